Source: an optimization exercise on an open RTL-to-GDS flow (aim: small area). Production flows keep margins and buffers that such runs may drop. RTL that was checked went through simulation tests only; none was proved equivalent to the original. The runs stand in the order in which they began. Some may have run side by side, so a run need not build on the results above it, and the first need not be the original design. Not every run is shown, and edits may drop behaviour that the tests do not exercise. No functional check of the RTL was part of runs 2 to 5, 9, 10, 23 and 24. Power figures rest on the tool's default switching activity, not on a simulated workload.

**flow/run.sh**
```bash
#!/bin/bash
# synth_recipe.tcl (not shown) runs the flow's synth.tcl, then flattens the netlist and writes it again
# the make line also repeats each setting of config.mk as NAME=value (left out here)
make -C /OpenROAD-flow-scripts/flow DESIGN_CONFIG=/design/flow/config.mk WORK_HOME=/design/flow/orfs CLKGATE_MAP_FILE= SYNTH_SCRIPT=/design/flow/synth_recipe.tcl finish
```
**flow/config.mk**
```make
export PLATFORM = sky130hd
export DESIGN_NAME = crypto_dimension
export DESIGN_NICKNAME = crypto_dimension
export VERILOG_FILES = /design/flow/design.v
export SDC_FILE = /design/flow/constraint.sdc
export NUM_CORES = 8
export LEC_CHECK = 0
export ABC_AREA = 1
export CAP_MARGIN = 20
export CORE_MARGIN = 2
export CORE_UTILIZATION = 40
export SLEW_MARGIN = 20
```
**flow/constraint.sdc**
```tcl
create_clock -name core_clock -period 250.0 [get_ports {clk}]
set_input_delay 50.0000 -clock core_clock [delete_from_list [all_inputs] [get_ports {clk}]]
set_output_delay 50.0000 -clock core_clock [all_outputs]
set_load 0.01 [all_outputs]
```
**flow/design.v**
```verilog
module debouncer(
    input clk,
    input rst,
    input btnIn,
    output wire btnOut
);
    reg [2:0] cnt;
    reg btnO;
    assign btnOut = btnO;
    always @(posedge clk) begin
        if (~rst) begin
            cnt <= 0;
            btnO <= 1'b0;
        end else begin
            btnO <= ~btnIn & (cnt == 3'd7);
            if (btnIn)
                cnt <= (cnt == 3'd7) ? cnt : cnt + 3'd1;
            else
                cnt <= 0;
        end
    end
endmodule
module debouncer_long(
    input clk,
    input rst,
    input btnIn,
    output wire btnOut,
    output wire btnOutLong
);
    reg [4:0] cnt;
    reg btnO;
    reg btnL;
    assign btnOut = btnO;
    assign btnOutLong = btnL;
    always @(posedge clk) begin
        if (~rst) begin
            cnt <= 0;
            btnO <= 1'b0;
            btnL <= 1'b0;
        end else begin
            btnO <= ~btnIn & (cnt >= 5'd7);
            btnL <= ~btnIn & (cnt == 5'd21);
            if (btnIn)
                cnt <= (cnt == 5'd21) ? cnt : cnt + 5'd1;
            else
                cnt <= 0;
        end
    end
endmodule
module sonic(
    input clk,
    input rst,
    input ech,
    output trg,
    output [10:0] distance
);
    reg [10:0] period_cnt;
    reg counting;
    reg [5:0] rem;
    reg [10:0] quo;
    reg [10:0] dist_r;
    assign trg = (period_cnt != 0) && (period_cnt <= 11'd10);
    assign distance = dist_r;
    always @(posedge clk) begin
        if (~rst) begin
            period_cnt <= 0;
            counting <= 1'b0;
            rem <= 0;
            quo <= 0;
            dist_r <= 0;
        end else begin
            period_cnt <= (period_cnt >= 11'd1999) ? 11'd0 : period_cnt + 11'd1;
            if (~counting)
                dist_r <= quo;
            if (ech) begin
                counting <= 1'b1;
                if (~counting) begin
                    quo <= 0;
                    rem <= 6'd1;
                end else if (rem == 6'd57) begin
                    quo <= quo + 11'd1;
                    rem <= 0;
                end else begin
                    rem <= rem + 6'd1;
                end
            end else begin
                counting <= 1'b0;
            end
        end
    end
endmodule
module seg_dis(
    input [2:0] offset,
    input [1:0] data_left,
    input [1:0] data_type,
    input [18:0] value_to_display,
    output [7:0] segment,
    output [7:0] anode
);
    reg [23:0] bcd;
    reg [3:0] what_number;
    reg [2:0] equal_position;
    reg [3:0] digit;
    reg [7:0] seg_val;
    integer i, j;
    assign anode = ~(8'd1 << offset);
    assign segment = seg_val;
    always @(*) begin
        bcd = 0;
        for (i = 18; i >= 0; i = i - 1) begin
            for (j = 0; j < 6; j = j + 1)
                if (bcd[4*j +: 4] >= 4'd5)
                    bcd[4*j +: 4] = bcd[4*j +: 4] + 4'd3;
            bcd = {bcd[22:0], value_to_display[i]};
        end
        if (bcd[23:20] != 0)      equal_position = 6;
        else if (bcd[19:16] != 0) equal_position = 5;
        else if (bcd[15:12] != 0) equal_position = 4;
        else if (bcd[11:8] != 0)  equal_position = 3;
        else if (bcd[7:4] != 0)   equal_position = 2;
        else                      equal_position = 1;
        case (offset)
            3'd0: digit = bcd[3:0];
            3'd1: digit = bcd[7:4];
            3'd2: digit = bcd[11:8];
            3'd3: digit = bcd[15:12];
            3'd4: digit = bcd[19:16];
            default: digit = bcd[23:20];
        endcase
        if (data_left == 0) begin
            if (offset > equal_position) begin
                if (offset - 3'd1 == equal_position) begin
                    if (data_type == 0)
                        what_number = 11;
                    else if (data_type == 1)
                        what_number = 12;
                    else
                        what_number = 13;
                end else begin
                    what_number = 15;
                end
            end else if (offset == equal_position) begin
                what_number = 10;
            end else begin
                what_number = digit;
            end
        end else begin
            what_number = 14;
        end
    end
    always @(*) begin
        case (what_number)
            4'b0000: seg_val = 8'b11000000;  
            4'b0001: seg_val = 8'b11111001;  
            4'b0010: seg_val = 8'b10100100;  
            4'b0011: seg_val = 8'b10110000;  
            4'b0100: seg_val = 8'b10011001;  
            4'b0101: seg_val = 8'b10010010;  
            4'b0110: seg_val = 8'b10000010;  
            4'b0111: seg_val = 8'b11111000;  
            4'b1000: seg_val = 8'b10000000;  
            4'b1001: seg_val = 8'b10010000;  
            4'b1010: seg_val = 8'b10110111;  
            4'b1011: seg_val = 8'b11000111;  
            4'b1100: seg_val = 8'b10001000;  
            4'b1101: seg_val = 8'b11000001;  
            4'b1110: seg_val = 8'b10111111;  
            default: seg_val = 8'b11111111;  
        endcase
    end
endmodule
module crypto_dimension(
    input clk,
    input btns,
    input btnr,
    input btnd,
    input btnl,
    input btnu,
    input rst,
    input echo,
    input [15:0] sw,
    output led16_b,
    output led16_g,
    output led16_r,
    output led17_b,
    output led17_g,
    output led17_r,
    output trig,
    output [15:0] Led,
    output wire [7:0] seg,
    output wire [7:0] an
);
    wire [10:0] good_data;
    wire s, r, d, l, u, d_long;
    reg rst_seen;
    reg [2:0] offset;
    reg [1:0] dat;
    reg [15:0] pw;
    reg auth;
    reg [15:0] enc_mask;
    reg [1:0] units;
    reg [1:0] dimension;
    reg [1:0] measurements_left;
    reg [1:0] dimension_id;
    reg [10:0] dim0, dim1, dim2;
    reg [1:0] l16;       
    reg l17_blue;        
    reg [6:0] storage_id;
    reg storage_full;
    reg [6:0] current;
    reg orig_valid;
    reg [18:0] orig_data;
    reg [18:0] sec_data;
    reg [18:0] first_data;
    reg [18:0] prev_data;
    reg prev_fetch;
    reg [18:0] hist_val;
    reg [1899:0] ring;
    reg [6:0] rot;
    reg pend;
    reg [6:0] pend_slot;
    assign Led = sw & {16{auth}};
    assign led16_b = l16[1];
    assign led16_g = l16[0];
    assign led16_r = 1'b0;
    assign led17_b = (|l16) & l17_blue;
    assign led17_g = (|l16) & ~l17_blue;
    assign led17_r = 1'b0;
    function [6:0] up_target;
        input [6:0] c;
        input [6:0] size;
        begin
            if (c == 7'd0 || (c - 7'd1) > size)
                up_target = size - 7'd1;
            else
                up_target = c - 7'd1;
        end
    endfunction
    reg rl, unlock, set_pw, auth_n, uu, ss, commit;
    reg [15:0] orig_lo;
    reg [6:0] sid_m1, size, c1, c2, cur_n, sid_inc, sid_n, size_n, x_n, newest_n;
    reg full_n;
    reg [1:0] id_a, id_b;
    reg [10:0] fac, d0n, d1n, d2n, mb, mc;
    reg [18:0] prod, hist_n, prev_n, sel_val;
    reg prev_fetch_n;
    reg [7:0] add_s;
    reg [6:0] add_a, slot;
    reg [18:0] tap;
    reg [6:0] wslot;
    reg wr;
    integer k;
    always @(*) begin
        rl = (r | l) & auth & rst;
        orig_lo = orig_valid ? orig_data[15:0] : 16'd0;
        set_pw = d_long & auth;
        unlock = d & ~auth & (pw == sw);
        auth_n = d ? unlock : auth;
        uu = u & auth_n & rst;
        ss = s & auth_n & rst;
        sid_m1 = storage_id - 7'd1;
        size = storage_full ? 7'd100 : storage_id;
        c1 = rl ? sid_m1 : current;
        c2 = uu ? up_target(c1, size) : c1;
        case (units)
            2'd0: fac = good_data / 7'd100;
            2'd1: fac = good_data;
            2'd2: fac = good_data / 5'd30;
            default: fac = {good_data, 1'b0} / 12'd5;
        endcase
        id_a = rl ? 2'd0 : dimension_id;
        d0n = (ss && id_a == 2'd0) ? fac : dim0;
        d1n = (ss && id_a == 2'd1) ? fac : dim1;
        d2n = (ss && id_a == 2'd2) ? fac : dim2;
        id_b = id_a + 2'd1;
        commit = ss && (id_b >= measurements_left);
        mb = (measurements_left == 2'd1) ? 11'd1 : d1n;
        mc = (measurements_left == 2'd1 || measurements_left == 2'd2) ? 11'd1 : d2n;
        prod = d0n * mb;
        prod = prod * mc;
        sid_inc = (storage_id == 7'd99) ? 7'd0 : storage_id + 7'd1;
        sid_n = commit ? sid_inc : storage_id;
        full_n = storage_full | (commit && storage_id == 7'd99);
        size_n = full_n ? 7'd100 : sid_n;
        cur_n = ss ? ((sid_n != 7'd0) ? sid_n - 7'd1 : 7'd0) : c2;
        if (storage_id >= 7'd2 || (storage_id == 7'd1 && storage_full))
            sel_val = sec_data;
        else if (storage_id == 7'd1 || storage_full)
            sel_val = orig_data;
        else
            sel_val = 19'd0;
        if (ss)
            hist_n = (sid_n == 7'd0) ? first_data : (commit ? prod : orig_data);
        else if (uu && rl)
            hist_n = sel_val;
        else if (uu)
            hist_n = prev_data;
        else if (rl)
            hist_n = (storage_id == 7'd0) ? 19'd0 : orig_data;
        else
            hist_n = hist_val;
        x_n = up_target(cur_n, size_n);
        newest_n = (sid_n == 7'd0) ? 7'd99 : sid_n - 7'd1;
        add_a = commit ? sid_inc : x_n;
        add_s = {1'b0, add_a} + {1'b0, rot};
        slot = (add_s >= 8'd100) ? add_s - 8'd100 : add_s[6:0];
        tap = 19'd0;
        for (k = 0; k < 13; k = k + 1)
            if (slot[6:3] == k)
                tap = ring[152*k +: 19];
        prev_fetch_n = 1'b0;
        if (ss) begin
            if (commit)
                prev_n = (sid_n >= 7'd2 || (sid_n == 7'd1 && full_n)) ? orig_data : prod;
            else
                prev_n = sel_val;
        end else if (rl && !uu) begin
            prev_n = sel_val;
        end else if (uu || prev_fetch) begin
            if (x_n >= 7'd100)
                prev_n = 19'd0;
            else if (x_n == newest_n)
                prev_n = orig_data;
            else if (slot[2:0] == 3'd0)
                prev_n = tap;
            else begin
                prev_n = prev_data;
                prev_fetch_n = 1'b1;
            end
        end else begin
            prev_n = prev_data;
        end
        wslot = (pend_slot >= 7'd99) ? 7'd0 : pend_slot + 7'd1;
        wr = pend && (wslot[2:0] == 3'd0);
    end
    genvar p;
    generate
        for (p = 0; p < 100; p = p + 1) begin : ring_slot
            if (p % 8 == 0) begin : ins
                always @(posedge clk)
                    ring[19*p +: 19] <= (wr && wslot[6:3] == p / 8) ? orig_data
                                                                    : ring[19*((p + 99) % 100) +: 19];
            end else begin : sh
                always @(posedge clk)
                    ring[19*p +: 19] <= ring[19*(p - 1) +: 19];
            end
        end
    endgenerate
    always @(posedge clk) begin
        rot <= (rot >= 7'd99) ? 7'd0 : rot + 7'd1;
        pend <= commit | (pend & ~wr);
        pend_slot <= commit ? slot : wslot;
    end
    always @(posedge clk) begin
        if (rst) begin
            measurements_left <= dimension + 2'd1;
            if (commit) begin
                orig_data <= prod;
                sec_data <= orig_data;
                if (storage_id == 7'd0)
                    first_data <= prod;
            end
        end
    end
    always @(posedge clk) begin
        if (~rst) begin
            rst_seen <= 1'b1;
            offset <= 3'd7;
            dat <= 0;
            pw <= 0;
            auth <= 1'b0;
            enc_mask <= 0;
            units <= 0;
            dimension <= 0;
            dimension_id <= 0;
            dim0 <= 0;
            dim1 <= 0;
            dim2 <= 0;
            l16 <= 0;
            storage_id <= 0;
            storage_full <= 1'b0;
            current <= 7'd127;
            orig_valid <= 1'b0;
            prev_data <= 0;
            prev_fetch <= 1'b0;
            hist_val <= 0;
        end else begin
            rst_seen <= 1'b0;
            offset <= rst_seen ? 3'd7 : offset + 3'd1;
            if (units[1] ? (l16 == 2'b10) : (l16 == 2'b01)) begin
                l16 <= 2'b00;
            end else begin
                l16 <= units[1] ? 2'b10 : 2'b01;
                l17_blue <= units[1] ^ units[0];
            end
            if (r && auth)
                units <= sw[1:0];
            if (l && auth)
                dimension <= dimension + 2'd1;
            if (set_pw)
                pw <= sw;
            auth <= auth_n;
            if (rst_seen)
                enc_mask <= 16'd5000;
            else if (d)
                enc_mask <= unlock ? 16'd0 : {5'd0, good_data} ^ orig_lo;
            if (ss) begin
                dim0 <= d0n;
                dim1 <= d1n;
                dim2 <= d2n;
                dat <= measurements_left - id_b;
                dimension_id <= commit ? 2'd0 : id_b;
            end else begin
                dimension_id <= id_a;
            end
            if (commit) begin
                orig_valid <= 1'b1;
                storage_id <= sid_n;
                storage_full <= full_n;
            end
            current <= cur_n;
            hist_val <= hist_n;
            prev_data <= prev_n;
            prev_fetch <= prev_fetch_n;
        end
    end
    debouncer dbs(clk, rst, btns, s);
    debouncer dbr(clk, rst, btnr, r);
    debouncer dbl(clk, rst, btnl, l);
    debouncer dbu(clk, rst, btnu, u);
    debouncer_long dbd(clk, rst, btnd, d, d_long);
    sonic MEASUREMENT(clk, rst, echo, trig, good_data);
    seg_dis DISP_SEG(offset, dat, dimension, hist_val ^ {3'd0, enc_mask}, seg, an);
endmodule
```
==> reports/results.ini, run 1 <==
[clocking]
clk_latency_ns=0.83
max-clock-path-buffers=3
path_clk_slew_ns=0.06
cts_sinks=2173
ctsResizeCount=0
clockRootBuffer=clkbuf_16
cts_post_setup_buffers_inserted=0
cts_hold_buf=0
htreeDepth=4
numCtsBuffers=198
cts_tree=yes

[die]
core_area_um2=187400
die_h_um=438.0
pin_count=63
rows=159
die-area_um2=191800
fp.dieW_um=438.0
initial_utilization=0.4020

[final_layout]
nNetsFinal=8397
drive_gt1_frac=0.08451
fill_cells=17737
syn2layout_area_growth_pct=13.40

[route]
ant_nets=0
wire_per_inst_um=15.73
first_pass_iters=5
drc=0
dr.first_iter.drc_count=3061
avgViaCountPerCell=4.723
num_vias=49798
wirelength_um=165800

[global_route]
met1_usage=0.2352
antenna_found_initial=3
grt_pass1_vias=49340
grtUsageMet2=0.2794
gr-usage-met3=0.02776
grt_max_degree=81
overflow=0
grt_use_total=0.1718
busiest_layer=met2
grt_pass1_wl_um=264800

[setup_path]
crit_path_start=sw[0]
reg2reg_to=hist_val[18]$_SDFFE_PN0P_
crit_type=in2out
startpoint_type=input port
cp_max_fo=5
r2r_slack_ns=227.83
reg2reg_depth=119
r2r_start=units[0]$_SDFFE_PN0P_
cp-endpoint=Led[0]
crit_required_ns=200.00
crit_path_end_kind=primary output
worstPathArrival_ns=51.24

[synth]
synth.top_cell.area_share=0.5615
synth_edf_count=60
yosysWarnings=5
yosysMostFrequentCell=dfxtp_1
ys_ff_latch=2173
synth_commonest_cells=2,113 x dfxtp_1, 1,552 x nand2_1, 873 x inv_1
synth_top_area_cell=dfxtp_1
synthFlopType=dfxtp_1
synth.distinct_cells=70
synth_area_um2=75340
syn_area_per_cell_um2=9.688
synth_area_leaders=dfxtp_1 56%, nand2_1 7.7%, ha_1 5.1%
syn_inst=7777
synthArstFlopShare=0
seq_area_frac_synth=0.5854

[status]
outcome=no timing/DRC/antenna violations

[sta]
report.final.slew_viol_count=0
max_slew_margin=0.2675
fmax_mhz=9.878
finalCritPeriodShare=0.4049
hold_viol=0
fin_crit_ns=101.24
worst_pin_slew_ns=1.095
fin_ws_ns=148.76
setup_viol=0
rsz0062_at_grt=false
skew_ns=0.08506
fin_tns_setup_ns=0

[placement]
portBuffers=59
dpl.hpwl_um=112800
pre_cts_ws_ns=148.77
place_congestion=0.8777

[hold_path]
holdCritPathClass=reg2reg

[power]
p_per_area_nw_per_um2=10.05
p_leak_nw=37.31
vdd_drop_max_mv=0.02569

[run]
max_cap_viol_count=0

-- worst max-delay path: stages --
cell,delay (ns)
clkdlybuf4s50_1,0.56
nand2_1,0.07
inv_1,0.08
clkdlybuf4s50_1,0.53
-- state kept, by name, summed over array words and instances (netlist names), 11 cells and up --
| register | flops |
|---|---|
| dim0 | 11 |
| MEASUREMENT.period_cnt | 11 |
| orig_data | 19 |
| dim2 | 11 |
| first_data | 19 |
| sec_data | 19 |
| dim1 | 11 |
| hist_val | 19 |
| enc_mask | 16 |
| prev_data | 19 |
| pw | 16 |
| MEASUREMENT.quo | 11 |
| ring | 1900 |
| MEASUREMENT.dist_r | 11 |
-- area by class of cell --
class / instances / area (um2) / share of cell area
inverter: 954 / 3586 / 0.04197
clock inverter: 81 / 992.2 / 0.01161
clock buffer: 280 / 5831 / 0.06825
multi-input combinational: 4450 / 26840 / 0.3142
tap: 2495 / 3122 / 0.03654
antenna: 2 / 5.005 / 0.00005858
sequential: 2173 / 44100 / 0.5162
timing repair buffer: 108 / 955.9 / 0.01119
-- worst min-delay path by stage --
stage / start / to / slack, ns / cells after the start
6_report: ring[1708]$_DFF_P_ / ring[1727]$_DFF_P_ / 0.26 / 0
3_3_place_gp: ring[229]$_DFF_P_ / ring[248]$_DFF_P_ / 0.31 / 0
3_5_place_dp: ring[1709]$_DFF_P_ / ring[1728]$_DFF_P_ / 0.31 / 0
4_1_cts: ring[1708]$_DFF_P_ / ring[1727]$_DFF_P_ / 0.27 / 0
5_1_grt: ring[1708]$_DFF_P_ / ring[1727]$_DFF_P_ / 0.28 / 0
2_1_floorplan: ring[981]$_DFF_P_ / ring[1000]$_DFF_P_ / 0.31 / 0
-- logic make-up (layout without fill, tap and decap cells) --
logic type                 count (synthesis)  after routing  share of synthesized area
other                                      2              5                 0.00009968
adders and majority gates                488            488                    0.09918
buffers and inverters                   1155           1423                    0.05927
xor gates and xnor gates                 143            143                    0.01662
and+or+nand+nor                         2780           2780                     0.1599
AOI/OAI and AO/OA                       1036           1036                    0.07950
DFF                                     2173           2173                     0.5854
-- per-layer routing --
metal  share of wire  vias to the layer above  wire, um
met3           0.046                      248      7615
met4           0.023                        2      3832
met5        0.000078                        -        13
li1                -                    24982         -
met1            0.48                    23582     79060
met2            0.45                      984     75320
-- cell usage in the layout (no fill, tap or decap), drive strengths merged, types with 182 or more instances in the layout --
cell / netlist / final
fa: 182 / 182
nand2: 1649 / 1649
dfxtp: 2113 / 2113
ha: 306 / 306
nor2: 454 / 454
inv: 935 / 948
a21oi: 250 / 250
clkbuf: 180 / 280
o21ai: 579 / 579
nand3: 484 / 484
-- through the flow --
step	util	hold WS [ns]	instances	total power [mW]	instance area [um2]
2_1_floorplan	-	0.3096	7778	0.5039	75340
3_3_place_gp	0.4194	0.3096	10180	0.5516	78600
3_5_place_dp	0.4195	0.3121	10180	0.5583	78610
4_1_cts	0.4559	0.2669	10541	0.8652	85430
5_1_grt	0.4559	0.2759	10542	0.9097	85430
6_report	0.4559	0.2592	10543	0.8586	85430
-- where the power goes --
group          internal (mW)  switching (mW)
Combinational         0.0737           0.117
Clock                  0.177           0.130
Sequential             0.357         0.00340
==> inputs of run 2 (changes only) <==
--- a/flow/design.v
+++ b/flow/design.v
@@ -4,3 +4,4 @@
     input btnIn,
-    output wire btnOut
+    output wire btnOut,
+    output wire btnNext      
 );
@@ -9,2 +10,3 @@
     assign btnOut = btnO;
+    assign btnNext = ~btnIn & (cnt == 3'd7);
     always @(posedge clk) begin
@@ -14,3 +16,3 @@
         end else begin
-            btnO <= ~btnIn & (cnt == 3'd7);
+            btnO <= btnNext;
             if (btnIn)
@@ -54,3 +56,10 @@
     output trg,
-    output [10:0] distance
+    output [10:0] dist_cm,
+    output [3:0] dist_m,
+    output [5:0] dist_ft,
+    output [8:0] dist_in,
+    output [10:0] next_cm,   
+    output [3:0] next_m,     
+    output [5:0] next_ft,
+    output [8:0] next_in
 );
@@ -58,7 +67,23 @@
     reg counting;
-    reg [5:0] rem;
-    reg [10:0] quo;
-    reg [10:0] dist_r;
-    assign trg = (period_cnt != 0) && (period_cnt <= 11'd10);
-    assign distance = dist_r;
+    reg [5:0] rem;       
+    reg [10:0] quo;      
+    reg [2:0] r5;        
+    reg [4:0] t20;       
+    reg [2:0] t6;        
+    reg [3:0] qm;        
+    reg [5:0] qf;        
+    reg [8:0] qi;        
+    reg [10:0] g_cm;
+    reg [3:0] g_m;
+    reg [5:0] g_ft;
+    reg [8:0] g_in;
+    assign trg = (period_cnt != 0) && (period_cnt[10:4] == 0) && (period_cnt[3:0] <= 4'd10);
+    assign dist_cm = g_cm;
+    assign dist_m = g_m;
+    assign dist_ft = g_ft;
+    assign dist_in = g_in;
+    assign next_cm = counting ? g_cm : quo;
+    assign next_m = counting ? g_m : qm;
+    assign next_ft = counting ? g_ft : qf;
+    assign next_in = counting ? g_in : qi;
     always @(posedge clk) begin
@@ -69,7 +94,18 @@
             quo <= 0;
-            dist_r <= 0;
+            r5 <= 0;
+            t20 <= 0;
+            t6 <= 0;
+            qm <= 0;
+            qf <= 0;
+            qi <= 0;
+            g_cm <= 0;
+            g_m <= 0;
+            g_ft <= 0;
+            g_in <= 0;
         end else begin
-            period_cnt <= (period_cnt >= 11'd1999) ? 11'd0 : period_cnt + 11'd1;
-            if (~counting)
-                dist_r <= quo;
+            period_cnt <= (period_cnt == 11'd1999) ? 11'd0 : period_cnt + 11'd1;
+            g_cm <= next_cm;
+            g_m <= next_m;
+            g_ft <= next_ft;
+            g_in <= next_in;
             if (ech) begin
@@ -77,7 +113,24 @@
                 if (~counting) begin
-                    quo <= 0;
                     rem <= 6'd1;
+                    quo <= 0;
+                    r5 <= 0;
+                    t20 <= 0;
+                    t6 <= 0;
+                    qm <= 0;
+                    qf <= 0;
+                    qi <= 0;
                 end else if (rem == 6'd57) begin
-                    quo <= quo + 11'd1;
                     rem <= 0;
+                    quo <= quo + 11'd1;
+                    r5 <= (r5 == 3'd4) ? 3'd0 : r5 + 3'd1;
+                    if (r5 == 3'd2 || r5 == 3'd4)
+                        qi <= qi + 9'd1;
+                    if (r5 == 3'd4) begin
+                        t20 <= (t20 == 5'd19) ? 5'd0 : t20 + 5'd1;
+                        if (t20 == 5'd19)
+                            qm <= qm + 4'd1;
+                        t6 <= (t6 == 3'd5) ? 3'd0 : t6 + 3'd1;
+                        if (t6 == 3'd5)
+                            qf <= qf + 6'd1;
+                    end
                 end else begin
@@ -99,2 +152,15 @@
 );
+    function [3:0] add3;
+        input [3:0] x;
+        begin
+            case (x)
+                4'd5: add3 = 4'd8;
+                4'd6: add3 = 4'd9;
+                4'd7: add3 = 4'd10;
+                4'd8: add3 = 4'd11;
+                4'd9: add3 = 4'd12;
+                default: add3 = x;
+            endcase
+        end
+    endfunction
     reg [23:0] bcd;
@@ -111,4 +177,3 @@
             for (j = 0; j < 6; j = j + 1)
-                if (bcd[4*j +: 4] >= 4'd5)
-                    bcd[4*j +: 4] = bcd[4*j +: 4] + 4'd3;
+                bcd[4*j +: 4] = add3(bcd[4*j +: 4]);
             bcd = {bcd[22:0], value_to_display[i]};
@@ -193,3 +258,11 @@
     wire [10:0] good_data;
+    wire [3:0] dist_m;
+    wire [5:0] dist_ft;
+    wire [8:0] dist_in;
     wire s, r, d, l, u, d_long;
+    wire r_next, l_next;
+    wire [10:0] cm_next;
+    wire [3:0] m_next;
+    wire [5:0] ft_next;
+    wire [8:0] in_next;
     reg rst_seen;
@@ -219,4 +292,6 @@
     reg [6:0] rot;
-    reg pend;
-    reg [6:0] pend_slot;
+    reg pend_a;          
+    reg pend_b;          
+    reg [6:0] pend_slot;     
+    reg [18:0] mul_lo;
     assign Led = sw & {16{auth}};
@@ -228,2 +303,40 @@
     assign led17_r = 1'b0;
+    function [18:0] mul19x11;
+        input [18:0] x;
+        input [10:0] y;
+        reg [18:0] s, cy, pp, t;
+        reg cc;
+        integer i, j;
+        begin
+            s = x & {19{y[0]}};
+            cy = 0;
+            for (i = 1; i < 11; i = i + 1) begin
+                pp = (x << i) & {19{y[i]}};
+                t = s ^ cy ^ pp;
+                cy = ((s & cy) | (s & pp) | (cy & pp)) << 1;
+                s = t;
+            end
+            cc = 1'b0;
+            for (j = 0; j < 19; j = j + 1) begin
+                mul19x11[j] = s[j] ^ cy[j] ^ cc;
+                cc = (s[j] & cy[j]) | (s[j] & cc) | (cy[j] & cc);
+            end
+        end
+    endfunction
+    function [6:0] add_mod100;
+        input [6:0] a;
+        input [6:0] b;
+        reg [7:0] sum;
+        reg cc;
+        integer j;
+        begin
+            cc = 1'b0;
+            for (j = 0; j < 7; j = j + 1) begin
+                sum[j] = a[j] ^ b[j] ^ cc;
+                cc = (a[j] & b[j]) | (a[j] & cc) | (b[j] & cc);
+            end
+            sum[7] = cc;
+            add_mod100 = (sum >= 8'd100) ? sum - 8'd100 : sum[6:0];
+        end
+    endfunction
     function [6:0] up_target;
@@ -240,13 +353,16 @@
     reg [15:0] orig_lo;
-    reg [6:0] sid_m1, size, c1, c2, cur_n, sid_inc, sid_n, size_n, x_n, newest_n;
+    reg [6:0] sid_m1, size, c1, c2, cur_n, sid_inc, sid_n, size_n, x_n, newest_n, second_n;
     reg full_n;
     reg [1:0] id_a, id_b;
-    reg [10:0] fac, d0n, d1n, d2n, mb, mc;
+    reg [10:0] fac, d0n, d1n, d2n, mc;
+    reg [1:0] units_la, ml_la, id_la;
+    reg [10:0] fac_la, ma_la, mb_la, mul_y;
+    reg [18:0] mul_x, mul_out;
     reg [18:0] prod, hist_n, prev_n, sel_val;
     reg prev_fetch_n;
-    reg [7:0] add_s;
     reg [6:0] add_a, slot;
     reg [18:0] tap;
-    reg [6:0] wslot;
-    reg wr;
+    reg [6:0] slot_a, wslot;
+    reg wr_a, wr_b, wr;
+    reg [18:0] wdata;
     integer k;
@@ -265,6 +381,6 @@
         case (units)
-            2'd0: fac = good_data / 7'd100;
+            2'd0: fac = {7'd0, dist_m};
             2'd1: fac = good_data;
-            2'd2: fac = good_data / 5'd30;
-            default: fac = {good_data, 1'b0} / 12'd5;
+            2'd2: fac = {5'd0, dist_ft};
+            default: fac = {2'd0, dist_in};
         endcase
@@ -276,6 +392,19 @@
         commit = ss && (id_b >= measurements_left);
-        mb = (measurements_left == 2'd1) ? 11'd1 : d1n;
-        mc = (measurements_left == 2'd1 || measurements_left == 2'd2) ? 11'd1 : d2n;
-        prod = d0n * mb;
-        prod = prod * mc;
+        mc = (measurements_left == 2'd1 || measurements_left == 2'd2) ? 11'd1
+             : (id_a == 2'd2) ? fac : dim2;
+        units_la = (r && auth && rst) ? sw[1:0] : units;
+        case (units_la)
+            2'd0: fac_la = {7'd0, m_next};
+            2'd1: fac_la = cm_next;
+            2'd2: fac_la = {5'd0, ft_next};
+            default: fac_la = {2'd0, in_next};
+        endcase
+        ml_la = dimension + 2'd1;
+        id_la = (rl || ((r_next | l_next) && auth_n)) ? 2'd0 : dimension_id;
+        ma_la = (id_la == 2'd0) ? fac_la : dim0;
+        mb_la = (ml_la == 2'd1) ? 11'd1 : (id_la == 2'd1) ? fac_la : dim1;
+        mul_x = s ? mul_lo : {8'd0, ma_la};
+        mul_y = s ? mc : mb_la;
+        mul_out = mul19x11(mul_x, mul_y);
+        prod = mul_out;
         sid_inc = (storage_id == 7'd99) ? 7'd0 : storage_id + 7'd1;
@@ -303,5 +432,5 @@
         newest_n = (sid_n == 7'd0) ? 7'd99 : sid_n - 7'd1;
+        second_n = (newest_n == 7'd0) ? 7'd99 : newest_n - 7'd1;
         add_a = commit ? sid_inc : x_n;
-        add_s = {1'b0, add_a} + {1'b0, rot};
-        slot = (add_s >= 8'd100) ? add_s - 8'd100 : add_s[6:0];
+        slot = add_mod100(add_a, rot);
         tap = 19'd0;
@@ -323,2 +452,4 @@
                 prev_n = orig_data;
+            else if (x_n == second_n)
+                prev_n = sec_data;
             else if (slot[2:0] == 3'd0)
@@ -332,4 +463,8 @@
         end
-        wslot = (pend_slot >= 7'd99) ? 7'd0 : pend_slot + 7'd1;
-        wr = pend && (wslot[2:0] == 3'd0);
+        slot_a = (pend_slot >= 7'd99) ? 7'd0 : pend_slot + 7'd1;
+        wr_a = pend_a && (slot_a[3:0] == 4'd0);
+        wr_b = pend_b && (pend_slot[3:0] == 4'd0);
+        wr = wr_a | wr_b;
+        wslot = wr_a ? slot_a : pend_slot;
+        wdata = wr_a ? orig_data : sec_data;
     end
@@ -338,6 +473,6 @@
         for (p = 0; p < 100; p = p + 1) begin : ring_slot
-            if (p % 8 == 0) begin : ins
+            if (p % 16 == 0) begin : ins
                 always @(posedge clk)
-                    ring[19*p +: 19] <= (wr && wslot[6:3] == p / 8) ? orig_data
-                                                                    : ring[19*((p + 99) % 100) +: 19];
+                    ring[19*p +: 19] <= (wr && wslot[6:4] == p / 16) ? wdata
+                                                                     : ring[19*((p + 99) % 100) +: 19];
             end else begin : sh
@@ -350,4 +485,14 @@
         rot <= (rot >= 7'd99) ? 7'd0 : rot + 7'd1;
-        pend <= commit | (pend & ~wr);
-        pend_slot <= commit ? slot : wslot;
+        mul_lo <= mul_out;
+        pend_slot <= commit ? slot : slot_a;
+        if (~rst) begin
+            pend_a <= 1'b0;
+            pend_b <= 1'b0;
+        end else if (commit) begin
+            pend_a <= 1'b1;
+            pend_b <= pend_a & ~wr_a;
+        end else begin
+            pend_a <= pend_a & ~wr_a;
+            pend_b <= pend_b & ~wr_b;
+        end
     end
@@ -426,8 +571,9 @@
     end
-    debouncer dbs(clk, rst, btns, s);
-    debouncer dbr(clk, rst, btnr, r);
-    debouncer dbl(clk, rst, btnl, l);
-    debouncer dbu(clk, rst, btnu, u);
+    debouncer dbs(clk, rst, btns, s, );
+    debouncer dbr(clk, rst, btnr, r, r_next);
+    debouncer dbl(clk, rst, btnl, l, l_next);
+    debouncer dbu(clk, rst, btnu, u, );
     debouncer_long dbd(clk, rst, btnd, d, d_long);
-    sonic MEASUREMENT(clk, rst, echo, trig, good_data);
+    sonic MEASUREMENT(clk, rst, echo, trig, good_data, dist_m, dist_ft, dist_in,
+                      cm_next, m_next, ft_next, in_next);
     seg_dis DISP_SEG(offset, dat, dimension, hist_val ^ {3'd0, enc_mask}, seg, an);
--- a/flow/config.mk
+++ b/flow/config.mk
@@ -11,2 +11,4 @@
 export CORE_UTILIZATION = 40
+export CTS_CLUSTER_DIAMETER = 60
+export CTS_CLUSTER_SIZE = 24
 export SLEW_MARGIN = 20
==> run 2 against run 1 <==
  * Largest power group unchanged
  * Global-route usage down 0.98 points
  * Largest cell class unchanged
  * Non-clock buffer count up 20
  * Clock power down 28%
  * Routed wire length down 14%
  * Synthesized area down 9.6%
==> reports/results.ini, run 2 <==
[status]
outcome=no timing/DRC/antenna violations

[clocking]
path_clk_slew_ns=0.08  ; +0.02 ns
cts_hold_buf=0  ; unchanged
clk_latency_ns=0.78  ; -0.05 ns
htreeDepth=4  ; unchanged
cts_post_setup_buffers_inserted=0  ; unchanged
numCtsBuffers=130  ; -34%
max-clock-path-buffers=3  ; unchanged
cts_tree=yes
ctsResizeCount=0  ; unchanged
cts_sinks=2242  ; +3.2%
clockRootBuffer=clkbuf_16

[die]
die_h_um=416.7  ; -4.9%
die-area_um2=173600  ; -9.5%
initial_utilization=0.4024  ; about the same
core_area_um2=169300  ; -9.7%
rows=151  ; -5.0%
pin_count=63  ; unchanged
fp.dieW_um=416.7  ; -4.9%

[final_layout]
multiInputGateArea_um2=19750  ; -26%
syn2layout_area_growth_pct=10.79
final_cell_mix=2,181 x dfxtp_1, 1,068 x nand2_1, 573 x inv_1, 369 x nor2_1, 286 x o21ai_0
regArea_um2=45480  ; +3.1%
largest_reg_flops=1900  ; unchanged
final_common_cell=dfxtp_1
fin_cells=8701  ; -17%
nNetsFinal=6678  ; -20%
diodes=0  ; -2
drive_gt1_frac=0.08839  ; +0.003871
fill_cells=15747  ; -11%
largest_register=ring

[synth]
synth.distinct_cells=72  ; +2.9%
synthFlopType=dfxtp_1
synthArstFlopShare=0  ; unchanged
synth.top_cell.area_share=0.6413  ; +0.07981
seq_area_frac_synth=0.6677  ; +0.08234
yosysWarnings=5  ; unchanged
yosysMostFrequentCell=dfxtp_1
synth_area_leaders=dfxtp_1 64%, nand2_1 5.9%, fa_1 3.6%
synth_edf_count=60  ; unchanged
syn_area_per_cell_um2=10.77  ; +11%
synth_top_area_cell=dfxtp_1
syn_inst=6326  ; -19%
synth_area_um2=68120  ; -9.6%
synth_commonest_cells=2,182 x dfxtp_1, 1,068 x nand2_1, 573 x inv_1
ys_ff_latch=2242  ; +3.2%

[route]
avgViaCountPerCell=4.783  ; +1.3%
wirelength_um=142200  ; -14%
drc=0  ; unchanged
wire_per_inst_um=16.34  ; +3.9%
first_pass_iters=6  ; +1
dr.first_iter.drc_count=3159  ; +3.2%
ant_nets=0  ; unchanged
num_vias=41617  ; -16%

[power]
p_per_area_nw_per_um2=8.661  ; -14%
vdd_drop_max_mv=0.005985  ; -77%
p_leak_nw=30.69  ; -18%

[setup_path]
r2r_start=auth$_SDFF_PN0_
crit_path_end_kind=primary output
startpoint_type=input port
cp_cell_sequence=clkdlybuf4s50_1 -> nand2_1 -> inv_1 -> clkdlybuf4s50_1
crit_path_start=sw[0]
crit_top_cell=clkdlybuf4s50_1
cp_max_fo=5  ; unchanged
crit_type=in2out
cp_top_family=buffers and inverters
path_buf_inv=3  ; unchanged
max_stage_delay_ns=0.58  ; +0.02 ns
crit_required_ns=200.00  ; about the same
crit_slowest_cell=clkdlybuf4s50_1
worstPathArrival_ns=51.25  ; about the same

[global_route]
overflow=0  ; unchanged
antenna_found_initial=2  ; -1
grt_pass1_wl_um=222800  ; -16%
grt_max_degree=82  ; +1.2%
grt_use_total=0.1620  ; -0.009796
grt_pass1_vias=40265  ; -18%

[sta]
report.final.slew_viol_count=0  ; unchanged
finalCritPeriodShare=0.4050  ; about the same
hold_viol=0  ; unchanged
rsz0062_at_grt=false
worst_pin_slew_ns=1.156  ; +0.06087 ns
max_slew_margin=0.2245  ; -0.04305
fmax_mhz=9.877  ; about the same
fin_crit_ns=101.25  ; +0.01200 ns
fin_tns_setup_ns=0  ; unchanged
setup_viol=0  ; unchanged
skew_ns=0.03617  ; -0.04888 ns

[hold_path]
min_from=ring[1059]$_DFF_P_
holdCritPathClass=reg2reg

[placement]
dpl.hpwl_um=95720  ; -15%
place_congestion=0.8402  ; -4.3%
portBuffers=59  ; unchanged
place_inst=8515  ; -16%

[run]
max_cap_viol_count=0  ; unchanged

==> run 2: changes by cell type after synthesis, sizes merged, moves of 61 or more <==
cell   before   now
nand3     484   275
fa        182   121
o21ai     579   348
ha        306   103
inv       935   625
nand2    1649  1107
dfxtp    2113  2182
mux2        0   133
==> run 2: metal layers <==
metal,wire length [um],vias up,share of wire,track usage
li1,-,20574,-,-
met1,70460,19970,0.50,0.2342
met2,62420,877,0.44,0.2529
met3,6407,196,0.045,0.02450
met4,2884,0,0.020,0.04237
met5,0,-,0,0
==> run 2: final timing paths <==
path         cells after the start  slack, ns                         end
max                              4     148.75                      Led[0]
min                              0       0.31          ring[1078]$_DFF_P_
max reg2reg                     70     232.96  prev_data[11]$_SDFFE_PN0P_
min reg2reg                      0       0.31          ring[1078]$_DFF_P_
==> run 2: power by group <==
part | total [mW] | leakage, nW | switching (mW) | internal, mW
clock | 0.220 | 1.92 | 0.118 | 0.103
combinational | 0.0717 | 10.6 | 0.0440 | 0.0276
sequential | 0.362 | 18.1 | 0.00159 | 0.360
total | 0.654 | 30.7 | 0.163 | 0.490
==> run 2: logic make-up after synthesis <==
kind of cell	Yosys count	share of synthesized area
flops	2242	0.6677
compound gates	857	0.07494
other cells	2	0.0001103
xor+xnor	97	0.01247
simple gates	1971	0.1236
buf+inv	796	0.04408
fa+ha+maj	224	0.05448
mux	137	0.02257
==> run 2: area by class of cell <==
class	instances	share of cell area
Sequential cell	2242	0.6027
Timing Repair Buffer	128	0.01462
Tap cell	2218	0.03677
Clock inverter	46	0.008704
Inverter	639	0.03180
Multi-Input combinational cell	3289	0.2617
Clock buffer	139	0.04369
==> run 2: per-stage QoR <==
stage	worst slack, ns	hold slack [ns]	total power [mW]	area (um2)	utilization
2_1_floorplan	149.88	0.3096	0.4181	68120	-
3_3_place_gp	148.75	0.3096	0.4399	71500	0.4224
3_5_place_dp	148.75	0.3121	0.4410	71500	0.4224
4_1_cts	148.75	0.2954	0.6591	75450	0.4457
5_1_grt	148.68	0.3106	0.6834	75470	0.4458
6_report	148.75	0.3051	0.6536	75470	0.4458
==> inputs of run 3 (changes only) <==
--- a/flow/config.mk
+++ b/flow/config.mk
@@ -11,4 +11,4 @@
 export CORE_UTILIZATION = 40
-export CTS_CLUSTER_DIAMETER = 60
-export CTS_CLUSTER_SIZE = 24
+export CTS_CLUSTER_DIAMETER = 80
+export CTS_CLUSTER_SIZE = 30
 export SLEW_MARGIN = 20
==> run 3 against run 2 <==
  * Still clean on timing, DRC and antenna
  * Maximum frequency is essentially flat
  * Power decreased by 5.0%
  * Non-clock buffer count unchanged
  * Sequential cell count stayed put
  * Count of clock-buffer cells in the layout is 39 lower
==> reports/results.ini, run 3 <==
[synth]
yosysWarnings=5  ; unchanged
synth_compound_area_frac=0.07494  ; unchanged
synth_area_um2=68120  ; unchanged
syn_area_per_cell_um2=10.77  ; unchanged
synth.distinct_cells=72  ; unchanged
yosysMostFrequentCell=dfxtp_1
ys_ff_latch=2242  ; unchanged
synthArstFlopShare=0  ; unchanged
synth_xor_area_frac=0.01247  ; unchanged
synth_top_area_cell=dfxtp_1
synth_commonest_cells=2,182 x dfxtp_1, 1,068 x nand2_1, 573 x inv_1
synth_edf_count=60  ; unchanged
synth-simple-area-share=0.1236  ; unchanged
synthAdderAreaFrac=0.05448  ; unchanged
synthFlopType=dfxtp_1
synth.top_cell.area_share=0.6413  ; unchanged
synth_area_leaders=dfxtp_1 64%, nand2_1 5.9%, fa_1 3.6%
syn_inst=6326  ; unchanged
muxShareOfSynthArea=0.02257  ; unchanged
seq_area_frac_synth=0.6677  ; unchanged
synth_top_family_by_area=simple AND/OR/NAND/NOR gates

[power]
finalPower_mw=0.6209  ; -5.0%
seq_power_share=0.583  ; +0.030
vdd_drop_max_mv=0.006047  ; +1.0%
p_clk_frac=0.302  ; -0.035
p_leak_nw=30.21  ; -1.6%
pwr-share-comb=0.115  ; +0.005
p_per_area_nw_per_um2=8.335  ; -3.8%
switching_power_mw=0.1575  ; -3.5%
p_int_mw=0.4634  ; -5.5%
swShare=0.2537  ; +0.003969

[setup_path]
crit_required_ns=200.00  ; about the same
crit_path_end_kind=primary output
r2r_slack_ns=232.93  ; -0.03 ns
startpoint_type=input port
worstPathArrival_ns=51.25  ; about the same
r2r_start=auth$_SDFF_PN0_
reg2reg_depth=71  ; +1.4%
cp_max_fo=5  ; unchanged
reg2reg_to=prev_data[11]$_SDFFE_PN0P_
crit_type=in2out

[final_layout]
largest_register=ring
drive_gt1_frac=0.08122  ; -0.007165
fin_util=0.4401  ; -0.005721
diodes=0  ; unchanged
nNetsFinal=6643  ; -0.52%
fill_cells=15843  ; +0.61%
largest_reg_flops=1900  ; unchanged
syn2layout_area_growth_pct=9.370
final_cell_mix=2,181 x dfxtp_1, 1,068 x nand2_1, 573 x inv_1, 369 x nor2_1, 286 x o21ai_0
final_common_cell=dfxtp_1

[hold_path]
min_from=ring[253]$_DFF_P_
hold_depth=0  ; unchanged
hold_path_end=ring[272]$_DFF_P_
holdCritPathClass=reg2reg

[sta]
max_slew_margin=0.2110  ; -0.01343
report.final.slew_viol_count=0  ; unchanged
fin_crit_ns=101.25  ; -0.001000 ns
worst_pin_slew_ns=1.176  ; +0.02001 ns
setup_viol=0  ; unchanged
finalCritPeriodShare=0.4050  ; about the same
fin_tns_setup_ns=0  ; unchanged
hold_viol=0  ; unchanged
fin_hold_ws_ns=0.3070  ; +0.001945 ns
fmax_mhz=9.877  ; about the same
rsz0062_at_grt=false
skew_ns=0.06180  ; +0.02562 ns

[clocking]
path_clk_slew_ns=0.10  ; +0.02 ns
max-clock-path-buffers=3  ; unchanged
cts_sinks=2242  ; unchanged
clk_latency_ns=0.77  ; about the same
clockRootBuffer=clkbuf_16
cts_post_setup_buffers_inserted=0  ; unchanged
numCtsBuffers=95  ; -27%
ctsResizeCount=0  ; unchanged
cts_hold_buf=0  ; unchanged
htreeDepth=3  ; -1
cts_tree=yes

[route]
drc=0  ; unchanged
avgViaCountPerCell=4.771  ; -0.25%
num_vias=41247  ; -0.89%
ant_nets=0  ; unchanged
wire_per_inst_um=16.33  ; about the same
wirelength_um=141200  ; -0.70%
first_pass_iters=7  ; +1
dr.first_iter.drc_count=3095  ; -2.0%

[die]
die-area_um2=173600  ; unchanged
initial_utilization=0.4024  ; unchanged
pin_count=63  ; unchanged
rows=151  ; unchanged
fp.dieW_um=416.7  ; unchanged
core_area_um2=169300  ; unchanged
die_h_um=416.7  ; unchanged

[placement]
dpl.hpwl_um=95720  ; unchanged
place_congestion=0.8402  ; unchanged
portBuffers=59  ; unchanged

[run]
max_cap_viol_count=0  ; unchanged

[global_route]
grt_pass1_wl_um=221200  ; -0.74%
overflow=0  ; unchanged
grt_max_degree=82  ; unchanged
antenna_found_initial=1  ; -1
grt_use_total=0.1605  ; -0.001525
grt_pass1_vias=39849  ; -1.0%

[status]
outcome=no timing/DRC/antenna violations

run 3: cell counts after synthesis:
No cell type changed its count.
run 3: kinds of logic (layout without fill, tap and decap cells):
logic type | Yosys count | in the layout
AO/OA/AOI/OAI | 857 | 857
XOR/XNOR | 97 | 97
adder cells (fa/ha/maj) | 224 | 224
buffers and inverters | 796 | 896
flip-flops | 2242 | 2242
multiplexers | 137 | 137
other | 2 | 3
AND/OR/NAND/NOR | 1971 | 1971
run 3: power groups by stage:
stage,logic (mW),registers (mW),clock network [mW]
4_1_cts,0.0716,0.362,0.193
3_3_place_gp,0.0699,0.370,0
3_5_place_dp,0.0710,0.370,0
6_report,0.0716,0.362,0.188
5_1_grt,0.0816,0.362,0.205
2_1_floorplan,0.0487,0.369,0
run 3: area by class of cell:
type | count | area, um2 | share of cell area
flip-flops and latches | 2242 | 45480 | 0.6105
clock buffers | 100 | 2427 | 0.03258
repair buffers | 128 | 1104 | 0.01481
inverters | 639 | 2400 | 0.03221
multi-input cells | 3289 | 19750 | 0.2651
clock inverters | 29 | 558.0 | 0.007490
well taps | 2218 | 2775 | 0.03725
run 3: critical path, cell delays in order:
cell,delay [ns]
clkdlybuf4s50_1,0.58
nand2_1,0.07
inv_1,0.07
clkdlybuf4s50_1,0.52
run 3: worst max path at each step:
stage | cells after the start | startpoint | endpoint
finish | 4 | sw[0] | Led[0]
global route | 4 | sw[0] | Led[0]
CTS | 4 | sw[0] | Led[0]
detailed placement | 4 | sw[0] | Led[0]
global placement | 4 | sw[0] | Led[0]
floorplan | 2 | sw[0] | Led[0]
run 3: routing by layer:
| metal | part of all wire | global-route usage | wire (um) | vias up |
|---|---|---|---|---|
| met3 | 0.038 | 0.02165 | 5400 | 186 |
| met2 | 0.44 | 0.2524 | 62170 | 717 |
| met5 | 0 | 0 | 0 | - |
| li1 | - | - | - | 20473 |
| met1 | 0.50 | 0.2326 | 70560 | 19871 |
| met4 | 0.022 | 0.04071 | 3048 | 0 |
run 3: metrics by stage:
stage	cell area (um2)	setup slack, ns	cells
floorplan	68120	149.88	6327
global placement	71500	148.75	8515
detailed placement	71500	148.75	8515
CTS	74490	148.75	8644
global route	74500	148.68	8645
finish	74500	148.75	8645
==> inputs of run 4 (changes only) <==
--- a/flow/design.v
+++ b/flow/design.v
@@ -89,2 +89,8 @@
     always @(posedge clk) begin
+        g_cm <= next_cm;
+        g_m <= next_m;
+        g_ft <= next_ft;
+        g_in <= next_in;
+    end
+    always @(posedge clk) begin
         if (~rst) begin
@@ -92,7 +98,3 @@
             counting <= 1'b0;
-            rem <= 0;
             quo <= 0;
-            r5 <= 0;
-            t20 <= 0;
-            t6 <= 0;
             qm <= 0;
@@ -100,12 +102,4 @@
             qi <= 0;
-            g_cm <= 0;
-            g_m <= 0;
-            g_ft <= 0;
-            g_in <= 0;
         end else begin
             period_cnt <= (period_cnt == 11'd1999) ? 11'd0 : period_cnt + 11'd1;
-            g_cm <= next_cm;
-            g_m <= next_m;
-            g_ft <= next_ft;
-            g_in <= next_in;
             if (ech) begin
@@ -345,3 +339,3 @@
         begin
-            if (c == 7'd0 || (c - 7'd1) > size)
+            if (c == 7'd0 || c == 7'd127)
                 up_target = size - 7'd1;
@@ -448,3 +442,3 @@
         end else if (uu || prev_fetch) begin
-            if (x_n >= 7'd100)
+            if (x_n == 7'd127)
                 prev_n = 19'd0;
@@ -486,2 +480,3 @@
         mul_lo <= mul_out;
+        prev_data <= prev_n;
         pend_slot <= commit ? slot : slot_a;
@@ -528,4 +523,3 @@
             orig_valid <= 1'b0;
-            prev_data <= 0;
-            prev_fetch <= 1'b0;
+            prev_fetch <= 1'b1;
             hist_val <= 0;
@@ -567,3 +561,2 @@
             hist_val <= hist_n;
-            prev_data <= prev_n;
             prev_fetch <= prev_fetch_n;
--- a/flow/config.mk
+++ b/flow/config.mk
@@ -11,4 +11,4 @@
 export CORE_UTILIZATION = 40
-export CTS_CLUSTER_DIAMETER = 80
-export CTS_CLUSTER_SIZE = 30
+export CTS_CLUSTER_DIAMETER = 70
+export CTS_CLUSTER_SIZE = 36
 export SLEW_MARGIN = 20
==> run 4 against run 3 <==
  * Die area is 0.69% lower
  * Clock power up 7%
  * Routed wire length decreased by 3.6%
  * Utilization increased by 0.42 points
  * Global-route usage fell by 0.53 points
  * Sequential share of layout area increased by 0.52 points
  * Power is 2.6% higher
  * Largest power group unchanged
==> reports/results.ini, run 4 <==
[status]
outcome=no timing/DRC/antenna violations

[sta]
hold_viol=0  ; unchanged
max_slew_margin=0.2513  ; +0.04022
rsz0062_at_grt=false
fmax_mhz=9.879  ; about the same
setup_viol=0  ; unchanged
fin_ws_ns=148.78  ; +0.02300 ns
report.final.slew_viol_count=0  ; unchanged
finalCritPeriodShare=0.4049  ; about the same
worst_pin_slew_ns=1.116  ; -0.05992 ns
skew_ns=0.07026  ; +0.008462 ns
fin_tns_setup_ns=0  ; unchanged
fin_hold_ws_ns=0.2733  ; -0.03371 ns
fin_crit_ns=101.22  ; -0.02300 ns

[route]
avgViaCountPerCell=4.713  ; -1.2%
num_vias=40138  ; -2.7%
drc=0  ; unchanged
wirelength_um=136100  ; -3.6%
dr.first_iter.drc_count=2788  ; -9.9%
wire_per_inst_um=15.99  ; -2.1%
ant_nets=0  ; unchanged
first_pass_iters=8  ; +1

[synth]
synthArstFlopShare=0  ; unchanged
synth.distinct_cells=68  ; -5.6%
synthFlopType=dfxtp_1
yosysWarnings=5  ; unchanged
synth_area_um2=67650  ; -0.69%
syn_area_per_cell_um2=10.95  ; +1.7%
syn_inst=6175  ; -2.4%
synth_top_area_cell=dfxtp_1
synth.top_cell.area_share=0.6351  ; -0.006182
seq_area_frac_synth=0.6777  ; +0.009983
ys_ff_latch=2242  ; unchanged
yosysMostFrequentCell=dfxtp_1
synth_edf_count=96  ; +60%
synth_area_leaders=dfxtp_1 64%, nand2_1 5.9%, edfxtp_1 4.3%
synth_commonest_cells=2,146 x dfxtp_1, 1,068 x nand2_1, 582 x inv_1

[setup_path]
crit_slowest_cell=clkdlybuf4s50_1
r2r_slack_ns=236.18  ; +3.25 ns
crit_required_ns=200.00  ; about the same
worstPathArrival_ns=51.22  ; -0.03 ns
crit_path_end_kind=primary output
startpoint_type=input port
cp_top_family=buffers and inverters
reg2reg_to=prev_data[8]$_DFFE_PP_
cp_max_fo=5  ; unchanged
max_stage_delay_ns=0.55  ; -0.03 ns
reg2reg_depth=66  ; -7.0%
crit_path_start=sw[0]
crit_top_cell=clkdlybuf4s50_1
r2r_start=auth$_SDFF_PN0_
cp_cell_sequence=clkdlybuf4s50_1 -> nand2_1 -> inv_1 -> clkdlybuf4s50_1
crit_type=in2out
path_buf_inv=3  ; unchanged

[hold_path]
min_from=ring[1727]$_DFF_P_
holdCritPathClass=reg2reg
hold_path_end=ring[1746]$_DFF_P_
hold_depth=0  ; unchanged

[power]
p_leak_nw=30.46  ; +0.82%
p_per_area_nw_per_um2=8.557  ; +2.7%
vdd_drop_max_mv=0.01310  ; +120%
finalPower_mw=0.6371  ; +2.6%

[placement]
place_congestion=0.8853  ; +5.4%
pre_cts_ws_ns=148.79  ; +0.04000 ns
dpl.hpwl_um=91920  ; -4.0%
portBuffers=59  ; unchanged

[clocking]
cts_hold_buf=0  ; unchanged
cts_sinks=2242  ; unchanged
htreeDepth=3  ; unchanged
clockRootBuffer=clkbuf_16
numCtsBuffers=93  ; -2.1%
max-clock-path-buffers=3  ; unchanged
cts_tree=yes
ctsResizeCount=0  ; unchanged
cts_post_setup_buffers_inserted=0  ; unchanged
clk_latency_ns=0.77  ; about the same
path_clk_slew_ns=0.11  ; about the same

[final_layout]
final_cell_mix=2,145 x dfxtp_1, 1,067 x nand2_1, 581 x inv_1, 313 x nor2_1, 285 x o21ai_0
largest_reg_flops=1900  ; unchanged
syn2layout_area_growth_pct=10.07
largest_register=ring
nNetsFinal=6479  ; -2.5%
drive_gt1_frac=0.08605  ; +0.004834
final_common_cell=dfxtp_1

[global_route]
grt_use_total=0.1552  ; -0.005283
grt_max_degree=66  ; -20%
antenna_found_initial=2  ; +1
overflow=0  ; unchanged
grt_pass1_vias=38549  ; -3.3%
grt_pass1_wl_um=213700  ; -3.4%

[die]
pin_count=63  ; unchanged
core_area_um2=167600  ; -0.99%
initial_utilization=0.4036  ; +0.001229
fp.dieW_um=415.2  ; -0.34%
die_h_um=415.2  ; -0.34%
rows=150  ; -0.66%
die-area_um2=172400  ; -0.69%

[run]
max_cap_viol_count=0  ; unchanged

## run 4: cell count changes after synthesis, sizes merged, moves of 13 or more
cell,change
nor2,-61
nand3,-38
dfxtp,-36
edfxtp,+36
a31oi,+27
ha,-15
nor3b,-15
a21oi,-13
o22ai,+13
## run 4: stage by stage
step	util	instances	instance area [um2]
4_1_cts	0.4441	8513	74430
2_1_floorplan	-	6176	67650
3_5_place_dp	0.4236	8354	71000
5_1_grt	0.4442	8514	74450
6_report	0.4443	8516	74460
3_3_place_gp	0.4236	8354	71000
## run 4: final cells by class
cell class	count	area [um2]
Antenna cell	2	5.005
Clock buffer	103	2416
Clock inverter	56	1011
Fill cell	15480	93140
Inverter	647	2429
Multi-Input combinational cell	3136	18890
Sequential cell	2242	45850
Tap cell	2204	2758
Timing Repair Buffer	126	1109
## run 4: logic make-up (layout without fill, tap and decap cells)
| group | count (synthesis) | count (layout) | synth area share |
|---|---|---|---|
| flip-flops | 2242 | 2242 | 0.6777 |
| AND/OR/NAND/NOR | 1828 | 1828 | 0.1139 |
| AO/OA/AOI/OAI | 876 | 876 | 0.07817 |
| buffers and inverters | 798 | 932 | 0.04463 |
| adder cells (fa/ha/maj) | 209 | 209 | 0.05209 |
| multiplexers | 134 | 134 | 0.02229 |
| XOR/XNOR | 86 | 86 | 0.01113 |
| other | 2 | 5 | 0.0001110 |
## run 4: power by group
part / switching (mW) / internal (mW)
Combinational: 0.0453 / 0.0276
Sequential: 0.00165 / 0.362
Clock: 0.117 / 0.0838
## run 4: worst max path at each step
stage                         end  slack, ns  cells after the start
after global placement     Led[0]     148.79                      4
after detailed placement   Led[0]     148.79                      4
after global routing       Led[0]     148.73                      4
final                      Led[0]     148.78                      4
after CTS                  Led[0]     148.78                      4
after floorplan           Led[10]     149.88                      2
## run 4: per-layer routing
| metal | vias to the layer above | share of wire | GRT usage |
|---|---|---|---|
| li1 | 20020 | - | - |
| met1 | 19277 | 0.51 | 0.2280 |
| met4 | 0 | 0.020 | 0.03823 |
| met5 | - | 0 | 0 |
| met2 | 670 | 0.44 | 0.2402 |
| met3 | 171 | 0.039 | 0.02151 |
==> inputs of run 5 (changes only) <==
--- a/flow/config.mk
+++ b/flow/config.mk
@@ -11,4 +11,5 @@
 export CORE_UTILIZATION = 40
-export CTS_CLUSTER_DIAMETER = 70
-export CTS_CLUSTER_SIZE = 36
+export CTS_BUF_LIST = sky130_fd_sc_hd__clkbuf_8
+export CTS_CLUSTER_DIAMETER = 50
+export CTS_CLUSTER_SIZE = 20
 export SLEW_MARGIN = 20
==> run 5 against run 4 <==
  * Routed wire length increased by 0.74%
  * Clock skew decreased by 0.0026 ns
  * Clock power decreased by 8%
  * Register-to-register slack got worse by 0.03 ns
  * Still clean on timing, DRC and antenna
  * Critical endpoint unchanged
  * Final cell count increased by 0.90%
==> reports/results.ini, run 5 <==
[die]
rows=150  ; unchanged
fp.dieW_um=415.2  ; unchanged
core_area_um2=167600  ; unchanged
pin_count=63  ; unchanged
die-area_um2=172400  ; unchanged
die_h_um=415.2  ; unchanged
initial_utilization=0.4036  ; unchanged

[sta]
fin_ws_ns=148.78  ; +0.003000 ns
fin_tns_setup_ns=0  ; unchanged
setup_viol=0  ; unchanged
max_slew_margin=0.2374  ; -0.01383
skew_ns=0.06770  ; -0.002558 ns
report.final.slew_viol_count=0  ; unchanged
fin_crit_ns=101.22  ; -0.003000 ns
fmax_mhz=9.879  ; about the same
rsz0062_at_grt=false
finalCritPeriodShare=0.4049  ; about the same
fin_hold_ws_ns=0.2767  ; +0.003436 ns
worst_pin_slew_ns=1.143  ; +0.02700 ns
hold_viol=0  ; unchanged

[route]
avgViaCountPerCell=4.711  ; about the same
ant_nets=0  ; unchanged
wire_per_inst_um=15.96  ; -0.16%
first_pass_iters=6  ; -2
dr_wl_met2_um=59470  ; +0.30%
m1WireLength_um=68340  ; -0.61%
top_layer_used=met4
wirelength_um=137100  ; +0.74%
num_vias=40482  ; +0.86%
wl_met3_um=6460  ; +22%
drc=0  ; unchanged
dr.first_iter.drc_count=2725  ; -2.3%

[setup_path]
max_stage_delay_ns=0.54  ; about the same
crit_type=in2out
path_buf_inv=3  ; unchanged
crit_slowest_cell=clkdlybuf4s50_1
cp-endpoint=Led[0]
crit_required_ns=200.00  ; about the same
worstPathArrival_ns=51.22  ; about the same
r2r_start=auth$_SDFF_PN0_
startpoint_type=input port
reg2reg_to=prev_data[8]$_DFFE_PP_
crit_path_start=sw[0]
crit_top_cell=clkdlybuf4s50_1
cp_top_family=buffers and inverters
reg2reg_depth=65  ; -1.5%
r2r_slack_ns=236.15  ; -0.03 ns
cp_max_fo=5  ; unchanged
crit_path_end_kind=primary output
cp_num_cells=4  ; unchanged
cp_cell_sequence=clkdlybuf4s50_1 -> nand2_1 -> inv_1 -> clkdlybuf4s50_1

[clocking]
cts_post_setup_buffers_inserted=0  ; unchanged
clockRootBuffer=clkbuf_8
path_clk_slew_ns=0.11  ; about the same
cts_sinks=2242  ; unchanged
clk_latency_ns=0.91  ; +0.14 ns
ctsResizeCount=0  ; unchanged
cts_tree=yes
htreeDepth=4  ; +1
cts_hold_buf=0  ; unchanged
numCtsBuffers=157  ; +69%
max-clock-path-buffers=3  ; unchanged

[global_route]
grt_pass1_wl_um=215800  ; +0.97%
grt_pass1_vias=39158  ; +1.6%
antenna_found_initial=4  ; +2
overflow=0  ; unchanged
grt_max_degree=66  ; unchanged
grt_use_total=0.1572  ; +0.001984

[synth]
synth_area_leaders=dfxtp_1 64%, nand2_1 5.9%, edfxtp_1 4.3%
synth_edf_count=96  ; unchanged
ys_ff_latch=2242  ; unchanged
syn_inst=6175  ; unchanged
synthFlopType=dfxtp_1
synth_commonest_cells=2,146 x dfxtp_1, 1,068 x nand2_1, 582 x inv_1
synth_top_area_cell=dfxtp_1
seq_area_frac_synth=0.6777  ; unchanged
yosysMostFrequentCell=dfxtp_1
synthArstFlopShare=0  ; unchanged
syn_area_per_cell_um2=10.95  ; unchanged
synth.distinct_cells=68  ; unchanged
yosysWarnings=5  ; unchanged
synth.top_cell.area_share=0.6351  ; unchanged
synth_area_um2=67650  ; unchanged

[power]
p_int_mw=0.4609  ; -2.6%
swShare=0.2569  ; about the same
seq_power_share=0.586  ; +0.015
switching_power_mw=0.1594  ; -2.7%
p_per_area_nw_per_um2=8.376  ; -2.1%
vdd_drop_max_mv=0.01320  ; +0.74%
p_leak_nw=30.41  ; -0.17%
pwr-share-comb=0.118  ; +0.004
finalPower_mw=0.6203  ; -2.6%
p_clk_frac=0.296  ; -0.019

[final_layout]
drive_gt1_frac=0.09569  ; +0.009639
largest_register=ring
nNetsFinal=6543  ; +0.99%
final_cell_mix=2,145 x dfxtp_1, 1,067 x nand2_1, 594 x inv_1, 313 x nor2_1, 285 x o21ai_0
syn2layout_area_growth_pct=9.470
final_common_cell=dfxtp_1
largest_reg_flops=1900  ; unchanged
stdcell_area_um2=74050  ; -0.55%

[placement]
dpl.hpwl_um=91920  ; unchanged
pre_cts_ws_ns=148.79  ; unchanged
portBuffers=59  ; unchanged
place_congestion=0.8853  ; unchanged
dpl_cell_area_um2=71000  ; unchanged

[hold_path]
holdCritPathClass=reg2reg

[run]
max_cap_viol_count=0  ; unchanged

[status]
outcome=no timing/DRC/antenna violations

==> run 5: cell counts after synthesis <==
No cell type changed its count.
==> run 5: how the worst min path moves through the flow <==
stage	from	to	depth (start not counted)
3_3_place_gp	ring[1451]$_DFF_P_	ring[1470]$_DFF_P_	0
6_report	ring[1428]$_DFF_P_	ring[1447]$_DFF_P_	0
4_1_cts	ring[1428]$_DFF_P_	ring[1447]$_DFF_P_	0
2_1_floorplan	ring[981]$_DFF_P_	ring[1000]$_DFF_P_	0
3_5_place_dp	ring[1281]$_DFF_P_	ring[1300]$_DFF_P_	0
5_1_grt	ring[1428]$_DFF_P_	ring[1447]$_DFF_P_	0
==> run 5: cells by family (layout without fill, tap and decap cells) <==
| group | after synthesis | in the layout | synth area share |
|---|---|---|---|
| mux | 134 | 134 | 0.02229 |
| buf+inv | 798 | 1007 | 0.04463 |
| fa+ha+maj | 209 | 209 | 0.05209 |
| compound gates | 876 | 876 | 0.07817 |
| simple gates | 1828 | 1828 | 0.1139 |
| other cells | 2 | 7 | 0.0001110 |
| xor+xnor | 86 | 86 | 0.01113 |
| flops | 2242 | 2242 | 0.6777 |
==> run 5: worst reg2reg max path: cells and delay by family (launching register included) <==
family / cells / cell delay [ns]
buffers and inverters: 21 / 3.87
and+or+nand+nor: 22 / 3.47
adders and majority gates: 10 / 2.86
AOI/OAI and AO/OA: 12 / 2.68
DFF: 1 / 0.77
==> run 5: final cells by class <==
cell class,instances,area (um2)
Inverter,647,2429
Clock buffer,164,2257
Sequential cell,2242,45850
Multi-Input combinational cell,3136,18890
Timing Repair Buffer,126,1109
Fill cell,15549,93550
Tap cell,2204,2758
Clock inverter,70,758.2
Antenna cell,4,10.01
==> run 5: per-layer routing <==
| metal | track usage | up-vias |
|---|---|---|
| met1 | 0.2284 | 19320 |
| met5 | 0 | - |
| met2 | 0.2410 | 794 |
| met4 | 0.04330 | 0 |
| li1 | - | 20148 |
| met3 | 0.02598 | 220 |
==> run 5: power groups by stage <==
stage,Sequential [mW],Combinational (mW),Clock (mW)
floorplan,0.371,0.0490,0
global placement,0.372,0.0706,0
detailed placement,0.372,0.0725,0
CTS,0.363,0.0727,0.190
global route,0.364,0.0825,0.203
finish,0.363,0.0730,0.184
==> run 5: metrics by stage <==
step	util	instances
2_1_floorplan	-	6176
3_3_place_gp	0.4236	8354
3_5_place_dp	0.4236	8354
4_1_cts	0.4416	8588
5_1_grt	0.4418	8590
6_report	0.4418	8593
==> inputs of run 6 (changes only) <==
--- a/flow/design.v
+++ b/flow/design.v
@@ -59,8 +59,8 @@
     output [5:0] dist_ft,
-    output [8:0] dist_in,
-    output [10:0] next_cm,   
-    output [3:0] next_m,     
-    output [5:0] next_ft,
-    output [8:0] next_in
+    output [8:0] dist_in
 );
+    wire [10:0] next_cm;
+    wire [3:0] next_m;
+    wire [5:0] next_ft;
+    wire [8:0] next_in;
     reg [10:0] period_cnt;
@@ -257,6 +257,2 @@
     wire r_next, l_next;
-    wire [10:0] cm_next;
-    wire [3:0] m_next;
-    wire [5:0] ft_next;
-    wire [8:0] in_next;
     reg rst_seen;
@@ -351,4 +347,4 @@
     reg [10:0] fac, d0n, d1n, d2n, mc;
-    reg [1:0] units_la, ml_la, id_la;
-    reg [10:0] fac_la, ma_la, mb_la, mul_y;
+    reg [1:0] ml_la, id_la;
+    reg [10:0] ma_la, mb_la, mul_y;
     reg [18:0] mul_x, mul_out;
@@ -386,15 +382,15 @@
         commit = ss && (id_b >= measurements_left);
-        mc = (measurements_left == 2'd1 || measurements_left == 2'd2) ? 11'd1
-             : (id_a == 2'd2) ? fac : dim2;
-        units_la = (r && auth && rst) ? sw[1:0] : units;
-        case (units_la)
-            2'd0: fac_la = {7'd0, m_next};
-            2'd1: fac_la = cm_next;
-            2'd2: fac_la = {5'd0, ft_next};
-            default: fac_la = {2'd0, in_next};
-        endcase
         ml_la = dimension + 2'd1;
         id_la = (rl || ((r_next | l_next) && auth_n)) ? 2'd0 : dimension_id;
-        ma_la = (id_la == 2'd0) ? fac_la : dim0;
-        mb_la = (ml_la == 2'd1) ? 11'd1 : (id_la == 2'd1) ? fac_la : dim1;
+        if (ml_la == 2'd1)
+            ma_la = (id_la == 2'd0) ? 11'd1 : dim0;
+        else
+            ma_la = (id_la == 2'd0) ? dim1 : dim0;
+        if (ml_la == 2'd1)
+            mb_la = 11'd1;
+        else if (ml_la == 2'd2)
+            mb_la = (id_la == 2'd2) ? dim1 : 11'd1;
+        else
+            mb_la = (id_la == 2'd2) ? dim1 : dim2;
+        mc = (id_a < measurements_left || measurements_left == 2'd0) ? fac : 11'd1;
         mul_x = s ? mul_lo : {8'd0, ma_la};
@@ -569,4 +565,3 @@
     debouncer_long dbd(clk, rst, btnd, d, d_long);
-    sonic MEASUREMENT(clk, rst, echo, trig, good_data, dist_m, dist_ft, dist_in,
-                      cm_next, m_next, ft_next, in_next);
+    sonic MEASUREMENT(clk, rst, echo, trig, good_data, dist_m, dist_ft, dist_in);
     seg_dis DISP_SEG(offset, dat, dimension, hist_val ^ {3'd0, enc_mask}, seg, an);
==> run 6 against run 5 <==
  * Still clean on timing, DRC and antenna
  * Worst hold slack gained 0.030 ns
  * Combinational power shrank 8.9%
  * Power decreased by 1.1%
  * Final area is 1.2% lower
  * Count of clock-buffer cells in the layout fell by 1
  * Final cell count decreased by 0.21%
  * Routed wire length barely moved
  * Via count decreased by 0.64%
  * Critical path depth unchanged
  * Synthesized cell count is essentially flat
  * Sequential power barely moved
  * Critical path type unchanged
  * Largest cell class unchanged
==> reports/results.ini, run 6 <==
[synth]
synth_edf_count=126  ; +31%
seq_area_frac_synth=0.6896  ; +0.01191
synthFlopType=dfxtp_1
syn_area_per_cell_um2=10.84  ; -1.1%
synth_area_leaders=dfxtp_1 63%, nand2_1 6.2%, edfxtp_1 5.7%
synth.top_cell.area_share=0.6331  ; -0.002016
yosysMostFrequentCell=dfxtp_1
syn_inst=6174  ; -0.016%
yosysWarnings=5  ; unchanged
synth_area_um2=66910  ; -1.1%
synth.distinct_cells=73  ; +7.4%
synthArstFlopShare=0  ; unchanged
synth_commonest_cells=2,116 x dfxtp_1, 1,102 x nand2_1, 572 x inv_1
ys_ff_latch=2242  ; unchanged
synth_top_area_cell=dfxtp_1

[setup_path]
r2r_start=auth$_SDFF_PN0_
r2r_slack_ns=235.06  ; -1.09 ns
startpoint_type=input port
crit_required_ns=200.00  ; about the same
cp-endpoint=Led[5]
worstPathArrival_ns=51.21  ; about the same
crit_path_start=sw[5]
reg2reg_to=prev_data[4]$_DFFE_PP_
reg2reg_depth=64  ; -1.5%
cp_max_fo=4  ; -1
crit_type=in2out
crit_path_end_kind=primary output

[clocking]
path_clk_slew_ns=0.11  ; about the same
cts_tree=yes
clockRootBuffer=clkbuf_8
max-clock-path-buffers=3  ; unchanged
cts_post_setup_buffers_inserted=0  ; unchanged
htreeDepth=4  ; unchanged
clk_latency_ns=0.94  ; +0.03 ns
ctsResizeCount=0  ; unchanged
numCtsBuffers=157  ; unchanged
cts_sinks=2242  ; unchanged
cts_hold_buf=0  ; unchanged

[sta]
fin_hold_ws_ns=0.3065  ; +0.02976 ns
fin_crit_ns=101.21  ; -0.01600 ns
setup_viol=0  ; unchanged
worst_pin_slew_ns=1.184  ; +0.04112 ns
max_slew_margin=0.2055  ; -0.03189
skew_ns=0.05038  ; -0.01732 ns
finalCritPeriodShare=0.4048  ; about the same
rsz0062_at_grt=false
hold_viol=0  ; unchanged
fmax_mhz=9.881  ; about the same
report.final.slew_viol_count=0  ; unchanged
fin_tns_setup_ns=0  ; unchanged

[global_route]
overflow=0  ; unchanged
grt_pass1_wl_um=217600  ; +0.85%
grt_pass1_vias=39838  ; +1.7%
grt_max_degree=73  ; +11%
grt_use_total=0.1620  ; +0.004812
antenna_found_initial=9  ; +5

[route]
num_vias=40223  ; -0.64%
dr_wl_met2_um=59650  ; +0.32%
dr.first_iter.drc_count=2981  ; +9.4%
wl_met3_um=7447  ; +15%
ant_nets=0  ; unchanged
m1WireLength_um=66800  ; -2.3%
drc=0  ; unchanged
top_layer_used=met4
wirelength_um=137200  ; about the same
avgViaCountPerCell=4.691  ; -0.43%
first_pass_iters=5  ; -1
wire_per_inst_um=16.00  ; +0.28%

[die]
rows=150  ; unchanged
pin_count=63  ; unchanged
die_h_um=413  ; -0.54%
initial_utilization=0.4015  ; -0.002127
die-area_um2=170600  ; -1.1%
fp.dieW_um=413  ; -0.54%
core_area_um2=166700  ; -0.56%

[placement]
portBuffers=59  ; unchanged
dpl.hpwl_um=89990  ; -2.1%
place_congestion=0.8481  ; -4.2%

[status]
outcome=no timing/DRC/antenna violations

[hold_path]
holdCritPathClass=reg2reg

[power]
p_per_area_nw_per_um2=8.379  ; about the same
vdd_drop_max_mv=0.007676  ; -42%
p_leak_nw=29.55  ; -2.8%

[final_layout]
final_common_cell=dfxtp_1
drive_gt1_frac=0.06582  ; -0.02987
syn2layout_area_growth_pct=9.385  ; about the same
largest_reg_flops=1900  ; unchanged
largest_register=ring
nNetsFinal=6525  ; -0.28%
final_cell_mix=2,116 x dfxtp_1, 1,098 x nand2_1, 587 x inv_1, 412 x o21ai_0, 342 x nor2_1

[run]
max_cap_viol_count=0  ; unchanged

==> run 6: cells by family (layout without fill, tap and decap cells) <==
kind of cell             after synthesis  in the layout  share of synthesized area
buffers and inverters                762            953                    0.04295
adder cells (fa/ha/maj)              212            212                    0.05322
AND/OR/NAND/NOR                     1925           1925                     0.1208
other                                  2              8                  0.0001122
flip-flops                          2242           2242                     0.6896
AO/OA/AOI/OAI                        941            941                    0.08140
XOR/XNOR                              90             90                    0.01189
==> run 6: how the worst min path moves through the flow <==
stage	depth (start not counted)	end	startpoint
6_report	0	ring[1168]$_DFF_P_	ring[1149]$_DFF_P_
4_1_cts	0	ring[549]$_DFF_P_	ring[530]$_DFF_P_
3_5_place_dp	0	ring[345]$_DFF_P_	ring[326]$_DFF_P_
3_3_place_gp	0	ring[353]$_DFF_P_	ring[334]$_DFF_P_
2_1_floorplan	0	ring[1000]$_DFF_P_	ring[981]$_DFF_P_
5_1_grt	0	ring[1730]$_DFF_P_	ring[1711]$_DFF_P_
==> run 6: power by group <==
part           switching [mW]  internal (mW)  total (mW)
registers             0.00170          0.362       0.364
clock network           0.115         0.0684       0.183
logic                  0.0405         0.0260      0.0665
==> run 6: critical path, cell delays in order <==
cell	delay [ns]
clkdlybuf4s50_1	0.53
nand2_1	0.07
inv_1	0.08
clkdlybuf4s50_1	0.53
==> run 6: final cells by class <==
cell class	instances	area, um2
fill	15556	93470
sequential	2242	46140
multi-input combinational	3171	17970
tap	2204	2758
inverter	604	2267
clock buffer	163	2243
timing repair buffer	113	1033
clock inverter	73	763.2
antenna	5	12.51
==> run 6: stage by stage <==
step           utilization  std cells  instance area [um2]  total power, mW  worst slack [ns]
6_report            0.4392       8575                73190           0.6133            148.80
2_1_floorplan            -       6175                66920           0.4182            149.88
3_3_place_gp        0.4207       8332                70110           0.4361            148.79
4_1_cts             0.4388       8568                73130           0.6191            148.79
5_1_grt             0.4391       8573                73190           0.6421            148.69
3_5_place_dp        0.4207       8332                70120           0.4380            148.79
==> run 6: routing by layer <==
metal	up-vias	global-route usage
met3	222	0.03414
met2	836	0.2490
met5	-	0
li1	20094	-
met1	19071	0.2282
met4	0	0.05009
==> inputs of run 7 (changes only) <==
==> flow/flow/run.sh (new file) <==
#!/bin/bash
# Own layout flow:
#  1. the standard synthesis (standard.sh synth), unchanged;
#  2. its combinational logic mapped again for area with Yosys and ABC
#     (remap.tcl, remap.abc); every register and tie cell stays as it is;
#  3. the standard layout from floorplan to finish on that netlist, with
#     the clock tree built without dummy loads (CTS_ARGS).
# Each tool's output goes to a log file of its own in the work folder.
set -euo pipefail
WORK=$(pwd)
RES=$WORK/orfs/results/$FLOW_PLATFORM/crypto_dimension/base
PLAT=$FLOW_HOME/platforms/$FLOW_PLATFORM

bash standard.sh synth > 1_synth_standard.log 2>&1
cp "$RES/1_2_yosys.v" "$WORK/1_2_yosys_standard.v"

export REMAP_LIB=$PLAT/lib/sky130_fd_sc_hd__tt_025C_1v80.lib
export REMAP_IN=$WORK/1_2_yosys_standard.v
export REMAP_TOP=$FLOW_TOP
export REMAP_ABC=$WORK/flow/remap.abc
export REMAP_OUT=$RES/1_2_yosys.v
export REMAP_DONT_USE="$(sed -n '/DONT_USE_CELLS += /,/^$/p' "$PLAT/config.mk" | tr -d '\\' | sed 's/export DONT_USE_CELLS += //' | tr '\n' ' ')"
yosys -c flow/remap.tcl > 1_remap.log 2>&1
rm -f "$RES/1_synth.odb" "$RES/1_synth.sdc"

export CTS_ARGS="-sink_clustering_enable -repair_clock_nets -sink_clustering_size 20 -sink_clustering_max_diameter 50 -buf_list sky130_fd_sc_hd__clkbuf_8 -dont_use_dummy_load"
bash standard.sh > 2_layout.log 2>&1
==> flow/flow/remap.abc (new file) <==
strash
&get -n
&fraig -x
&put
dch -f
amap
mfs2
strash
dch -f
amap
topo
==> flow/flow/remap.tcl (new file) <==
# Re-map the combinational logic of the standard synthesis netlist for area.
# Every register and tie cell is kept as it is (same instance, name and cell).
yosys -import
set lib $::env(REMAP_LIB)
read_liberty -ignore_miss_func $lib
read_verilog -noblackbox $::env(REMAP_IN)
hierarchy -top $::env(REMAP_TOP)
# the sequential and tie cells stay as they are
blackbox =sky130_fd_sc_hd__*df* =sky130_fd_sc_hd__*dl* =sky130_fd_sc_hd__conb_*
setattr -set keep 1 t:sky130_fd_sc_hd__*df* t:sky130_fd_sc_hd__*dl* t:sky130_fd_sc_hd__conb_*
flatten
opt_clean -purge
opt_expr
opt_clean -purge
set du {}
foreach c $::env(REMAP_DONT_USE) { lappend du -dont_use $c }
abc -liberty $lib {*}$du -script $::env(REMAP_ABC)
opt_clean -purge
splitnets
opt_clean -purge
hilomap -singleton -hicell sky130_fd_sc_hd__conb_1 HI -locell sky130_fd_sc_hd__conb_1 LO
insbuf -buf sky130_fd_sc_hd__buf_4 A X
opt_clean -purge
select -module $::env(REMAP_TOP)
stat -liberty $lib
write_verilog -noattr -nohex -nodec -selected $::env(REMAP_OUT)
==> flow/standard.sh (new file) <==
#!/bin/bash
# synth_recipe.tcl (not shown) runs the flow's synth.tcl, then flattens the netlist and writes it again
# the make line also repeats each setting of config.mk as NAME=value (left out here)
make -C /OpenROAD-flow-scripts/flow DESIGN_CONFIG=/design/flow/config.mk WORK_HOME=/design/flow/orfs CLKGATE_MAP_FILE= SYNTH_SCRIPT=/design/flow/synth_recipe.tcl "${@:-finish}"
--- a/flow/config.mk
+++ b/flow/config.mk
@@ -11,5 +11,2 @@
 export CORE_UTILIZATION = 40
-export CTS_BUF_LIST = sky130_fd_sc_hd__clkbuf_8
-export CTS_CLUSTER_DIAMETER = 50
-export CTS_CLUSTER_SIZE = 20
 export SLEW_MARGIN = 20
removed: flow/run.sh
==> run 7 against run 6 <==
  * Final area down 5.4%
  * Setup slack worse by 0.094 ns
  * Count of clock-buffer cells in the layout down 11
  * Synthesized cell count down 9.7%
  * Critical path type unchanged
  * Largest cell class unchanged
  * Largest power group unchanged
==> reports/results.ini, run 7 <==
[status]
outcome=no timing/DRC/antenna violations

[sta]
fmax_mhz=9.872  ; about the same
fin_ws_ns=148.70  ; -0.09400 ns
finalCritPeriodShare=0.4052  ; about the same
rsz0062_at_grt=false
worst_pin_slew_ns=1.141  ; -0.04293 ns
report.final.slew_viol_count=0  ; unchanged
fin_crit_ns=101.30  ; +0.09400 ns
skew_ns=0.1100  ; +0.05966 ns
fin_tns_setup_ns=0  ; unchanged
max_slew_margin=0.2314  ; +0.02588
hold_viol=0  ; unchanged
setup_viol=0  ; unchanged

[route]
drc=0  ; unchanged
dr.first_iter.drc_count=3200  ; +7.3%
wirelength_um=143300  ; +4.4%
ant_nets=0  ; unchanged
avgViaCountPerCell=5.072  ; +8.1%
first_pass_iters=8  ; +3
num_vias=40250  ; +0.067%
wire_per_inst_um=18.06  ; +13%

[setup_path]
path_buf_inv=3  ; unchanged
startpoint_type=input port
crit_slowest_cell=clkdlybuf4s50_1
cp_max_fo=4  ; unchanged
crit_top_cell=clkdlybuf4s50_1
worstPathArrival_ns=51.30  ; +0.09 ns
crit_type=in2out
cp_cell_sequence=clkdlybuf4s50_1 -> clkinv_1 -> nor2_1 -> clkdlybuf4s50_1
crit_required_ns=200.00  ; about the same
crit_path_end_kind=primary output
cp_top_family=buffers and inverters
max_stage_delay_ns=0.57  ; +0.04 ns

[die]
fp.dieW_um=401.5  ; -2.8%
die_h_um=401.5  ; -2.8%
core_area_um2=156600  ; -6.1%
die-area_um2=161200  ; -5.5%
initial_utilization=0.4036  ; +0.002126
rows=145  ; -3.3%
pin_count=63  ; unchanged

[global_route]
antenna_found_initial=4  ; -5
grt_max_degree=56  ; -23%
grt_use_total=0.1746  ; +0.01258
grt_pass1_wl_um=218700  ; +0.49%
grt_pass1_vias=37317  ; -6.3%
overflow=0  ; unchanged

[placement]
place_congestion=0.8526  ; +0.53%
portBuffers=59  ; unchanged
place_inst=7778  ; -6.6%
dpl.hpwl_um=96460  ; +7.2%
pre_cts_ws_ns=148.68  ; -0.1060 ns

[final_layout]
multiInputGateArea_um2=15780  ; -12%
largest_reg_flops=1900  ; unchanged
fill_cells=14368  ; -7.6%
drive_gt1_frac=0.04614  ; -0.01968
final_common_cell=dfxtp_1
nNetsFinal=5900  ; -9.6%
final_cell_mix=2,116 x dfxtp_1, 935 x nor2_1, 389 x o21ai_0, 355 x clkinv_1, 332 x nand2_1
syn2layout_area_growth_pct=9.543
fin_cells=7936  ; -7.5%
regArea_um2=46140  ; unchanged
largest_register=ring
fin_util=0.4421  ; +0.002964

[clocking]
cts_post_setup_buffers_inserted=0  ; unchanged
clockRootBuffer=clkbuf_8
htreeDepth=4  ; unchanged
cts_sinks=2242  ; unchanged
ctsResizeCount=0  ; unchanged
max-clock-path-buffers=3  ; unchanged
path_clk_slew_ns=0.10  ; about the same
clk_latency_ns=0.90  ; -0.04 ns
numCtsBuffers=152  ; -3.2%
cts_hold_buf=0  ; unchanged
cts_tree=yes

[run]
max_cap_viol_count=0  ; unchanged

[power]
finalPower_mw=0.5556  ; -9.4%
p_per_area_nw_per_um2=8.027  ; -4.2%
p_leak_nw=25.38  ; -14%
vdd_drop_max_mv=0.005665  ; -26%

[synth]
synth_area_um2=63190  ; -5.6%
syn_area_per_cell_um2=11.34  ; +4.6%
syn_inst=5573  ; -9.7%
yosysWarnings=5  ; unchanged

[hold_path]
holdCritPathClass=reg2reg

-- run 7: cell count changes in the layout (fill, tap and decap cells not counted), sizes merged, moves of 55 or more --
cell and change:
inv -633, clkinv +324, o21ai -61, fa -121, ha -91, xor2 -55
nand2 -801, o22a +142, a222oi +56, nand4 -55, o22ai +108, nand3 -223
nor2 +578
-- run 7: power breakdown --
| part | internal, mW | total, mW | switching [mW] |
|---|---|---|---|
| Combinational | 0.0149 | 0.0363 | 0.0215 |
| Clock | 0.0546 | 0.156 | 0.101 |
| Sequential | 0.362 | 0.364 | 0.00136 |
| Total | 0.432 | 0.556 | 0.124 |
-- run 7: final timing paths --
path	start	cells past startpoint	slack [ns]	to
worst max-delay path	sw[10]	4	148.70	Led[10]
worst min-delay path	ring[91]$_DFF_P_	0	0.27	ring[110]$_DFF_P_
worst max register to register	pw[0]$_SDFFE_PN0P_	63	233.63	prev_data[5]$_DFFE_PP_
worst min register to register	ring[91]$_DFF_P_	0	0.27	ring[110]$_DFF_P_
-- run 7: metal layers --
metal  up-vias  track usage  wire length, um
met1     19032       0.2517            69330
met4         0      0.05051             3415
met3       226      0.03111             8532
met2      1087       0.2673            62040
met5         -            0                0
li1      19905            -                -
-- run 7: area by class of cell --
type                            instances  share of cell area
Antenna cell                            4           0.0001446
Clock buffer                          152             0.03022
Inverter                              358             0.01941
Multi-Input combinational cell       2971              0.2280
Sequential cell                      2242              0.6666
Tap cell                             2058             0.03720
Timing Repair Buffer                  151             0.01844
-- run 7: worst register-to-register path: cells and delay by family (launching register included) --
| family | cells | cell delay [ns] |
|---|---|---|
| AOI/OAI and AO/OA | 23 | 5.69 |
| and+or+nand+nor | 27 | 5.49 |
| buffers and inverters | 13 | 4.50 |
| DFF | 1 | 0.38 |
-- run 7: metrics by stage --
stage	hold WS (ns)	instance area [um2]
floorplan	0.3096	63200
global placement	0.3097	67100
detailed placement	0.3121	67110
CTS	0.2634	69200
global route	0.2603	69220
finish	0.2656	69230
==> inputs of run 8 (changes only) <==
--- a/flow/flow/run.sh
+++ b/flow/flow/run.sh
@@ -25,2 +25,4 @@
 
+# delay cells are no use here: setup slack is large and hold is met with buffers
+export DONT_USE_CELLS="sky130_fd_sc_hd__clkdlybuf4s15_1 sky130_fd_sc_hd__clkdlybuf4s15_2 sky130_fd_sc_hd__clkdlybuf4s18_1 sky130_fd_sc_hd__clkdlybuf4s18_2 sky130_fd_sc_hd__clkdlybuf4s25_1 sky130_fd_sc_hd__clkdlybuf4s25_2 sky130_fd_sc_hd__clkdlybuf4s50_1 sky130_fd_sc_hd__clkdlybuf4s50_2"
 export CTS_ARGS="-sink_clustering_enable -repair_clock_nets -sink_clustering_size 20 -sink_clustering_max_diameter 50 -buf_list sky130_fd_sc_hd__clkbuf_8 -dont_use_dummy_load"
==> flow/flow/remap.abc (replaced) <==
strash
&get -n
&deepsyn -T 300
&put
dch -f
amap
mfs2
strash
dch -f
amap
topo
--- a/flow/config.mk
+++ b/flow/config.mk
@@ -8,5 +8,5 @@
 export ABC_AREA = 1
-export CAP_MARGIN = 20
+export CAP_MARGIN = 0
 export CORE_MARGIN = 2
 export CORE_UTILIZATION = 40
-export SLEW_MARGIN = 20
+export SLEW_MARGIN = 0
==> run 8 against run 7 <==
  * Still clean on timing, DRC and antenna
  * Synthesized cell count decreased by 5.6%
  * Sequential cell count unchanged
  * Setup slack got worse by 0.031 ns
  * Clock skew increased by 0.0061 ns
  * Die area decreased by 2.1%
  * Final area decreased by 2.2%
  * Critical path depth unchanged
  * Utilization decreased by 0.19 points
  * Non-clock buffer count decreased by 15
  * Critical endpoint is now Led[1]
  * Largest power group unchanged
==> reports/results.ini, run 8 <==
[global_route]
grt_pass1_vias=35413  ; -5.1%
grt_pass1_wl_um=212600  ; -2.8%
overflow=0  ; unchanged
grt_max_degree=52  ; -7.1%
antenna_found_initial=3  ; -1
grt_use_total=0.1761  ; +0.001527

[setup_path]
cp_cell_sequence=clkdlybuf4s50_1 -> clkinv_1 -> nor2_1 -> clkdlybuf4s50_1
crit_type=in2out
startpoint_type=input port
cp_max_fo=3  ; -1
crit_top_cell=clkdlybuf4s50_1
worstPathArrival_ns=51.33  ; +0.03 ns
crit_required_ns=200.00  ; about the same
max_stage_delay_ns=0.58  ; about the same
crit_path_end_kind=primary output
reg2reg_depth=55  ; -13%
crit_slowest_cell=clkdlybuf4s50_1

[placement]
dpl.hpwl_um=93330  ; -3.2%
place_congestion=0.9077  ; +6.5%
pre_cts_ws_ns=148.70  ; +0.01700 ns
dpl_cell_area_um2=65660  ; -2.2%
portBuffers=59  ; unchanged

[final_layout]
fill_cells=14322  ; -0.32%
nNetsFinal=5571  ; -5.6%
syn2layout_area_growth_pct=9.554  ; about the same
largest_register=ring
stdcell_area_um2=67740  ; -2.2%
largest_reg_flops=1900  ; unchanged
final_common_cell=dfxtp_1
final_cell_mix=2,116 x dfxtp_1, 694 x nor2_1, 419 x clkinv_1, 295 x nand2_1, 293 x o21ai_0
drive_gt1_frac=0.04653  ; +0.0003929

[power]
p_clk_frac=0.261  ; -0.019
seq_power_share=0.614  ; -0.040
vdd_drop_max_mv=0.01441  ; +150%
switching_power_mw=0.1464  ; +18%
p_per_area_nw_per_um2=8.730  ; +8.8%
pwr-share-comb=0.125  ; +0.060
p_int_mw=0.4450  ; +3.1%
p_leak_nw=24.72  ; -2.6%
finalPower_mw=0.5913  ; +6.4%
swShare=0.2475  ; +0.02438

[route]
ant_nets=0  ; unchanged
dr.first_iter.drc_count=3027  ; -5.4%
num_vias=38449  ; -4.5%
avgViaCountPerCell=5.064  ; -0.16%
wirelength_um=141500  ; -1.3%
wire_per_inst_um=18.63  ; +3.2%
drc=0  ; unchanged
first_pass_iters=6  ; -2

[synth]
syn_inst=5261  ; -5.6%
yosysWarnings=5  ; unchanged
synth_area_um2=61830  ; -2.2%
syn_area_per_cell_um2=11.75  ; +3.6%

[clocking]
cts_hold_buf=0  ; unchanged
clk_latency_ns=0.91  ; about the same
cts_tree=yes
max-clock-path-buffers=3  ; unchanged
ctsResizeCount=0  ; unchanged
htreeDepth=4  ; unchanged
numCtsBuffers=150  ; -1.3%
path_clk_slew_ns=0.11  ; about the same
clockRootBuffer=clkbuf_8
cts_post_setup_buffers_inserted=0  ; unchanged
cts_sinks=2242  ; unchanged

[die]
fp.dieW_um=397.2  ; -1.1%
rows=144  ; -0.69%
die-area_um2=157700  ; -2.1%
pin_count=63  ; unchanged
core_area_um2=153900  ; -1.7%
initial_utilization=0.4018  ; -0.001786
die_h_um=397.2  ; -1.1%

[sta]
setup_viol=0  ; unchanged
rsz0062_at_grt=false
worst_pin_slew_ns=1.301  ; +0.1600 ns
report.final.slew_viol_count=0  ; unchanged
hold_viol=0  ; unchanged
fmax_mhz=9.869  ; about the same
max_slew_margin=0.1328  ; -0.09865
skew_ns=0.1161  ; +0.006101 ns
fin_ws_ns=148.67  ; -0.03100 ns
fin_tns_setup_ns=0  ; unchanged
finalCritPeriodShare=0.4053  ; about the same
fin_crit_ns=101.33  ; +0.03100 ns

[hold_path]
hold_depth=0  ; unchanged
holdCritPathClass=reg2reg

[status]
outcome=no timing/DRC/antenna violations

[run]
max_cap_viol_count=0  ; unchanged

## run 8: metrics by stage
step / instances / hold slack [ns] / utilization
floorplan: 5262 / 0.3096 / -
global placement: 7439 / 0.3096 / 0.4267
detailed placement: 7439 / 0.3121 / 0.4267
CTS: 7589 / 0.2687 / 0.4402
global route: 7591 / 0.2758 / 0.4402
finish: 7593 / 0.2689 / 0.4402
## run 8: path summary, 6_finish.rpt
path                                               end  slack (ns)           startpoint
worst max-delay path                            Led[1]      148.67                sw[1]
worst max register to register  prev_data[3]$_DFFE_PP_      235.97  pw[11]$_SDFFE_PN0P_
worst min-delay path                 ring[673]$_DFF_P_        0.27    ring[654]$_DFF_P_
worst min register to register       ring[673]$_DFF_P_        0.27    ring[654]$_DFF_P_
## run 8: per-layer routing
layer  global-route usage  up-vias  wire length, um
li1                     -    18848                -
met1               0.2566    18307            69280
met2               0.2658     1034            60750
met3              0.02826      260             7617
met4              0.05844        0             3820
met5                    0        -                0
## run 8: power by group through the flow
stage | combinational, mW | clock, mW | sequential [mW]
6_report | 0.0740 | 0.154 | 0.363
5_1_grt | 0.0831 | 0.172 | 0.363
4_1_cts | 0.0732 | 0.160 | 0.363
3_5_place_dp | 0.0728 | 0 | 0.371
3_3_place_gp | 0.0707 | 0 | 0.371
2_1_floorplan | 0.0490 | 0 | 0.371
## run 8: area by class of cell
cell class / instances / area (um2) / area share
Clock buffer: 150 / 2064 / 0.03048
Inverter: 421 / 1580 / 0.02333
Tap cell: 2044 / 2557 / 0.03776
Antenna cell: 4 / 10.01 / 0.0001478
Sequential cell: 2242 / 46140 / 0.6812
Timing Repair Buffer: 136 / 1164 / 0.01718
Multi-Input combinational cell: 2596 / 14220 / 0.2099
## run 8: critical path, delay by kind of cell
| family | cells | cell delay, ns |
|---|---|---|
| buf+inv | 3 | 1.22 |
| simple gates | 1 | 0.11 |
==> inputs of run 9 (changes only) <==
--- a/flow/design.v
+++ b/flow/design.v
@@ -270,2 +270,4 @@
     reg l17_blue;        
+    localparam [2:0] SEL_ZERO = 3'd0, SEL_A = 3'd1, SEL_B = 3'd2,
+                     SEL_ORIG = 3'd3, SEL_SEC = 3'd4, SEL_FIRST = 3'd5;
     reg [6:0] storage_id;
@@ -277,6 +279,8 @@
     reg [18:0] first_data;
-    reg [18:0] prev_data;
-    reg prev_fetch;
-    reg [18:0] hist_val;
-    reg [1899:0] ring;
+    reg [18:0] buf_a;
+    reg [18:0] buf_b;
+    reg [2:0] disp_sel;
+    reg [2:0] next_sel;
+    reg next_fetch;      
+    reg [1880:0] ring;   
     reg [6:0] rot;
@@ -315,3 +319,3 @@
     endfunction
-    function [6:0] add_mod100;
+    function [6:0] add_mod99;
         input [6:0] a;
@@ -328,3 +332,3 @@
             sum[7] = cc;
-            add_mod100 = (sum >= 8'd100) ? sum - 8'd100 : sum[6:0];
+            add_mod99 = (sum >= 8'd99) ? sum - 8'd99 : sum[6:0];
         end
@@ -349,5 +353,5 @@
     reg [10:0] ma_la, mb_la, mul_y;
-    reg [18:0] mul_x, mul_out;
-    reg [18:0] prod, hist_n, prev_n, sel_val;
-    reg prev_fetch_n;
+    reg [18:0] mul_x, mul_out, hist_val;
+    reg [2:0] sel_jump, disp_n, next_n, fetch_to;
+    reg next_fetch_n, load_a, load_b;
     reg [6:0] add_a, slot;
@@ -398,3 +402,2 @@
         mul_out = mul19x11(mul_x, mul_y);
-        prod = mul_out;
         sid_inc = (storage_id == 7'd99) ? 7'd0 : storage_id + 7'd1;
@@ -405,17 +408,17 @@
         if (storage_id >= 7'd2 || (storage_id == 7'd1 && storage_full))
-            sel_val = sec_data;
+            sel_jump = SEL_SEC;
         else if (storage_id == 7'd1 || storage_full)
-            sel_val = orig_data;
+            sel_jump = SEL_ORIG;
         else
-            sel_val = 19'd0;
+            sel_jump = SEL_ZERO;
         if (ss)
-            hist_n = (sid_n == 7'd0) ? first_data : (commit ? prod : orig_data);
+            disp_n = (sid_n == 7'd0) ? SEL_FIRST : SEL_ORIG;
         else if (uu && rl)
-            hist_n = sel_val;
+            disp_n = sel_jump;
         else if (uu)
-            hist_n = prev_data;
+            disp_n = next_sel;
         else if (rl)
-            hist_n = (storage_id == 7'd0) ? 19'd0 : orig_data;
+            disp_n = (storage_id == 7'd0) ? SEL_ZERO : SEL_ORIG;
         else
-            hist_n = hist_val;
+            disp_n = disp_sel;
         x_n = up_target(cur_n, size_n);
@@ -423,4 +426,7 @@
         second_n = (newest_n == 7'd0) ? 7'd99 : newest_n - 7'd1;
-        add_a = commit ? sid_inc : x_n;
-        slot = add_mod100(add_a, rot);
+        if (commit)
+            add_a = (storage_id == 7'd0) ? 7'd2 : (storage_id == 7'd99) ? 7'd1 : storage_id + 7'd1;
+        else
+            add_a = x_n;
+        slot = add_mod99(add_a, rot);
         tap = 19'd0;
@@ -429,27 +435,43 @@
                 tap = ring[152*k +: 19];
-        prev_fetch_n = 1'b0;
+        fetch_to = (disp_n == SEL_A) ? SEL_B : SEL_A;
+        next_fetch_n = 1'b0;
+        load_a = 1'b0;
+        load_b = 1'b0;
         if (ss) begin
             if (commit)
-                prev_n = (sid_n >= 7'd2 || (sid_n == 7'd1 && full_n)) ? orig_data : prod;
+                next_n = (sid_n >= 7'd2 || (sid_n == 7'd1 && full_n)) ? SEL_SEC : SEL_ORIG;
             else
-                prev_n = sel_val;
+                next_n = sel_jump;
         end else if (rl && !uu) begin
-            prev_n = sel_val;
-        end else if (uu || prev_fetch) begin
+            next_n = sel_jump;
+        end else if (uu || next_fetch) begin
             if (x_n == 7'd127)
-                prev_n = 19'd0;
+                next_n = SEL_ZERO;
             else if (x_n == newest_n)
-                prev_n = orig_data;
+                next_n = SEL_ORIG;
             else if (x_n == second_n)
-                prev_n = sec_data;
-            else if (slot[2:0] == 3'd0)
-                prev_n = tap;
+                next_n = SEL_SEC;
+            else if (x_n == 7'd0)
+                next_n = SEL_FIRST;
             else begin
-                prev_n = prev_data;
-                prev_fetch_n = 1'b1;
+                next_n = fetch_to;
+                if (slot[2:0] == 3'd0) begin
+                    load_a = (fetch_to == SEL_A);
+                    load_b = (fetch_to == SEL_B);
+                end else begin
+                    next_fetch_n = 1'b1;
+                end
             end
         end else begin
-            prev_n = prev_data;
+            next_n = next_sel;
         end
-        slot_a = (pend_slot >= 7'd99) ? 7'd0 : pend_slot + 7'd1;
+        case (disp_sel)
+            SEL_A: hist_val = buf_a;
+            SEL_B: hist_val = buf_b;
+            SEL_ORIG: hist_val = orig_data;
+            SEL_SEC: hist_val = sec_data;
+            SEL_FIRST: hist_val = first_data;
+            default: hist_val = 19'd0;
+        endcase
+        slot_a = (pend_slot >= 7'd98) ? 7'd0 : pend_slot + 7'd1;
         wr_a = pend_a && (slot_a[3:0] == 4'd0);
@@ -462,3 +484,3 @@
     generate
-        for (p = 0; p < 100; p = p + 1) begin : ring_slot
+        for (p = 0; p < 99; p = p + 1) begin : ring_slot
             if (p % 16 == 0) begin : ins
@@ -466,3 +488,3 @@
                     ring[19*p +: 19] <= (wr && wslot[6:4] == p / 16) ? wdata
-                                                                     : ring[19*((p + 99) % 100) +: 19];
+                                                                     : ring[19*((p + 98) % 99) +: 19];
             end else begin : sh
@@ -474,5 +496,4 @@
     always @(posedge clk) begin
-        rot <= (rot >= 7'd99) ? 7'd0 : rot + 7'd1;
+        rot <= (rot >= 7'd98) ? 7'd0 : rot + 7'd1;
         mul_lo <= mul_out;
-        prev_data <= prev_n;
         pend_slot <= commit ? slot : slot_a;
@@ -482,3 +503,3 @@
         end else if (commit) begin
-            pend_a <= 1'b1;
+            pend_a <= (storage_id != 7'd0);
             pend_b <= pend_a & ~wr_a;
@@ -488,2 +509,6 @@
         end
+        if (load_a)
+            buf_a <= tap;
+        if (load_b)
+            buf_b <= tap;
     end
@@ -493,6 +518,6 @@
             if (commit) begin
-                orig_data <= prod;
+                orig_data <= mul_out;
                 sec_data <= orig_data;
                 if (storage_id == 7'd0)
-                    first_data <= prod;
+                    first_data <= mul_out;
             end
@@ -519,4 +544,5 @@
             orig_valid <= 1'b0;
-            prev_fetch <= 1'b1;
-            hist_val <= 0;
+            disp_sel <= SEL_ZERO;
+            next_sel <= SEL_ZERO;
+            next_fetch <= 1'b0;
         end else begin
@@ -556,4 +582,5 @@
             current <= cur_n;
-            hist_val <= hist_n;
-            prev_fetch <= prev_fetch_n;
+            disp_sel <= disp_n;
+            next_sel <= next_n;
+            next_fetch <= next_fetch_n;
         end
--- a/flow/flow/run.sh
+++ b/flow/flow/run.sh
@@ -25,4 +25,4 @@
 
-# delay cells are no use here: setup slack is large and hold is met with buffers
-export DONT_USE_CELLS="sky130_fd_sc_hd__clkdlybuf4s15_1 sky130_fd_sc_hd__clkdlybuf4s15_2 sky130_fd_sc_hd__clkdlybuf4s18_1 sky130_fd_sc_hd__clkdlybuf4s18_2 sky130_fd_sc_hd__clkdlybuf4s25_1 sky130_fd_sc_hd__clkdlybuf4s25_2 sky130_fd_sc_hd__clkdlybuf4s50_1 sky130_fd_sc_hd__clkdlybuf4s50_2"
+# plain buffers on the ports (the delay cells the default picks are larger)
+export BUFFER_PORTS_ARGS="-buffer_cell sky130_fd_sc_hd__buf_1"
 export CTS_ARGS="-sink_clustering_enable -repair_clock_nets -sink_clustering_size 20 -sink_clustering_max_diameter 50 -buf_list sky130_fd_sc_hd__clkbuf_8 -dont_use_dummy_load"
--- a/flow/config.mk
+++ b/flow/config.mk
@@ -10,3 +10,4 @@
 export CORE_MARGIN = 2
-export CORE_UTILIZATION = 40
+export CORE_UTILIZATION = 60
+export PLACE_DENSITY = 0.72
 export SLEW_MARGIN = 0
==> run 9 against run 8 <==
  * Via count is 4.6% lower
  * Power is 6.3% lower
  * Sequential power hardly changed
  * Routed wire length is 11% lower
  * Final cell count is 12% lower
  * Count of clock-buffer cells in the layout is 3 higher
  * Setup slack better by 0.69 ns
  * Critical endpoint unchanged
==> reports/results.ini, run 9 <==
[status]
outcome=no timing/DRC/antenna violations

[final_layout]
largest_register=ring
final_common_cell=dfxtp_1
fill_cells=7504  ; -48%
final_cell_mix=2,084 x dfxtp_1, 703 x nor2_1, 342 x o21ai_0, 317 x nand2_1, 290 x a21oi_1
drive_gt1_frac=0.04625  ; -0.0002824
syn2layout_area_growth_pct=7.543
fin_util=0.6530  ; +0.2127
nNetsFinal=5367  ; -3.7%
largest_reg_flops=1881  ; -1.0%

[route]
num_vias=36698  ; -4.6%
drc=0  ; unchanged
wire_per_inst_um=18.83  ; +1.1%
ant_nets=0  ; unchanged
avgViaCountPerCell=5.477  ; +8.2%
first_pass_iters=7  ; +1
wirelength_um=126100  ; -11%
dr.first_iter.drc_count=3310  ; +9.3%

[hold_path]
holdCritPathClass=reg2reg
min_from=ring[852]$_DFF_P_

[setup_path]
crit_required_ns=200.00  ; about the same
cp_max_fo=4  ; +1
crit_path_start=sw[1]
crit_type=in2out
worstPathArrival_ns=50.64  ; -0.69 ns
r2r_start=auth$_SDFF_PN0_
startpoint_type=input port
crit_path_end_kind=primary output

[die]
die_h_um=322.6  ; -19%
fp.dieW_um=322.6  ; -19%
die-area_um2=104100  ; -34%
pin_count=63  ; unchanged
rows=116  ; -19%
core_area_um2=100300  ; -35%
initial_utilization=0.6072  ; +0.2053

[sta]
fin_crit_ns=100.64  ; -0.6910 ns
worst_pin_slew_ns=1.234  ; -0.06675 ns
max_slew_margin=0.1722  ; +0.03942
setup_viol=0  ; unchanged
rsz0062_at_grt=false
fin_tns_setup_ns=0  ; unchanged
fmax_mhz=9.936  ; +0.69%
report.final.slew_viol_count=0  ; unchanged
finalCritPeriodShare=0.4026  ; -0.002764
skew_ns=0.1121  ; -0.004020 ns
hold_viol=0  ; unchanged
fin_ws_ns=149.36  ; +0.6910 ns

[power]
vdd_drop_max_mv=0.006974  ; -52%
p_leak_nw=24.42  ; -1.2%
p_per_area_nw_per_um2=8.459  ; -3.1%

[clocking]
path_clk_slew_ns=0.10  ; about the same
ctsResizeCount=0  ; unchanged
cts_hold_buf=0  ; unchanged
cts_sinks=2229  ; -0.58%
clockRootBuffer=clkbuf_8
numCtsBuffers=153  ; +2.0%
htreeDepth=4  ; unchanged
cts_tree=yes
clk_latency_ns=0.86  ; -0.05 ns
max-clock-path-buffers=3  ; unchanged
cts_post_setup_buffers_inserted=0  ; unchanged

[global_route]
overflow=0  ; unchanged
grt_max_degree=55  ; +5.8%
grt_pass1_vias=33793  ; -4.6%
grt_use_total=0.2413  ; +0.06524
grt_pass1_wl_um=191100  ; -10%
antenna_found_initial=3  ; unchanged

[synth]
yosysWarnings=5  ; unchanged
syn_area_per_cell_um2=12.01  ; +2.2%
syn_inst=5070  ; -3.6%
synth_area_um2=60890  ; -1.5%

[placement]
pre_cts_ws_ns=149.36  ; +0.6670 ns
place_congestion=0.9297  ; +2.4%
dpl.hpwl_um=81370  ; -13%
portBuffers=59  ; unchanged

[run]
max_cap_viol_count=0  ; unchanged

==> run 9: critical path, stage by stage <==
cell and delay [ns]:
buf_1 0.16, clkinv_1 0.18, nor2_1 0.12, buf_1 0.18
==> run 9: layout make-up <==
class                      instances  area, um2  area share
tap                             1357       1698     0.02593
clock buffer                     153       2106     0.03216
multi-input combinational       2574      13930      0.2127
timing repair buffer             120      680.7     0.01039
inverter                         265      994.7     0.01519
antenna                            2      5.005  0.00007642
sequential                      2229      46070      0.7036
==> run 9: path summary, 6_finish.rpt <==
kind | cells after the start | end | slack (ns)
worst max-delay path | 4 | Led[1] | 149.36
worst min-delay path | 0 | ring[871]$_DFF_P_ | 0.27
worst max register to register | 69 | buf_a[7]$_DFFE_PP_ | 235.58
worst min register to register | 0 | ring[871]$_DFF_P_ | 0.27
==> run 9: power breakdown <==
group	switching (mW)	leakage, nW	internal (mW)	total (mW)
Clock	0.0984	1.10	0.0549	0.153
Combinational	0.0251	5.07	0.0118	0.0370
Sequential	0.00206	18.3	0.362	0.364
==> run 9: metrics by stage <==
| stage | instances | hold WS (ns) | cell area, um2 | power [mW] |
|---|---|---|---|---|
| after floorplan | 5071 | 0.3096 | 60900 | 0.3980 |
| after global placement | 6545 | 0.3095 | 63380 | 0.4066 |
| after detailed placement | 6545 | 0.3121 | 63380 | 0.4078 |
| after global routing | 6699 | 0.2658 | 65480 | 0.5755 |
| final | 6700 | 0.2678 | 65490 | 0.5540 |
| after CTS | 6698 | 0.2668 | 65480 | 0.5574 |
==> run 9: per-layer routing <==
metal / share of wire / vias up / track usage
met1: 0.47 / 17261 / 0.3514
met4: 0.029 / 0 / 0.07934
met3: 0.070 / 257 / 0.04182
li1: - / 18058 / -
met5: 0 / - / 0
met2: 0.43 / 1122 / 0.3674
==> inputs of run 10 (changes only) <==
--- a/flow/config.mk
+++ b/flow/config.mk
@@ -10,4 +10,3 @@
 export CORE_MARGIN = 2
-export CORE_UTILIZATION = 60
-export PLACE_DENSITY = 0.72
+export CORE_UTILIZATION = 40
 export SLEW_MARGIN = 0
==> run 10 against run 9 <==
  * Routed wire length grew 5.2%
  * Global-route usage shrank 7.4 points
  * Critical endpoint is now Led[13]
  * Sequential power is essentially flat
  * Clock power is essentially flat
  * Still clean
  * Clock skew shrank 0.016 ns
  * Count of clock-buffer cells in the layout grew 3
  * Critical path depth is the same
  * Highest routed layer unchanged
  * Utilization shrank 21 points
==> reports/results.ini, run 10 <==
[setup_path]
cp_max_fo=4  ; unchanged
reg2reg_depth=71  ; +2.9%
crit_path_end_kind=primary output
crit_slowest_cell=clkinv_1
cp_top_family=buffers and inverters
path_buf_inv=3  ; unchanged
cp_cell_sequence=buf_1 -> clkinv_1 -> nor2_1 -> buf_1
crit_top_cell=buf_1
crit_required_ns=200.00  ; about the same
worstPathArrival_ns=50.59  ; -0.05 ns
cp_num_cells=4  ; unchanged
max_stage_delay_ns=0.21  ; +0.03 ns
crit_type=in2out
startpoint_type=input port

[power]
swShare=0.2287  ; +0.001915
p_clk_frac=0.281  ; +0.004
p_leak_nw=24.48  ; +0.23%
pwr-share-comb=0.066  ; about the same
finalPower_mw=0.5567  ; +0.49%
p_per_area_nw_per_um2=8.383  ; -0.90%
seq_power_share=0.653  ; -0.003
vdd_drop_max_mv=0.005277  ; -24%
switching_power_mw=0.1273  ; +1.3%
p_int_mw=0.4293  ; +0.25%

[status]
outcome=no timing/DRC/antenna violations

[synth]
syn_area_per_cell_um2=12.01  ; unchanged
synth_area_um2=60890  ; unchanged
yosysWarnings=5  ; unchanged
syn_inst=5070  ; unchanged

[clocking]
cts_post_setup_buffers_inserted=0  ; unchanged
path_clk_slew_ns=0.10  ; about the same
cts_hold_buf=0  ; unchanged
clk_latency_ns=0.87  ; about the same
max-clock-path-buffers=3  ; unchanged
cts_tree=yes
numCtsBuffers=156  ; +2.0%
cts_sinks=2229  ; unchanged
htreeDepth=4  ; unchanged
ctsResizeCount=0  ; unchanged
clockRootBuffer=clkbuf_8

[die]
die_h_um=394.2  ; +22%
die-area_um2=155400  ; +49%
rows=143  ; +23%
initial_utilization=0.4018  ; -0.2054
fp.dieW_um=394.2  ; +22%
pin_count=63  ; unchanged
core_area_um2=151500  ; +51%

[sta]
skew_ns=0.09578  ; -0.01634 ns
hold_viol=0  ; unchanged
fin_ws_ns=149.41  ; +0.05000 ns
setup_viol=0  ; unchanged
finalCritPeriodShare=0.4024  ; about the same
max_slew_margin=0.1591  ; -0.01311
report.final.slew_viol_count=0  ; unchanged
fmax_mhz=9.941  ; about the same
rsz0062_at_grt=false
fin_tns_setup_ns=0  ; unchanged
fin_crit_ns=100.59  ; -0.05000 ns
worst_pin_slew_ns=1.261  ; +0.02729 ns

[final_layout]
drive_gt1_frac=0.04786  ; +0.001613
largest_register=ring
largest_reg_flops=1881  ; unchanged
nNetsFinal=5375  ; +0.15%
final_common_cell=dfxtp_1
syn2layout_area_growth_pct=9.055
fin_cells=7381  ; +10%
final_cell_mix=2,084 x dfxtp_1, 704 x nor2_1, 342 x o21ai_0, 317 x nand2_1, 290 x a21oi_1

[run]
max_cap_viol_count=0  ; unchanged

[route]
dr.first_iter.drc_count=2915  ; -12%
first_pass_iters=7  ; unchanged
ant_nets=0  ; unchanged
wire_per_inst_um=17.98  ; -4.5%
drc=0  ; unchanged
wirelength_um=132700  ; +5.2%
num_vias=36493  ; -0.56%
avgViaCountPerCell=4.944  ; -9.7%

[hold_path]
hold_depth=0  ; unchanged
holdCritPathClass=reg2reg

[placement]
pre_cts_ws_ns=149.41  ; +0.04300 ns
dpl.hpwl_um=83780  ; +3.0%
place_inst=7223  ; +10%
portBuffers=59  ; unchanged
place_congestion=0.8816  ; -5.2%

[global_route]
antenna_found_initial=4  ; +1
grt_pass1_vias=33958  ; +0.49%
grt_use_total=0.1675  ; -0.07381
grt_pass1_wl_um=200400  ; +4.8%
overflow=0  ; unchanged
grt_max_degree=60  ; +9.1%

-- run 10: metal layers --
| layer | routed length (um) | global-route usage |
|---|---|---|
| met4 | 3337 | 0.05268 |
| met1 | 65680 | 0.2468 |
| met5 | 0 | 0 |
| met2 | 55960 | 0.2506 |
| met3 | 7719 | 0.02774 |
-- run 10: stage by stage --
step           utilization  hold WS, ns  cell area, um2
2_1_floorplan            -       0.3096           60900
3_3_place_gp        0.4240       0.3095           64260
3_5_place_dp        0.4240       0.3121           64260
4_1_cts             0.4382       0.2552           66400
5_1_grt             0.4382       0.2542           66400
6_report            0.4382       0.2576           66410
-- run 10: final cells by class --
cell class                 instances  area [um2]
antenna                            2       5.005
multi-input combinational       2574       13930
clock buffer                     156        2147
fill                           13973       85140
timing repair buffer             125       718.2
tap                             2030        2540
inverter                         265       994.7
sequential                      2229       46070
-- run 10: final timing paths --
path | end | startpoint | slack, ns
worst max-delay path | Led[13] | sw[13] | 149.41
worst max register to register | buf_a[2]$_DFFE_PP_ | auth$_SDFF_PN0_ | 233.43
worst min register to register | ring[1306]$_DFF_P_ | ring[1287]$_DFF_P_ | 0.26
worst min-delay path | ring[1306]$_DFF_P_ | ring[1287]$_DFF_P_ | 0.26
-- run 10: power groups by stage --
stage | clock network, mW | registers [mW] | logic, mW
global placement | 0 | 0.372 | 0.0357
detailed placement | 0 | 0.372 | 0.0365
floorplan | 0 | 0.371 | 0.0273
finish | 0.156 | 0.364 | 0.0367
CTS | 0.162 | 0.364 | 0.0366
global route | 0.175 | 0.364 | 0.0418
==> inputs of run 11 (changes only) <==
--- a/flow/design.v
+++ b/flow/design.v
@@ -61,34 +61,37 @@
 );
-    wire [10:0] next_cm;
-    wire [3:0] next_m;
-    wire [5:0] next_ft;
-    wire [8:0] next_in;
     reg [10:0] period_cnt;
     reg counting;
-    reg [5:0] rem;       
-    reg [10:0] quo;      
-    reg [2:0] r5;        
-    reg [4:0] t20;       
-    reg [2:0] t6;        
-    reg [3:0] qm;        
-    reg [5:0] qf;        
-    reg [8:0] qi;        
-    reg [10:0] g_cm;
-    reg [3:0] g_m;
-    reg [5:0] g_ft;
-    reg [8:0] g_in;
+    reg [5:0] rem;
+    reg [2:0] r5;
+    reg [7:0] t;
+    reg [2:0] hold_r5;
+    reg [7:0] hold_t;
+    function [10:0] times5_plus;
+        input [7:0] a;
+        input [2:0] b;
+        reg [10:0] x, y, z;
+        reg cc;
+        integer j;
+        begin
+            x = {1'b0, a, 2'b00};
+            y = {3'b000, a};
+            z = 0;
+            cc = 1'b0;
+            for (j = 0; j < 11; j = j + 1) begin
+                z[j] = x[j] ^ y[j] ^ cc;
+                cc = (x[j] & y[j]) | (x[j] & cc) | (y[j] & cc);
+            end
+            times5_plus = z + {8'd0, b};
+        end
+    endfunction
     assign trg = (period_cnt != 0) && (period_cnt[10:4] == 0) && (period_cnt[3:0] <= 4'd10);
-    assign dist_cm = g_cm;
-    assign dist_m = g_m;
-    assign dist_ft = g_ft;
-    assign dist_in = g_in;
-    assign next_cm = counting ? g_cm : quo;
-    assign next_m = counting ? g_m : qm;
-    assign next_ft = counting ? g_ft : qf;
-    assign next_in = counting ? g_in : qi;
+    assign dist_cm = times5_plus(hold_t, hold_r5);
+    assign dist_m = hold_t / 5'd20;
+    assign dist_ft = hold_t / 3'd6;
+    assign dist_in = {hold_t, hold_r5 >= 3'd3};
     always @(posedge clk) begin
-        g_cm <= next_cm;
-        g_m <= next_m;
-        g_ft <= next_ft;
-        g_in <= next_in;
+        if (~counting) begin
+            hold_t <= t;
+            hold_r5 <= r5;
+        end
     end
@@ -98,6 +101,4 @@
             counting <= 1'b0;
-            quo <= 0;
-            qm <= 0;
-            qf <= 0;
-            qi <= 0;
+            r5 <= 0;
+            t <= 0;
         end else begin
@@ -108,22 +109,11 @@
                     rem <= 6'd1;
-                    quo <= 0;
                     r5 <= 0;
-                    t20 <= 0;
-                    t6 <= 0;
-                    qm <= 0;
-                    qf <= 0;
-                    qi <= 0;
+                    t <= 0;
                 end else if (rem == 6'd57) begin
                     rem <= 0;
-                    quo <= quo + 11'd1;
-                    r5 <= (r5 == 3'd4) ? 3'd0 : r5 + 3'd1;
-                    if (r5 == 3'd2 || r5 == 3'd4)
-                        qi <= qi + 9'd1;
                     if (r5 == 3'd4) begin
-                        t20 <= (t20 == 5'd19) ? 5'd0 : t20 + 5'd1;
-                        if (t20 == 5'd19)
-                            qm <= qm + 4'd1;
-                        t6 <= (t6 == 3'd5) ? 3'd0 : t6 + 3'd1;
-                        if (t6 == 3'd5)
-                            qf <= qf + 6'd1;
+                        r5 <= 0;
+                        t <= t + 8'd1;
+                    end else begin
+                        r5 <= r5 + 3'd1;
                     end
--- a/flow/flow/run.sh
+++ b/flow/flow/run.sh
@@ -27,3 +27,3 @@
 export BUFFER_PORTS_ARGS="-buffer_cell sky130_fd_sc_hd__buf_1"
-export CTS_ARGS="-sink_clustering_enable -repair_clock_nets -sink_clustering_size 20 -sink_clustering_max_diameter 50 -buf_list sky130_fd_sc_hd__clkbuf_8 -dont_use_dummy_load"
+export CTS_ARGS="-sink_clustering_enable -repair_clock_nets -sink_clustering_size 40 -sink_clustering_max_diameter 55 -buf_list sky130_fd_sc_hd__clkbuf_16 -dont_use_dummy_load"
 bash standard.sh > 2_layout.log 2>&1
--- a/flow/config.mk
+++ b/flow/config.mk
@@ -10,3 +10,4 @@
 export CORE_MARGIN = 2
-export CORE_UTILIZATION = 40
+export CORE_UTILIZATION = 60
+export PLACE_DENSITY = 0.72
 export SLEW_MARGIN = 0
==> run 11 against run 10 <==
  * Count of clock-buffer cells in the layout fell by 45
  * Maximum frequency hardly changed
  * Sequential share of layout area decreased by 0.52 points
  * Register-to-register slack gained 0.02 ns
  * Critical path depth stayed put
  * Via count decreased by 1.2%
  * Synthesized area shrank 1.7%
  * Utilization increased by 22 points
  * Power grew 1.6%
  * Worst hold slack improved by 0.0010 ns
  * Critical path type unchanged
  * Largest cell class unchanged
  * Highest routed layer is now met5
==> reports/results.ini, run 11 <==
[status]
outcome=no timing/DRC/antenna violations

[global_route]
grt_pass1_wl_um=192700  ; -3.8%
grt_max_degree=55  ; -8.3%
grt_use_total=0.2446  ; +0.07704
antenna_found_initial=3  ; -1
overflow=0  ; unchanged
grt_pass1_vias=33809  ; -0.44%

[power]
p_leak_nw=24.54  ; +0.26%
vdd_drop_max_mv=0.01088  ; +110%
p_per_area_nw_per_um2=8.691  ; +3.7%

[die]
rows=115  ; -20%
die-area_um2=102300  ; -34%
fp.dieW_um=319.8  ; -19%
pin_count=63  ; unchanged
die_h_um=319.8  ; -19%
core_area_um2=98560  ; -35%
initial_utilization=0.6071  ; +0.2053

[placement]
dpl.hpwl_um=82790  ; -1.2%
place_inst=6493  ; -10%
pre_cts_ws_ns=149.44  ; +0.03000 ns
portBuffers=59  ; unchanged
place_congestion=0.8969  ; +1.7%

[setup_path]
cp_cell_sequence=buf_1 -> clkinv_1 -> nor2_1 -> buf_1
max_stage_delay_ns=0.17  ; -0.04 ns
crit_required_ns=200.00  ; about the same
crit_slowest_cell=clkinv_1
crit_top_cell=buf_1
worstPathArrival_ns=50.55  ; -0.04 ns
startpoint_type=input port
cp_max_fo=5  ; +1
crit_type=in2out
crit_path_end_kind=primary output

[route]
dr.first_iter.drc_count=2843  ; -2.5%
first_pass_iters=6  ; -1
drc=0  ; unchanged
ant_nets=0  ; unchanged
wire_per_inst_um=19.13  ; +6.4%
num_vias=36057  ; -1.2%
wirelength_um=126300  ; -4.8%
avgViaCountPerCell=5.459  ; +10%

[final_layout]
largest_register=ring
fin_util=0.6599  ; +0.2217
final_cell_mix=2,065 x dfxtp_1, 713 x nor2_1, 354 x nand2_1, 326 x o21ai_0, 292 x clkinv_1
nNetsFinal=5343  ; -0.60%
largest_reg_flops=1881  ; unchanged
fill_cells=7313  ; -48%
final_common_cell=dfxtp_1
syn2layout_area_growth_pct=8.700
drive_gt1_frac=0.03931  ; -0.008552
fin_cells=6605  ; -11%

[synth]
syn_inst=5081  ; +0.22%
synth_area_um2=59840  ; -1.7%
yosysWarnings=5  ; unchanged
syn_area_per_cell_um2=11.78  ; -1.9%

[sta]
worst_pin_slew_ns=1.205  ; -0.05655 ns
fin_ws_ns=149.45  ; +0.03900 ns
fin_crit_ns=100.55  ; -0.03900 ns
rsz0062_at_grt=false
hold_viol=0  ; unchanged
max_slew_margin=0.1968  ; +0.03770
finalCritPeriodShare=0.4022  ; about the same
report.final.slew_viol_count=0  ; unchanged
skew_ns=0.1424  ; +0.04662 ns
fin_tns_setup_ns=0  ; unchanged
fmax_mhz=9.945  ; about the same
setup_viol=0  ; unchanged

[clocking]
cts_hold_buf=0  ; unchanged
htreeDepth=3  ; -1
ctsResizeCount=0  ; unchanged
clk_latency_ns=0.76  ; -0.11 ns
cts_post_setup_buffers_inserted=0  ; unchanged
numCtsBuffers=111  ; -29%
path_clk_slew_ns=0.12  ; +0.02 ns
cts_sinks=2180  ; -2.2%
max-clock-path-buffers=3  ; unchanged
clockRootBuffer=clkbuf_16
cts_tree=yes

[hold_path]
holdCritPathClass=reg2reg

[run]
max_cap_viol_count=0  ; unchanged

## run 11: worst paths after layout
kind                                          start            endpoint  slack (ns)  depth (start not counted)
worst max register to register  dbd.btnO$_SDFF_PN0_  buf_a[3]$_DFFE_PP_      233.45                         66
worst max-delay path                          sw[0]              Led[0]      149.45                          4
worst min-delay path              ring[858]$_DFF_P_   ring[877]$_DFF_P_        0.26                          0
worst min register to register    ring[858]$_DFF_P_   ring[877]$_DFF_P_        0.26                          0
## run 11: metrics by stage
step	hold slack (ns)	area, um2	total power [mW]
2_1_floorplan	0.3096	59840	0.3865
3_3_place_gp	0.3096	62270	0.3940
3_5_place_dp	0.3121	62270	0.3953
4_1_cts	0.2618	65040	0.5677
5_1_grt	0.2601	65040	0.5856
6_report	0.2587	65050	0.5653
## run 11: cell type report
type / count / area (um2) / share of cell area
Multi-Input combinational cell: 2605 / 14030 / 0.2156
Tap cell: 1287 / 1610 / 0.02476
Sequential cell: 2180 / 44790 / 0.6886
Timing Repair Buffer: 127 / 733.2 / 0.01127
Inverter: 294 / 1104 / 0.01697
Clock buffer: 111 / 2778 / 0.04270
Antenna cell: 1 / 2.502 / 0.00003847
## run 11: critical path, delay by kind of cell
family	cells	cell delay, ns
buffers and inverters	3	0.40
AND/OR/NAND/NOR	1	0.14
## run 11: power by group
group          internal, mW  total, mW  switching [mW]
logic                0.0116     0.0356          0.0240
registers             0.351      0.352         0.00123
clock network        0.0786      0.177          0.0988
total                 0.441      0.565           0.124
## run 11: per-layer routing
layer / up-vias / GRT usage / wire (um)
li1: 18024 / - / -
met1: 16875 / 0.3429 / 58720
met4: 2 / 0.07631 / 4108
met2: 918 / 0.3976 / 57110
met3: 238 / 0.03172 / 6401
met5: - / 0 / 10
==> inputs of run 12 (changes only) <==
--- a/flow/flow/run.sh
+++ b/flow/flow/run.sh
@@ -27,3 +27,3 @@
 export BUFFER_PORTS_ARGS="-buffer_cell sky130_fd_sc_hd__buf_1"
-export CTS_ARGS="-sink_clustering_enable -repair_clock_nets -sink_clustering_size 40 -sink_clustering_max_diameter 55 -buf_list sky130_fd_sc_hd__clkbuf_16 -dont_use_dummy_load"
+export CTS_ARGS="-sink_clustering_enable -repair_clock_nets -sink_clustering_size 20 -sink_clustering_max_diameter 50 -buf_list sky130_fd_sc_hd__clkbuf_8 -dont_use_dummy_load"
 bash standard.sh > 2_layout.log 2>&1
==> run 12 against run 11 <==
  * Clock skew decreased by 0.0099 ns
  * Final cell count increased by 0.56%
  * Non-clock buffer count did not move
  * Die area unchanged
  * Largest power group unchanged
  * Still clean on timing, DRC and antenna
==> reports/results.ini, run 12 <==
[status]
outcome=no timing/DRC/antenna violations

[synth]
yosysWarnings=5  ; unchanged
synth_area_um2=59840  ; unchanged
syn_area_per_cell_um2=11.78  ; unchanged
syn_inst=5081  ; unchanged

[clocking]
max-clock-path-buffers=3  ; unchanged
cts_hold_buf=0  ; unchanged
clk_latency_ns=0.87  ; +0.11 ns
ctsResizeCount=0  ; unchanged
numCtsBuffers=144  ; +30%
clockRootBuffer=clkbuf_8
cts_tree=yes
path_clk_slew_ns=0.11  ; about the same
cts_sinks=2180  ; unchanged
cts_post_setup_buffers_inserted=0  ; unchanged
htreeDepth=4  ; +1

[final_layout]
multiInputGateArea_um2=14030  ; unchanged
stdcell_area_um2=64260  ; -1.2%
final_common_cell=dfxtp_1
fin_cells=6642  ; +0.56%
nNetsFinal=5376  ; +0.62%
syn2layout_area_growth_pct=7.387
regArea_um2=44790  ; unchanged
largest_reg_flops=1881  ; unchanged
largest_register=ring
fill_cells=7435  ; +1.7%
drive_gt1_frac=0.04523  ; +0.005926
final_cell_mix=2,065 x dfxtp_1, 713 x nor2_1, 354 x nand2_1, 326 x o21ai_0, 292 x clkinv_1

[power]
vdd_drop_max_mv=0.01055  ; -3.0%
p_leak_nw=24.21  ; -1.4%
p_per_area_nw_per_um2=8.335  ; -4.1%

[sta]
report.final.slew_viol_count=0  ; unchanged
fin_ws_ns=149.44  ; -0.01200 ns
worst_pin_slew_ns=1.198  ; -0.006912 ns
fmax_mhz=9.944  ; about the same
fin_crit_ns=100.56  ; +0.01200 ns
hold_viol=0  ; unchanged
rsz0062_at_grt=false
finalCritPeriodShare=0.4022  ; about the same
skew_ns=0.1325  ; -0.009851 ns
fin_tns_setup_ns=0  ; unchanged
max_slew_margin=0.1984  ; +0.001657
setup_viol=0  ; unchanged
fin_hold_ws_ns=0.2809  ; +0.02224 ns

[global_route]
grt_max_degree=55  ; unchanged
grt_use_total=0.2438  ; -0.0007821
overflow=0  ; unchanged
grt_pass1_wl_um=191500  ; -0.63%
grt_pass1_vias=33884  ; +0.22%
antenna_found_initial=6  ; +3

[die]
die-area_um2=102300  ; unchanged
rows=115  ; unchanged
fp.dieW_um=319.8  ; unchanged
pin_count=63  ; unchanged
core_area_um2=98560  ; unchanged
die_h_um=319.8  ; unchanged
initial_utilization=0.6071  ; unchanged

[setup_path]
startpoint_type=input port
cp_max_fo=5  ; unchanged
crit_required_ns=200.00  ; about the same
crit_path_end_kind=primary output
worstPathArrival_ns=50.56  ; about the same
crit_type=in2out

[run]
max_cap_viol_count=0  ; unchanged

[route]
dr.first_iter.drc_count=2703  ; -4.9%
num_vias=36139  ; +0.23%
wire_per_inst_um=18.86  ; -1.4%
avgViaCountPerCell=5.441  ; -0.33%
wirelength_um=125300  ; -0.86%
first_pass_iters=6  ; unchanged
drc=0  ; unchanged
ant_nets=0  ; unchanged

[placement]
place_congestion=0.8969  ; unchanged
dpl_cell_area_um2=62270  ; unchanged
portBuffers=59  ; unchanged
pre_cts_ws_ns=149.44  ; unchanged
dpl.hpwl_um=82790  ; unchanged
place_inst=6493  ; unchanged

[hold_path]
holdCritPathClass=reg2reg

## run 12: power breakdown
part	internal (mW)	switching, mW
logic	0.0116	0.0240
registers	0.351	0.00121
clock network	0.0519	0.0958
## run 12: metrics by stage
step,power (mW),util
after global routing,0.5574,0.6519
after floorplan,0.3865,-
after detailed placement,0.3953,0.6317
final,0.5356,0.6520
after global placement,0.3940,0.6317
after CTS,0.5390,0.6518
## run 12: area by class of cell
type	instances	share of cell area
antenna	5	0.0001947
multi-input combinational	2605	0.2183
clock buffer	144	0.03084
tap	1287	0.02506
inverter	294	0.01717
timing repair buffer	127	0.01141
sequential	2180	0.6971
## run 12: final timing paths
| check | start | to | slack (ns) | cells after the start |
|---|---|---|---|---|
| hold / removal | ring[889]$_DFF_P_ | ring[908]$_DFF_P_ | 0.28 | 0 |
| hold reg to reg | ring[889]$_DFF_P_ | ring[908]$_DFF_P_ | 0.28 | 0 |
| setup / recovery | sw[0] | Led[0] | 149.44 | 4 |
| setup reg to reg | dbd.btnO$_SDFF_PN0_ | buf_a[3]$_DFFE_PP_ | 233.39 | 66 |
## run 12: worst max-delay path: stages
cell and delay [ns]:
buf_1 0.07, clkinv_1 0.18, nor2_1 0.15, buf_1 0.16
## run 12: metal layers
layer	track usage	vias to the layer above	wire [um]
met3	0.04084	263	7279
met4	0.08973	4	4241
li1	-	18057	-
met2	0.3865	1017	55930
met5	0	-	23
met1	0.3388	16798	57790
==> inputs of run 13 (changes only) <==
--- a/flow/flow/run.sh
+++ b/flow/flow/run.sh
@@ -4,3 +4,4 @@
 #  2. its combinational logic mapped again for area with Yosys and ABC
-#     (remap.tcl, remap.abc); every register and tie cell stays as it is;
+#     (remap.tcl, remap.abc); every register and tie cell stays as it is, and
+#     so do the full and half adders of the multiplier (keep_cells.v);
 #  3. the standard layout from floorplan to finish on that netlist, with
@@ -20,2 +21,3 @@
 export REMAP_ABC=$WORK/flow/remap.abc
+export REMAP_KEEP=$WORK/flow/keep_cells.v
 export REMAP_OUT=$RES/1_2_yosys.v
@@ -27,3 +29,3 @@
 export BUFFER_PORTS_ARGS="-buffer_cell sky130_fd_sc_hd__buf_1"
-export CTS_ARGS="-sink_clustering_enable -repair_clock_nets -sink_clustering_size 20 -sink_clustering_max_diameter 50 -buf_list sky130_fd_sc_hd__clkbuf_8 -dont_use_dummy_load"
+export CTS_ARGS="-sink_clustering_enable -repair_clock_nets -sink_clustering_size 22 -sink_clustering_max_diameter 45 -buf_list sky130_fd_sc_hd__clkbuf_8 -dont_use_dummy_load"
 bash standard.sh > 2_layout.log 2>&1
==> flow/flow/keep_cells.v (new file) <==
module sky130_fd_sc_hd__fa_1_keep(A, B, CIN, COUT, SUM);
  input A, B, CIN;
  output COUT, SUM;
endmodule
module sky130_fd_sc_hd__ha_1_keep(A, B, COUT, SUM);
  input A, B;
  output COUT, SUM;
endmodule
==> flow/flow/remap.abc (replaced) <==
strash
&get -n
&deepsyn -T 120
&put
dch -f
amap -m -F 4 -A 8
mfs2
strash
dch -f
amap -m -F 4 -A 8
topo
--- a/flow/flow/remap.tcl
+++ b/flow/flow/remap.tcl
@@ -10,2 +10,12 @@
 setattr -set keep 1 t:sky130_fd_sc_hd__*df* t:sky130_fd_sc_hd__*dl* t:sky130_fd_sc_hd__conb_*
+# the full and half adders that feed mul_lo (the multiplier) stay as they are
+read_verilog -lib $::env(REMAP_KEEP)
+select -set mulff c:*mul_lo* {%ci1:+sky130_fd_sc_hd__dfxtp_1[D]}
+select -set cone @mulff %ci*:-sky130_fd_sc_hd__dfxtp_1:-sky130_fd_sc_hd__edfxtp_1
+select -set mulfa @cone t:sky130_fd_sc_hd__fa_1 %i
+select -set mulha @cone t:sky130_fd_sc_hd__ha_1 %i
+select -list @mulfa
+chtype -set sky130_fd_sc_hd__fa_1_keep @mulfa
+chtype -set sky130_fd_sc_hd__ha_1_keep @mulha
+select -clear
 flatten
@@ -17,2 +27,4 @@
 abc -liberty $lib {*}$du -script $::env(REMAP_ABC)
+chtype -set sky130_fd_sc_hd__fa_1 t:sky130_fd_sc_hd__fa_1_keep
+chtype -set sky130_fd_sc_hd__ha_1 t:sky130_fd_sc_hd__ha_1_keep
 opt_clean -purge
==> run 13 against run 12 <==
  * First-iteration DRC count grew 21%
  * Die area shrank 0.48%
  * Global-route usage is 0.46 points lower
  * Sequential cell count stayed put
  * Sequential power about the same
  * Critical path depth unchanged
  * Final area down 0.32%
  * Synthesized cell count fell by 9.9%
  * Count of clock-buffer cells in the layout increased by 6
  * Power hardly changed
  * Still clean on timing, DRC and antenna
  * Worst hold slack worse by 0.035 ns
==> reports/results.ini, run 13 <==
[clocking]
path_clk_slew_ns=0.11  ; about the same
cts_hold_buf=0  ; unchanged
cts_sinks=2180  ; unchanged
cts_post_setup_buffers_inserted=0  ; unchanged
clk_latency_ns=0.87  ; about the same
ctsResizeCount=0  ; unchanged
clockRootBuffer=clkbuf_8
numCtsBuffers=150  ; +4.2%
cts_tree=yes
htreeDepth=4  ; unchanged
max-clock-path-buffers=3  ; unchanged

[setup_path]
cp_max_fo=3  ; -2
crit_top_cell=buf_1
crit_path_end_kind=primary output
max_stage_delay_ns=0.18  ; about the same
crit_required_ns=200.00  ; about the same
crit_path_start=sw[0]
r2r_start=pw[9]$_SDFFE_PN0P_
cp_cell_sequence=buf_1 -> clkinv_1 -> nor2_1 -> buf_1
worstPathArrival_ns=50.58  ; +0.02 ns
startpoint_type=input port
crit_type=in2out
crit_slowest_cell=buf_1

[route]
drc=0  ; unchanged
avgViaCountPerCell=5.443  ; about the same
dr.first_iter.drc_count=3278  ; +21%
wirelength_um=121800  ; -2.8%
ant_nets=0  ; unchanged
wire_per_inst_um=19.81  ; +5.1%
first_pass_iters=9  ; +3
num_vias=33453  ; -7.4%

[power]
switching_power_mw=0.1205  ; -0.36%
p_int_mw=0.4153  ; +0.16%
p_clk_frac=0.280  ; +0.004
p_per_area_nw_per_um2=8.365  ; +0.36%
finalPower_mw=0.5359  ; about the same
pwr-share-comb=0.062  ; -0.004
p_leak_nw=24.11  ; -0.41%
seq_power_share=0.657  ; about the same
swShare=0.2250  ; -0.0009052
vdd_drop_max_mv=0.005556  ; -47%

[sta]
report.final.slew_viol_count=0  ; unchanged
setup_viol=0  ; unchanged
fin_tns_setup_ns=0  ; unchanged
max_slew_margin=0.1578  ; -0.04063
fmax_mhz=9.942  ; about the same
finalCritPeriodShare=0.4023  ; about the same
fin_crit_ns=100.58  ; +0.01800 ns
worst_pin_slew_ns=1.250  ; +0.05216 ns
skew_ns=0.1061  ; -0.02649 ns
hold_viol=0  ; unchanged
rsz0062_at_grt=false

[global_route]
grt_max_degree=45  ; -18%
antenna_found_initial=5  ; -1
grt_use_total=0.2392  ; -0.004627
grt_pass1_wl_um=184300  ; -3.7%
overflow=0  ; unchanged
grt_pass1_vias=31985  ; -5.6%

[placement]
place_congestion=0.8788  ; -2.0%
portBuffers=59  ; unchanged
dpl.hpwl_um=81050  ; -2.1%

[hold_path]
min_from=ring[816]$_DFF_P_
holdCritPathClass=reg2reg

[final_layout]
nNetsFinal=5037  ; -6.3%
largest_reg_flops=1881  ; unchanged
final_cell_mix=2,065 x dfxtp_1, 449 x nor2_1, 431 x clkinv_1, 200 x nand2_1, 168 x o21ai_0
final_common_cell=dfxtp_1
drive_gt1_frac=0.05088  ; +0.005642
fill_cells=7336  ; -1.3%
syn2layout_area_growth_pct=7.568
largest_register=ring

[die]
fp.dieW_um=319.0  ; -0.24%
core_area_um2=98420  ; -0.15%
pin_count=63  ; unchanged
rows=115  ; unchanged
die_h_um=319.0  ; -0.24%
die-area_um2=101800  ; -0.48%
initial_utilization=0.6051  ; -0.002049

[synth]
syn_inst=4579  ; -9.9%
yosysWarnings=5  ; unchanged
syn_area_per_cell_um2=13.01  ; +10%
synth_area_um2=59550  ; -0.48%

[run]
max_cap_viol_count=0  ; unchanged

[status]
outcome=no timing/DRC/antenna violations

-- run 13: area by class of cell --
class	instances	area [um2]	share of cell area
antenna	4	10.01	0.0001563
clock buffer	150	2064	0.03223
inverter	431	1618	0.02526
multi-input combinational	1966	13220	0.2064
sequential	2180	44790	0.6993
tap	1287	1610	0.02514
timing repair buffer	128	740.7	0.01156
-- run 13: metrics by stage --
step                      instance area (um2)  utilization  worst slack, ns  instances  hold slack [ns]
final                                   64060       0.6509           149.42       6146           0.2456
after detailed placement                61980       0.6298           149.41       5992           0.3121
after floorplan                         59550            -           149.75       4580           0.3096
after global placement                  61980       0.6298           149.42       5992           0.3097
after CTS                               64050       0.6508           149.41       6142           0.2496
after global routing                    64050       0.6508           149.39       6143           0.2436
-- run 13: routing by layer --
| layer | part of all wire | GRT usage | vias to the layer above | wire [um] |
|---|---|---|---|---|
| met3 | 0.074 | 0.04750 | 235 | 8979 |
| met2 | 0.42 | 0.3551 | 1016 | 51610 |
| met1 | 0.47 | 0.3510 | 16065 | 57430 |
| met5 | 0.00011 | 0 | - | 13 |
| li1 | - | - | 16135 | - |
| met4 | 0.031 | 0.08470 | 2 | 3740 |
-- run 13: worst max-delay path: cells and delay by family --
family	cells	cell delay (ns)
buffers and inverters	3	0.47
and+or+nand+nor	1	0.11
-- run 13: power by group through the flow --
stage          registers [mW]  clock network [mW]  logic [mW]
3_3_place_gp            0.360                   0      0.0323
3_5_place_dp            0.360                   0      0.0330
6_report                0.352               0.150      0.0335
5_1_grt                 0.352               0.167      0.0377
4_1_cts                 0.352               0.154      0.0331
2_1_floorplan           0.360                   0      0.0248
-- run 13: worst paths after layout --
| check | to | slack [ns] | cells after the start |
|---|---|---|---|
| setup / recovery | Led[0] | 149.42 | 4 |
| hold / removal | ring[835]$_DFF_P_ | 0.25 | 0 |
| setup reg to reg | buf_a[17]$_DFFE_PP_ | 235.91 | 51 |
| hold reg to reg | ring[835]$_DFF_P_ | 0.25 | 0 |
==> inputs of run 14 (changes only) <==
--- a/flow/flow/run.sh
+++ b/flow/flow/run.sh
@@ -29,3 +29,3 @@
 export BUFFER_PORTS_ARGS="-buffer_cell sky130_fd_sc_hd__buf_1"
-export CTS_ARGS="-sink_clustering_enable -repair_clock_nets -sink_clustering_size 22 -sink_clustering_max_diameter 45 -buf_list sky130_fd_sc_hd__clkbuf_8 -dont_use_dummy_load"
+export CTS_ARGS="-sink_clustering_enable -repair_clock_nets -sink_clustering_size 20 -sink_clustering_max_diameter 50 -buf_list sky130_fd_sc_hd__clkbuf_8 -dont_use_dummy_load"
 bash standard.sh > 2_layout.log 2>&1
==> run 14 against run 13 <==
  * Sequential power hardly changed
  * Power down 0.40%
  * Clock skew fell by 0.024 ns
  * Sequential cell count unchanged
  * Via count grew 0.25%
  * Combinational power about the same
  * Worst hold slack better by 0.037 ns
  * Die area stayed put
  * Highest routed layer is now met4
  * Final cell count barely moved
  * Synthesized cell count stayed put
  * Routed wire length is 0.42% lower
==> reports/results.ini, run 14 <==
[status]
outcome=no timing/DRC/antenna violations

[sta]
skew_ns=0.08238  ; -0.02367 ns
fin_crit_ns=100.57  ; -0.005000 ns
worst_pin_slew_ns=1.299  ; +0.04896 ns
fin_tns_setup_ns=0  ; unchanged
rsz0062_at_grt=false
setup_viol=0  ; unchanged
fmax_mhz=9.943  ; about the same
report.final.slew_viol_count=0  ; unchanged
finalCritPeriodShare=0.4023  ; about the same
hold_viol=0  ; unchanged
max_slew_margin=0.1286  ; -0.02919

[clocking]
ctsResizeCount=0  ; unchanged
path_clk_slew_ns=0.11  ; about the same
numCtsBuffers=145  ; -3.3%
max-clock-path-buffers=3  ; unchanged
cts_sinks=2180  ; unchanged
cts_post_setup_buffers_inserted=0  ; unchanged
clk_latency_ns=0.87  ; about the same
clockRootBuffer=clkbuf_8
htreeDepth=4  ; unchanged
cts_hold_buf=0  ; unchanged
cts_tree=yes

[final_layout]
fin_util=0.6502  ; -0.0006990
nNetsFinal=5032  ; -0.099%
syn2layout_area_growth_pct=7.453
drive_gt1_frac=0.04990  ; -0.0009785
final_common_cell=dfxtp_1
fin_cells=6141  ; -0.081%
final_cell_mix=2,065 x dfxtp_1, 449 x nor2_1, 431 x clkinv_1, 200 x nand2_1, 168 x o21ai_0
largest_reg_flops=1881  ; unchanged
largest_register=ring

[synth]
yosysWarnings=5  ; unchanged
syn_area_per_cell_um2=13.01  ; unchanged
syn_inst=4579  ; unchanged
synth_area_um2=59550  ; unchanged

[hold_path]
holdCritPathClass=reg2reg
hold_depth=0  ; unchanged

[placement]
place_congestion=0.8788  ; unchanged
place_inst=5992  ; unchanged
portBuffers=59  ; unchanged
dpl.hpwl_um=81050  ; unchanged

[global_route]
antenna_found_initial=3  ; -2
grt_pass1_wl_um=184800  ; +0.26%
grt_pass1_vias=31916  ; -0.22%
overflow=0  ; unchanged
grt_use_total=0.2390  ; about the same
grt_max_degree=45  ; unchanged

[power]
p_leak_nw=24.07  ; -0.15%
vdd_drop_max_mv=0.006400  ; +15%
p_per_area_nw_per_um2=8.341  ; -0.29%

[setup_path]
crit_required_ns=200.00  ; about the same
reg2reg_depth=52  ; +2.0%
crit_type=in2out
worstPathArrival_ns=50.58  ; about the same
cp_max_fo=3  ; unchanged
startpoint_type=input port
crit_path_end_kind=primary output

[run]
max_cap_viol_count=0  ; unchanged

[route]
first_pass_iters=7  ; -2
num_vias=33537  ; +0.25%
wirelength_um=121300  ; -0.42%
avgViaCountPerCell=5.461  ; +0.33%
wire_per_inst_um=19.75  ; -0.34%
drc=0  ; unchanged
dr.first_iter.drc_count=3284  ; +0.18%
ant_nets=0  ; unchanged

[die]
pin_count=63  ; unchanged
initial_utilization=0.6051  ; unchanged
core_area_um2=98420  ; unchanged
die_h_um=319.0  ; unchanged
rows=115  ; unchanged
die-area_um2=101800  ; unchanged
fp.dieW_um=319.0  ; unchanged

run 14: stage by stage:
stage | setup slack (ns) | area (um2) | total power [mW] | hold slack, ns
floorplan | 149.75 | 59550 | 0.3845 | 0.3096
global placement | 149.42 | 61980 | 0.3922 | 0.3097
detailed placement | 149.41 | 61980 | 0.3930 | 0.3121
CTS | 149.41 | 63980 | 0.5375 | 0.2809
global route | 149.39 | 63980 | 0.5546 | 0.2743
finish | 149.43 | 63990 | 0.5337 | 0.2830
run 14: where the power goes:
part	switching (mW)	total [mW]	leakage, nW	internal (mW)
clock network	0.0959	0.148	1.04	0.0522
registers	0.00101	0.352	17.8	0.351
logic	0.0232	0.0336	5.27	0.0103
total	0.120	0.534	24.1	0.414
run 14: worst paths after layout:
path	from	endpoint	slack, ns
hold / removal	ring[1014]$_DFF_P_	ring[1033]$_DFF_P_	0.28
setup reg to reg	pw[10]$_SDFFE_PN0P_	buf_b[17]$_DFFE_PP_	235.95
setup / recovery	sw[0]	Led[0]	149.43
hold reg to reg	ring[1014]$_DFF_P_	ring[1033]$_DFF_P_	0.28
run 14: layout make-up:
cell class              instances  area [um2]
clock buffers                 145        1996
inverters                     431        1618
diodes                          4       10.01
repair buffers                128       740.7
multi-input cells            1966       13220
flip-flops and latches       2180       44790
fillers                      7321       34430
well taps                    1287        1610
run 14: critical path, cell delays in order:
cell and delay, ns:
buf_1 0.13, clkinv_1 0.16, nor2_1 0.11, buf_1 0.18
run 14: layer usage:
layer / GRT usage / routed length, um / up-vias
li1: - / - / 16118
met1: 0.3587 / 58450 / 16239
met2: 0.3593 / 52310 / 974
met3: 0.03702 / 7574 / 206
met4: 0.07317 / 2932 / 0
met5: 0 / 0 / -
==> inputs of run 15 (changes only) <==
--- a/flow/design.v
+++ b/flow/design.v
@@ -290,10 +290,22 @@
         input [10:0] y;
-        reg [18:0] s, cy, pp, t;
-        reg cc;
+        reg [18:0] s, cy, pp, t, negs;
+        reg [11:0] ye;
+        reg one, two, neg, cc;
         integer i, j;
         begin
-            s = x & {19{y[0]}};
+            ye = {y, 1'b0};
+            s = 0;
             cy = 0;
-            for (i = 1; i < 11; i = i + 1) begin
-                pp = (x << i) & {19{y[i]}};
+            negs = 0;
+            for (i = 0; i < 6; i = i + 1) begin
+                one = ye[2*i] ^ ye[2*i+1];
+                if (i < 5) begin
+                    two = (ye[2*i+2] & ~ye[2*i+1] & ~ye[2*i]) | (~ye[2*i+2] & ye[2*i+1] & ye[2*i]);
+                    neg = ye[2*i+2];
+                end else begin
+                    two = ye[11] & ye[10];
+                    neg = 1'b0;
+                end
+                pp = ((({19{one}} & x) | ({19{two}} & (x << 1))) ^ {19{neg}}) << (2*i);
+                negs[2*i] = neg;
                 t = s ^ cy ^ pp;
@@ -302,2 +314,5 @@
             end
+            t = s ^ cy ^ negs;
+            cy = ((s & cy) | (s & negs) | (cy & negs)) << 1;
+            s = t;
             cc = 1'b0;
--- a/flow/flow/run.sh
+++ b/flow/flow/run.sh
@@ -4,4 +4,3 @@
 #  2. its combinational logic mapped again for area with Yosys and ABC
-#     (remap.tcl, remap.abc); every register and tie cell stays as it is, and
-#     so do the full and half adders of the multiplier (keep_cells.v);
+#     (remap.tcl, remap.abc); every register and tie cell stays as it is;
 #  3. the standard layout from floorplan to finish on that netlist, with
@@ -21,3 +20,2 @@
 export REMAP_ABC=$WORK/flow/remap.abc
-export REMAP_KEEP=$WORK/flow/keep_cells.v
 export REMAP_OUT=$RES/1_2_yosys.v
--- a/flow/flow/remap.tcl
+++ b/flow/flow/remap.tcl
@@ -10,12 +10,2 @@
 setattr -set keep 1 t:sky130_fd_sc_hd__*df* t:sky130_fd_sc_hd__*dl* t:sky130_fd_sc_hd__conb_*
-# the full and half adders that feed mul_lo (the multiplier) stay as they are
-read_verilog -lib $::env(REMAP_KEEP)
-select -set mulff c:*mul_lo* {%ci1:+sky130_fd_sc_hd__dfxtp_1[D]}
-select -set cone @mulff %ci*:-sky130_fd_sc_hd__dfxtp_1:-sky130_fd_sc_hd__edfxtp_1
-select -set mulfa @cone t:sky130_fd_sc_hd__fa_1 %i
-select -set mulha @cone t:sky130_fd_sc_hd__ha_1 %i
-select -list @mulfa
-chtype -set sky130_fd_sc_hd__fa_1_keep @mulfa
-chtype -set sky130_fd_sc_hd__ha_1_keep @mulha
-select -clear
 flatten
@@ -27,4 +17,2 @@
 abc -liberty $lib {*}$du -script $::env(REMAP_ABC)
-chtype -set sky130_fd_sc_hd__fa_1 t:sky130_fd_sc_hd__fa_1_keep
-chtype -set sky130_fd_sc_hd__ha_1 t:sky130_fd_sc_hd__ha_1_keep
 opt_clean -purge
removed: flow/flow/keep_cells.v
==> run 15 against run 14 <==
  * Still clean
  * Final area decreased by 0.76%
  * Utilization decreased by 0.21 points
  * Routed wire length increased by 2.7%
  * Sequential cell count unchanged
  * Combinational power increased by 4%
  * Count of clock-buffer cells in the layout increased by 5
  * Synthesized cell count increased by 6.8%
  * Final cell count increased by 4.9%
  * Die area decreased by 0.79%
  * Setup slack got worse by 0.028 ns
  * Clock power about the same
  * Global-route usage increased by 0.49 points
  * Largest power group unchanged
==> reports/results.ini, run 15 <==
[status]
outcome=no timing/DRC/antenna violations

[global_route]
grt_max_degree=57  ; +27%
overflow=0  ; unchanged
grt_pass1_vias=33438  ; +4.8%
antenna_found_initial=1  ; -2
grt_pass1_wl_um=190400  ; +3.0%
grt_use_total=0.2439  ; +0.004920

[clocking]
clockRootBuffer=clkbuf_8
path_clk_slew_ns=0.11  ; about the same
cts_hold_buf=0  ; unchanged
cts_post_setup_buffers_inserted=0  ; unchanged
numCtsBuffers=150  ; +3.4%
ctsResizeCount=0  ; unchanged
cts_tree=yes
htreeDepth=4  ; unchanged
clk_latency_ns=0.85  ; -0.02 ns
cts_sinks=2180  ; unchanged
max-clock-path-buffers=3  ; unchanged

[die]
pin_count=63  ; unchanged
core_area_um2=97990  ; -0.44%
initial_utilization=0.6028  ; -0.002238
rows=115  ; unchanged
fp.dieW_um=317.8  ; -0.40%
die-area_um2=101000  ; -0.79%
die_h_um=317.8  ; -0.40%

[sta]
fin_crit_ns=100.60  ; +0.02800 ns
hold_viol=0  ; unchanged
report.final.slew_viol_count=0  ; unchanged
skew_ns=0.1195  ; +0.03710 ns
fin_tns_setup_ns=0  ; unchanged
fmax_mhz=9.940  ; about the same
setup_viol=0  ; unchanged
worst_pin_slew_ns=1.219  ; -0.07984 ns
rsz0062_at_grt=false
finalCritPeriodShare=0.4024  ; about the same
fin_hold_ws_ns=0.2528  ; -0.03020 ns
max_slew_margin=0.1872  ; +0.05858

[synth]
syn_area_per_cell_um2=12.08  ; -7.1%
yosysWarnings=5  ; unchanged
synth_area_um2=59070  ; -0.81%
syn_inst=4889  ; +6.8%

[setup_path]
crit_type=in2out
cp_max_fo=4  ; +1
startpoint_type=input port
crit_required_ns=200.00  ; about the same
worstPathArrival_ns=50.60  ; +0.02 ns
crit_path_end_kind=primary output

[final_layout]
final_cell_mix=2,065 x dfxtp_1, 520 x nor2_1, 371 x o21ai_0, 323 x clkinv_1, 320 x nand2_1
multiInputGateArea_um2=13150  ; -0.55%
regArea_um2=44790  ; unchanged
nNetsFinal=5180  ; +2.9%
largest_reg_flops=1881  ; unchanged
final_common_cell=dfxtp_1
largest_register=ring
fill_cells=7329  ; +0.11%
syn2layout_area_growth_pct=7.503  ; about the same
drive_gt1_frac=0.04695  ; -0.002943
fin_util=0.6481  ; -0.002103

[route]
wire_per_inst_um=19.32  ; -2.2%
avgViaCountPerCell=5.491  ; +0.55%
drc=0  ; unchanged
wirelength_um=124500  ; +2.7%
dr.first_iter.drc_count=2742  ; -17%
first_pass_iters=6  ; -1
num_vias=35386  ; +5.5%
ant_nets=0  ; unchanged

[power]
p_leak_nw=23.42  ; -2.7%
finalPower_mw=0.5374  ; +0.68%
vdd_drop_max_mv=0.008884  ; +39%
p_per_area_nw_per_um2=8.462  ; +1.5%

[run]
max_cap_viol_count=0  ; unchanged

[placement]
place_congestion=0.9466  ; +7.7%
portBuffers=59  ; unchanged
dpl.hpwl_um=80670  ; -0.46%

[hold_path]
holdCritPathClass=reg2reg

run 15: metrics by stage:
step	area [um2]	setup WS [ns]	std cells
after floorplan	59070	149.75	4890
after global placement	61430	149.41	6291
after detailed placement	61430	149.41	6291
after CTS	63490	149.41	6441
after global routing	63500	149.30	6443
final	63500	149.40	6444
run 15: final timing paths:
| path | depth (start not counted) | from | slack (ns) | to |
|---|---|---|---|---|
| max | 4 | sw[0] | 149.40 | Led[0] |
| min | 0 | ring[439]$_DFF_P_ | 0.25 | ring[458]$_DFF_P_ |
| max reg2reg | 63 | pw[1]$_SDFFE_PN0P_ | 234.26 | buf_b[4]$_DFFE_PP_ |
| min reg2reg | 0 | ring[439]$_DFF_P_ | 0.25 | ring[458]$_DFF_P_ |
run 15: worst max-delay path, stage by stage:
cell and delay, ns:
buf_1 0.10, clkinv_1 0.17, nor2_1 0.14, buf_1 0.19
run 15: cell type report:
cell class | count | share of cell area
Sequential cell | 2180 | 0.7054
Multi-Input combinational cell | 2382 | 0.2071
Clock buffer | 150 | 0.03251
Tap cell | 1287 | 0.02536
Inverter | 325 | 0.01921
Timing Repair Buffer | 117 | 0.01036
Antenna cell | 3 | 0.0001182
run 15: metal layers:
metal | vias to the layer above | wire (um) | global-route usage
met5 | - | 0 | 0
met3 | 222 | 6693 | 0.03694
li1 | 17583 | - | -
met4 | 0 | 3547 | 0.08201
met2 | 938 | 54880 | 0.3847
met1 | 16643 | 59380 | 0.3468
run 15: power breakdown:
part / internal (mW) / total, mW / switching (mW)
Clock: 0.0539 / 0.151 / 0.0974
Combinational: 0.0117 / 0.0348 / 0.0231
Sequential: 0.351 / 0.351 / 0.000669
Total: 0.416 / 0.537 / 0.121
==> inputs of run 16 (changes only) <==
--- a/flow/flow/run.sh
+++ b/flow/flow/run.sh
@@ -27,3 +27,3 @@
 export BUFFER_PORTS_ARGS="-buffer_cell sky130_fd_sc_hd__buf_1"
-export CTS_ARGS="-sink_clustering_enable -repair_clock_nets -sink_clustering_size 20 -sink_clustering_max_diameter 50 -buf_list sky130_fd_sc_hd__clkbuf_8 -dont_use_dummy_load"
+export CTS_ARGS="-sink_clustering_enable -repair_clock_nets -sink_clustering_size 21 -sink_clustering_max_diameter 55 -buf_list sky130_fd_sc_hd__clkbuf_8 -dont_use_dummy_load"
 bash standard.sh > 2_layout.log 2>&1
==> flow/flow/remap.abc (replaced) <==
strash
&get -n
&fraig -x
&put
dch -f
amap
mfs2
strash
dch -f
amap
topo
==> run 16 against run 15 <==
  * Via count is 2.5% higher
  * Final cell count increased by 3.3%
  * Still clean
  * Synthesized area rose by 1.3%
==> reports/results.ini, run 16 <==
[hold_path]
holdCritPathClass=reg2reg

[clocking]
cts_post_setup_buffers_inserted=0  ; unchanged
htreeDepth=4  ; unchanged
cts_sinks=2180  ; unchanged
path_clk_slew_ns=0.11  ; about the same
ctsResizeCount=0  ; unchanged
cts_tree=yes
cts_hold_buf=0  ; unchanged
clk_latency_ns=0.82  ; -0.03 ns
numCtsBuffers=137  ; -8.7%
max-clock-path-buffers=3  ; unchanged
clockRootBuffer=clkbuf_8

[power]
p_per_area_nw_per_um2=8.253  ; -2.5%
finalPower_mw=0.5296  ; -1.4%
vdd_drop_max_mv=0.007613  ; -14%
p_leak_nw=23.66  ; +1.0%

[final_layout]
nNetsFinal=5388  ; +4.0%
fin_util=0.6511  ; +0.002995
stdcell_area_um2=64170  ; +1.1%
syn2layout_area_growth_pct=7.241
largest_register=ring
final_common_cell=dfxtp_1
largest_reg_flops=1881  ; unchanged
drive_gt1_frac=0.04308  ; -0.003873
final_cell_mix=2,065 x dfxtp_1, 737 x nor2_1, 336 x clkinv_1, 317 x o21ai_0, 300 x nand2_1

[route]
drc=0  ; unchanged
wire_per_inst_um=18.62  ; -3.6%
avgViaCountPerCell=5.448  ; -0.78%
first_pass_iters=9  ; +3
wirelength_um=123900  ; -0.44%
dr.first_iter.drc_count=2887  ; +5.3%
ant_nets=0  ; unchanged
num_vias=36259  ; +2.5%

[die]
initial_utilization=0.6071  ; +0.004261
die_h_um=319.8  ; +0.64%
die-area_um2=102300  ; +1.3%
pin_count=63  ; unchanged
core_area_um2=98560  ; +0.59%
fp.dieW_um=319.8  ; +0.64%
rows=115  ; unchanged

[global_route]
grt_max_degree=58  ; +1.8%
antenna_found_initial=3  ; +2
overflow=0  ; unchanged
grt_use_total=0.2396  ; -0.004324
grt_pass1_vias=33412  ; -0.078%
grt_pass1_wl_um=188800  ; -0.81%

[placement]
place_congestion=0.9103  ; -3.8%
dpl_cell_area_um2=62270  ; +1.4%
pre_cts_ws_ns=149.51  ; +0.09600 ns
portBuffers=59  ; unchanged
dpl.hpwl_um=81790  ; +1.4%

[status]
outcome=no timing/DRC/antenna violations

[setup_path]
crit_slowest_cell=buf_1
worstPathArrival_ns=50.49  ; -0.11 ns
r2r_slack_ns=235.79  ; +1.53 ns
crit_path_end_kind=primary output
cp_cell_sequence=buf_1 -> clkinv_1 -> nor2_1 -> buf_1
crit_top_cell=buf_1
crit_type=in2out
startpoint_type=input port
cp_max_fo=3  ; -1
max_stage_delay_ns=0.16  ; -0.03 ns
crit_required_ns=200.00  ; about the same

[sta]
report.final.slew_viol_count=0  ; unchanged
max_slew_margin=0.1300  ; -0.05718
fin_tns_setup_ns=0  ; unchanged
fin_ws_ns=149.51  ; +0.1150 ns
fin_crit_ns=100.49  ; -0.1150 ns
hold_viol=0  ; unchanged
setup_viol=0  ; unchanged
rsz0062_at_grt=false
worst_pin_slew_ns=1.291  ; +0.07213 ns
skew_ns=0.09607  ; -0.02341 ns
fmax_mhz=9.951  ; +0.11%
finalCritPeriodShare=0.4020  ; -0.0004600

[synth]
yosysWarnings=5  ; unchanged
syn_area_per_cell_um2=11.73  ; -2.9%
synth_area_um2=59840  ; +1.3%
syn_inst=5100  ; +4.3%

[run]
max_cap_viol_count=0  ; unchanged

## run 16: where the power goes
part           internal, mW  switching (mW)
Combinational        0.0107          0.0213
Sequential            0.351         0.00118
Clock                0.0496          0.0955
Total                 0.412           0.118
## run 16: final timing paths
kind	startpoint	to	cells after the start
worst min register to register	ring[1670]$_DFF_P_	ring[1689]$_DFF_P_	0
worst min-delay path	ring[1670]$_DFF_P_	ring[1689]$_DFF_P_	0
worst max register to register	auth$_SDFF_PN0_	buf_b[16]$_DFFE_PP_	58
worst max-delay path	sw[15]	Led[15]	4
## run 16: through the flow
stage	hold slack, ns	std cells
2_1_floorplan	0.3096	5101
3_3_place_gp	0.3096	6512
3_5_place_dp	0.3121	6512
4_1_cts	0.2802	6649
5_1_grt	0.2797	6652
6_report	0.2775	6655
## run 16: worst max-delay path, delay by kind of cell
| family | cells | cell delay, ns |
|---|---|---|
| buf+inv | 3 | 0.38 |
| simple gates | 1 | 0.10 |
## run 16: metal layers
| layer | track usage | vias up | share of wire |
|---|---|---|---|
| li1 | - | 18134 | - |
| met1 | 0.3354 | 16990 | 0.47 |
| met2 | 0.3899 | 953 | 0.46 |
| met3 | 0.03337 | 182 | 0.051 |
| met4 | 0.07170 | 0 | 0.023 |
| met5 | 0 | - | 0 |
## run 16: cell type report
cell class              instances  area, um2
repair buffers                127      733.2
fillers                      7529      34390
multi-input cells            2581      13870
diodes                          6      15.01
inverters                     337       1265
well taps                    1287       1610
clock buffers                 137       1886
flip-flops and latches       2180      44790
==> inputs of run 17 (changes only) <==
--- a/flow/flow/run.sh
+++ b/flow/flow/run.sh
@@ -27,3 +27,3 @@
 export BUFFER_PORTS_ARGS="-buffer_cell sky130_fd_sc_hd__buf_1"
-export CTS_ARGS="-sink_clustering_enable -repair_clock_nets -sink_clustering_size 21 -sink_clustering_max_diameter 55 -buf_list sky130_fd_sc_hd__clkbuf_8 -dont_use_dummy_load"
+export CTS_ARGS="-sink_clustering_enable -repair_clock_nets -sink_clustering_size 20 -sink_clustering_max_diameter 50 -buf_list sky130_fd_sc_hd__clkbuf_8 -dont_use_dummy_load"
 bash standard.sh > 2_layout.log 2>&1
==> run 17 against run 16 <==
  * Synthesized cell count did not move
  * Synthesized area is the same
  * Combinational power barely moved
  * Maximum frequency about the same
  * Sequential share of layout area decreased by 0.14 points
  * Power rose by 0.74%
  * Worst hold slack got worse by 0.0040 ns
  * Sequential power hardly changed
==> reports/results.ini, run 17 <==
[status]
outcome=no timing/DRC/antenna violations

[die]
die_h_um=319.8  ; unchanged
rows=115  ; unchanged
pin_count=63  ; unchanged
initial_utilization=0.6071  ; unchanged
fp.dieW_um=319.8  ; unchanged
core_area_um2=98560  ; unchanged
die-area_um2=102300  ; unchanged

[synth]
yosysWarnings=5  ; unchanged
syn_area_per_cell_um2=11.73  ; unchanged
synth_area_um2=59840  ; unchanged
syn_inst=5100  ; unchanged

[global_route]
antenna_found_initial=3  ; unchanged
grt_pass1_wl_um=189400  ; +0.31%
grt_pass1_vias=33449  ; +0.11%
grt_max_degree=58  ; unchanged
overflow=0  ; unchanged
grt_use_total=0.2404  ; +0.0008151

[clocking]
ctsResizeCount=0  ; unchanged
htreeDepth=4  ; unchanged
max-clock-path-buffers=3  ; unchanged
cts_post_setup_buffers_inserted=0  ; unchanged
cts_tree=yes
clockRootBuffer=clkbuf_8
path_clk_slew_ns=0.11  ; about the same
cts_sinks=2180  ; unchanged
clk_latency_ns=0.85  ; +0.03 ns
numCtsBuffers=147  ; +7.3%
cts_hold_buf=0  ; unchanged

[setup_path]
r2r_slack_ns=235.82  ; +0.03 ns
cp_max_fo=4  ; +1
crit_path_end_kind=primary output
r2r_start=auth$_SDFF_PN0_
startpoint_type=input port
crit_path_start=sw[9]
crit_type=in2out
crit_required_ns=200.00  ; about the same
worstPathArrival_ns=50.49  ; about the same

[sta]
fin_tns_setup_ns=0  ; unchanged
report.final.slew_viol_count=0  ; unchanged
setup_viol=0  ; unchanged
skew_ns=0.1175  ; +0.02146 ns
worst_pin_slew_ns=1.274  ; -0.01724 ns
rsz0062_at_grt=false
max_slew_margin=0.1416  ; +0.01162
finalCritPeriodShare=0.4020  ; about the same
fmax_mhz=9.951  ; about the same
fin_crit_ns=100.49  ; +0.003000 ns
hold_viol=0  ; unchanged
fin_ws_ns=149.51  ; -0.003000 ns

[route]
num_vias=36233  ; -0.072%
first_pass_iters=7  ; -2
dr.first_iter.drc_count=2913  ; +0.90%
ant_nets=0  ; unchanged
drc=0  ; unchanged
avgViaCountPerCell=5.439  ; -0.18%
wire_per_inst_um=18.60  ; -0.12%
wirelength_um=123900  ; about the same

[final_layout]
drive_gt1_frac=0.04486  ; +0.001781
fin_cells=6662  ; +0.11%
syn2layout_area_growth_pct=7.459
largest_register=ring
final_cell_mix=2,065 x dfxtp_1, 737 x nor2_1, 336 x clkinv_1, 317 x o21ai_0, 300 x nand2_1
fin_util=0.6524  ; +0.001320
final_common_cell=dfxtp_1
nNetsFinal=5398  ; +0.19%
largest_reg_flops=1881  ; unchanged

[power]
p_per_area_nw_per_um2=8.297  ; +0.53%
vdd_drop_max_mv=0.007580  ; -0.43%
p_leak_nw=23.74  ; +0.30%

[hold_path]
min_from=ring[1727]$_DFF_P_
holdCritPathClass=reg2reg

[placement]
place_congestion=0.9103  ; unchanged
dpl.hpwl_um=81790  ; unchanged
portBuffers=59  ; unchanged
place_inst=6512  ; unchanged
pre_cts_ws_ns=149.51  ; unchanged

[run]
max_cap_viol_count=0  ; unchanged

==> run 17: final timing paths <==
kind	cells past startpoint	endpoint
min reg2reg	0	ring[1746]$_DFF_P_
max reg2reg	58	buf_a[16]$_DFFE_PP_
max	3	Led[9]
min	0	ring[1746]$_DFF_P_
==> run 17: metrics by stage <==
stage / power (mW) / area [um2] / hold WS, ns
after global routing: 0.5548 / 64300 / 0.2747
after detailed placement: 0.3923 / 62270 / 0.3121
after floorplan: 0.3842 / 59840 / 0.3096
after CTS: 0.5374 / 64290 / 0.2706
after global placement: 0.3911 / 62270 / 0.3096
final: 0.5335 / 64300 / 0.2735
==> run 17: area by class of cell <==
cell class / instances / area [um2]
fillers: 7496 / 34260
multi-input cells: 2581 / 13870
flip-flops and latches: 2180 / 44790
repair buffers: 127 / 733.2
diodes: 3 / 7.507
inverters: 337 / 1265
well taps: 1287 / 1610
clock buffers: 147 / 2023
==> run 17: power by group <==
group          internal [mW]  switching (mW)  leakage [nW]
sequential             0.351         0.00117          17.7
combinational         0.0107          0.0213          4.99
clock                 0.0529          0.0961          1.06
total                  0.415           0.119          23.7
==> run 17: critical path, stage by stage <==
cell,delay [ns]
buf_1,0.15
nor2b_1,0.17
buf_1,0.17
==> run 17: metal layers <==
| metal | track usage | part of all wire | vias up |
|---|---|---|---|
| met2 | 0.3917 | 0.46 | 972 |
| met1 | 0.3350 | 0.47 | 16907 |
| met5 | 0 | 0 | - |
| li1 | - | - | 18158 |
| met4 | 0.06897 | 0.023 | 0 |
| met3 | 0.03692 | 0.049 | 196 |
==> inputs of run 18 (changes only) <==
--- a/flow/flow/run.sh
+++ b/flow/flow/run.sh
@@ -27,3 +27,3 @@
 export BUFFER_PORTS_ARGS="-buffer_cell sky130_fd_sc_hd__buf_1"
-export CTS_ARGS="-sink_clustering_enable -repair_clock_nets -sink_clustering_size 20 -sink_clustering_max_diameter 50 -buf_list sky130_fd_sc_hd__clkbuf_8 -dont_use_dummy_load"
+export CTS_ARGS="-sink_clustering_enable -repair_clock_nets -sink_clustering_size 22 -sink_clustering_max_diameter 55 -buf_list sky130_fd_sc_hd__clkbuf_8 -dont_use_dummy_load"
 bash standard.sh > 2_layout.log 2>&1
==> run 18 against run 17 <==
  * Worst hold slack got worse by 0.017 ns
  * Die area unchanged
  * Combinational power hardly changed
  * Routed wire length is 0.14% lower
  * Clock skew shrank 0.023 ns
  * Largest power group unchanged
  * Sequential share of layout area up 0.21 points
  * Still clean on timing, DRC and antenna
  * Non-clock buffer count did not move
  * Critical path type unchanged
==> reports/results.ini, run 18 <==
[global_route]
grt_pass1_vias=33394  ; -0.16%
antenna_found_initial=2  ; -1
grt_pass1_wl_um=188800  ; -0.32%
overflow=0  ; unchanged
grt_use_total=0.2399  ; -0.0005546
grt_max_degree=58  ; unchanged

[die]
fp.dieW_um=319.8  ; unchanged
pin_count=63  ; unchanged
core_area_um2=98560  ; unchanged
die-area_um2=102300  ; unchanged
rows=115  ; unchanged
initial_utilization=0.6071  ; unchanged
die_h_um=319.8  ; unchanged

[hold_path]
min_from=ring[1651]$_DFF_P_
hold_path_end=ring[1670]$_DFF_P_
holdCritPathClass=reg2reg
hold_depth=0  ; unchanged

[final_layout]
final_cell_mix=2,065 x dfxtp_1, 737 x nor2_1, 336 x clkinv_1, 317 x o21ai_0, 300 x nand2_1
final_common_cell=dfxtp_1
drive_gt1_frac=0.04237  ; -0.002496
fill_cells=7509  ; +0.17%
syn2layout_area_growth_pct=7.137
nNetsFinal=5384  ; -0.26%
largest_register=ring
largest_reg_flops=1881  ; unchanged

[clocking]
cts_hold_buf=0  ; unchanged
numCtsBuffers=133  ; -9.5%
clockRootBuffer=clkbuf_8
clk_latency_ns=0.84  ; about the same
path_clk_slew_ns=0.11  ; about the same
cts_post_setup_buffers_inserted=0  ; unchanged
cts_tree=yes
max-clock-path-buffers=3  ; unchanged
htreeDepth=4  ; unchanged
ctsResizeCount=0  ; unchanged
cts_sinks=2180  ; unchanged

[setup_path]
reg2reg_to=buf_b[16]$_DFFE_PP_
startpoint_type=input port
r2r_start=auth$_SDFF_PN0_
crit_type=in2out
crit_path_end_kind=primary output
worstPathArrival_ns=50.49  ; about the same
cp_max_fo=3  ; -1
crit_required_ns=200.00  ; about the same
r2r_slack_ns=235.76  ; -0.06 ns
reg2reg_depth=58  ; unchanged
crit_path_start=sw[15]

[sta]
fin_ws_ns=149.51  ; +0.003000 ns
report.final.slew_viol_count=0  ; unchanged
fin_tns_setup_ns=0  ; unchanged
setup_viol=0  ; unchanged
rsz0062_at_grt=false
skew_ns=0.09454  ; -0.02299 ns
finalCritPeriodShare=0.4020  ; about the same
fin_crit_ns=100.49  ; -0.003000 ns
fmax_mhz=9.951  ; about the same
hold_viol=0  ; unchanged
worst_pin_slew_ns=1.271  ; -0.002763 ns
max_slew_margin=0.1435  ; +0.001861

[placement]
portBuffers=59  ; unchanged
place_congestion=0.9103  ; unchanged
dpl.hpwl_um=81790  ; unchanged
pre_cts_ws_ns=149.51  ; unchanged

[status]
outcome=no timing/DRC/antenna violations

[power]
vdd_drop_max_mv=0.007611  ; +0.40%
finalPower_mw=0.5277  ; -1.1%
p_leak_nw=23.63  ; -0.42%
p_per_area_nw_per_um2=8.231  ; -0.80%

[synth]
syn_inst=5100  ; unchanged
yosysWarnings=5  ; unchanged
syn_area_per_cell_um2=11.73  ; unchanged
synth_area_um2=59840  ; unchanged

[route]
dr.first_iter.drc_count=2962  ; +1.7%
wirelength_um=123700  ; -0.14%
wire_per_inst_um=18.61  ; about the same
drc=0  ; unchanged
num_vias=36212  ; -0.058%
first_pass_iters=7  ; unchanged
avgViaCountPerCell=5.447  ; +0.15%
ant_nets=0  ; unchanged

[run]
max_cap_viol_count=0  ; unchanged

run 18: how the worst max path moves through the flow:
stage                   end  slack [ns]  cells past startpoint
global placement     Led[5]      149.52                      4
CTS                  Led[0]      149.51                      4
finish              Led[15]      149.51                      4
global route         Led[0]      149.42                      4
floorplan            Led[0]      149.73                      2
detailed placement   Led[0]      149.51                      4
run 18: layout make-up:
cell class                      instances  area [um2]  share of cell area
Tap cell                             1287        1610             0.02512
Clock buffer                          133        1831             0.02855
Sequential cell                      2180       44790              0.6987
Multi-Input combinational cell       2581       13870              0.2163
Timing Repair Buffer                  127       733.2             0.01144
Inverter                              337        1265             0.01973
Antenna cell                            3       7.507           0.0001171
run 18: routing by layer:
metal  GRT usage  part of all wire  up-vias
met2      0.3894              0.46      961
li1            -                 -    18128
met4     0.07600             0.026        0
met3     0.03261             0.050      202
met5           0                 0        -
met1      0.3353              0.47    16921
run 18: stage by stage:
| stage | utilization | area [um2] | hold slack [ns] | std cells |
|---|---|---|---|---|
| finish | 0.6504 | 64110 | 0.2562 | 6648 |
| global route | 0.6504 | 64100 | 0.2579 | 6646 |
| CTS | 0.6503 | 64100 | 0.2584 | 6645 |
| detailed placement | 0.6318 | 62270 | 0.3121 | 6512 |
| global placement | 0.6318 | 62270 | 0.3096 | 6512 |
| floorplan | - | 59840 | 0.3096 | 5101 |
run 18: report_power, final:
group          total (mW)  internal [mW]  switching (mW)
Sequential          0.353          0.351         0.00117
Combinational      0.0320         0.0107          0.0213
Clock               0.143         0.0482          0.0949
Total               0.528          0.410           0.117
run 18: worst max-delay path, stage by stage:
cell,delay (ns)
buf_1,0.11
clkinv_1,0.11
nor2_1,0.10
buf_1,0.16
==> inputs of run 19 (changes only) <==
--- a/flow/flow/run.sh
+++ b/flow/flow/run.sh
@@ -27,3 +27,3 @@
 export BUFFER_PORTS_ARGS="-buffer_cell sky130_fd_sc_hd__buf_1"
-export CTS_ARGS="-sink_clustering_enable -repair_clock_nets -sink_clustering_size 22 -sink_clustering_max_diameter 55 -buf_list sky130_fd_sc_hd__clkbuf_8 -dont_use_dummy_load"
+export CTS_ARGS="-sink_clustering_enable -repair_clock_nets -sink_clustering_size 21 -sink_clustering_max_diameter 55 -buf_list sky130_fd_sc_hd__clkbuf_8 -dont_use_dummy_load"
 bash standard.sh > 2_layout.log 2>&1
==> flow/flow/remap.abc (replaced) <==
strash
&get -n
&deepsyn -T 120
&put
dch -f
amap -m -F 4 -A 8
mfs2
strash
dch -f
amap -m -F 4 -A 8
topo
==> run 19 against run 18 <==
  * Sequential share of layout area up 0.87 points
  * Setup slack got worse by 0.11 ns
  * Die area shrank 1.3%
  * Synthesized area fell by 1.3%
  * Sequential power about the same
  * Final cell count shrank 3.3%
  * Critical path depth did not move
  * Clock skew increased by 0.0042 ns
  * Final area shrank 1.2%
  * Worst hold slack worse by 0.0075 ns
  * Combinational power is 8.8% higher
  * Largest cell class unchanged
  * Largest power group unchanged
==> reports/results.ini, run 19 <==
[status]
outcome=no timing/DRC/antenna violations

[setup_path]
crit_type=in2out
reg2reg_depth=61  ; +5.2%
crit_slowest_cell=buf_1
cp_top_family=buffers and inverters
crit_required_ns=200.00  ; about the same
crit_path_end_kind=primary output
r2r_start=pw[1]$_SDFFE_PN0P_
max_stage_delay_ns=0.19  ; +0.03 ns
path_buf_inv=3  ; unchanged
r2r_slack_ns=234.22  ; -1.54 ns
startpoint_type=input port
cp_cell_sequence=buf_1 -> clkinv_1 -> nor2_1 -> buf_1
reg2reg_to=buf_b[1]$_DFFE_PP_
cp_max_fo=4  ; +1
crit_top_cell=buf_1
worstPathArrival_ns=50.60  ; +0.11 ns

[sta]
setup_viol=0  ; unchanged
skew_ns=0.09875  ; +0.004210 ns
worst_pin_slew_ns=1.231  ; -0.04070 ns
hold_viol=0  ; unchanged
fmax_mhz=9.940  ; -0.11%
fin_crit_ns=100.60  ; +0.1140 ns
finalCritPeriodShare=0.4024  ; +0.0004560
report.final.slew_viol_count=0  ; unchanged
fin_hold_ws_ns=0.2487  ; -0.007454 ns
fin_ws_ns=149.40  ; -0.1140 ns
rsz0062_at_grt=false
fin_tns_setup_ns=0  ; unchanged
max_slew_margin=0.1796  ; +0.03609

[synth]
syn_inst=4889  ; -4.1%
synth_area_um2=59070  ; -1.3%
syn_area_per_cell_um2=12.08  ; +3.0%
yosysWarnings=5  ; unchanged

[final_layout]
largest_reg_flops=1881  ; unchanged
syn2layout_area_growth_pct=7.195  ; about the same
largest_register=ring
nNetsFinal=5167  ; -4.0%
drive_gt1_frac=0.04454  ; +0.002177
fin_util=0.6462  ; -0.004211
final_cell_mix=2,065 x dfxtp_1, 520 x nor2_1, 371 x o21ai_0, 323 x clkinv_1, 320 x nand2_1
final_common_cell=dfxtp_1

[die]
core_area_um2=97990  ; -0.58%
rows=115  ; unchanged
die_h_um=317.8  ; -0.63%
fp.dieW_um=317.8  ; -0.63%
pin_count=63  ; unchanged
die-area_um2=101000  ; -1.3%
initial_utilization=0.6028  ; -0.004261

[global_route]
grt_pass1_vias=33334  ; -0.18%
antenna_found_initial=1  ; -1
grt_pass1_wl_um=189800  ; +0.52%
grt_use_total=0.2436  ; +0.003695
overflow=0  ; unchanged
grt_max_degree=57  ; -1.7%

[power]
vdd_drop_max_mv=0.008885  ; +17%
finalPower_mw=0.5316  ; +0.74%
p_leak_nw=23.33  ; -1.3%
p_per_area_nw_per_um2=8.395  ; +2.0%

[clocking]
ctsResizeCount=0  ; unchanged
numCtsBuffers=137  ; +3.0%
htreeDepth=4  ; unchanged
clk_latency_ns=0.86  ; +0.02 ns
cts_sinks=2180  ; unchanged
cts_tree=yes
cts_post_setup_buffers_inserted=0  ; unchanged
clockRootBuffer=clkbuf_8
max-clock-path-buffers=3  ; unchanged
cts_hold_buf=0  ; unchanged
path_clk_slew_ns=0.11  ; about the same

[route]
dr.first_iter.drc_count=3012  ; +1.7%
first_pass_iters=6  ; -1
avgViaCountPerCell=5.509  ; +1.1%
num_vias=35421  ; -2.2%
drc=0  ; unchanged
wire_per_inst_um=19.32  ; +3.8%
ant_nets=0  ; unchanged
wirelength_um=124200  ; +0.37%

[hold_path]
holdCritPathClass=reg2reg
min_from=ring[515]$_DFF_P_
hold_path_end=ring[534]$_DFF_P_
hold_depth=0  ; unchanged

[placement]
portBuffers=59  ; unchanged
dpl.hpwl_um=80670  ; -1.4%
pre_cts_ws_ns=149.41  ; -0.09600 ns
place_congestion=0.9466  ; +4.0%

[run]
max_cap_viol_count=0  ; unchanged

-- run 19: metal layers --
| layer | share of wire | up-vias | GRT usage |
|---|---|---|---|
| met2 | 0.44 | 951 | 0.3836 |
| met5 | 0 | - | 0 |
| met4 | 0.029 | 0 | 0.08444 |
| li1 | - | 17551 | - |
| met1 | 0.47 | 16706 | 0.3452 |
| met3 | 0.055 | 213 | 0.03764 |
-- run 19: area by class of cell --
type	instances	area, um2
well taps	1287	1610
inverters	325	1220
repair buffers	117	658.1
multi-input cells	2382	13150
fillers	7344	34670
diodes	2	5.005
flip-flops and latches	2180	44790
clock buffers	137	1886
-- run 19: worst reg2reg max path: cells and delay by family (launching register included) --
| kind | cells | cell delay (ns) |
|---|---|---|
| flops | 1 | 0.36 |
| buf+inv | 11 | 3.35 |
| compound gates | 28 | 7.20 |
| simple gates | 22 | 4.62 |
-- run 19: worst max path at each step --
stage | start | endpoint | slack [ns] | depth (start not counted)
final | sw[0] | Led[0] | 149.40 | 4
after global routing | sw[0] | Led[0] | 149.30 | 4
after CTS | sw[0] | Led[0] | 149.41 | 4
after detailed placement | sw[0] | Led[0] | 149.41 | 4
after global placement | sw[0] | Led[0] | 149.41 | 4
after floorplan | sw[12] | Led[12] | 149.75 | 2
-- run 19: report_power, final --
| group | switching [mW] | leakage, nW | internal [mW] | total, mW |
|---|---|---|---|---|
| clock | 0.0960 | 0.985 | 0.0495 | 0.146 |
| combinational | 0.0231 | 4.62 | 0.0117 | 0.0348 |
| sequential | 0.000666 | 17.7 | 0.351 | 0.351 |
| total | 0.120 | 23.3 | 0.412 | 0.532 |
-- run 19: metrics by stage --
step | instance area, um2 | std cells
after CTS | 63320 | 6428
final | 63320 | 6430
after global placement | 61430 | 6291
after floorplan | 59070 | 4890
after detailed placement | 61430 | 6291
after global routing | 63320 | 6430
==> inputs of run 20 (changes only) <==
--- a/flow/config.mk
+++ b/flow/config.mk
@@ -10,4 +10,4 @@
 export CORE_MARGIN = 2
-export CORE_UTILIZATION = 60
-export PLACE_DENSITY = 0.72
+export CORE_UTILIZATION = 70
+export PLACE_DENSITY = 0.82
 export SLEW_MARGIN = 0
==> run 20 against run 19 <==
  * Sequential cell count stayed put
  * Synthesized area unchanged
  * Count of clock-buffer cells in the layout fell by 5
  * Critical endpoint unchanged
  * Largest cell class unchanged
  * Highest routed layer is now met5
==> reports/results.ini, run 20 <==
[route]
wire_per_inst_um=20.65  ; +6.9%
dr.first_iter.drc_count=3497  ; +16%
wirelength_um=128500  ; +3.4%
first_pass_iters=9  ; +3
num_vias=36080  ; +1.9%
ant_nets=0  ; unchanged
avgViaCountPerCell=5.800  ; +5.3%
drc=0  ; unchanged

[setup_path]
crit_path_end_kind=primary output
cp_max_fo=4  ; unchanged
crit_required_ns=200.00  ; about the same
r2r_slack_ns=234.06  ; -0.16 ns
crit_type=in2out
startpoint_type=input port
worstPathArrival_ns=50.59  ; about the same

[sta]
finalCritPeriodShare=0.4024  ; about the same
skew_ns=0.1245  ; +0.02578 ns
fin_crit_ns=100.59  ; -0.01100 ns
rsz0062_at_grt=false
fmax_mhz=9.941  ; about the same
max_slew_margin=0.1911  ; +0.01149
report.final.slew_viol_count=0  ; unchanged
fin_tns_setup_ns=0  ; unchanged
setup_viol=0  ; unchanged
worst_pin_slew_ns=1.213  ; -0.01723 ns
hold_viol=0  ; unchanged

[clocking]
htreeDepth=4  ; unchanged
cts_tree=yes
cts_hold_buf=0  ; unchanged
ctsResizeCount=0  ; unchanged
numCtsBuffers=132  ; -3.6%
clk_latency_ns=0.86  ; about the same
clockRootBuffer=clkbuf_8
max-clock-path-buffers=3  ; unchanged
cts_sinks=2180  ; unchanged
path_clk_slew_ns=0.12  ; about the same
cts_post_setup_buffers_inserted=0  ; unchanged

[hold_path]
holdCritPathClass=reg2reg

[synth]
synth_area_um2=59070  ; unchanged
syn_area_per_cell_um2=12.08  ; unchanged
yosysWarnings=5  ; unchanged
syn_inst=4889  ; unchanged

[final_layout]
nNetsFinal=5166  ; -0.019%
largest_register=ring
final_cell_mix=2,065 x dfxtp_1, 520 x nor2_1, 371 x o21ai_0, 323 x clkinv_1, 320 x nand2_1
drive_gt1_frac=0.04455  ; about the same
final_common_cell=dfxtp_1
syn2layout_area_growth_pct=6.719
largest_reg_flops=1881  ; unchanged
stdcell_area_um2=63040  ; -0.44%

[global_route]
grt_max_degree=54  ; -5.3%
grt_pass1_vias=33915  ; +1.7%
grt_pass1_wl_um=193300  ; +1.9%
antenna_found_initial=6  ; +5
grt_use_total=0.2959  ; +0.05234
overflow=0  ; unchanged

[die]
initial_utilization=0.7070  ; +0.1041
rows=106  ; -7.8%
die-area_um2=86730  ; -14%
die_h_um=294.5  ; -7.3%
core_area_um2=83560  ; -15%
fp.dieW_um=294.5  ; -7.3%
pin_count=63  ; unchanged

[placement]
dpl.hpwl_um=84880  ; +5.2%
place_congestion=0.9110  ; -3.8%
dpl_cell_area_um2=61220  ; -0.34%
portBuffers=59  ; unchanged

[power]
finalPower_mw=0.5293  ; -0.42%
p_per_area_nw_per_um2=8.397  ; about the same
vdd_drop_max_mv=0.01226  ; +38%
p_leak_nw=23.31  ; about the same

[run]
max_cap_viol_count=0  ; unchanged

[status]
outcome=no timing/DRC/antenna violations

## run 20: routing by layer
metal  wire (um)  track usage  up-vias
li1            -            -    17555
met1       55050       0.3958    16911
met2       59240       0.4814     1304
met3        9173      0.05414      308
met4        4989       0.1171        2
met5          13            0        -
## run 20: worst max-delay path, stage by stage
cell and delay (ns):
buf_1 0.11, clkinv_1 0.18, nor2_1 0.13, buf_1 0.17
## run 20: report_power, final
part | internal, mW | switching [mW] | leakage, nW | total (mW)
Combinational | 0.0117 | 0.0229 | 4.65 | 0.0346
Clock | 0.0479 | 0.0956 | 0.949 | 0.144
Sequential | 0.351 | 0.000700 | 17.7 | 0.351
## run 20: final timing paths
check | startpoint | to | cells after the start
max | sw[0] | Led[0] | 4
min | ring[1579]$_DFF_P_ | ring[1598]$_DFF_P_ | 0
max reg2reg | pw[1]$_SDFFE_PN0P_ | buf_a[6]$_DFFE_PP_ | 59
min reg2reg | ring[1579]$_DFF_P_ | ring[1598]$_DFF_P_ | 0
## run 20: final cells by class
type,instances,area (um2)
clock buffer,132,1817
multi-input combinational,2382,13170
fill,5151,20520
tap,1080,1351
inverter,325,1220
sequential,2180,44790
antenna,1,2.502
timing repair buffer,121,688.2
## run 20: through the flow
stage	hold slack (ns)	worst slack (ns)	utilization	cells
finish	0.2403	149.41	0.7545	6221
global placement	0.3095	149.41	0.7327	6088
global route	0.2353	149.35	0.7545	6221
detailed placement	0.3121	149.42	0.7327	6088
floorplan	0.3096	149.75	-	4890
CTS	0.2353	149.42	0.7544	6220
==> inputs of run 21 (changes only) <==
--- a/flow/design.v
+++ b/flow/design.v
@@ -61,3 +61,4 @@
 );
-    reg [10:0] period_cnt;
+    reg [10:0] period_lfsr;      
+    reg trig_r;
     reg counting;
@@ -86,3 +87,3 @@
     endfunction
-    assign trg = (period_cnt != 0) && (period_cnt[10:4] == 0) && (period_cnt[3:0] <= 4'd10);
+    assign trg = trig_r;
     assign dist_cm = times5_plus(hold_t, hold_r5);
@@ -99,3 +100,4 @@
         if (~rst) begin
-            period_cnt <= 0;
+            period_lfsr <= 11'd1;
+            trig_r <= 1'b0;
             counting <= 1'b0;
@@ -104,3 +106,8 @@
         end else begin
-            period_cnt <= (period_cnt == 11'd1999) ? 11'd0 : period_cnt + 11'd1;
+            period_lfsr <= (period_lfsr == 11'd1652) ? 11'd1
+                           : {period_lfsr[9:0], period_lfsr[10] ^ period_lfsr[8]};
+            if (period_lfsr == 11'd1)
+                trig_r <= 1'b1;
+            else if (period_lfsr == 11'd1026)
+                trig_r <= 1'b0;
             if (ech) begin
@@ -265,3 +272,2 @@
     reg [6:0] current;
-    reg orig_valid;
     reg [18:0] orig_data;
@@ -369,3 +375,3 @@
         rl = (r | l) & auth & rst;
-        orig_lo = orig_valid ? orig_data[15:0] : 16'd0;
+        orig_lo = orig_data[15:0];
         set_pw = d_long & auth;
@@ -523,3 +529,2 @@
             if (commit) begin
-                orig_data <= mul_out;
                 sec_data <= orig_data;
@@ -548,3 +553,3 @@
             current <= 7'd127;
-            orig_valid <= 1'b0;
+            orig_data <= 0;
             disp_sel <= SEL_ZERO;
@@ -582,3 +587,3 @@
             if (commit) begin
-                orig_valid <= 1'b1;
+                orig_data <= mul_out;
                 storage_id <= sid_n;
--- a/flow/config.mk
+++ b/flow/config.mk
@@ -10,4 +10,4 @@
 export CORE_MARGIN = 2
-export CORE_UTILIZATION = 70
-export PLACE_DENSITY = 0.82
+export CORE_UTILIZATION = 60
+export PLACE_DENSITY = 0.72
 export SLEW_MARGIN = 0
==> run 21 against run 20 <==
  * Still clean on timing, DRC and antenna
  * Sequential cell count stayed put
  * Clock skew shrank 0.0088 ns
  * Global-route usage fell by 5.3 points
  * Sequential power is 1% higher
  * Combinational power is 51% higher
  * Maximum frequency barely moved
  * Critical path type unchanged
==> reports/results.ini, run 21 <==
[status]
outcome=no timing/DRC/antenna violations

[clocking]
htreeDepth=4  ; unchanged
max-clock-path-buffers=3  ; unchanged
cts_hold_buf=0  ; unchanged
clk_latency_ns=0.83  ; -0.03 ns
numCtsBuffers=135  ; +2.3%
ctsResizeCount=0  ; unchanged
cts_tree=yes
cts_sinks=2180  ; unchanged
clockRootBuffer=clkbuf_8
cts_post_setup_buffers_inserted=0  ; unchanged
path_clk_slew_ns=0.10  ; -0.02 ns

[setup_path]
crit_type=in2out
r2r_start=pw[15]$_SDFFE_PN0P_
cp_max_fo=5  ; +1
startpoint_type=input port
crit_path_start=sw[0]
crit_path_end_kind=primary output
cp_cell_sequence=buf_1 -> clkinv_1 -> nor2_1 -> buf_1
crit_required_ns=200.00  ; about the same
crit_top_cell=buf_1
worstPathArrival_ns=50.51  ; -0.08 ns
max_stage_delay_ns=0.16  ; -0.02 ns
cp_top_family=buffers and inverters
path_buf_inv=3  ; unchanged
crit_slowest_cell=buf_1

[sta]
report.final.slew_viol_count=0  ; unchanged
fin_crit_ns=100.51  ; -0.08300 ns
hold_viol=0  ; unchanged
finalCritPeriodShare=0.4020  ; about the same
fmax_mhz=9.949  ; about the same
skew_ns=0.1157  ; -0.008827 ns
fin_tns_setup_ns=0  ; unchanged
max_slew_margin=0.1616  ; -0.02942
worst_pin_slew_ns=1.258  ; +0.04412 ns
rsz0062_at_grt=false
setup_viol=0  ; unchanged

[final_layout]
nNetsFinal=5180  ; +0.27%
largest_reg_flops=1881  ; unchanged
drive_gt1_frac=0.04443  ; -0.0001210
largest_register=ring
fin_util=0.6517  ; -0.1027
final_common_cell=dfxtp_1
syn2layout_area_growth_pct=7.213
final_cell_mix=2,084 x dfxtp_1, 512 x nor2_1, 356 x o21ai_0, 322 x clkinv_1, 319 x nand2_1

[placement]
dpl.hpwl_um=80450  ; -5.2%
place_congestion=0.8981  ; -1.4%
portBuffers=59  ; unchanged

[die]
initial_utilization=0.6079  ; -0.09909
rows=114  ; +7.5%
core_area_um2=96990  ; +16%
die_h_um=317.5  ; +7.8%
fp.dieW_um=317.5  ; +7.8%
pin_count=63  ; unchanged
die-area_um2=100800  ; +16%

[synth]
yosysWarnings=5  ; unchanged
syn_inst=4899  ; +0.20%
syn_area_per_cell_um2=12.03  ; -0.39%
synth_area_um2=58960  ; -0.19%

[power]
p_leak_nw=23.41  ; +0.40%
p_per_area_nw_per_um2=8.727  ; +3.9%
vdd_drop_max_mv=0.008564  ; -30%

[global_route]
grt_use_total=0.2431  ; -0.05285
antenna_found_initial=3  ; -3
grt_max_degree=49  ; -9.3%
overflow=0  ; unchanged
grt_pass1_vias=33661  ; -0.75%
grt_pass1_wl_um=190000  ; -1.7%

[route]
ant_nets=0  ; unchanged
first_pass_iters=9  ; unchanged
wire_per_inst_um=19.16  ; -7.2%
dr.first_iter.drc_count=2998  ; -14%
drc=0  ; unchanged
num_vias=35239  ; -2.3%
avgViaCountPerCell=5.478  ; -5.5%
wirelength_um=123300  ; -4.0%

[hold_path]
holdCritPathClass=reg2reg
min_from=ring[345]$_DFF_P_

[run]
max_cap_viol_count=0  ; unchanged

==> run 21: routing by layer <==
layer,vias to the layer above,global-route usage,part of all wire
li1,17636,-,-
met1,16321,0.3388,0.47
met2,1030,0.3846,0.44
met3,252,0.03857,0.052
met4,0,0.09259,0.033
met5,-,0,0
==> run 21: worst paths after layout <==
check / cells after the start / end / slack, ns
max: 4 / Led[0] / 149.49
min: 0 / ring[364]$_DFF_P_ / 0.25
max reg2reg: 64 / buf_a[5]$_DFFE_PP_ / 234.44
min reg2reg: 0 / ring[364]$_DFF_P_ / 0.25
==> run 21: cell type report <==
| type | instances | area (um2) |
|---|---|---|
| Sequential cell | 2180 | 44600 |
| Inverter | 323 | 1212 |
| Antenna cell | 3 | 7.507 |
| Tap cell | 1276 | 1597 |
| Timing Repair Buffer | 122 | 695.7 |
| Clock buffer | 135 | 1858 |
| Fill cell | 7269 | 33780 |
| Multi-Input combinational cell | 2394 | 13240 |
==> run 21: power breakdown <==
group	switching, mW	leakage, nW	total, mW	internal (mW)
logic	0.0353	4.68	0.0523	0.0170
registers	0.00209	17.8	0.355	0.353
clock network	0.0954	0.971	0.144	0.0488
total	0.133	23.4	0.552	0.419
==> run 21: stage by stage <==
stage	hold slack [ns]	std cells	worst slack, ns	total power [mW]	instance area (um2)
2_1_floorplan	0.3096	4900	149.73	0.4018	58960
3_3_place_gp	0.3095	6295	149.49	0.4131	61350
3_5_place_dp	0.3121	6295	149.49	0.4148	61350
4_1_cts	0.2486	6430	149.48	0.5546	63200
5_1_grt	0.2519	6433	149.41	0.5760	63210
6_report	0.2456	6433	149.49	0.5516	63210
==> inputs of run 22 (changes only) <==
--- a/flow/config.mk
+++ b/flow/config.mk
@@ -11,2 +11,3 @@
 export CORE_UTILIZATION = 60
+export GPL_TIMING_DRIVEN = 0
 export PLACE_DENSITY = 0.72
==> run 22 against run 21 <==
  * Count of clock-buffer cells in the layout decreased by 1
  * Maximum frequency is essentially flat
  * Critical endpoint is now Led[1]
  * Register-to-register slack worse by 4.1 ns
  * Die area is the same
  * Highest routed layer unchanged
  * Clock power barely moved
==> reports/results.ini, run 22 <==
[status]
outcome=no timing/DRC/antenna violations

[setup_path]
crit_path_end_kind=primary output
cp_cell_sequence=buf_1 -> clkinv_1 -> nor2_1 -> buf_1
cp_top_family=buffers and inverters
path_buf_inv=3  ; unchanged
crit_path_start=sw[1]
crit_type=in2out
crit_slowest_cell=buf_1
startpoint_type=input port
crit_required_ns=200.00  ; about the same
max_stage_delay_ns=0.16  ; about the same
worstPathArrival_ns=50.52  ; about the same
crit_top_cell=buf_1
cp_max_fo=4  ; -1
r2r_start=dbs.btnO$_SDFF_PN0_

[sta]
report.final.slew_viol_count=0  ; unchanged
setup_viol=0  ; unchanged
rsz0062_at_grt=false
max_slew_margin=0.04984  ; -0.1118
skew_ns=0.1151  ; -0.0006140 ns
fin_tns_setup_ns=0  ; unchanged
fin_hold_ws_ns=0.2670  ; +0.02141 ns
fin_crit_ns=100.52  ; +0.01500 ns
worst_pin_slew_ns=1.425  ; +0.1677 ns
hold_viol=0  ; unchanged
fmax_mhz=9.948  ; about the same
finalCritPeriodShare=0.4021  ; about the same

[route]
wirelength_um=122200  ; -0.89%
ant_nets=0  ; unchanged
wire_per_inst_um=19.07  ; -0.47%
num_vias=35458  ; +0.62%
avgViaCountPerCell=5.535  ; +1.0%
first_pass_iters=9  ; unchanged
dr.first_iter.drc_count=2817  ; -6.0%
drc=0  ; unchanged

[global_route]
grt_pass1_wl_um=187100  ; -1.5%
antenna_found_initial=5  ; +2
overflow=0  ; unchanged
grt_max_degree=50  ; +2.0%
grt_pass1_vias=33183  ; -1.4%
grt_use_total=0.2386  ; -0.004464

[die]
fp.dieW_um=317.5  ; unchanged
core_area_um2=96990  ; unchanged
pin_count=63  ; unchanged
rows=114  ; unchanged
die_h_um=317.5  ; unchanged
initial_utilization=0.6079  ; unchanged
die-area_um2=100800  ; unchanged

[clocking]
cts_post_setup_buffers_inserted=0  ; unchanged
ctsResizeCount=0  ; unchanged
path_clk_slew_ns=0.11  ; about the same
cts_tree=yes
cts_hold_buf=0  ; unchanged
clk_latency_ns=0.86  ; +0.03 ns
numCtsBuffers=134  ; -0.74%
htreeDepth=4  ; unchanged
cts_sinks=2180  ; unchanged
max-clock-path-buffers=3  ; unchanged
clockRootBuffer=clkbuf_8

[final_layout]
regArea_um2=44600  ; unchanged
nNetsFinal=5155  ; -0.48%
largest_reg_flops=1881  ; unchanged
largest_register=ring
fill_cells=7235  ; -0.47%
multiInputGateArea_um2=13330  ; +0.68%
syn2layout_area_growth_pct=7.544
final_cell_mix=2,084 x dfxtp_1, 511 x nor2_1, 354 x o21ai_0, 322 x clkinv_1, 319 x nand2_1
final_common_cell=dfxtp_1
drive_gt1_frac=0.04016  ; -0.004268

[placement]
portBuffers=59  ; unchanged
place_congestion=0.9030  ; +0.55%
dpl.hpwl_um=81820  ; +1.7%

[power]
p_per_area_nw_per_um2=8.692  ; -0.39%
p_leak_nw=23.38  ; -0.11%
vdd_drop_max_mv=0.009431  ; +10%

[synth]
syn_inst=4899  ; unchanged
synth_area_um2=58960  ; unchanged
yosysWarnings=5  ; unchanged
syn_area_per_cell_um2=12.03  ; unchanged

[hold_path]
holdCritPathClass=reg2reg
min_from=ring[764]$_DFF_P_

[run]
max_cap_viol_count=0  ; unchanged

==> run 22: layout make-up <==
type,count,share of cell area
Tap cell,1276,0.02518
Clock buffer,134,0.02909
Buffer,3,0.0002960
Timing Repair Buffer,95,0.01261
Inverter,323,0.01914
Sequential cell,2180,0.7034
Multi-Input combinational cell,2394,0.2102
Antenna cell,1,0.00003947
==> run 22: worst paths after layout <==
kind	depth (start not counted)	slack, ns	endpoint
worst max-delay path	4	149.48	Led[1]
worst min-delay path	0	0.27	ring[783]$_DFF_P_
worst max register to register	56	230.31	buf_b[10]$_DFFE_PP_
worst min register to register	0	0.27	ring[783]$_DFF_P_
==> run 22: stage by stage <==
stage / utilization / cells / area, um2 / setup slack (ns) / power, mW
global route: 0.6537 / 6406 / 63410 / 149.41 / 0.5744
detailed placement: 0.6340 / 6267 / 61490 / 149.47 / 0.4147
floorplan: - / 4900 / 58960 / 149.73 / 0.4018
finish: 0.6537 / 6406 / 63410 / 149.48 / 0.5512
CTS: 0.6530 / 6401 / 63340 / 149.47 / 0.5544
global placement: 0.6267 / 6235 / 60780 / 149.48 / 0.4124
==> run 22: power by group <==
part           total [mW]  switching (mW)  leakage (nW)  internal [mW]
Combinational      0.0523          0.0353          4.66         0.0170
Sequential          0.355         0.00206          17.8          0.353
Clock               0.144          0.0953         0.963         0.0485
Total               0.551           0.133          23.4          0.419
==> run 22: worst register-to-register path: cells and delay by family (launching register included) <==
family | cells | cell delay [ns]
AND/OR/NAND/NOR | 26 | 7.59
buffers and inverters | 12 | 5.67
AO/OA/AOI/OAI | 18 | 5.10
flip-flops | 1 | 1.01
==> run 22: metal layers <==
metal  up-vias  share of wire  routed length (um)  global-route usage
met4         0          0.031                3830             0.08381
li1      17573              -                   -                   -
met3       247          0.056                6819             0.03908
met5         -              0                   0                   0
met1     16574           0.46               56610              0.3307
met2      1064           0.45               54910              0.3819
==> inputs of run 23 (changes only) <==
--- a/flow/design.v
+++ b/flow/design.v
@@ -358,3 +358,3 @@
     reg [15:0] orig_lo;
-    reg [6:0] sid_m1, size, c1, c2, cur_n, sid_inc, sid_n, size_n, x_n, newest_n, second_n;
+    reg [6:0] sid_m1, size, c1, c2, cur_n, sid_inc, sid_n, x_n, newest_n, second_n;
     reg full_n;
@@ -416,3 +416,2 @@
         full_n = storage_full | (commit && storage_id == 7'd99);
-        size_n = full_n ? 7'd100 : sid_n;
         cur_n = ss ? ((sid_n != 7'd0) ? sid_n - 7'd1 : 7'd0) : c2;
@@ -434,5 +433,5 @@
             disp_n = disp_sel;
-        x_n = up_target(cur_n, size_n);
-        newest_n = (sid_n == 7'd0) ? 7'd99 : sid_n - 7'd1;
-        second_n = (newest_n == 7'd0) ? 7'd99 : newest_n - 7'd1;
+        x_n = up_target(c2, size);
+        newest_n = (storage_id == 7'd0) ? 7'd99 : sid_m1;
+        second_n = (storage_id == 7'd0) ? 7'd98 : (storage_id == 7'd1) ? 7'd99 : storage_id - 7'd2;
         if (commit)
--- a/flow/config.mk
+++ b/flow/config.mk
@@ -11,3 +11,2 @@
 export CORE_UTILIZATION = 60
-export GPL_TIMING_DRIVEN = 0
 export PLACE_DENSITY = 0.72
==> run 23 against run 22 <==
  * Clock skew fell by 0.015 ns
  * Utilization is 0.23 points lower
  * Register-to-register slack improved by 8.2 ns
  * Sequential power is essentially flat
  * Worst hold slack worse by 0.013 ns
  * Final cell count barely moved
  * Synthesized cell count down 0.73%
  * First-iteration DRC count is 7.1% higher
  * Largest cell class unchanged
==> reports/results.ini, run 23 <==
[synth]
yosysWarnings=5  ; unchanged
syn_area_per_cell_um2=12.12  ; +0.67%
synth_area_um2=58920  ; about the same
syn_inst=4863  ; -0.73%

[final_layout]
nNetsFinal=5147  ; -0.16%
final_common_cell=dfxtp_1
drive_gt1_frac=0.04491  ; +0.004749
stdcell_area_um2=63180  ; -0.36%
final_cell_mix=2,084 x dfxtp_1, 532 x nor2_1, 361 x clkinv_1, 292 x o21ai_0, 282 x nand2_1
largest_register=ring
multiInputGateArea_um2=13050  ; -2.1%
fill_cells=7299  ; +0.88%
syn2layout_area_growth_pct=7.240
largest_reg_flops=1881  ; unchanged
regArea_um2=44600  ; unchanged

[placement]
dpl.hpwl_um=81500  ; -0.39%
portBuffers=59  ; unchanged
dpl_cell_area_um2=61330  ; -0.27%
place_congestion=0.9378  ; +3.9%

[setup_path]
crit_path_end_kind=primary output
reg2reg_depth=47  ; -16%
cp_max_fo=3  ; -1
cp_cell_sequence=buf_1 -> clkinv_1 -> nor2_1 -> buf_1
crit_top_cell=buf_1
reg2reg_to=buf_a[18]$_DFFE_PP_
crit_required_ns=200.00  ; about the same
cp-endpoint=Led[0]
r2r_slack_ns=238.48  ; +8.17 ns
startpoint_type=input port
max_stage_delay_ns=0.17  ; about the same
crit_path_start=sw[0]
worstPathArrival_ns=50.56  ; +0.04 ns
crit_type=in2out
crit_slowest_cell=buf_1
r2r_start=auth$_SDFF_PN0_

[global_route]
overflow=0  ; unchanged
grt_pass1_vias=33191  ; +0.024%
grt_max_degree=52  ; +4.0%
grt_use_total=0.2475  ; +0.008879
antenna_found_initial=4  ; -1
grt_pass1_wl_um=189800  ; +1.4%

[clocking]
path_clk_slew_ns=0.11  ; about the same
max-clock-path-buffers=3  ; unchanged
clockRootBuffer=clkbuf_8
cts_post_setup_buffers_inserted=0  ; unchanged
ctsResizeCount=0  ; unchanged
cts_hold_buf=0  ; unchanged
cts_tree=yes
numCtsBuffers=134  ; unchanged
clk_latency_ns=0.85  ; about the same
htreeDepth=4  ; unchanged
cts_sinks=2180  ; unchanged

[route]
dr.first_iter.drc_count=3016  ; +7.1%
wirelength_um=125600  ; +2.8%
avgViaCountPerCell=5.575  ; +0.72%
first_pass_iters=7  ; -2
num_vias=35686  ; +0.64%
drc=0  ; unchanged
wire_per_inst_um=19.61  ; +2.9%
ant_nets=0  ; unchanged

[sta]
max_slew_margin=0.2335  ; +0.1836
hold_viol=0  ; unchanged
setup_viol=0  ; unchanged
worst_pin_slew_ns=1.150  ; -0.2754 ns
finalCritPeriodShare=0.4023  ; about the same
rsz0062_at_grt=false
skew_ns=0.09985  ; -0.01525 ns
fin_crit_ns=100.56  ; +0.04100 ns
fin_tns_setup_ns=0  ; unchanged
report.final.slew_viol_count=0  ; unchanged
fmax_mhz=9.944  ; about the same

[die]
initial_utilization=0.6074  ; about the same
core_area_um2=96990  ; unchanged
pin_count=63  ; unchanged
die_h_um=317.4  ; about the same
rows=114  ; unchanged
fp.dieW_um=317.4  ; about the same
die-area_um2=100700  ; about the same

[power]
finalPower_mw=0.5269  ; -4.4%
swShare=0.2205  ; -0.02009
switching_power_mw=0.1162  ; -12%
p_per_area_nw_per_um2=8.339  ; -4.1%
p_leak_nw=23.21  ; -0.74%
vdd_drop_max_mv=0.006375  ; -32%
seq_power_share=0.674  ; +0.030
pwr-share-comb=0.053  ; -0.042
p_int_mw=0.4106  ; -1.9%
p_clk_frac=0.273  ; +0.012

[hold_path]
hold_depth=0  ; unchanged
holdCritPathClass=reg2reg

[status]
outcome=no timing/DRC/antenna violations

[run]
max_cap_viol_count=0  ; unchanged

run 23: worst max-delay path, delay by kind of cell:
kind | cells | cell delay (ns)
and+or+nand+nor | 1 | 0.11
buffers and inverters | 3 | 0.46
run 23: power groups by stage:
stage	clock, mW	combinational (mW)	sequential (mW)
3_5_place_dp	0	0.0277	0.363
4_1_cts	0.148	0.0278	0.355
3_3_place_gp	0	0.0270	0.363
5_1_grt	0.160	0.0320	0.355
2_1_floorplan	0	0.0213	0.362
6_report	0.144	0.0282	0.355
run 23: area by class of cell:
type | instances | area share
clock buffers | 134 | 0.02919
flip-flops and latches | 2180 | 0.7060
multi-input cells | 2320 | 0.2065
inverters | 361 | 0.02145
well taps | 1276 | 0.02527
diodes | 4 | 0.0001584
repair buffers | 126 | 0.01149
run 23: how the worst min path moves through the flow:
stage | startpoint | endpoint | slack [ns]
finish | ring[102]$_DFF_P_ | ring[121]$_DFF_P_ | 0.25
global route | ring[1109]$_DFF_P_ | ring[1128]$_DFF_P_ | 0.25
CTS | ring[102]$_DFF_P_ | ring[121]$_DFF_P_ | 0.25
detailed placement | ring[1354]$_DFF_P_ | ring[1373]$_DFF_P_ | 0.31
global placement | ring[1584]$_DFF_P_ | ring[1603]$_DFF_P_ | 0.31
floorplan | ring[981]$_DFF_P_ | ring[1000]$_DFF_P_ | 0.31
run 23: per-layer routing:
layer,GRT usage,up-vias,part of all wire
met5,0,-,0
met4,0.09070,0,0.031
met3,0.03906,240,0.058
met2,0.3928,1147,0.45
met1,0.3455,16755,0.46
li1,-,17544,-
run 23: stage by stage:
stage / hold slack, ns / cells / setup slack [ns] / util
final: 0.2544 / 6401 / 149.44 / 0.6514
after global routing: 0.2470 / 6400 / 149.40 / 0.6514
after CTS: 0.2491 / 6397 / 149.44 / 0.6513
after detailed placement: 0.3121 / 6263 / 149.44 / 0.6323
after global placement: 0.3096 / 6263 / 149.49 / 0.6323
after floorplan: 0.3096 / 4864 / 149.75 / -
==> inputs of run 24 (changes only) <==
--- a/flow/flow/run.sh
+++ b/flow/flow/run.sh
@@ -27,3 +27,3 @@
 export BUFFER_PORTS_ARGS="-buffer_cell sky130_fd_sc_hd__buf_1"
-export CTS_ARGS="-sink_clustering_enable -repair_clock_nets -sink_clustering_size 21 -sink_clustering_max_diameter 55 -buf_list sky130_fd_sc_hd__clkbuf_8 -dont_use_dummy_load"
+export CTS_ARGS="-sink_clustering_enable -repair_clock_nets -sink_clustering_size 21 -sink_clustering_max_diameter 52 -buf_list sky130_fd_sc_hd__clkbuf_8 -dont_use_dummy_load"
 bash standard.sh > 2_layout.log 2>&1
==> run 24 against run 23 <==
  * Final area is 0.13% higher
  * Non-clock buffer count stayed put
  * Combinational power hardly changed
  * Die area stayed put
  * Worst hold slack better by 0.0057 ns
  * Critical path depth stayed put
  * Clock power hardly changed
  * Largest cell class unchanged
  * Largest power group unchanged
  * Critical endpoint unchanged
==> reports/results.ini, run 24 <==
[final_layout]
final_cell_mix=2,084 x dfxtp_1, 532 x nor2_1, 361 x clkinv_1, 292 x o21ai_0, 282 x nand2_1
syn2layout_area_growth_pct=7.384
nNetsFinal=5153  ; +0.12%
multiInputGateArea_um2=13050  ; unchanged
largest_register=ring
drive_gt1_frac=0.04603  ; +0.001118
largest_reg_flops=1881  ; unchanged
regArea_um2=44600  ; unchanged
fill_cells=7300  ; +0.014%
final_common_cell=dfxtp_1
fin_util=0.6523  ; +0.0008770
fin_cells=6408  ; +0.11%

[clocking]
max-clock-path-buffers=3  ; unchanged
path_clk_slew_ns=0.11  ; about the same
numCtsBuffers=140  ; +4.5%
ctsResizeCount=0  ; unchanged
clockRootBuffer=clkbuf_8
cts_hold_buf=0  ; unchanged
cts_tree=yes
cts_post_setup_buffers_inserted=0  ; unchanged
clk_latency_ns=0.85  ; about the same
cts_sinks=2180  ; unchanged
htreeDepth=4  ; unchanged

[sta]
fmax_mhz=9.943  ; about the same
skew_ns=0.1044  ; +0.004549 ns
report.final.slew_viol_count=0  ; unchanged
max_slew_margin=0.2234  ; -0.01005
rsz0062_at_grt=false
worst_pin_slew_ns=1.165  ; +0.01508 ns
fin_crit_ns=100.58  ; +0.01400 ns
fin_tns_setup_ns=0  ; unchanged
finalCritPeriodShare=0.4023  ; about the same
hold_viol=0  ; unchanged
fin_hold_ws_ns=0.2601  ; +0.005656 ns
setup_viol=0  ; unchanged

[die]
rows=114  ; unchanged
initial_utilization=0.6074  ; unchanged
fp.dieW_um=317.4  ; unchanged
die_h_um=317.4  ; unchanged
pin_count=63  ; unchanged
core_area_um2=96990  ; unchanged
die-area_um2=100700  ; unchanged

[route]
m1WireLength_um=57580  ; -0.27%
drc=0  ; unchanged
ant_nets=0  ; unchanged
top_layer_used=met4
num_vias=35741  ; +0.15%
wirelength_um=125500  ; about the same
wl_met3_um=7233  ; -1.0%
dr_wl_met2_um=56760  ; +0.32%
avgViaCountPerCell=5.578  ; about the same
first_pass_iters=9  ; +2
wire_per_inst_um=19.59  ; -0.12%
dr.first_iter.drc_count=3022  ; +0.20%

[global_route]
grt_use_total=0.2473  ; about the same
grt_pass1_vias=33360  ; +0.51%
grt_max_degree=52  ; unchanged
antenna_found_initial=3  ; -1
grt_pass1_wl_um=189900  ; about the same
overflow=0  ; unchanged

[synth]
syn_area_per_cell_um2=12.12  ; unchanged
syn_inst=4863  ; unchanged
synth_area_um2=58920  ; unchanged
yosysWarnings=5  ; unchanged

[placement]
place_inst=6263  ; unchanged
portBuffers=59  ; unchanged
dpl.hpwl_um=81500  ; unchanged
place_congestion=0.9378  ; unchanged

[status]
outcome=no timing/DRC/antenna violations

[setup_path]
worstPathArrival_ns=50.58  ; +0.02 ns
startpoint_type=input port
cp_max_fo=3  ; unchanged
r2r_slack_ns=238.46  ; -0.02 ns
reg2reg_depth=47  ; unchanged
reg2reg_to=buf_a[18]$_DFFE_PP_
r2r_start=auth$_SDFF_PN0_
crit_path_end_kind=primary output
crit_required_ns=200.00  ; about the same
crit_path_start=sw[0]
crit_type=in2out
cp-endpoint=Led[0]

[power]
p_per_area_nw_per_um2=8.362  ; +0.27%
finalPower_mw=0.5290  ; +0.41%
vdd_drop_max_mv=0.005534  ; -13%
p_leak_nw=23.25  ; +0.19%

[hold_path]
holdCritPathClass=reg2reg
min_from=ring[197]$_DFF_P_

[run]
max_cap_viol_count=0  ; unchanged

[run 24: layout make-up]
cell class,instances,share of cell area
diodes,5,0.0001978
clock buffers,140,0.03046
inverters,361,0.02142
multi-input cells,2320,0.2062
flip-flops and latches,2180,0.7050
well taps,1276,0.02524
repair buffers,126,0.01147
[run 24: worst min path at each step]
stage / endpoint / slack [ns] / depth (start not counted)
global route: ring[976]$_DFF_P_ / 0.25 / 0
CTS: ring[371]$_DFF_P_ / 0.26 / 0
floorplan: ring[1000]$_DFF_P_ / 0.31 / 0
finish: ring[216]$_DFF_P_ / 0.26 / 0
global placement: ring[1603]$_DFF_P_ / 0.31 / 0
detailed placement: ring[1373]$_DFF_P_ / 0.31 / 0
[run 24: where the power goes]
| part | internal (mW) | total, mW | leakage, nW | switching, mW |
|---|---|---|---|---|
| Sequential | 0.353 | 0.355 | 17.6 | 0.00188 |
| Combinational | 0.00917 | 0.0281 | 4.61 | 0.0190 |
| Clock | 0.0505 | 0.146 | 1.01 | 0.0954 |
[run 24: layer usage]
metal | vias up | GRT usage
met3 | 212 | 0.03776
met1 | 16865 | 0.3436
met5 | - | 0
met2 | 1108 | 0.3941
met4 | 0 | 0.09304
li1 | 17556 | -
[run 24: worst max-delay path, cell delays in order]
cell,delay [ns]
buf_1,0.15
clkinv_1,0.15
nor2_1,0.11
buf_1,0.17
[run 24: per-stage QoR]
stage          instance area [um2]  setup slack, ns
6_report                     63270           149.42
5_1_grt                      63260           149.40
4_1_cts                      63250           149.44
3_5_place_dp                 61330           149.44
3_3_place_gp                 61330           149.49
2_1_floorplan                58920           149.75
==> inputs of run 25 (changes only) <==
--- a/flow/design.v
+++ b/flow/design.v
@@ -358,3 +358,3 @@
     reg [15:0] orig_lo;
-    reg [6:0] sid_m1, size, c1, c2, cur_n, sid_inc, sid_n, x_n, newest_n, second_n;
+    reg [6:0] sid_m1, size, c1, c2, cur_n, sid_inc, sid_n, size_n, x_n, newest_n, second_n;
     reg full_n;
@@ -416,2 +416,3 @@
         full_n = storage_full | (commit && storage_id == 7'd99);
+        size_n = full_n ? 7'd100 : sid_n;
         cur_n = ss ? ((sid_n != 7'd0) ? sid_n - 7'd1 : 7'd0) : c2;
@@ -433,5 +434,5 @@
             disp_n = disp_sel;
-        x_n = up_target(c2, size);
-        newest_n = (storage_id == 7'd0) ? 7'd99 : sid_m1;
-        second_n = (storage_id == 7'd0) ? 7'd98 : (storage_id == 7'd1) ? 7'd99 : storage_id - 7'd2;
+        x_n = up_target(cur_n, size_n);
+        newest_n = (sid_n == 7'd0) ? 7'd99 : sid_n - 7'd1;
+        second_n = (newest_n == 7'd0) ? 7'd99 : newest_n - 7'd1;
         if (commit)
--- a/flow/flow/run.sh
+++ b/flow/flow/run.sh
@@ -27,3 +27,3 @@
 export BUFFER_PORTS_ARGS="-buffer_cell sky130_fd_sc_hd__buf_1"
-export CTS_ARGS="-sink_clustering_enable -repair_clock_nets -sink_clustering_size 21 -sink_clustering_max_diameter 52 -buf_list sky130_fd_sc_hd__clkbuf_8 -dont_use_dummy_load"
+export CTS_ARGS="-sink_clustering_enable -repair_clock_nets -sink_clustering_size 21 -sink_clustering_max_diameter 55 -buf_list {sky130_fd_sc_hd__clkbuf_4 sky130_fd_sc_hd__clkbuf_8} -dont_use_dummy_load"
 bash standard.sh > 2_layout.log 2>&1
==> run 25 against run 24 <==
  * Routed wire length down 1.8%
  * Still clean
  * Power up 4.3%
  * Critical path type unchanged
  * Utilization down 0.055 points
  * Largest power group unchanged
==> reports/results.ini, run 25 <==
[status]
outcome=no timing/DRC/antenna violations

[run]
max_cap_viol_count=0  ; unchanged

[clocking]
numCtsBuffers=135  ; -3.6%
max-clock-path-buffers=3  ; unchanged
cts_hold_buf=0  ; unchanged
clockRootBuffer=clkbuf_8
cts_sinks=2180  ; unchanged
path_clk_slew_ns=0.10  ; about the same
ctsResizeCount=0  ; unchanged
htreeDepth=4  ; unchanged
cts_tree=yes
cts_post_setup_buffers_inserted=0  ; unchanged
clk_latency_ns=0.83  ; -0.02 ns

[synth]
synth_area_um2=58960  ; about the same
syn_inst=4899  ; +0.74%
yosysWarnings=5  ; unchanged
syn_area_per_cell_um2=12.03  ; -0.66%

[route]
avgViaCountPerCell=5.478  ; -1.8%
dr.first_iter.drc_count=2998  ; -0.79%
ant_nets=0  ; unchanged
num_vias=35239  ; -1.4%
first_pass_iters=9  ; unchanged
wirelength_um=123300  ; -1.8%
wire_per_inst_um=19.16  ; -2.2%
drc=0  ; unchanged

[hold_path]
holdCritPathClass=reg2reg

[power]
p_leak_nw=23.41  ; +0.66%
vdd_drop_max_mv=0.008564  ; +55%
p_per_area_nw_per_um2=8.727  ; +4.4%

[sta]
skew_ns=0.1157  ; +0.01131 ns
worst_pin_slew_ns=1.258  ; +0.09266 ns
fmax_mhz=9.949  ; about the same
hold_viol=0  ; unchanged
setup_viol=0  ; unchanged
finalCritPeriodShare=0.4020  ; about the same
max_slew_margin=0.1616  ; -0.06177
rsz0062_at_grt=false
fin_crit_ns=100.51  ; -0.07000 ns
fin_tns_setup_ns=0  ; unchanged
report.final.slew_viol_count=0  ; unchanged
fin_ws_ns=149.49  ; +0.07000 ns

[global_route]
antenna_found_initial=3  ; unchanged
overflow=0  ; unchanged
grt_pass1_vias=33661  ; +0.90%
grt_max_degree=49  ; -5.8%
grt_use_total=0.2431  ; -0.004208
grt_pass1_wl_um=190000  ; about the same

[setup_path]
crit_path_end_kind=primary output
startpoint_type=input port
crit_type=in2out
cp_max_fo=5  ; +2
crit_required_ns=200.00  ; about the same
worstPathArrival_ns=50.51  ; -0.07 ns

[placement]
portBuffers=59  ; unchanged
dpl.hpwl_um=80450  ; -1.3%
pre_cts_ws_ns=149.49  ; +0.05100 ns
place_congestion=0.8981  ; -4.2%

[die]
initial_utilization=0.6079  ; about the same
die-area_um2=100800  ; about the same
die_h_um=317.5  ; about the same
rows=114  ; unchanged
core_area_um2=96990  ; unchanged
fp.dieW_um=317.5  ; about the same
pin_count=63  ; unchanged

[final_layout]
final_cell_mix=2,084 x dfxtp_1, 512 x nor2_1, 356 x o21ai_0, 322 x clkinv_1, 319 x nand2_1
largest_reg_flops=1881  ; unchanged
largest_register=ring
syn2layout_area_growth_pct=7.213
drive_gt1_frac=0.04443  ; -0.001599
nNetsFinal=5180  ; +0.52%
final_common_cell=dfxtp_1

-- run 25: worst paths after layout --
kind,from,endpoint,slack [ns],cells past startpoint
worst max-delay path,sw[0],Led[0],149.49,4
worst max register to register,pw[15]$_SDFFE_PN0P_,buf_a[5]$_DFFE_PP_,234.44,64
worst min-delay path,ring[345]$_DFF_P_,ring[364]$_DFF_P_,0.25,0
worst min register to register,ring[345]$_DFF_P_,ring[364]$_DFF_P_,0.25,0
-- run 25: cell type report --
class                   count  area [um2]
repair buffers            122       695.7
multi-input cells        2394       13240
well taps                1276        1597
fillers                  7269       33780
diodes                      3       7.507
clock buffers             135        1858
inverters                 323        1212
flip-flops and latches   2180       44600
-- run 25: worst max-delay path: stages --
cell and delay [ns]:
buf_1 0.08, clkinv_1 0.15, nor2_1 0.12, buf_1 0.16
-- run 25: power by group --
part	switching, mW	internal (mW)
logic	0.0353	0.0170
clock network	0.0954	0.0488
registers	0.00209	0.353
-- run 25: stage by stage --
step	power [mW]	cells	hold WS, ns	utilization	instance area (um2)
5_1_grt	0.5760	6433	0.2519	0.6517	63210
3_3_place_gp	0.4131	6295	0.3095	0.6325	61350
4_1_cts	0.5546	6430	0.2486	0.6516	63200
2_1_floorplan	0.4018	4900	0.3096	-	58960
6_report	0.5516	6433	0.2456	0.6517	63210
3_5_place_dp	0.4148	6295	0.3121	0.6325	61350
-- run 25: layer usage --
metal	GRT usage	vias to the layer above	wire [um]
met5	0	-	0
met4	0.09259	0	4070
met3	0.03857	252	6441
met2	0.3846	1030	54510
met1	0.3388	16321	58250
li1	-	17636	-
==> inputs of run 26 (changes only) <==
--- a/flow/flow/run.sh
+++ b/flow/flow/run.sh
@@ -27,3 +27,3 @@
 export BUFFER_PORTS_ARGS="-buffer_cell sky130_fd_sc_hd__buf_1"
-export CTS_ARGS="-sink_clustering_enable -repair_clock_nets -sink_clustering_size 21 -sink_clustering_max_diameter 55 -buf_list {sky130_fd_sc_hd__clkbuf_4 sky130_fd_sc_hd__clkbuf_8} -dont_use_dummy_load"
+export CTS_ARGS="-sink_clustering_enable -sink_clustering_levels 1 -repair_clock_nets -sink_clustering_size 21 -sink_clustering_max_diameter 55 -buf_list sky130_fd_sc_hd__clkbuf_8 -dont_use_dummy_load"
 bash standard.sh > 2_layout.log 2>&1
==> run 26 against run 25 <==
  * Still clean on timing, DRC and antenna
  * Sequential cell count did not move
  * Synthesized area stayed put
  * First-iteration DRC count unchanged
  * Largest cell class unchanged
  * Highest routed layer unchanged
==> reports/results.ini, run 26 <==
[route]
num_vias=35239  ; unchanged
first_pass_iters=9  ; unchanged
wirelength_um=123300  ; unchanged
ant_nets=0  ; unchanged
dr.first_iter.drc_count=2998  ; unchanged
wire_per_inst_um=19.16  ; unchanged
avgViaCountPerCell=5.478  ; unchanged
drc=0  ; unchanged

[clocking]
path_clk_slew_ns=0.10  ; about the same
cts_hold_buf=0  ; unchanged
cts_tree=yes
clk_latency_ns=0.83  ; about the same
ctsResizeCount=0  ; unchanged
cts_sinks=2180  ; unchanged
numCtsBuffers=135  ; unchanged
cts_post_setup_buffers_inserted=0  ; unchanged
htreeDepth=4  ; unchanged
max-clock-path-buffers=3  ; unchanged
clockRootBuffer=clkbuf_8

[synth]
syn_inst=4899  ; unchanged
syn_area_per_cell_um2=12.03  ; unchanged
synth_area_um2=58960  ; unchanged
yosysWarnings=5  ; unchanged

[power]
finalPower_mw=0.5516  ; unchanged
p_per_area_nw_per_um2=8.727  ; unchanged
vdd_drop_max_mv=0.008564  ; unchanged
p_leak_nw=23.41  ; unchanged

[run]
max_cap_viol_count=0  ; unchanged

[sta]
hold_viol=0  ; unchanged
rsz0062_at_grt=false
setup_viol=0  ; unchanged
worst_pin_slew_ns=1.258  ; unchanged
max_slew_margin=0.1616  ; unchanged
skew_ns=0.1157  ; unchanged
report.final.slew_viol_count=0  ; unchanged
fin_tns_setup_ns=0  ; unchanged
fin_crit_ns=100.51  ; unchanged
fmax_mhz=9.949  ; unchanged
fin_ws_ns=149.49  ; unchanged
finalCritPeriodShare=0.4020  ; unchanged

[setup_path]
r2r_slack_ns=234.44  ; about the same
crit_required_ns=200.00  ; about the same
cp_max_fo=5  ; unchanged
crit_path_end_kind=primary output
startpoint_type=input port
crit_type=in2out
worstPathArrival_ns=50.51  ; about the same

[placement]
portBuffers=59  ; unchanged
place_congestion=0.8981  ; unchanged
pre_cts_ws_ns=149.49  ; unchanged
dpl.hpwl_um=80450  ; unchanged

[final_layout]
final_cell_mix=2,084 x dfxtp_1, 512 x nor2_1, 356 x o21ai_0, 322 x clkinv_1, 319 x nand2_1
drive_gt1_frac=0.04443  ; unchanged
largest_reg_flops=1881  ; unchanged
nNetsFinal=5180  ; unchanged
largest_register=ring
final_common_cell=dfxtp_1
syn2layout_area_growth_pct=7.213  ; unchanged

[die]
initial_utilization=0.6079  ; unchanged
pin_count=63  ; unchanged
fp.dieW_um=317.5  ; unchanged
die-area_um2=100800  ; unchanged
core_area_um2=96990  ; unchanged
die_h_um=317.5  ; unchanged
rows=114  ; unchanged

[global_route]
antenna_found_initial=3  ; unchanged
grt_pass1_vias=33661  ; unchanged
grt_use_total=0.2431  ; unchanged
overflow=0  ; unchanged
grt_pass1_wl_um=190000  ; unchanged
grt_max_degree=49  ; unchanged

[status]
outcome=no timing/DRC/antenna violations

[hold_path]
holdCritPathClass=reg2reg

-- run 26: path summary, 6_finish.rpt --
check	start	to	depth (start not counted)
worst min register to register	ring[345]$_DFF_P_	ring[364]$_DFF_P_	0
worst max register to register	pw[15]$_SDFFE_PN0P_	buf_a[5]$_DFFE_PP_	64
worst max-delay path	sw[0]	Led[0]	4
worst min-delay path	ring[345]$_DFF_P_	ring[364]$_DFF_P_	0
-- run 26: cell type report --
cell class | instances | area (um2)
tap | 1276 | 1597
multi-input combinational | 2394 | 13240
clock buffer | 135 | 1858
fill | 7269 | 33780
antenna | 3 | 7.507
inverter | 323 | 1212
timing repair buffer | 122 | 695.7
sequential | 2180 | 44600
-- run 26: critical path, cell delays in order --
cell      delay, ns
buf_1          0.08
clkinv_1       0.15
nor2_1         0.12
buf_1          0.16
-- run 26: where the power goes --
group	switching (mW)	leakage (nW)	internal [mW]
combinational	0.0353	4.68	0.0170
clock	0.0954	0.971	0.0488
sequential	0.00209	17.8	0.353
total	0.133	23.4	0.419
-- run 26: metrics by stage --
step	utilization	hold slack (ns)	cells	instance area, um2
global placement	0.6325	0.3095	6295	61350
global route	0.6517	0.2519	6433	63210
CTS	0.6516	0.2486	6430	63200
floorplan	-	0.3096	4900	58960
finish	0.6517	0.2456	6433	63210
detailed placement	0.6325	0.3121	6295	61350
-- run 26: metal layers --
metal	vias to the layer above	wire length (um)	global-route usage
met5	-	0	0
li1	17636	-	-
met3	252	6441	0.03857
met4	0	4070	0.09259
met1	16321	58250	0.3388
met2	1030	54510	0.3846
==> inputs of run 27 (changes only) <==
--- a/flow/flow/run.sh
+++ b/flow/flow/run.sh
@@ -27,3 +27,3 @@
 export BUFFER_PORTS_ARGS="-buffer_cell sky130_fd_sc_hd__buf_1"
-export CTS_ARGS="-sink_clustering_enable -sink_clustering_levels 1 -repair_clock_nets -sink_clustering_size 21 -sink_clustering_max_diameter 55 -buf_list sky130_fd_sc_hd__clkbuf_8 -dont_use_dummy_load"
+export CTS_ARGS="-repair_clock_nets -buf_list sky130_fd_sc_hd__clkbuf_8 -dont_use_dummy_load"
 bash standard.sh > 2_layout.log 2>&1
==> run 27 against run 26 <==
  * Still clean
  * Register-to-register slack about the same
  * Routed wire length increased by 2.6%
  * Global-route usage increased by 0.67 points
  * Final area increased by 3.0%
  * Power increased by 11%
  * Clock skew decreased by 0.045 ns
  * Sequential power about the same
  * Count of clock-buffer cells in the layout increased by 138
  * Final cell count increased by 2.1%
  * First-iteration DRC count decreased by 4.7%
  * Largest cell class unchanged
  * Largest power group unchanged
==> reports/results.ini, run 27 <==
[die]
core_area_um2=96990  ; unchanged
die-area_um2=100800  ; unchanged
pin_count=63  ; unchanged
fp.dieW_um=317.5  ; unchanged
initial_utilization=0.6079  ; unchanged
rows=114  ; unchanged
die_h_um=317.5  ; unchanged

[sta]
fmax_mhz=9.948  ; about the same
worst_pin_slew_ns=1.172  ; -0.08571 ns
setup_viol=0  ; unchanged
fin_tns_setup_ns=0  ; unchanged
fin_hold_ws_ns=0.2849  ; +0.03934 ns
fin_crit_ns=100.52  ; +0.01000 ns
max_slew_margin=0.2179  ; +0.05630
skew_ns=0.07083  ; -0.04488 ns
rsz0062_at_grt=false
fin_ws_ns=149.48  ; -0.01000 ns
finalCritPeriodShare=0.4021  ; about the same
hold_viol=0  ; unchanged
report.final.slew_viol_count=0  ; unchanged

[setup_path]
max_stage_delay_ns=0.16  ; about the same
crit_slowest_cell=clkinv_1
cp_cell_sequence=buf_1 -> clkinv_1 -> nor2_1 -> buf_1
crit_top_cell=buf_1
cp_max_fo=5  ; unchanged
startpoint_type=input port
worstPathArrival_ns=50.52  ; about the same
crit_path_end_kind=primary output
crit_required_ns=200.00  ; about the same
crit_type=in2out

[route]
wirelength_um=126500  ; +2.6%
num_vias=36184  ; +2.7%
drc=0  ; unchanged
ant_nets=0  ; unchanged
dr.first_iter.drc_count=2858  ; -4.7%
avgViaCountPerCell=5.507  ; +0.53%
wire_per_inst_um=19.25  ; +0.48%
first_pass_iters=9  ; unchanged

[placement]
portBuffers=59  ; unchanged
dpl_cell_area_um2=61350  ; unchanged
place_inst=6295  ; unchanged
place_congestion=0.8981  ; unchanged
dpl.hpwl_um=80450  ; unchanged
pre_cts_ws_ns=149.49  ; unchanged

[power]
p_leak_nw=24.40  ; +4.2%
p_per_area_nw_per_um2=9.371  ; +7.4%
vdd_drop_max_mv=0.008574  ; +0.11%
finalPower_mw=0.6102  ; +11%

[clocking]
cts_hold_buf=0  ; unchanged
htreeDepth=8  ; +4
clockRootBuffer=clkbuf_8
cts_post_setup_buffers_inserted=0  ; unchanged
cts_tree=yes
path_clk_slew_ns=0.11  ; about the same
clk_latency_ns=0.89  ; +0.06 ns
cts_sinks=2180  ; unchanged
ctsResizeCount=0  ; unchanged
numCtsBuffers=273  ; +100%
max-clock-path-buffers=3  ; unchanged

[global_route]
overflow=0  ; unchanged
grt_max_degree=49  ; unchanged
grt_pass1_wl_um=195700  ; +3.0%
grt_use_total=0.2497  ; +0.006675
grt_pass1_vias=35182  ; +4.5%
antenna_found_initial=2  ; -1

[final_layout]
stdcell_area_um2=65110  ; +3.0%
final_cell_mix=2,084 x dfxtp_1, 512 x nor2_1, 356 x o21ai_0, 322 x clkinv_1, 319 x nand2_1
syn2layout_area_growth_pct=10.43
fin_cells=6571  ; +2.1%
fin_util=0.6713  ; +0.01958
largest_register=ring
nNetsFinal=5318  ; +2.7%
drive_gt1_frac=0.06935  ; +0.02492
largest_reg_flops=1881  ; unchanged
final_common_cell=dfxtp_1

[status]
outcome=no timing/DRC/antenna violations

[synth]
synth_area_um2=58960  ; unchanged
syn_area_per_cell_um2=12.03  ; unchanged
yosysWarnings=5  ; unchanged
syn_inst=4899  ; unchanged

[hold_path]
holdCritPathClass=reg2reg

[run]
max_cap_viol_count=0  ; unchanged

==> run 27: area by class of cell <==
type / count / area (um2)
diodes: 3 / 7.507
clock buffers: 273 / 3757
fillers: 7003 / 31880
inverters: 323 / 1212
multi-input cells: 2394 / 13240
flip-flops and latches: 2180 / 44600
well taps: 1276 / 1597
repair buffers: 122 / 695.7
==> run 27: final timing paths <==
path / slack, ns / end / startpoint / cells after the start
setup / recovery: 149.48 / Led[0] / sw[0] / 4
setup reg to reg: 234.45 / buf_a[6]$_DFFE_PP_ / pw[15]$_SDFFE_PN0P_ / 63
hold / removal: 0.28 / ring[1148]$_DFF_P_ / ring[1129]$_DFF_P_ / 0
hold reg to reg: 0.28 / ring[1148]$_DFF_P_ / ring[1129]$_DFF_P_ / 0
==> run 27: worst max-delay path: cells and delay by family <==
kind / cells / cell delay (ns)
simple gates: 1 / 0.12
buf+inv: 3 / 0.40
==> run 27: metal layers <==
layer / track usage / wire [um]
met5: 0 / 0
met4: 0.09513 / 3324
met3: 0.03901 / 6324
met2: 0.3997 / 57770
met1: 0.3446 / 59100
==> run 27: report_power, final <==
| part | switching [mW] | leakage, nW | total, mW | internal (mW) |
|---|---|---|---|---|
| registers | 0.00210 | 17.8 | 0.356 | 0.353 |
| clock network | 0.107 | 1.96 | 0.202 | 0.0955 |
| logic | 0.0355 | 4.68 | 0.0525 | 0.0170 |
| total | 0.144 | 24.4 | 0.610 | 0.466 |

==> what the ideal ports hide <==
No port has a modelled driver above. Below, the same layouts with a new extraction and two added sets of constraints.
Step 1 assumes that a clkbuf_16 drives the clock port and a buf_2 every other input.
Step 2 adds t to the input delays and takes it off the output delays; t is the mean of the earliest and latest rising clock arrival at the registers after step 1. Input paths then give back, and output paths get back, about the clock's delay inside the block.
Slacks: ideal ports / drivers / drivers and shift; pairs: ideal ports / drivers.
| run | shift t [ns] | setup slack, ns | hold WS [ns] | pins driven straight from the clock port |
|---|---|---|---|---|
| run 1 | 0.870 | 148.764 / 148.735 / 148.735 | 0.259 / 0.259 / 0.259 | 1 |
| run 2 | 0.856 | 148.752 / 148.722 / 148.722 | 0.305 / 0.305 / 0.305 | 1 |
| run 3 | 0.830 | 148.753 / 148.723 / 148.723 | 0.307 / 0.307 / 0.307 | 1 |
| run 4 | 0.822 | 148.776 / 148.742 / 148.742 | 0.273 / 0.273 / 0.273 | 1 |
| run 5 | 0.952 | 148.779 / 148.746 / 148.746 | 0.277 / 0.277 / 0.277 | 1 |
| run 6 | 0.987 | 148.795 / 148.764 / 148.764 | 0.306 / 0.306 / 0.306 | 1 |
| run 7 | 0.923 | 148.701 / 148.675 / 148.675 | 0.266 / 0.266 / 0.266 | 1 |
| run 8 | 0.920 | 148.670 / 148.632 / 148.632 | 0.269 / 0.269 / 0.269 | 1 |
| run 9 | 0.871 | 149.361 / 149.335 / 149.335 | 0.268 / 0.268 / 0.268 | 1 |
| run 10 | 0.901 | 149.411 / 149.358 / 149.358 | 0.258 / 0.258 / 0.258 | 1 |
| run 11 | 0.738 | 149.450 / 149.424 / 149.424 | 0.259 / 0.259 / 0.259 | 1 |
| run 12 | 0.859 | 149.438 / 149.411 / 149.411 | 0.281 / 0.281 / 0.281 | 1 |
| run 13 | 0.880 | 149.420 / 149.393 / 149.393 | 0.246 / 0.246 / 0.246 | 1 |
| run 14 | 0.887 | 149.425 / 149.398 / 149.398 | 0.283 / 0.283 / 0.283 | 1 |
| run 15 | 0.857 | 149.397 / 149.363 / 149.363 | 0.253 / 0.253 / 0.253 | 1 |
| run 16 | 0.849 | 149.512 / 149.487 / 149.487 | 0.278 / 0.278 / 0.278 | 1 |
| run 17 | 0.858 | 149.509 / 149.486 / 149.486 | 0.274 / 0.274 / 0.274 | 1 |
| run 18 | 0.859 | 149.512 / 149.487 / 149.487 | 0.256 / 0.256 / 0.256 | 1 |
| run 19 | 0.881 | 149.398 / 149.363 / 149.363 | 0.249 / 0.249 / 0.249 | 1 |
| run 20 | 0.862 | 149.409 / 149.385 / 149.385 | 0.240 / 0.240 / 0.240 | 1 |
| run 21 | 0.845 | 149.492 / 149.467 / 149.467 | 0.246 / 0.246 / 0.246 | 1 |
| run 22 | 0.855 | 149.477 / 149.445 / 149.445 | 0.267 / 0.267 / 0.267 | 1 |
| run 23 | 0.869 | 149.436 / 149.414 / 149.414 | 0.254 / 0.254 / 0.254 | 1 |
| run 24 | 0.861 | 149.422 / 149.400 / 149.400 | 0.260 / 0.260 / 0.260 | 1 |
| run 25 | 0.845 | 149.492 / 149.467 / 149.467 | 0.246 / 0.246 / 0.246 | 1 |
| run 26 | 0.845 | 149.492 / 149.467 / 149.467 | 0.246 / 0.246 / 0.246 | 1 |
| run 27 | 0.912 | 149.482 / 149.459 / 149.459 | 0.285 / 0.285 / 0.285 | 1 |
After both steps setup and hold are still met in every run listed. The setup slack of run 10, which loses most, moves by -0.053 ns with the drivers and by -0.053 ns with both steps.
